This design comes from an exercise in tuning for small area on the open sky130 flow, not from production work. Only simulation tests tie the RTL to the original design; equivalence was not proved. Runs are listed by start time; runs that overlapped did not see each other's results, and the first one shown may already differ from the original design. The series may have gaps, and a smaller design here may also do less where the tests do not look. The clock cells of runs 9 to 15 and 17 to 24 come from the design's own scripts or RTL, not from TritonCTS. The clock port is modelled as an ideal driver, which makes a skipped or thinned clock tree look cheaper than it is; a real chip needs a root buffer or a tree. Power figures rest on the tool's default switching activity, not on a simulated workload.

--- flow/design.v ---
`timescale 1ns / 1ps
module uart_parity_gen #(
    parameter WIDTH = 32
)(
    input  wire [WIDTH-1:0] data,
    input  wire parity_even_n,   
    output wire parity_bit
);
    wire even_parity = ^data; 
    assign parity_bit = (parity_even_n) ? ~even_parity : even_parity;
endmodule
`timescale 1ns / 1ps
module uart_baud_gen #(
    parameter CLK_FREQ = 32000000,        
    parameter BAUD_RATE = 115200          
)(
    input  wire clk,
    input  wire rst_n,
    output reg  baud_tick
);
    localparam integer BAUD_DIV = (CLK_FREQ + BAUD_RATE/2) / BAUD_RATE;
    reg [31:0] count;
    always @(posedge clk or negedge rst_n) begin
        if (!rst_n) begin
            count <= 0;
            baud_tick <= 1'b0;
        end else begin
            if (count >= BAUD_DIV-1) begin
                count <= 0;
                baud_tick <= 1'b1;    
            end else begin
                count <= count + 1;
                baud_tick <= 1'b0;
            end
        end
    end
endmodule
`timescale 1ns / 1ps
module uart_tx #(
    parameter WIDTH = 32
)(
    input  wire       clk,
    input  wire       rst_n,
    input  wire       tx_start,            
    input  wire [WIDTH-1:0] tx_data,       
    input  wire       parity_even_n,       
    input  wire       baud_tick,           
    output reg        tx_line,             
    output reg        tx_busy              
);
    localparam [2:0] IDLE=3'd0, START=3'd1, DATA=3'd2, PARITY=3'd3, STOP=3'd4;
    reg [2:0] state;
    reg [5:0] tx_bit_count;          
    reg       parity_bit; 
    reg [WIDTH-1:0] data_buf;       
    wire calc_parity;
    uart_parity_gen #(.WIDTH(WIDTH)) PARITY_GEN (
        .data(data_buf),
        .parity_even_n(parity_even_n),
        .parity_bit(calc_parity)
    );
    always @(posedge clk or negedge rst_n) begin
        if (!rst_n) begin
            state <= IDLE;
            tx_line <= 1'b1;        
            tx_busy <= 1'b0;
            tx_bit_count <= 0;
            data_buf <= {WIDTH{1'b0}};
            parity_bit <= 1'b0;
        end else begin
            case (state)
            IDLE: begin
                tx_line <= 1'b1;
                tx_busy <= 1'b0;
                tx_bit_count <= 0;
                if (tx_start) begin
                    data_buf <= tx_data;
                    parity_bit <= (^tx_data) ^ parity_even_n;   
                    tx_busy <= 1'b1;
                    state <= START;
                end
            end
            START: begin
                if (baud_tick) begin
                    tx_line <= 1'b0;
                    state <= DATA;
                    tx_bit_count <= 0;
                end
            end
            DATA: begin
                if (baud_tick) begin
                    tx_line <= data_buf[0];                
                    data_buf <= {1'b0, data_buf[WIDTH-1:1]};   
                    tx_bit_count <= tx_bit_count + 1;
                    if (tx_bit_count == WIDTH-1) begin
                        state <= PARITY;
                    end
                end
            end
            PARITY: begin
                if (baud_tick) begin
                    tx_line <= parity_bit;   
                    state <= STOP;
                end
            end
            STOP: begin
                if (baud_tick) begin
                    tx_line <= 1'b1;    
                    state <= IDLE;
                    tx_busy <= 1'b0;
                end
            end
            default: state <= IDLE;
            endcase
        end
    end
endmodule
`timescale 1ns / 1ps
module uart_rx #(
    parameter WIDTH = 32
)(
    input  wire       clk,
    input  wire       rst_n,
    input  wire       rx_line,         
    input  wire       parity_even_n,   
    input  wire       rx_clear,        
    output reg  [WIDTH-1:0] rx_data,   
    output reg        rx_ready,        
    output reg        parity_error,    
    output reg        framing_error    
);
    localparam [2:0] RX_IDLE   = 3'd0,
                     RX_START  = 3'd1,
                     RX_DATA   = 3'd2,
                     RX_PARITY = 3'd3,
                     RX_STOP   = 3'd4;
    reg [2:0] state;
    reg [5:0] rx_bit_count;
    reg [15:0] baud_count;   
    localparam integer CLK_FREQ = 32000000;
    localparam integer BAUD_RATE = 115200;
    localparam integer BAUD_DIV = (CLK_FREQ + BAUD_RATE/2) / BAUD_RATE;   
    wire expected_parity;
    assign expected_parity = (^rx_data) ^ parity_even_n;
    always @(posedge clk or negedge rst_n) begin
        if (!rst_n) begin
            state <= RX_IDLE;
            rx_bit_count <= 0;
            baud_count <= 0;
            rx_data <= {WIDTH{1'b0}};
            rx_ready <= 1'b0;
            parity_error <= 1'b0;
            framing_error <= 1'b0;
        end else begin
            case (state)
            RX_IDLE: begin
                rx_ready <= 1'b0;
                parity_error <= 1'b0;
                framing_error <= 1'b0;
                rx_bit_count <= 0;
                if (rx_line == 1'b0) begin   
                    baud_count <= (BAUD_DIV >> 1);   
                    state <= RX_START;
                end
                if (rx_clear)
                    rx_ready <= 1'b0;
            end
            RX_START: begin
                if (baud_count > 0)
                    baud_count <= baud_count - 1;
                else begin
                    if (rx_line == 1'b0) begin
                        baud_count <= BAUD_DIV - 1; 
                        rx_bit_count <= 0;
                        state <= RX_DATA;
                    end else begin
                        state <= RX_IDLE;
                    end
                end
            end
            RX_DATA: begin
                if (baud_count > 0)
                    baud_count <= baud_count - 1;
                else begin
                    rx_data[rx_bit_count] <= rx_line;   
                    rx_bit_count <= rx_bit_count + 1;
                    if (rx_bit_count == WIDTH - 1) begin
                        baud_count <= BAUD_DIV - 1;
                        state <= RX_PARITY;
                    end else begin
                        baud_count <= BAUD_DIV - 1;
                    end
                end
            end
            RX_PARITY: begin
                if (baud_count > 0)
                    baud_count <= baud_count - 1;
                else begin
                    if (rx_line != expected_parity) 
                        parity_error <= 1'b1;
                    baud_count <= BAUD_DIV - 1;
                    state <= RX_STOP;
                end
            end
            RX_STOP: begin
                if (baud_count > 0)
                    baud_count <= baud_count - 1;
                else begin
                    if (rx_line != 1'b1)
                        framing_error <= 1'b1;
                    rx_ready <= 1'b1;
                    state <= RX_IDLE;
                end
            end
            default: state <= RX_IDLE;
            endcase
        end
    end
endmodule
`timescale 1ns / 1ps
module uart_full_duplex_32bit #(
    parameter CLK_FREQ = 32000000,
    parameter BAUD_RATE = 115200
)(
    input  wire        clk,
    input  wire        rst_n,
    input  wire        tx_start,
    input  wire [31:0] tx_data,
    output wire        tx_busy,
    output wire [31:0] rx_data,
    output wire        rx_ready,
    input  wire        rx_clear,
    input  wire        parity_even_n,    
    output wire        uart_tx,    
    input  wire        uart_rx,    
    output wire        parity_error,
    output wire        framing_error
);
    wire baud_tick;
    uart_baud_gen #(.CLK_FREQ(CLK_FREQ), .BAUD_RATE(BAUD_RATE)) BAUDGEN (
        .clk(clk), .rst_n(rst_n), .baud_tick(baud_tick)
    );
    uart_tx #(.WIDTH(32)) TX (
        .clk(clk), .rst_n(rst_n),
        .tx_start(tx_start), .tx_data(tx_data),
        .parity_even_n(parity_even_n),
        .baud_tick(baud_tick),
        .tx_line(uart_tx),
        .tx_busy(tx_busy)
    );
    uart_rx #(.WIDTH(32)) RX (
        .clk(clk), .rst_n(rst_n),
        .rx_line(uart_rx),
        .parity_even_n(parity_even_n),
        .rx_clear(rx_clear),
        .rx_data(rx_data),
        .rx_ready(rx_ready),
        .parity_error(parity_error),
        .framing_error(framing_error)
    );
endmodule
--- flow/constraint.sdc ---
create_clock -name core_clock -period 10.0 [get_ports {clk}]
set_input_delay 2.0000 -clock core_clock [delete_from_list [all_inputs] [get_ports {clk}]]
set_output_delay 2.0000 -clock core_clock [all_outputs]
set_load 0.01 [all_outputs]
--- flow/config.mk ---
export PLATFORM = sky130hd
export DESIGN_NAME = uart_full_duplex_32bit
export DESIGN_NICKNAME = uart_full_duplex_32bit
export VERILOG_FILES = /design/flow/design.v
export SDC_FILE = /design/flow/constraint.sdc
export NUM_CORES = 4
export LEC_CHECK = 0
export CAP_MARGIN = 20
export CORE_MARGIN = 2
export CORE_UTILIZATION = 40
export SLEW_MARGIN = 20
--- flow/run.sh ---
#!/bin/bash
# synth_recipe.tcl (not shown) runs the flow's synth.tcl, then flattens the netlist and writes it again
# the make line also repeats each setting of config.mk as NAME=value (left out here)
make -C /OpenROAD-flow-scripts/flow DESIGN_CONFIG=/design/flow/config.mk WORK_HOME=/design/flow/orfs CLKGATE_MAP_FILE= SYNTH_SCRIPT=/design/flow/synth_recipe.tcl finish
==> results of run 1 <==
-- cell type report --
type	count	area (µm²)	share of cell area, %
flip-flops and latches	137	3430	40.24
clock buffers	20	466.7	5.476
multi-input cells	514	3318	38.93
repair buffers	76	754.5	8.852
well taps	220	275.3	3.230
inverters	16	60.06	0.7046
clock inverters	12	219.0	2.569
-- worst paths after layout --
check | slack, ns | endpoint | cells past startpoint | startpoint
worst max-delay path | 6.05 | RX.baud_count[7] | 6 | uart_rx
worst min-delay path | 0.48 | TX.data_buf[30] | 2 | TX.data_buf[30]
worst max register to register | 7.08 | RX.rx_data[20] | 8 | RX.baud_count[0]
worst min register to register | 0.48 | TX.data_buf[30] | 2 | TX.data_buf[30]
max in group asynchronous | 7.08 | BAUDGEN.count[12] | 2 | rst_n
min in group asynchronous | 1.54 | TX.data_buf[12] | 1 | rst_n
-- cell usage in the layout (no fill, tap or decap), types with 7 or more instances in the layout --
| master | n |
|---|---|
| o21ai_1 | 40 |
| ha_1 | 10 |
| mux2i_1 | 33 |
| dfrtp_1 | 136 |
| nand4_1 | 10 |
| clkdlybuf4s50_1 | 72 |
| o21ai_0 | 62 |
| nor3_1 | 10 |
| a21oi_1 | 17 |
| nand3_1 | 9 |
| xor2_1 | 15 |
| inv_1 | 16 |
| nand2_1 | 70 |
| conb_1 | 23 |
| mux2_1 | 7 |
| xnor2_1 | 66 |
| clkbuf_16 | 17 |
| nor4_1 | 13 |
| nor2_1 | 55 |
-- where the power goes --
group	switching [W]	internal, W
combinational	0.000213	0.000173
clock	0.000236	0.000486
sequential	0.0000567	0.000647
-- state kept, by name, summed over array words and instances (netlist names) --
register           cells
RX.rx_bit_count        6
BAUDGEN.baud_tick      1
RX.baud_count         16
TX.tx_busy             1
TX.state               3
TX.tx_line             1
RX.rx_ready            1
TX.tx_bit_count        6
TX.parity_bit          1
TX.data_buf           32
RX.rx_data            32
RX.state               3
BAUDGEN.count         32
RX.parity_error        1
RX.framing_error       1
-- worst max-delay path: stages --
cell             delay (ns)
clkdlybuf4s50_1        0.77
and2b_2                0.43
o22ai_1                0.56
o21ai_0                0.20
nand2_1                0.13
o221ai_1               0.12
-- cells by family (layout without fill, tap and decap cells) --
kind of cell / count (synthesis) / in the layout / synth area share, %
adders and majority gates: 11 / 11 / 1.970
muxes: 42 / 42 / 6.292
AOI/OAI and AO/OA: 148 / 148 / 12.29
other: 1 / 23 / 0.05466
xor gates and xnor gates: 83 / 83 / 11.00
DFF: 137 / 137 / 49.99
buffers and inverters: 44 / 124 / 3.082
and+or+nand+nor: 207 / 207 / 15.32
-- per-stage QoR --
stage	instances	hold WS [ns]
after floorplan	695	0.4465
final	995	0.4790
after CTS	995	0.4832
after detailed placement	963	0.4704
after global routing	995	0.5131
after global placement	963	0.4620
-- metal layers --
metal	vias to the layer above	share of wire (%)	GRT usage, %	wire (µm)
met3	24	6.5	6.044	996
met2	120	45	27.69	6833
met5	-	0	0	0
li1	2500	-	-	-
met4	0	1.8	5.845	271
met1	2427	47	23.97	7196
==> results.cfg, run 1 <==
[status]
status = finished clean

[final_layout]
fin_area_um2 = 8523
syn2layout_area_growth_pct = 24.24
drive_above_1_share_pct = 7.742
final_nets = 810
fill_cells = 1510
utilization_pct = 51.03
antenna_cells = 0

[timing]
layout_setup_ws_ns = 6.053
hold_violations = 0
clock.fmax_mhz = 253.4
finalSetupTns_ns = 0
setup_viol = 0
slew_headroom_pct = 35.70
worst_pin_slew_ns = 0.9646
skew_ns = 0.005769
period_needed_ns = 3.947
slew_violations = 0
period_share_pct = 39.47
rsz0062_at_grt = no

[synth]
synthFlopType = dfrtp_1
ys_warn_count = 3
yosysTopAreaCellShare_pct = 49.61
syn_area_per_cell_um2 = 10.19
synth_seq_cells = 137
synth.most_common_cell = dfrtp_1
yosysTopAreaCell = dfrtp_1
synth_commonest_cells = dfrtp_1, nand2_1, xnor2_1
synthArstFlopShare_pct = 100.0
synth-edff-count = 0
synthesis.area_um2 = 6860
ys_seq_area_share_pct = 49.99
synth_cell_types = 57
synth_area_leaders = dfrtp_1, xnor2_1, mux2i_1
syn_inst = 673

[global_route]
grt_pass1_vias = 5170
grt_usage_pct = 17.97
grt-ovfl-total = 0
grt_pass1_wl_um = 25670
grt_max_degree = 78
antenna_found_initial = 0

[cts]
cts_resized = 0
cts_hold_buf = 0
numCtsBuffers = 17
clk_latency_ns = 0.42
cts_htree_levels = 4
clockBufferDepth = 2
cts_tree = yes
root_buffer = clkbuf_16
cts_setup_buffers = 0
cts.sink_count = 137
clkTransAtPathRegs_ns = 0.06

[die]
core_um2 = 16700
dieArea_um2 = 18210
die_x_um = 135.0
ioPinCount = 75
start_util_pct = 41.08
fp.dieH_um = 135.0
rows = 47

[critical_path]
endpoint_kind = flip-flop
crit_arrival_ns = 4.21
required_ns = 10.26
cp-start-kind = input pin
crit_path_max_fanout = 16
critical_path_class = input pin to flip-flop

[placement]
gp_congestion = 0.8372
hpwl_um = 10820
dp_slack_ns = 5.625
portBuffers = 73
placed_cell_area_um2 = 7838

[power_and_ir_drop]
leakage_nw = 3.462
p_per_area_nw_per_um2 = 212.5
power_w = 0.001812
peakVddDrop_uv = 141.8

[detailed_routing]
drtIter0Drc = 310
detailroute.via_count = 5071
dr.pass1.iters = 4
routed_wl_um = 15300
drc = 0
avgRoutedWirePerCell_um = 15.37
final_antenna_net_count = 0
vias_per_cell = 5.096

[hold_path]
hold_path.class = flip-flop to flip-flop

[job]
max_cap_violations = 0
==> run 2: changes to the inputs <==
==> flow/design.v (replaced) <==
`timescale 1ns / 1ps
module uart_parity_gen #(
    parameter WIDTH = 32
)(
    input  wire [WIDTH-1:0] data,
    input  wire parity_even_n,   
    output wire parity_bit
);
    wire even_parity = ^data; 
    assign parity_bit = (parity_even_n) ? ~even_parity : even_parity;
endmodule
`timescale 1ns / 1ps
module uart_baud_gen #(
    parameter CLK_FREQ = 32000000,
    parameter BAUD_RATE = 115200
)(
    input  wire clk,
    input  wire rst_n,
    output wire baud_tick
);
    localparam [8:0] JUMP  = 9'd358;
    localparam [8:0] RESET = 9'd102;    
    localparam [8:0] MASK  = 9'h17f;    
    reg [8:0] lfsr;
    assign baud_tick = (lfsr & MASK) == (JUMP & MASK);
    always @(posedge clk or negedge rst_n) begin
        if (!rst_n)
            lfsr <= RESET;
        else
            lfsr <= {lfsr[7:0], (lfsr[8] ^ lfsr[3]) & ~baud_tick};
    end
endmodule
`timescale 1ns / 1ps
module uart_tx #(
    parameter WIDTH = 32
)(
    input  wire       clk,
    input  wire       rst_n,
    input  wire       tx_start,
    input  wire [WIDTH-1:0] tx_data,
    input  wire       parity_even_n,
    input  wire       baud_tick,
    output reg        tx_line,
    output reg        tx_busy
);
    reg [WIDTH+2:1] shreg;
    reg             parity;
    wire upper_empty = ~|shreg[WIDTH+2:2];
    always @(posedge clk or negedge rst_n) begin
        if (!rst_n) begin
            tx_line <= 1'b1;
            tx_busy <= 1'b0;
        end else if (!tx_busy) begin
            tx_busy <= tx_start;
        end else if (baud_tick) begin
            tx_line <= upper_empty ? (~shreg[1] | parity) : shreg[1];
            if (upper_empty & ~shreg[1])
                tx_busy <= 1'b0;
        end
    end
    always @(posedge clk) begin
        if (!tx_busy) begin
            shreg  <= {1'b1, tx_data, 1'b0};
            parity <= parity_even_n;
        end else if (baud_tick) begin
            shreg  <= {1'b0, shreg[WIDTH+2:2]};
            parity <= parity ^ shreg[1];
        end
    end
endmodule
`timescale 1ns / 1ps
module uart_rx #(
    parameter WIDTH = 32
)(
    input  wire       clk,
    input  wire       rst_n,
    input  wire       rx_line,
    input  wire       parity_even_n,
    input  wire       rx_clear,
    output wire [WIDTH-1:0] rx_data,
    output reg        rx_ready,
    output reg        parity_error,
    output wire       framing_error
);
    localparam [8:0] JUMP  = 9'd358;
    localparam [8:0] MASK  = 9'h17f;
    localparam [8:0] START = 9'd200;    
    reg              idle;
    reg              start_chk;
    reg [8:0]        timer;
    reg [WIDTH+2:1]  shreg;              
    wire sample = (timer & MASK) == (JUMP & MASK);
    assign rx_data       = shreg[WIDTH:1];
    assign framing_error = ~shreg[WIDTH+2];
    always @(posedge clk or negedge rst_n) begin
        if (!rst_n) begin
            idle     <= 1'b1;
            rx_ready <= 1'b0;
        end else begin
            rx_ready <= ~idle & sample & ~start_chk & shreg[1];
            if (idle)
                idle <= rx_line;
            else if (sample)
                idle <= start_chk ? rx_line : shreg[1];
        end
    end
    always @(posedge clk) begin
        if (idle) begin
            timer        <= START;
            start_chk    <= 1'b1;
            shreg        <= {1'b1, {(WIDTH+1){1'b0}}};
            parity_error <= 1'b0;
        end else begin
            timer <= {timer[7:0], (timer[8] ^ timer[3]) & ~sample};
            if (sample) begin
                start_chk <= 1'b0;
                if (!start_chk) begin
                    shreg <= {rx_line, shreg[WIDTH+2:2]};
                    if (!shreg[1])
                        parity_error <= parity_error ^ rx_line ^ (shreg[2] & parity_even_n);
                end
            end
        end
    end
endmodule
`timescale 1ns / 1ps
module uart_full_duplex_32bit #(
    parameter CLK_FREQ = 32000000,
    parameter BAUD_RATE = 115200
)(
    input  wire        clk,
    input  wire        rst_n,
    input  wire        tx_start,
    input  wire [31:0] tx_data,
    output wire        tx_busy,
    output wire [31:0] rx_data,
    output wire        rx_ready,
    input  wire        rx_clear,
    input  wire        parity_even_n,    
    output wire        uart_tx,    
    input  wire        uart_rx,    
    output wire        parity_error,
    output wire        framing_error
);
    wire baud_tick;
    uart_baud_gen #(.CLK_FREQ(CLK_FREQ), .BAUD_RATE(BAUD_RATE)) BAUDGEN (
        .clk(clk), .rst_n(rst_n), .baud_tick(baud_tick)
    );
    uart_tx #(.WIDTH(32)) TX (
        .clk(clk), .rst_n(rst_n),
        .tx_start(tx_start), .tx_data(tx_data),
        .parity_even_n(parity_even_n),
        .baud_tick(baud_tick),
        .tx_line(uart_tx),
        .tx_busy(tx_busy)
    );
    uart_rx #(.WIDTH(32)) RX (
        .clk(clk), .rst_n(rst_n),
        .rx_line(uart_rx),
        .parity_even_n(parity_even_n),
        .rx_clear(rx_clear),
        .rx_data(rx_data),
        .rx_ready(rx_ready),
        .parity_error(parity_error),
        .framing_error(framing_error)
    );
endmodule
==> results.cfg, run 2 <==
[die]
dieArea_um2 = 10440
start_util_pct = 41.52
rows = 35
core_um2 = 9284
die_x_um = 102.2
ioPinCount = 75
fp.dieH_um = 102.2

[cts]
cts_setup_buffers = 0
cts_hold_buf = 0
numCtsBuffers = 9
cts_htree_levels = 3
root_buffer = clkbuf_8
cts_resized = 0
cts.sink_count = 93
clockBufferDepth = 2
cts_tree = yes
clkTransAtPathRegs_ns = 0.08
clk_latency_ns = 0.35

[final_layout]
layout_commonest_cell = nand2_1
reg.largest.list = RX.shreg: 34 flops, TX.shreg: 34 flops
drive_above_1_share_pct = 7.637
syn2layout_area_growth_pct = 21.78
antenna_cells = 0
final_cell_mix = nand2_1, clkdlybuf4s50_1, dfxtp_1
final_nets = 453

[timing]
hold_violations = 0
setup_viol = 0
clock.fmax_mhz = 291.9
skew_ns = 0.01504
slew_headroom_pct = 36.92
slew_violations = 0
rsz0062_at_grt = no
worst_pin_slew_ns = 0.9404
period_needed_ns = 3.426
period_share_pct = 34.26
finalSetupTns_ns = 0
worst_hold_slack_ns = 0.3572

[synth]
synth_fa_ha_area_share_pct = 0.3246
yosysTopAreaCellShare_pct = 25.71
synth_mux_area_share_pct = 0.2597
ys_warn_count = 3
synth_cell_types = 38
ys_seq_area_share_pct = 58.75
synth_simple_gate_area_share_pct = 17.23
syn_inst = 380
synth_top_family_by_area = simple AND/OR/NAND/NOR gates
synth.most_common_cell = nand2_1
yosysTopAreaCell = edfxtp_1
synth_area_leaders = edfxtp_1, dfxtp_1, nand2_1
synthXorXnorAreaFrac_pct = 0.4544
synth_commonest_cells = nand2_1, dfxtp_1, a21oi_1
syn_area_per_cell_um2 = 10.14
synthesis.area_um2 = 3855
synth-compound-area-share_pct = 13.63
synthArstFlopShare_pct = 13.98
synth_seq_cells = 93
synthFlopType = dfxtp_1
synth-edff-count = 33

[global_route]
grt_pass1_wl_um = 12060
grt_pass1_vias = 2511
grt_usage_pct = 14.79
antenna_found_initial = 0
met3_usage_pct = 4.378
grt-ovfl-total = 0
use_met1_pct = 21.17
grt_use_met2_pct = 21.41
grt-busiest-layer = met2
grt_max_degree = 48

[critical_path]
cp_cell_sequence = clkdlybuf4s50_1
cp_num_buf_inv = 1
crit_arrival_ns = 1.43
critical_path_class = flip-flop to output port
path_delay_family = buffers and inverters
cpPeakStageDelay_ns = 0.56
required_ns = 8.00
crit_path_max_fanout = 2
cp_slowest_cell = clkdlybuf4s50_1
cp-start-kind = flip-flop
endpoint_kind = output port

[detailed_routing]
routed_wl_um = 7542
detailroute.via_count = 2656
vias_per_cell = 4.847
avgRoutedWirePerCell_um = 13.76
drc = 0
drtIter0Drc = 83
final_antenna_net_count = 0
dr.pass1.iters = 5

[placement]
gp_congestion = 0.7657
portBuffers = 73
hpwl_um = 4865

[power_and_ir_drop]
p_sw_w = 0.0001566
leakage_nw = 1.715
switching_share_pct = 20.68
p_int_w = 0.0006008
peakVddDrop_uv = 95.66
comb_power_share_pct = 6.8
clock_power_share_pct = 36.3
p_per_area_nw_per_um2 = 161.3
p_seq_share_pct = 56.9

[job]
max_cap_violations = 0

[status]
status = finished clean

[hold_path]
hold_path.class = flip-flop to flip-flop
run 2: cells by family (layout without fill, tap and decap cells):
logic type / after synthesis / count (layout)
flops: 93 / 93
compound gates: 77 / 77
mux: 1 / 1
simple gates: 144 / 144
xor+xnor: 2 / 2
buf+inv: 62 / 101
fa+ha+maj: 1 / 1
run 2: final timing paths:
kind | from | endpoint | slack [ns] | cells past startpoint
worst max-delay path | TX.tx_line | uart_tx | 6.57 | 1
worst min-delay path | BAUDGEN.lfsr[7] | BAUDGEN.lfsr[8] | 0.36 | 0
worst max register to register | BAUDGEN.lfsr[1] | TX.shreg[6] | 7.54 | 5
worst min register to register | BAUDGEN.lfsr[7] | BAUDGEN.lfsr[8] | 0.36 | 0
max in group asynchronous | rst_n | TX.tx_line | 7.59 | 1
min in group asynchronous | rst_n | TX.tx_busy | 2.03 | 1
run 2: final cells by class:
class	count	area, µm²
Clock buffer	13	191.4
Clock inverter	3	38.79
Fill cell	888	4589
Inverter	7	26.28
Multi-Input combinational cell	225	1236
Sequential cell	93	2265
Tap cell	129	161.4
Timing Repair Buffer	78	775.7
run 2: through the flow:
step	cells	cell area (µm²)	util [%]	total power (W)	worst slack, ns
floorplan	380	3855	-	0.0004666	7.245
global placement	531	4449	47.92	0.0004901	6.671
detailed placement	532	4464	48.09	0.0004915	6.647
CTS	548	4695	50.57	0.0007649	6.549
global route	548	4695	50.57	0.0007876	6.516
finish	548	4695	50.57	0.0007574	6.574
run 2: per-layer routing:
layer / up-vias / routed length (µm)
met5: - / 0
met1: 1249 / 3794
met4: 0 / 70
li1: 1344 / -
met3: 7 / 461
met2: 56 / 3215
run 2: power groups by stage:
stage / sequential [W] / combinational (W) / clock (W)
2_1_floorplan: 0.000435 / 0.0000317 / 0
3_3_place_gp: 0.000439 / 0.0000507 / 0
3_5_place_dp: 0.000440 / 0.0000517 / 0
4_1_cts: 0.000431 / 0.0000525 / 0.000281
5_1_grt: 0.000434 / 0.0000573 / 0.000296
6_report: 0.000431 / 0.0000518 / 0.000275
==> run 3: changes to the inputs <==
==> flow/flow/run.sh (new file) <==
#!/bin/bash
# Standard ORFS layout with two changes: port buffers use the smallest
# buffer cell, and the clock tree is built from small clock buffers without
# dummy loads. Each tool's full output stays in orfs/logs; make's own output
# goes to flow_make.log.
set -euo pipefail
export BUFFER_PORTS_ARGS="-buffer_cell sky130_fd_sc_hd__buf_1"
export CTS_ARGS="-sink_clustering_enable -repair_clock_nets -dont_use_dummy_load -buf_list {sky130_fd_sc_hd__clkbuf_4 sky130_fd_sc_hd__clkbuf_8} -sink_clustering_size 30 -sink_clustering_max_diameter 100"
bash standard.sh > flow_make.log 2>&1
==> flow/standard.sh (new file) <==
#!/bin/bash
# synth_recipe.tcl (not shown) runs the flow's synth.tcl, then flattens the netlist and writes it again
# the make line also repeats each setting of config.mk as NAME=value (left out here)
make -C /OpenROAD-flow-scripts/flow DESIGN_CONFIG=/design/flow/config.mk WORK_HOME=/design/flow/orfs CLKGATE_MAP_FILE= SYNTH_SCRIPT=/design/flow/synth_recipe.tcl "${@:-finish}"
--- a/flow/config.mk
+++ b/flow/config.mk
@@ -5,6 +5,7 @@
 export SDC_FILE = /design/flow/constraint.sdc
 export NUM_CORES = 4
 export LEC_CHECK = 0
+export ABC_AREA = 1
 export CAP_MARGIN = 20
 export CORE_MARGIN = 2
 export CORE_UTILIZATION = 40
removed: flow/run.sh
==> results.cfg, run 3 <==
[status]
status = finished clean

[synth]
syn_area_per_cell_um2 = 9.042
yosysTopAreaCellShare_pct = 25.31
synthFlopType = dfxtp_1
synthesis.area_um2 = 3915
syn_inst = 433
synth_simple_gate_area_share_pct = 17.10
synth_top_family_by_area = simple AND/OR/NAND/NOR gates
synth.most_common_cell = nand2_1
ys_warn_count = 3
synth-edff-count = 33
synth_cell_types = 29
synth_mux_area_share_pct = 0
yosysTopAreaCell = edfxtp_1
synth-compound-area-share_pct = 11.44
synth_seq_cells = 93
synth_commonest_cells = nand2_1, dfxtp_1, inv_1
synthXorXnorAreaFrac_pct = 0.2237
ys_seq_area_share_pct = 57.85
synthArstFlopShare_pct = 13.98
synth_area_leaders = edfxtp_1, dfxtp_1, nand2_1
synth_fa_ha_area_share_pct = 0.3196

[cts]
cts.sink_count = 93
cts_htree_levels = 3
clk_latency_ns = 0.35
root_buffer = clkbuf_8
cts_resized = 0
cts_setup_buffers = 0
clkTransAtPathRegs_ns = 0.08
numCtsBuffers = 9
cts_tree = yes
clockBufferDepth = 2
cts_hold_buf = 0

[hold_path]
hold_path.class = flip-flop to flip-flop

[global_route]
grt_pass1_wl_um = 11800
grt_pass1_vias = 2523
grt_max_degree = 42
antenna_found_initial = 0
grt-ovfl-total = 0
grt_usage_pct = 14.17

[power_and_ir_drop]
comb_power_share_pct = 6.0
p_seq_share_pct = 64.6
leakage_nw = 1.561
p_sw_w = 0.0001486
switching_share_pct = 22.50
peakVddDrop_uv = 66.68
clock_power_share_pct = 29.4
p_int_w = 0.0005118
power_w = 0.0006604
p_per_area_nw_per_um2 = 158.8

[placement]
dp_slack_ns = 7.237
placed_cell_area_um2 = 4034
gp_congestion = 0.8164
hpwl_um = 4912
portBuffers = 73

[final_layout]
drive_above_1_share_pct = 6.197
fin_area_um2 = 4158
final_nets = 509
reg.largest.list = RX.shreg: 34 flops, TX.shreg: 34 flops
layout_commonest_cell = nand2_1
final_cell_mix = nand2_1, buf_1, dfxtp_1
syn2layout_area_growth_pct = 6.200
antenna_cells = 0

[critical_path]
path_delay_family = flip-flops
endpoint_kind = output port
crit_arrival_ns = 1.03
cp_num_buf_inv = 1
cp_slowest_cell = dfstp_2
critical_path_class = flip-flop to output port
required_ns = 8.00
cp_cell_sequence = buf_1
cpPeakStageDelay_ns = 0.53
crit_path_max_fanout = 2
cp-start-kind = flip-flop

[job]
max_cap_violations = 0

[timing]
period_needed_ns = 3.026
skew_ns = 0.02244
setup_viol = 0
slew_violations = 0
worst_hold_slack_ns = 0.3540
rsz0062_at_grt = no
worst_pin_slew_ns = 0.6989
layout_setup_ws_ns = 6.974
finalSetupTns_ns = 0
period_share_pct = 30.26
hold_violations = 0
clock.fmax_mhz = 330.5
slew_headroom_pct = 53.41

[die]
core_um2 = 9639
die_x_um = 102.9
ioPinCount = 75
dieArea_um2 = 10590
start_util_pct = 40.62
fp.dieH_um = 102.9
rows = 36

[detailed_routing]
vias_per_cell = 4.686
avgRoutedWirePerCell_um = 12.17
detailroute.via_count = 2816
dr.pass1.iters = 4
final_antenna_net_count = 0
routed_wl_um = 7314
drtIter0Drc = 122
drc = 0
[run 3: changes by cell type in the layout (fill, tap and decap cells not counted), sizes merged, moves of 5 or more]
cell,change
nor2b,-5
inv,+39
buf,+70
o2bb2ai,-32
nor4,-7
clkdlybuf4s50,-73
nand3,+7
a22o,+10
nand2,+5
nor2,+23
o21ai,+31
[run 3: power by group through the flow]
stage / clock, W / sequential [W] / combinational [W]
floorplan: 0 / 0.000430 / 0.0000312
global placement: 0 / 0.000435 / 0.0000385
detailed placement: 0 / 0.000435 / 0.0000406
CTS: 0.000202 / 0.000427 / 0.0000406
global route: 0.000214 / 0.000430 / 0.0000462
finish: 0.000194 / 0.000427 / 0.0000398
[run 3: per-layer routing]
layer,vias up,routed length (µm),global-route usage [%]
li1,1434,-,-
met1,1293,3360,17.91
met2,85,3424,23.23
met3,4,490,4.949
met4,0,39,3.745
met5,-,0,0
[run 3: metrics by stage]
stage	cells	utilization (%)
finish	601	43.13
global route	601	43.13
CTS	601	43.13
detailed placement	592	41.85
global placement	592	41.85
floorplan	433	-
[run 3: kinds of logic after synthesis]
kind of cell	count (synthesis)
AO/OA/AOI/OAI	81
XOR/XNOR	1
adder cells (fa/ha/maj)	1
buffers and inverters	95
flip-flops	93
AND/OR/NAND/NOR	162
[run 3: final cells by class]
cell class | instances | area [µm²]
Clock buffer | 9 | 123.9
Fill cell | 973 | 5482
Inverter | 46 | 175.2
Multi-Input combinational cell | 245 | 1139
Sequential cell | 93 | 2265
Tap cell | 133 | 166.4
Timing Repair Buffer | 75 | 289.0
[run 3: worst reg2reg max path, stage by stage (launching register included)]
cell and delay, ns:
dfstp_2 0.53, inv_1 0.05, nor3_1 0.32, nand3_1 0.12
buf_4 0.23, inv_2 0.22, nand2_1 0.09, o21ai_1 0.12
inv_1 0.05
[run 3: worst paths after layout]
check / start / to / slack (ns) / depth (start not counted)
max in group asynchronous: rst_n / RX.rx_ready / 7.90 / 1
min: BAUDGEN.lfsr[7] / BAUDGEN.lfsr[8] / 0.35 / 0
max: TX.tx_line / uart_tx / 6.97 / 1
min reg2reg: BAUDGEN.lfsr[7] / BAUDGEN.lfsr[8] / 0.35 / 0
min in group asynchronous: rst_n / BAUDGEN.lfsr[3] / 1.65 / 1
max reg2reg: BAUDGEN.lfsr[5] / TX.tx_busy / 8.19 / 8
==> run 4: changes to the inputs <==
--- a/flow/config.mk
+++ b/flow/config.mk
@@ -5,7 +5,6 @@
 export SDC_FILE = /design/flow/constraint.sdc
 export NUM_CORES = 4
 export LEC_CHECK = 0
-export ABC_AREA = 1
 export CAP_MARGIN = 20
 export CORE_MARGIN = 2
 export CORE_UTILIZATION = 40
==> results.cfg, run 4 <==
[status]
status = finished clean

[placement]
hpwl_um = 4845
portBuffers = 73
placed_cell_area_um2 = 4008
gp_congestion = 0.7601

[timing]
period_share_pct = 30.42
period_needed_ns = 3.042
finalSetupTns_ns = 0
skew_ns = 0.03013
setup_viol = 0
worst_hold_slack_ns = 0.3477
rsz0062_at_grt = no
slew_violations = 0
clock.fmax_mhz = 328.7
hold_violations = 0
slew_headroom_pct = 33.29
worst_pin_slew_ns = 0.9945

[global_route]
grt_usage_pct = 14.31
grt_pass1_wl_um = 11760
antenna_found_initial = 0
grt_max_degree = 48
grt-ovfl-total = 0
grt_pass1_vias = 2462

[critical_path]
crit_arrival_ns = 1.04
crit_cells = 1
path_delay_family = flip-flops
cp_cell_sequence = buf_1
required_ns = 8.00
critPathCapture = uart_tx
reg2reg_depth = 5
crit_start = TX.tx_line
cpPeakStageDelay_ns = 0.53
cp_num_buf_inv = 1
r2r_start = BAUDGEN.lfsr[1]
cp-start-kind = flip-flop
rrSetupSlack_ns = 7.55
cp_slowest_cell = dfstp_2
critical_path_class = flip-flop to output port
r2r_end = TX.shreg[9]
endpoint_kind = output port
crit_path_max_fanout = 2

[die]
rows = 35
die_x_um = 102.2
fp.dieH_um = 102.2
core_um2 = 9284
start_util_pct = 41.52
dieArea_um2 = 10440
ioPinCount = 75

[synth]
synth_seq_cells = 93
synth.most_common_cell = nand2_1
syn_area_per_cell_um2 = 10.14
syn_inst = 380
yosysTopAreaCell = edfxtp_1
synth-edff-count = 33
synthFlopType = dfxtp_1
synth_commonest_cells = nand2_1, dfxtp_1, a21oi_1
synth_cell_types = 38
yosysTopAreaCellShare_pct = 25.71
ys_warn_count = 3
synthesis.area_um2 = 3855
synth_area_leaders = edfxtp_1, dfxtp_1, nand2_1
synthArstFlopShare_pct = 13.98
ys_seq_area_share_pct = 58.75

[final_layout]
antenna_cells = 0
syn2layout_area_growth_pct = 7.173
layout_commonest_cell = nand2_1
reg.largest.list = RX.shreg: 34 flops, TX.shreg: 34 flops
final_cell_mix = nand2_1, buf_1, dfxtp_1
drive_above_1_share_pct = 6.553
fin_area_um2 = 4131
final_nets = 453

[detailed_routing]
detailroute.via_count = 2664
final_antenna_net_count = 0
avgRoutedWirePerCell_um = 13.55
drc = 0
m1WireLength_um = 3512
vias_per_cell = 4.924
routed.top_layer = met4
dr.pass1.iters = 4
routed_wl_um = 7331
wl_met2_um = 3274
drtIter0Drc = 137
route.met3.wl_um = 468

[power_and_ir_drop]
p_seq_share_pct = 65.1
comb_power_share_pct = 6.2
power_w = 0.0006626
p_per_area_nw_per_um2 = 160.4
switching_share_pct = 21.53
leakage_nw = 1.478
peakVddDrop_uv = 79.39
p_sw_w = 0.0001426
clock_power_share_pct = 28.7
p_int_w = 0.0005200

[cts]
clockBufferDepth = 2
clkTransAtPathRegs_ns = 0.07
cts.sink_count = 93
clk_latency_ns = 0.35
cts_setup_buffers = 0
cts_htree_levels = 3
numCtsBuffers = 9
cts_hold_buf = 0
cts_tree = yes
root_buffer = clkbuf_8
cts_resized = 0

[hold_path]
hold_path.class = flip-flop to flip-flop

[job]
max_cap_violations = 0
## run 4: power by group through the flow
stage	clock network [W]	registers (W)	logic (W)
finish	0.000190	0.000432	0.0000411
global route	0.000213	0.000435	0.0000454
CTS	0.000197	0.000432	0.0000419
detailed placement	0	0.000440	0.0000416
global placement	0	0.000439	0.0000404
floorplan	0	0.000435	0.0000317
## run 4: worst min path at each step
stage | start | to | slack [ns] | depth (start not counted)
floorplan | BAUDGEN.lfsr[7] | BAUDGEN.lfsr[8] | 0.33 | 0
global placement | BAUDGEN.lfsr[7] | BAUDGEN.lfsr[8] | 0.33 | 0
detailed placement | BAUDGEN.lfsr[7] | BAUDGEN.lfsr[8] | 0.34 | 0
CTS | BAUDGEN.lfsr[7] | BAUDGEN.lfsr[8] | 0.35 | 0
global route | BAUDGEN.lfsr[7] | BAUDGEN.lfsr[8] | 0.37 | 0
finish | BAUDGEN.lfsr[7] | BAUDGEN.lfsr[8] | 0.35 | 0
## run 4: metal layers
layer,track usage (%),up-vias
li1,-,1335
met1,20.02,1261
met2,21.51,60
met3,4.104,8
met4,4.718,0
met5,0,-
## run 4: per-stage QoR
| step | utilization (%) | instances | setup WS, ns |
|---|---|---|---|
| 3_5_place_dp | 43.17 | 532 | 7.016 |
| 5_1_grt | 44.50 | 541 | 6.921 |
| 4_1_cts | 44.50 | 541 | 6.941 |
| 6_report | 44.50 | 541 | 6.958 |
| 2_1_floorplan | - | 380 | 7.245 |
| 3_3_place_gp | 43.01 | 531 | 7.046 |
## run 4: cells by family after synthesis
logic type | Yosys count | synth area share, %
AOI/OAI and AO/OA | 77 | 13.63
xor gates and xnor gates | 2 | 0.4545
adders and majority gates | 1 | 0.3245
buffers and inverters | 62 | 9.347
DFF | 93 | 58.75
muxes | 1 | 0.2597
and+or+nand+nor | 144 | 17.23
## run 4: layout make-up
class,count,area (µm²)
inverter,7,26.28
tap,129,161.4
multi-input combinational,225,1236
sequential,93,2265
clock buffer,9,123.9
fill,935,5152
timing repair buffer,78,319.1
==> run 5: changes to the inputs <==
--- a/flow/design.v
+++ b/flow/design.v
@@ -58,14 +58,14 @@
                 tx_busy <= 1'b0;
         end
     end
+    wire ld = ~tx_busy;
+    wire sh = tx_busy & baud_tick;
+    wire hd = tx_busy & ~baud_tick;
     always @(posedge clk) begin
-        if (!tx_busy) begin
-            shreg  <= {1'b1, tx_data, 1'b0};
-            parity <= parity_even_n;
-        end else if (baud_tick) begin
-            shreg  <= {1'b0, shreg[WIDTH+2:2]};
-            parity <= parity ^ shreg[1];
-        end
+        shreg  <= ({(WIDTH+2){ld}} & {1'b1, tx_data, 1'b0})
+                | ({(WIDTH+2){sh}} & {1'b0, shreg[WIDTH+2:2]})
+                | ({(WIDTH+2){hd}} & shreg);
+        parity <= (ld & parity_even_n) | (sh & (parity ^ shreg[1])) | (hd & parity);
     end
 endmodule
 `timescale 1ns / 1ps
@@ -104,21 +104,22 @@
                 idle <= start_chk ? rx_line : shreg[1];
         end
     end
+    wire sh = ~idle & sample & ~start_chk;
+    wire hd = ~idle & ~(sample & ~start_chk);
     always @(posedge clk) begin
+        shreg <= ({(WIDTH+2){sh}} & {rx_line, shreg[WIDTH+2:2]})
+               | ({(WIDTH+2){hd}} & shreg)
+               | {idle, {(WIDTH+1){1'b0}}};
         if (idle) begin
             timer        <= START;
             start_chk    <= 1'b1;
-            shreg        <= {1'b1, {(WIDTH+1){1'b0}}};
             parity_error <= 1'b0;
         end else begin
             timer <= {timer[7:0], (timer[8] ^ timer[3]) & ~sample};
             if (sample) begin
                 start_chk <= 1'b0;
-                if (!start_chk) begin
-                    shreg <= {rx_line, shreg[WIDTH+2:2]};
-                    if (!shreg[1])
-                        parity_error <= parity_error ^ rx_line ^ (shreg[2] & parity_even_n);
-                end
+                if (!start_chk && !shreg[1])
+                    parity_error <= parity_error ^ rx_line ^ (shreg[2] & parity_even_n);
             end
         end
     end
==> flow/flow/run.sh (replaced) <==
#!/bin/bash
# Standard ORFS layout with two changes: port buffers use the smallest
# buffer cell, and the clock tree is built from small clock buffers without
# dummy loads. Each tool's full output stays in orfs/logs; make's own output
# goes to flow_make.log.
set -euo pipefail
export BUFFER_PORTS_ARGS="-buffer_cell sky130_fd_sc_hd__buf_1"
export CTS_ARGS="-sink_clustering_enable -repair_clock_nets -dont_use_dummy_load -buf_list {sky130_fd_sc_hd__clkbuf_8}"
bash standard.sh > flow_make.log 2>&1
--- a/flow/config.mk
+++ b/flow/config.mk
@@ -7,5 +7,5 @@
 export LEC_CHECK = 0
 export CAP_MARGIN = 20
 export CORE_MARGIN = 2
-export CORE_UTILIZATION = 40
+export CORE_UTILIZATION = 60
 export SLEW_MARGIN = 20
==> results.cfg, run 5 <==
[timing]
rsz0062_at_grt = no
clock.fmax_mhz = 330.7
worst_pin_slew_ns = 1.050
period_needed_ns = 3.024
finalSetupTns_ns = 0
slew_headroom_pct = 29.98
skew_ns = 0.02256
layout_setup_ws_ns = 6.976
slew_violations = 0
period_share_pct = 30.24
setup_viol = 0
hold_violations = 0

[power_and_ir_drop]
peakVddDrop_uv = 168.0
leakage_nw = 1.663
p_per_area_nw_per_um2 = 186.5
power_w = 0.0007048

[critical_path]
reg2reg_depth = 4
r2r_start = BAUDGEN.lfsr[3]
path_delay_family = flip-flops
crit_path_max_fanout = 2
cp-start-kind = flip-flop
cp_slowest_cell = dfstp_2
required_ns = 8.00
endpoint_kind = output port
critical_path_class = flip-flop to output port
crit_arrival_ns = 1.02
cp_num_buf_inv = 1
crit_cells = 1
crit_start = TX.tx_line
cpPeakStageDelay_ns = 0.54
cp_cell_sequence = buf_1

[final_layout]
layout_commonest_cell = dfxtp_1
reg.largest.list = RX.shreg: 34 flops, TX.shreg: 34 flops
syn2layout_area_growth_pct = 5.042
drive_above_1_share_pct = 6.933
antenna_cells = 0
final_nets = 416
final_cell_mix = dfxtp_1, buf_1, nor2_1

[global_route]
grt_usage_pct = 19.03
grt_max_degree = 70
grt_pass1_wl_um = 9715
grt-ovfl-total = 0
antenna_found_initial = 0
grt_pass1_vias = 2149

[die]
rows = 28
die_x_um = 81.45
ioPinCount = 75
core_um2 = 5851
dieArea_um2 = 6633
start_util_pct = 61.51
fp.dieH_um = 81.45

[detailed_routing]
detailroute.via_count = 2417
vias_per_cell = 5.371
routed_wl_um = 6070
final_antenna_net_count = 0
drtIter0Drc = 84
dr.pass1.iters = 4
drc = 0
avgRoutedWirePerCell_um = 13.49

[synth]
yosysTopAreaCellShare_pct = 44.51
synth-edff-count = 0
synth_cell_types = 38
synthFlopType = dfxtp_1
syn_area_per_cell_um2 = 10.49
syn_inst = 343
yosysTopAreaCell = dfxtp_1
synthArstFlopShare_pct = 13.98
synth_seq_cells = 93
synthesis.area_um2 = 3598
synth_commonest_cells = dfxtp_1, nor2_1, a21oi_1
ys_seq_area_share_pct = 53.76
synth.most_common_cell = dfxtp_1
ys_warn_count = 3
synth_area_leaders = dfxtp_1, mux2i_1, a22o_1

[hold_path]
hold_depth = 0
hold_path.class = flip-flop to flip-flop
hp-start = BAUDGEN.lfsr[7]

[cts]
numCtsBuffers = 9
clockBufferDepth = 2
cts_hold_buf = 0
root_buffer = clkbuf_8
clk_latency_ns = 0.35
clkTransAtPathRegs_ns = 0.09
cts_htree_levels = 3
cts_tree = yes
cts_resized = 0
cts_setup_buffers = 0
cts.sink_count = 93

[status]
status = finished clean

[placement]
portBuffers = 73
hpwl_um = 4000
dp_slack_ns = 6.951
gp_congestion = 0.7438

[job]
max_cap_violations = 0
## run 5: worst paths after layout
| check | slack [ns] | endpoint |
|---|---|---|
| max in group asynchronous | 7.88 | TX.tx_busy |
| worst max-delay path | 6.98 | uart_tx |
| min in group asynchronous | 1.64 | BAUDGEN.lfsr[4] |
| worst max register to register | 8.00 | TX.parity |
| worst min register to register | 0.36 | BAUDGEN.lfsr[8] |
| worst min-delay path | 0.36 | BAUDGEN.lfsr[8] |
## run 5: routing by layer
metal / vias to the layer above / GRT usage [%] / wire length [µm]
li1: 1235 / - / -
met1: 1111 / 26.79 / 2956
met2: 59 / 27.54 / 2659
met3: 12 / 3.846 / 322
met4: 0 / 10.17 / 132
met5: - / 0 / 0
## run 5: layout make-up
type,instances,area [µm²]
clock buffers,9,123.9
fillers,514,2071
inverters,7,26.28
multi-input cells,190,1304
flip-flops and latches,93,1936
well taps,75,93.84
repair buffers,76,296.5
## run 5: cell families (layout without fill, tap and decap cells)
kind of cell	Yosys count	after routing	synth area share, %
adders and majority gates	1	1	0.3476
and+or+nand+nor	75	75	10.71
buffers and inverters	60	92	10.08
AOI/OAI and AO/OA	77	77	14.88
xor gates and xnor gates	3	3	0.7303
muxes	34	34	9.492
DFF	93	93	53.76
## run 5: metrics by stage
step	util (%)	cells	area [µm²]	hold WS, ns
finish	64.61	450	3780	0.3553
CTS	64.61	450	3780	0.3569
detailed placement	62.49	441	3656	0.3441
global placement	62.49	441	3656	0.3371
global route	64.61	450	3780	0.3652
floorplan	-	343	3598	0.3312
## run 5: power breakdown
part	switching (W)	internal, W	leakage (nW)
sequential	0.0000305	0.000418	0.815
clock	0.000110	0.0000807	0.0647
combinational	0.0000260	0.0000397	0.783
total	0.000167	0.000538	1.66
==> run 6: changes to the inputs <==
--- a/flow/flow/run.sh
+++ b/flow/flow/run.sh
@@ -5,5 +5,5 @@
 # goes to flow_make.log.
 set -euo pipefail
 export BUFFER_PORTS_ARGS="-buffer_cell sky130_fd_sc_hd__buf_1"
-export CTS_ARGS="-sink_clustering_enable -repair_clock_nets -dont_use_dummy_load -buf_list {sky130_fd_sc_hd__clkbuf_8}"
+export CTS_ARGS="-sink_clustering_enable -repair_clock_nets -dont_use_dummy_load -root_buf sky130_fd_sc_hd__clkbuf_8 -buf_list {sky130_fd_sc_hd__clkbuf_4} -sink_clustering_size 12"
 bash standard.sh > flow_make.log 2>&1
==> results.cfg, run 6 <==
[synth]
synthesis.area_um2 = 3598
synthArstFlopShare_pct = 13.98
syn_area_per_cell_um2 = 10.49
yosysTopAreaCellShare_pct = 44.51
synth_seq_cells = 93
ys_warn_count = 3
synth_cell_types = 38
syn_inst = 343
ys_seq_area_share_pct = 53.76
yosysTopAreaCell = dfxtp_1
synth.most_common_cell = dfxtp_1
synth-edff-count = 0
synth_area_leaders = dfxtp_1, mux2i_1, a22o_1
synth_commonest_cells = dfxtp_1, nor2_1, a21oi_1
synthFlopType = dfxtp_1

[global_route]
antenna_found_initial = 0
grt_max_degree = 70
grt-ovfl-total = 0
grt_usage_pct = 19.03
grt_pass1_vias = 2149
grt_pass1_wl_um = 9715

[critical_path]
cp_slowest_cell = dfstp_2
crit_arrival_ns = 1.02
required_ns = 8.00
r2r_end = TX.parity
rrSetupSlack_ns = 8.00
critical_path_class = flip-flop to output port
cpPeakStageDelay_ns = 0.54
crit_path_max_fanout = 2
cp-start-kind = flip-flop
path_delay_family = flip-flops
cp_cell_sequence = buf_1
r2r_start = BAUDGEN.lfsr[3]
endpoint_kind = output port
cp_num_buf_inv = 1
reg2reg_depth = 4

[cts]
clockBufferDepth = 2
clkTransAtPathRegs_ns = 0.09
cts_resized = 0
cts_hold_buf = 0
cts_tree = yes
cts.sink_count = 93
cts_setup_buffers = 0
cts_htree_levels = 3
root_buffer = clkbuf_8
numCtsBuffers = 9
clk_latency_ns = 0.35

[timing]
period_share_pct = 30.24
skew_ns = 0.02256
hold_violations = 0
period_needed_ns = 3.024
slew_violations = 0
finalSetupTns_ns = 0
rsz0062_at_grt = no
worst_pin_slew_ns = 1.050
clock.fmax_mhz = 330.7
setup_viol = 0
slew_headroom_pct = 29.98

[power_and_ir_drop]
switching_share_pct = 23.64
p_int_w = 0.0005382
clock_power_share_pct = 27.1
comb_power_share_pct = 9.3
power_w = 0.0007048
p_per_area_nw_per_um2 = 186.5
p_sw_w = 0.0001666
peakVddDrop_uv = 168.0
p_seq_share_pct = 63.6
leakage_nw = 1.663

[hold_path]
whs_endpoint = BAUDGEN.lfsr[8]
hold_path.class = flip-flop to flip-flop
hold_depth = 0
hp-start = BAUDGEN.lfsr[7]

[job]
max_cap_violations = 0

[final_layout]
layout_commonest_cell = dfxtp_1
antenna_cells = 0
final_nets = 416
final_cell_mix = dfxtp_1, buf_1, nor2_1
reg.largest.list = RX.shreg: 34 flops, TX.shreg: 34 flops
syn2layout_area_growth_pct = 5.042
drive_above_1_share_pct = 6.933

[die]
dieArea_um2 = 6633
rows = 28
ioPinCount = 75
core_um2 = 5851
die_x_um = 81.45
start_util_pct = 61.51
fp.dieH_um = 81.45

[detailed_routing]
routed_wl_um = 6070
final_antenna_net_count = 0
drtIter0Drc = 84
dr.pass1.iters = 4
vias_per_cell = 5.371
drc = 0
avgRoutedWirePerCell_um = 13.49
detailroute.via_count = 2417

[placement]
gp_congestion = 0.7438
portBuffers = 73
hpwl_um = 4000

[status]
status = finished clean
==> run 6: cell counts after synthesis <==
No cell type changed its count.
==> run 6: routing by layer <==
| layer | track usage [%] | part of all wire [%] | wire [µm] | vias up |
|---|---|---|---|---|
| met1 | 26.79 | 49 | 2956 | 1111 |
| li1 | - | - | - | 1235 |
| met3 | 3.846 | 5.3 | 322 | 12 |
| met4 | 10.17 | 2.2 | 132 | 0 |
| met2 | 27.54 | 44 | 2659 | 59 |
| met5 | 0 | 0 | 0 | - |
==> run 6: power groups by stage <==
| stage | sequential (W) | combinational [W] | clock, W |
|---|---|---|---|
| detailed placement | 0.000457 | 0.0000663 | 0 |
| global route | 0.000455 | 0.0000754 | 0.000210 |
| CTS | 0.000449 | 0.0000664 | 0.000197 |
| floorplan | 0.000445 | 0.0000575 | 0 |
| finish | 0.000448 | 0.0000658 | 0.000191 |
| global placement | 0.000456 | 0.0000637 | 0 |
==> run 6: final cells by class <==
class | count | area (µm²)
Fill cell | 514 | 2071
Sequential cell | 93 | 1936
Multi-Input combinational cell | 190 | 1304
Timing Repair Buffer | 76 | 296.5
Clock buffer | 9 | 123.9
Tap cell | 75 | 93.84
Inverter | 7 | 26.28
==> run 6: through the flow <==
| step | util [%] | cell area (µm²) | setup WS, ns | hold WS [ns] | instances |
|---|---|---|---|---|---|
| floorplan | - | 3598 | 7.177 | 0.3312 | 343 |
| global placement | 62.49 | 3656 | 7.008 | 0.3371 | 441 |
| detailed placement | 62.49 | 3656 | 6.951 | 0.3441 | 441 |
| CTS | 64.61 | 3780 | 6.963 | 0.3569 | 450 |
| global route | 64.61 | 3780 | 6.949 | 0.3652 | 450 |
| finish | 64.61 | 3780 | 6.976 | 0.3553 | 450 |
==> run 6: how the worst max path moves through the flow <==
stage | from | endpoint | cells past startpoint
4_1_cts | TX.tx_line | uart_tx | 1
3_3_place_gp | parity_even_n | RX.parity_error | 5
6_report | TX.tx_line | uart_tx | 1
5_1_grt | TX.tx_line | uart_tx | 1
3_5_place_dp | parity_even_n | RX.parity_error | 5
2_1_floorplan | parity_even_n | RX.parity_error | 4
==> run 6: worst register-to-register path: stages, from the launching register on <==
cell and delay [ns]:
dfrtp_1 0.39, nand4bb_1 0.18, or2_2 0.83, o21ai_0 0.17, mux2_2 0.29
==> run 6: kinds of logic after synthesis <==
family,synth area share [%]
AND/OR/NAND/NOR,10.71
adder cells (fa/ha/maj),0.3476
buffers and inverters,10.08
multiplexers,9.492
XOR/XNOR,0.7303
AO/OA/AOI/OAI,14.88
flip-flops,53.76
==> run 7: changes to the inputs <==
==> flow/flow/run.sh (replaced) <==
#!/bin/bash
# The standard layout (standard.sh) with three changes:
#  - synthesis maps logic with an area-oriented ABC script (flow/synth_area.tcl);
#  - port buffers use the smallest buffer cell;
#  - the clock tree is built without dummy loads.
# Each tool's full output stays in orfs/logs/; make's output is in flow_make.log.
set -euo pipefail
HERE=$(pwd)
export AREA_ABC_SCRIPT="$HERE/flow/abc_area.script"
export BUFFER_PORTS_ARGS="-buffer_cell sky130_fd_sc_hd__buf_1"
export CTS_ARGS="-sink_clustering_enable -repair_clock_nets -dont_use_dummy_load -buf_list {sky130_fd_sc_hd__clkbuf_8}"
sed "s#SYNTH_SCRIPT=[^ ]*#SYNTH_SCRIPT=$HERE/flow/synth_area.tcl#" standard.sh > flow_standard.sh
bash flow_standard.sh > flow_make.log 2>&1
==> flow/flow/abc_area.script (new file) <==
&get -n
&st
&syn2
&dch -f
&nf -p -R 1000 -F 8 -C 32 -E 10
&put
topo
dnsize -c
==> flow/flow/synth_area.tcl (new file) <==
# The standard synthesis (synth_recipe.tcl) with one change: ABC maps the
# combinational logic with an area-oriented script (flow/abc_area.script)
# instead of ORFS's speed script. Flip-flops are mapped before ABC runs, so
# the registers, their names and cell types are the standard synthesis's.
proc synth {args} { yosys synth -nofsm -noshare {*}$args }
proc abc {args} {
  set i [lsearch $args -script]
  if {$i >= 0} { lset args [expr {$i+1}] $::env(AREA_ABC_SCRIPT) }
  set j [lsearch $args -D]
  if {$j >= 0} { set args [lreplace $args $j [expr {$j+1}]] }
  yosys abc {*}$args
}
source $::env(SCRIPTS_DIR)/synth.tcl
# left out here: clear keep_hierarchy, flatten, clean up, hide names made inside functions, write 1_2_yosys.v
==> results.cfg, run 7 <==
[detailed_routing]
detailroute.via_count = 2378
routed_wl_um = 5958
drtIter0Drc = 144
drc = 0
dr.pass1.iters = 4
vias_per_cell = 5.454
final_antenna_net_count = 0
avgRoutedWirePerCell_um = 13.67

[power_and_ir_drop]
peakVddDrop_uv = 125.1
leakage_nw = 1.365
p_per_area_nw_per_um2 = 190.4

[timing]
period_needed_ns = 3.219
worst_pin_slew_ns = 0.6795
skew_ns = 0.02197
setup_viol = 0
finalSetupTns_ns = 0
layout_setup_ws_ns = 6.781
slew_headroom_pct = 54.70
clock.fmax_mhz = 310.6
rsz0062_at_grt = no
slew_violations = 0
hold_violations = 0
period_share_pct = 32.19

[synth]
synth_commonest_cells = dfxtp_1, nor2_1, a22o_1, o22ai_1, buf_4
syn_inst = 312
yosysTopAreaCell = dfxtp_1
ys_warn_count = 3
ys_seq_area_share_pct = 58.96
yosysTopAreaCellShare_pct = 48.82
synth_cell_types = 33
synth_seq_cells = 93
synthArstFlopShare_pct = 13.98
synthesis.area_um2 = 3281
synth.most_common_cell = dfxtp_1
syn_area_per_cell_um2 = 10.51
synthFlopType = dfxtp_1
synth-edff-count = 0
synth_area_leaders = dfxtp_1, a22o_1, nor2_1

[cts]
cts_setup_buffers = 0
numCtsBuffers = 9
clockBufferDepth = 2
cts_resized = 0
root_buffer = clkbuf_8
cts_htree_levels = 3
clkTransAtPathRegs_ns = 0.07
cts_hold_buf = 0
cts.sink_count = 93
clk_latency_ns = 0.34
cts_tree = yes

[critical_path]
cp-start-kind = flip-flop
path_delay_family = buffers and inverters
cp_num_buf_inv = 2
cp_slowest_cell = buf_4
reg2reg_depth = 5
crit_path_max_fanout = 39
cp_cell_sequence = buf_4 > buf_1
critical_path_class = flip-flop to output port
endpoint_kind = output port
crit_arrival_ns = 1.22
required_ns = 8.00
cpPeakStageDelay_ns = 0.36
crit_cells = 2

[placement]
gp_congestion = 0.7933
dp_slack_ns = 7.152
portBuffers = 73
hpwl_um = 3966

[final_layout]
multi_input_area_um2 = 1091
layout_commonest_cell = dfxtp_1
fill_cells = 436
utilization_pct = 68.53
register_area_um2 = 1934
final_cell_mix = dfxtp_1, buf_1, nor2_1
antenna_cells = 0
reg.largest.list = RX.shreg: 34 flops, TX.shreg: 34 flops
final_nets = 407
syn2layout_area_growth_pct = 8.734
drive_above_1_share_pct = 6.011

[die]
fp.dieH_um = 77.95
ioPinCount = 75
dieArea_um2 = 6075
rows = 26
core_um2 = 5205
die_x_um = 77.95
start_util_pct = 63.03

[global_route]
grt_pass1_wl_um = 10170
grt_usage_pct = 21.00
grt_pass1_vias = 2302
antenna_found_initial = 0
grt-ovfl-total = 0
grt_max_degree = 40

[status]
status = finished clean

[hold_path]
hold_path.class = flip-flop to flip-flop
hold_depth = 0

[job]
max_cap_violations = 0
run 7: cell types whose count changed after synthesis, moves of 8 or more:
cell	delta
clkbuf_1	-12
nor2_1	+26
o22ai_1	+33
buf_2	-8
a21oi_1	-32
mux2i_1	-32
run 7: worst reg2reg max path: cells and delay by family, from the launching register on:
family / cells / cell delay, ns
simple gates: 3 / 1.12
flops: 1 / 0.33
mux: 2 / 0.43
run 7: area by class of cell:
cell class | instances | area share [%]
repair buffers | 77 | 8.523
multi-input cells | 180 | 30.59
clock buffers | 9 | 3.472
inverters | 7 | 0.7366
well taps | 70 | 2.455
flip-flops and latches | 93 | 54.23
run 7: path summary, 6_finish.rpt:
kind	endpoint	slack [ns]	startpoint
worst min register to register	BAUDGEN.lfsr[2]	0.36	BAUDGEN.lfsr[1]
worst max register to register	TX.tx_line	8.05	TX.shreg[34]
worst min-delay path	BAUDGEN.lfsr[2]	0.36	BAUDGEN.lfsr[1]
worst max-delay path	tx_busy	6.78	TX.tx_busy
min in group asynchronous	RX.rx_ready	1.67	rst_n
max in group asynchronous	BAUDGEN.lfsr[0]	7.89	rst_n
run 7: layer usage:
layer  part of all wire [%]  up-vias  track usage (%)
li1                       -     1202                -
met1                     48     1105            26.46
met2                     45       57            33.53
met3                    4.0       14            4.070
met4                    2.5        0            12.46
met5                      0        -                0
run 7: where the power goes:
part / internal (W) / switching [W]
logic: 0.0000310 / 0.0000224
registers: 0.000415 / 0.0000263
clock network: 0.0000807 / 0.000104
run 7: through the flow:
step	cells	hold slack [ns]	instance area [µm²]	total power (W)
finish	436	0.3556	3567	0.0006792
global route	436	0.3696	3567	0.0007126
CTS	436	0.3631	3565	0.0006885
detailed placement	427	0.3516	3441	0.0005034
global placement	427	0.3367	3441	0.0005000
floorplan	312	0.3312	3281	0.0004830
run 7: kinds of logic (layout without fill, tap and decap cells):
kind of cell    after synthesis  in the layout  share of synthesized area [%]
fa+ha+maj                     1              1                         0.3813
compound gates               76             76                          17.24
simple gates                 98             98                          13.84
flops                        93             93                          58.96
buf+inv                      39             93                          8.124
mux                           2              2                         0.6483
xor+xnor                      3              3                         0.8011
==> run 8: changes to the inputs <==
--- a/flow/design.v
+++ b/flow/design.v
@@ -78,7 +78,7 @@
     input  wire       parity_even_n,
     input  wire       rx_clear,
     output wire [WIDTH-1:0] rx_data,
-    output reg        rx_ready,
+    output wire       rx_ready,
     output reg        parity_error,
     output wire       framing_error
 );
@@ -92,12 +92,16 @@
     wire sample = (timer & MASK) == (JUMP & MASK);
     assign rx_data       = shreg[WIDTH:1];
     assign framing_error = ~shreg[WIDTH+2];
+    assign rx_ready = idle & ~start_chk;
     always @(posedge clk or negedge rst_n) begin
         if (!rst_n) begin
-            idle     <= 1'b1;
-            rx_ready <= 1'b0;
+            idle      <= 1'b1;
+            start_chk <= 1'b1;
         end else begin
-            rx_ready <= ~idle & sample & ~start_chk & shreg[1];
+            if (idle)
+                start_chk <= 1'b1;
+            else if (sample & ~rx_line)
+                start_chk <= 1'b0;
             if (idle)
                 idle <= rx_line;
             else if (sample)
@@ -112,15 +116,11 @@
                | {idle, {(WIDTH+1){1'b0}}};
         if (idle) begin
             timer        <= START;
-            start_chk    <= 1'b1;
             parity_error <= 1'b0;
         end else begin
             timer <= {timer[7:0], (timer[8] ^ timer[3]) & ~sample};
-            if (sample) begin
-                start_chk <= 1'b0;
-                if (!start_chk && !shreg[1])
-                    parity_error <= parity_error ^ rx_line ^ (shreg[2] & parity_even_n);
-            end
+            if (sample & ~start_chk & ~shreg[1])
+                parity_error <= parity_error ^ rx_line ^ (shreg[2] & parity_even_n);
         end
     end
 endmodule
==> results.cfg, run 8 <==
[timing]
slew_violations = 0
period_share_pct = 33.41
setup_viol = 0
worst_hold_slack_ns = 0.3530
slew_headroom_pct = 54.87
worst_pin_slew_ns = 0.6769
clock.fmax_mhz = 299.3
finalSetupTns_ns = 0
rsz0062_at_grt = no
hold_violations = 0
skew_ns = 0.01331
period_needed_ns = 3.341

[placement]
hpwl_um = 3911
placed_cell_area_um2 = 3425
portBuffers = 73
gp_congestion = 0.7572

[critical_path]
rrSetupSlack_ns = 7.81
crit_path_max_fanout = 15
path_delay_family = flip-flops
cp_slowest_cell = dfstp_2
critical_path_class = flip-flop to output port
crit_start = RX.idle
required_ns = 8.00
cp_cell_sequence = nor2b_1 > buf_1
r2r_start = BAUDGEN.lfsr[2]
cp_num_buf_inv = 1
cp-start-kind = flip-flop
cpPeakStageDelay_ns = 0.69
endpoint_kind = output port
crit_arrival_ns = 1.34

[cts]
cts.sink_count = 92
clockBufferDepth = 2
cts_resized = 0
clk_latency_ns = 0.33
root_buffer = clkbuf_8
numCtsBuffers = 9
cts_setup_buffers = 0
cts_tree = yes
cts_hold_buf = 0
cts_htree_levels = 3
clkTransAtPathRegs_ns = 0.07

[die]
die_x_um = 77.81
ioPinCount = 75
dieArea_um2 = 6054
rows = 26
fp.dieH_um = 77.81
start_util_pct = 63.18
core_um2 = 5172

[hold_path]
hold_path.class = flip-flop to flip-flop
hp-start = BAUDGEN.lfsr[7]

[final_layout]
syn2layout_area_growth_pct = 8.653
final_cell_mix = dfxtp_1, buf_1, nor2_1
layout_commonest_cell = dfxtp_1
final_nets = 407
fin_area_um2 = 3551
utilization_pct = 68.65
antenna_cells = 0
drive_above_1_share_pct = 6.284
reg.largest.list = RX.shreg: 34 flops, TX.shreg: 34 flops

[global_route]
grt-ovfl-total = 0
grt_pass1_wl_um = 10070
grt_usage_pct = 20.77
grt_max_degree = 39
antenna_found_initial = 0
grt_pass1_vias = 2169

[power_and_ir_drop]
peakVddDrop_uv = 149.2
p_per_area_nw_per_um2 = 188.4
leakage_nw = 1.351

[detailed_routing]
detailroute.via_count = 2379
drc = 0
dr.pass1.iters = 4
vias_per_cell = 5.456
routed_wl_um = 5935
final_antenna_net_count = 0
avgRoutedWirePerCell_um = 13.61
drtIter0Drc = 128

[synth]
ys_seq_area_share_pct = 58.61
yosysTopAreaCellShare_pct = 48.39
synth_cell_types = 34
yosysTopAreaCell = dfxtp_1
synthFlopType = dfxtp_1
synth_commonest_cells = dfxtp_1, nor2_1, a22o_1, o22ai_1, buf_4
synth.most_common_cell = dfxtp_1
syn_area_per_cell_um2 = 10.47
syn_inst = 312
synthArstFlopShare_pct = 14.13
ys_warn_count = 3
synth-edff-count = 0
synthesis.area_um2 = 3268
synth_seq_cells = 92
synth_area_leaders = dfxtp_1, a22o_1, buf_4

[job]
max_cap_violations = 0

[status]
status = finished clean
[run 8: kinds of logic after synthesis]
group / count (synthesis) / synth area share, %
XOR/XNOR: 3 / 0.8041
flip-flops: 92 / 58.61
AO/OA/AOI/OAI: 76 / 17.23
adder cells (fa/ha/maj): 1 / 0.3828
multiplexers: 2 / 0.6508
AND/OR/NAND/NOR: 100 / 14.28
buffers and inverters: 38 / 8.040
[run 8: cell type report]
type | instances | area (µm²)
multi-input cells | 182 | 1097
fillers | 432 | 1622
repair buffers | 77 | 304.0
clock buffers | 9 | 123.9
inverters | 6 | 22.52
flip-flops and latches | 92 | 1916
well taps | 70 | 87.58
[run 8: per-layer routing]
layer  track usage [%]  wire length, µm  vias to the layer above  share of wire [%]
met4             9.643               87                        0                1.5
li1                  -                -                     1204                  -
met3             4.884              335                       10                5.6
met1             29.66             2872                     1103                 48
met5                 0                0                        -                  0
met2             29.83             2639                       62                 44
[run 8: path summary, 6_finish.rpt]
kind | endpoint | cells after the start
worst max-delay path | rx_ready | 2
min in group asynchronous | BAUDGEN.lfsr[0] | 1
worst max register to register | TX.shreg[27] | 6
max in group asynchronous | BAUDGEN.lfsr[4] | 1
worst min register to register | BAUDGEN.lfsr[8] | 0
worst min-delay path | BAUDGEN.lfsr[8] | 0
[run 8: through the flow]
| step | total power, W | instances | worst slack, ns |
|---|---|---|---|
| global route | 0.0007028 | 436 | 6.581 |
| floorplan | 0.0004731 | 312 | 7.112 |
| CTS | 0.0006761 | 436 | 6.624 |
| finish | 0.0006689 | 436 | 6.659 |
| global placement | 0.0004887 | 427 | 7.019 |
| detailed placement | 0.0004914 | 427 | 7.004 |
[run 8: report_power, final]
group / internal [W] / switching, W
clock: 0.0000807 / 0.000105
combinational: 0.0000295 / 0.0000210
sequential: 0.000408 / 0.0000244
==> run 9: changes to the inputs <==
==> flow/flow/run.sh (replaced) <==
#!/bin/bash
# The standard layout (standard.sh) with three changes:
#  - synthesis maps logic with an area-oriented ABC script (flow/synth_area.tcl);
#  - port buffers use the smallest buffer cell;
#  - the clock tree is one level of clock buffers, one per group of nearby
#    flip-flops, driven from the clock port (flow/manual_cts.tcl).
# Each tool's full output stays in orfs/logs/; make's output is in flow_make.log.
set -euo pipefail
HERE=$(pwd)
export AREA_ABC_SCRIPT="$HERE/flow/abc_area.script"
export BUFFER_PORTS_ARGS="-buffer_cell sky130_fd_sc_hd__buf_1"
export PRE_CTS_TCL="$HERE/flow/manual_cts.tcl"
export CLK_GROUPS=8
export CLK_ROOT=sky130_fd_sc_hd__clkbuf_4
export CLK_BUF=sky130_fd_sc_hd__clkbuf_4
sed "s#SYNTH_SCRIPT=[^ ]*#SYNTH_SCRIPT=$HERE/flow/synth_area.tcl#" standard.sh > flow_standard.sh
bash flow_standard.sh > flow_make.log 2>&1
==> flow/flow/manual_cts.tcl (new file) <==
# Hook sourced before ORFS's CTS step (PRE_CTS_TCL). It replaces
# clock_tree_synthesis with a one-level clock tree: the flip-flops are split
# into CLK_GROUPS groups by position and each group gets one clock buffer,
# placed at the group's centre and driven straight from the clock port.
proc clock_tree_synthesis {args} {
  set groups [expr {[info exists ::env(CLK_GROUPS)] ? $::env(CLK_GROUPS) : 4}]
  set cell [expr {[info exists ::env(CLK_BUF)] ? $::env(CLK_BUF) : "sky130_fd_sc_hd__clkbuf_8"}]
  set block [ord::get_db_block]
  set net [$block findNet clk]
  set sinks {}
  foreach pin [get_pins -of_objects [get_nets clk]] {
    set inst [sta::sta_to_db_inst [$pin instance]]
    set loc [$inst getLocation]
    lappend sinks [list [lindex $loc 0] [lindex $loc 1] $pin]
  }
  puts "manual CTS: [llength $sinks] sinks into $groups groups of $cell"
  # split recursively along the longer side into equal halves
  set parts [list $sinks]
  while {[llength $parts] < $groups} {
    # split the largest part
    set bi 0; set bn 0
    for {set i 0} {$i < [llength $parts]} {incr i} {
      set n [llength [lindex $parts $i]]
      if {$n > $bn} { set bn $n; set bi $i }
    }
    set p [lindex $parts $bi]
    set xs [lmap s $p {lindex $s 0}]; set ys [lmap s $p {lindex $s 1}]
    set w [expr {[tcl::mathfunc::max {*}$xs] - [tcl::mathfunc::min {*}$xs]}]
    set h [expr {[tcl::mathfunc::max {*}$ys] - [tcl::mathfunc::min {*}$ys]}]
    set k [expr {$w >= $h ? 0 : 1}]
    set p [lsort -integer -index $k $p]
    set m [expr {[llength $p] / 2}]
    set parts [lreplace $parts $bi $bi [lrange $p 0 [expr {$m-1}]] [lrange $p $m end]]
  }
  set i 0
  foreach p $parts {
    set sx 0; set sy 0
    foreach s $p { set sx [expr {$sx + [lindex $s 0]}]; set sy [expr {$sy + [lindex $s 1]}] }
    set cx [ord::dbu_to_microns [expr {$sx / [llength $p]}]]
    set cy [ord::dbu_to_microns [expr {$sy / [llength $p]}]]
    set pins [lmap s $p {lindex $s 2}]
    set r [insert_buffer -buffer_cell $cell -net clk -load_pins $pins -location [list $cx $cy] \
      -buffer_name clkbuf_manual_$i -net_name clknet_manual_$i]
    set b [sta::sta_to_db_inst $r]
    foreach it [$b getITerms] {
      set n [$it getNet]
      if {$n != "NULL"} { $n setSigType CLOCK }
    }
    puts "manual CTS: group $i, [llength $p] sinks, buffer at $cx $cy"
    incr i
  }
  # With CLK_ROOT set, one more buffer of that cell, at the centre of the
  # group buffers, drives them all, so the clock port feeds a single pin.
  if {[info exists ::env(CLK_ROOT)] && $::env(CLK_ROOT) ne ""} {
    set pins {}
    set sx 0; set sy 0
    foreach pin [get_pins -of_objects [get_nets clk]] {
      set loc [[sta::sta_to_db_inst [$pin instance]] getLocation]
      set sx [expr {$sx + [lindex $loc 0]}]; set sy [expr {$sy + [lindex $loc 1]}]
      lappend pins $pin
    }
    set cx [ord::dbu_to_microns [expr {$sx / [llength $pins]}]]
    set cy [ord::dbu_to_microns [expr {$sy / [llength $pins]}]]
    set r [insert_buffer -buffer_cell $::env(CLK_ROOT) -net clk -load_pins $pins \
      -location [list $cx $cy] -buffer_name clkbuf_manual_root -net_name clknet_manual_root]
    foreach it [[sta::sta_to_db_inst $r] getITerms] {
      set n [$it getNet]
      if {$n != "NULL"} { $n setSigType CLOCK }
    }
    puts "manual CTS: root $::env(CLK_ROOT) at $cx $cy"
  }
  $net setSigType CLOCK
}
==> results.cfg, run 9 <==
[status]
status = finished clean

[detailed_routing]
dr.pass1.iters = 4
vias_per_cell = 5.415
routed_wl_um = 5987
final_antenna_net_count = 0
avgRoutedWirePerCell_um = 13.73
drtIter0Drc = 112
drc = 0
detailroute.via_count = 2361

[final_layout]
fin_area_um2 = 3495
final_cell_mix = dfxtp_1, buf_1, nor2_1
fill_cells = 439
layout_commonest_cell = dfxtp_1
drive_above_1_share_pct = 6.284
final_nets = 407
antenna_cells = 0
reg.largest.list = RX.shreg: 34 flops, TX.shreg: 34 flops
syn2layout_area_growth_pct = 6.930

[die]
core_um2 = 5172
fp.dieH_um = 77.81
start_util_pct = 63.18
ioPinCount = 75
dieArea_um2 = 6054
rows = 26
die_x_um = 77.81

[hold_path]
hold_path.class = flip-flop to flip-flop
hold_depth = 0
hp-start = BAUDGEN.lfsr[1]
whs_endpoint = BAUDGEN.lfsr[2]

[critical_path]
required_ns = 8.00
cp-start-kind = flip-flop
r2r_start = BAUDGEN.lfsr[2]
critical_path_class = flip-flop to output port
reg2reg_depth = 6
endpoint_kind = output port
crit_arrival_ns = 1.44
r2r_end = TX.shreg[27]
cp_slowest_cell = dfstp_2
cp_num_buf_inv = 1
cpPeakStageDelay_ns = 0.71
rrSetupSlack_ns = 7.83
path_delay_family = flip-flops
cp_cell_sequence = nor2b_1 > buf_1
crit_path_max_fanout = 15

[timing]
slew_violations = 0
clock.fmax_mhz = 291.0
rsz0062_at_grt = no
slew_headroom_pct = 55.12
period_needed_ns = 3.436
skew_ns = 0.01388
worst_hold_slack_ns = 0.3567
setup_viol = 0
finalSetupTns_ns = 0
worst_pin_slew_ns = 0.6732
period_share_pct = 34.36
hold_violations = 0

[job]
max_cap_violations = 0

[power_and_ir_drop]
peakVddDrop_uv = 148.2
leakage_nw = 1.328
p_per_area_nw_per_um2 = 179.3

[synth]
yosysTopAreaCellShare_pct = 48.39
synth_cell_types = 34
yosysTopAreaCell = dfxtp_1
ys_warn_count = 3
synth_seq_cells = 92
synthFlopType = dfxtp_1
synthesis.area_um2 = 3268
synthArstFlopShare_pct = 14.13
syn_inst = 312
synth_area_leaders = dfxtp_1, a22o_1, buf_4
syn_area_per_cell_um2 = 10.47
synth_commonest_cells = dfxtp_1, nor2_1, a22o_1, o22ai_1, buf_4
ys_seq_area_share_pct = 58.61
synth-edff-count = 0
synth.most_common_cell = dfxtp_1

[placement]
portBuffers = 73
gp_congestion = 0.7572
hpwl_um = 3911
placed_cell_area_um2 = 3425

[cts]
cts_resized = 0
cts_setup_buffers = 0
cts_hold_buf = 0
clk_latency_ns = 0.40
clkTransAtPathRegs_ns = 0.12

[global_route]
grt_max_degree = 39
grt_pass1_wl_um = 10020
grt_usage_pct = 19.36
antenna_found_initial = 0
grt_pass1_vias = 2172
grt-ovfl-total = 0
-- run 9: metal layers --
metal	global-route usage [%]	part of all wire [%]	vias up
met5	0	0	-
met4	4.107	1.3	0
met3	2.791	6.0	8
met2	29.57	43	63
met1	29.30	50	1084
li1	-	-	1206
-- run 9: final cells by class, without the clock buffers --
class                           count  area (µm²)  share of cell area [%]
Sequential cell                    92        1916                   54.82
Multi-Input combinational cell    182        1097                   31.40
Timing Repair Buffer               77       304.0                   8.700
Tap cell                           70       87.58                   2.506
Inverter                            6       22.52                  0.6445
-- run 9: kinds of logic after synthesis --
kind of cell	after synthesis	synth area share, %
fa+ha+maj	1	0.3828
simple gates	100	14.28
mux	2	0.6508
xor+xnor	3	0.8041
compound gates	76	17.23
flops	92	58.61
buf+inv	38	8.040
-- run 9: how the worst max path moves through the flow --
| stage | start | endpoint | depth (start not counted) |
|---|---|---|---|
| floorplan | TX.tx_busy | tx_busy | 0 |
| global placement | RX.idle | rx_ready | 2 |
| detailed placement | RX.idle | rx_ready | 2 |
| CTS | RX.idle | rx_ready | 2 |
| global route | RX.idle | rx_ready | 2 |
| finish | RX.idle | rx_ready | 2 |
-- run 9: report_power, final --
part           switching [W]  internal [W]  total (W)
Combinational      0.0000209     0.0000295  0.0000504
Sequential         0.0000243      0.000408   0.000433
Clock               0.000101     0.0000421   0.000144
Total               0.000147      0.000480   0.000627
-- run 9: per-stage QoR --
step	worst slack [ns]	util (%)	total power, W	std cells
finish	6.564	67.56	0.0006267	436
global route	6.477	67.56	0.0006605	436
CTS	7.003	67.51	0.0005969	436
detailed placement	7.004	66.21	0.0004914	427
global placement	7.019	66.21	0.0004887	427
floorplan	7.112	-	0.0004731	312
==> run 10: changes to the inputs <==
--- a/flow/flow/run.sh
+++ b/flow/flow/run.sh
@@ -10,8 +10,7 @@
 export AREA_ABC_SCRIPT="$HERE/flow/abc_area.script"
 export BUFFER_PORTS_ARGS="-buffer_cell sky130_fd_sc_hd__buf_1"
 export PRE_CTS_TCL="$HERE/flow/manual_cts.tcl"
-export CLK_GROUPS=8
-export CLK_ROOT=sky130_fd_sc_hd__clkbuf_4
-export CLK_BUF=sky130_fd_sc_hd__clkbuf_4
+export CLK_GROUPS=4
+export CLK_BUF=sky130_fd_sc_hd__clkbuf_16
 sed "s#SYNTH_SCRIPT=[^ ]*#SYNTH_SCRIPT=$HERE/flow/synth_area.tcl#" standard.sh > flow_standard.sh
 bash flow_standard.sh > flow_make.log 2>&1
==> results.cfg, run 10 <==
[final_layout]
fin_cells = 431
reg.largest.list = RX.shreg: 34 flops, TX.shreg: 34 flops
final_cell_mix = dfxtp_1, buf_1, nor2_1
antenna_cells = 0
final_nets = 402
utilization_pct = 68.19
layout_commonest_cell = dfxtp_1
syn2layout_area_growth_pct = 7.925
drive_above_1_share_pct = 4.986

[synth]
synthArstFlopShare_pct = 14.13
synth-edff-count = 0
synth_seq_cells = 92
synth_cell_types = 34
ys_seq_area_share_pct = 58.61
synth_commonest_cells = dfxtp_1, nor2_1, a22o_1, o22ai_1, buf_4
yosysTopAreaCellShare_pct = 48.39
synthesis.area_um2 = 3268
synthFlopType = dfxtp_1
synth.most_common_cell = dfxtp_1
syn_inst = 312
syn_area_per_cell_um2 = 10.47
synth_area_leaders = dfxtp_1, a22o_1, buf_4
ys_warn_count = 3
yosysTopAreaCell = dfxtp_1

[global_route]
grt_pass1_wl_um = 9873
grt_max_degree = 39
grt-ovfl-total = 0
grt_usage_pct = 19.03
grt_pass1_vias = 2120
antenna_found_initial = 0

[die]
rows = 26
start_util_pct = 63.18
fp.dieH_um = 77.81
die_x_um = 77.81
dieArea_um2 = 6054
core_um2 = 5172
ioPinCount = 75

[detailed_routing]
final_antenna_net_count = 0
dr.pass1.iters = 4
avgRoutedWirePerCell_um = 13.49
drc = 0
vias_per_cell = 5.429
drtIter0Drc = 140
detailroute.via_count = 2340
routed_wl_um = 5816

[cts]
cts_setup_buffers = 0
clkTransAtPathRegs_ns = 0.08
clk_latency_ns = 0.15
cts_hold_buf = 0
cts_resized = 0

[critical_path]
crit_path_max_fanout = 15
cp_cell_sequence = nor2b_1 > buf_1
critical_path_class = flip-flop to output port
required_ns = 8.00
cp-start-kind = flip-flop
crit_arrival_ns = 1.17
endpoint_kind = output port
cp_slowest_cell = dfstp_2
cpPeakStageDelay_ns = 0.70

[hold_path]
hold_path.class = flip-flop to flip-flop

[power_and_ir_drop]
p_seq_share_pct = 67.4
leakage_nw = 1.336
switching_share_pct = 20.41
comb_power_share_pct = 7.8
p_per_area_nw_per_um2 = 181.9
p_sw_w = 0.0001310
p_int_w = 0.0005107
clock_power_share_pct = 24.8
peakVddDrop_uv = 115.7

[placement]
hpwl_um = 3911
gp_congestion = 0.7572
portBuffers = 73
dp_cells = 427

[timing]
period_share_pct = 31.66
hold_violations = 0
skew_ns = 0.004607
slew_headroom_pct = 54.48
slew_violations = 0
finalSetupTns_ns = 0
rsz0062_at_grt = no
clock.fmax_mhz = 315.8
worst_hold_slack_ns = 0.3606
period_needed_ns = 3.166
worst_pin_slew_ns = 0.6828
setup_viol = 0

[status]
status = finished clean

[job]
max_cap_violations = 0
## run 10: logic make-up after synthesis
logic type	share of synthesized area [%]
AO/OA/AOI/OAI	17.23
XOR/XNOR	0.8041
adder cells (fa/ha/maj)	0.3828
buffers and inverters	8.040
flip-flops	58.61
multiplexers	0.6508
AND/OR/NAND/NOR	14.28
## run 10: per-layer routing
| metal | track usage, % | vias up | wire length, µm | share of wire [%] |
|---|---|---|---|---|
| li1 | - | 1193 | - | - |
| met1 | 29.38 | 1084 | 2913 | 50 |
| met2 | 29.40 | 54 | 2510 | 43 |
| met3 | 1.977 | 9 | 296 | 5.1 |
| met4 | 3.214 | 0 | 95 | 1.6 |
| met5 | 0 | - | 0 | 0 |
## run 10: final timing paths
path	slack [ns]	start	end	cells past startpoint
min in group asynchronous	1.86	rst_n	BAUDGEN.lfsr[3]	1
min reg2reg	0.36	BAUDGEN.lfsr[7]	BAUDGEN.lfsr[8]	0
max reg2reg	7.85	BAUDGEN.lfsr[2]	TX.shreg[27]	6
max in group asynchronous	7.71	rst_n	BAUDGEN.lfsr[4]	1
max	6.83	RX.idle	rx_ready	2
min	0.36	BAUDGEN.lfsr[7]	BAUDGEN.lfsr[8]	0
## run 10: layout make-up, without the clock buffers
cell class / count / area [µm²]
fill: 429 / 1645
inverter: 6 / 22.52
tap: 70 / 87.58
sequential: 92 / 1916
multi-input combinational: 182 / 1097
timing repair buffer: 77 / 304.0
## run 10: worst max-delay path: cells and delay by family (launching register included)
| family | cells | cell delay [ns] |
|---|---|---|
| flip-flops | 1 | 0.70 |
| AND/OR/NAND/NOR | 1 | 0.17 |
| buffers and inverters | 1 | 0.15 |
## run 10: stage by stage
step | total power [W] | worst slack [ns] | area, µm²
finish | 0.0006417 | 6.834 | 3527
global route | 0.0006756 | 6.770 | 3527
floorplan | 0.0004731 | 7.112 | 3268
global placement | 0.0004887 | 7.019 | 3425
CTS | 0.0006198 | 7.003 | 3525
detailed placement | 0.0004914 | 7.004 | 3425
## run 10: power groups by stage
stage               Sequential (W)  Clock, W  Combinational (W)
finish                    0.000433  0.000159          0.0000503
global route              0.000438  0.000179          0.0000584
CTS                       0.000441  0.000128          0.0000512
detailed placement        0.000441         0          0.0000509
global placement          0.000440         0          0.0000489
floorplan                 0.000434         0          0.0000389
==> run 11: changes to the inputs <==
--- a/flow/design.v
+++ b/flow/design.v
@@ -87,7 +87,9 @@
     localparam [8:0] START = 9'd200;    
     reg              idle;
     reg              start_chk;
-    reg [8:0]        timer;
+    localparam [8:0] POL = 9'b010101010;
+    reg [8:0]        timer_q;
+    wire [8:0]       timer = timer_q ^ POL;
     reg [WIDTH+2:1]  shreg;              
     wire sample = (timer & MASK) == (JUMP & MASK);
     assign rx_data       = shreg[WIDTH:1];
@@ -115,10 +117,10 @@
                | ({(WIDTH+2){hd}} & shreg)
                | {idle, {(WIDTH+1){1'b0}}};
         if (idle) begin
-            timer        <= START;
+            timer_q      <= START ^ POL;
             parity_error <= 1'b0;
         end else begin
-            timer <= {timer[7:0], (timer[8] ^ timer[3]) & ~sample};
+            timer_q <= {timer[7:0], (timer[8] ^ timer[3]) & ~sample} ^ POL;
             if (sample & ~start_chk & ~shreg[1])
                 parity_error <= parity_error ^ rx_line ^ (shreg[2] & parity_even_n);
         end
--- a/flow/flow/run.sh
+++ b/flow/flow/run.sh
@@ -10,7 +10,9 @@
 export AREA_ABC_SCRIPT="$HERE/flow/abc_area.script"
 export BUFFER_PORTS_ARGS="-buffer_cell sky130_fd_sc_hd__buf_1"
 export PRE_CTS_TCL="$HERE/flow/manual_cts.tcl"
-export CLK_GROUPS=4
-export CLK_BUF=sky130_fd_sc_hd__clkbuf_16
+export CLK_GROUPS=8
+export CLK_ROOT=sky130_fd_sc_hd__clkbuf_4
+export CLK_BUF=sky130_fd_sc_hd__clkbuf_4
+export CLK_SLEW_TARGET=0.12
 sed "s#SYNTH_SCRIPT=[^ ]*#SYNTH_SCRIPT=$HERE/flow/synth_area.tcl#" standard.sh > flow_standard.sh
 bash flow_standard.sh > flow_make.log 2>&1
--- a/flow/flow/manual_cts.tcl
+++ b/flow/flow/manual_cts.tcl
@@ -70,4 +70,33 @@
     puts "manual CTS: root $::env(CLK_ROOT) at $cx $cy"
   }
   $net setSigType CLOCK
+  # Upsize any group buffer whose flip-flops would see a clock slew above
+  # CLK_SLEW_TARGET (ns) with placement-estimated wires.
+  if {[info exists ::env(CLK_SLEW_TARGET)]} {
+    set sizes {sky130_fd_sc_hd__clkbuf_4 sky130_fd_sc_hd__clkbuf_8 sky130_fd_sc_hd__clkbuf_16}
+    set_propagated_clock [all_clocks]
+    for {set pass 0} {$pass < 3} {incr pass} {
+      estimate_parasitics -placement
+      set changed 0
+      foreach inst [get_cells clkbuf_manual_*] {
+        if {[string match *root* [get_full_name $inst]]} { continue }
+        set worst 0
+        foreach out [get_pins -of_objects $inst -filter "direction==output"] {
+          foreach p [get_pins -of_objects [get_nets -of_objects $out] -filter "direction==input"] {
+            set sl [get_property $p slew_max]
+            if {$sl > $worst} { set worst $sl }
+          }
+        }
+        set ref [get_property $inst ref_name]
+        set k [lsearch $sizes $ref]
+        if {$worst > $::env(CLK_SLEW_TARGET) && $k >= 0 && $k < 2} {
+          replace_cell $inst [lindex $sizes [expr {$k+1}]]
+          puts "manual CTS: [get_full_name $inst] slew $worst, $ref -> [lindex $sizes [expr {$k+1}]]"
+          set changed 1
+        }
+      }
+      if {!$changed} { break }
+    }
+    unset_propagated_clock [all_clocks]
+  }
 }
==> results.cfg, run 11 <==
[timing]
slew_headroom_pct = 50.86
clock.fmax_mhz = 293.2
skew_ns = 0.03070
rsz0062_at_grt = no
finalSetupTns_ns = 0
period_needed_ns = 3.411
slew_violations = 0
period_share_pct = 34.11
setup_viol = 0
hold_violations = 0
worst_pin_slew_ns = 0.7353

[detailed_routing]
final_antenna_net_count = 0
vias_per_cell = 5.484
detailroute.via_count = 2413
routed_wl_um = 5961
drtIter0Drc = 97
avgRoutedWirePerCell_um = 13.55
dr.pass1.iters = 4
drc = 0

[power_and_ir_drop]
p_seq_share_pct = 69.0
switching_share_pct = 23.93
p_per_area_nw_per_um2 = 179.8
comb_power_share_pct = 7.5
p_int_w = 0.0004780
p_sw_w = 0.0001504
leakage_nw = 1.336
clock_power_share_pct = 23.5
peakVddDrop_uv = 173.7

[cts]
cts_resized = 0
cts_hold_buf = 0
cts_setup_buffers = 0
clk_latency_ns = 0.41
clkTransAtPathRegs_ns = 0.12

[global_route]
grt_usage_pct = 19.58
grt_pass1_vias = 2147
grt-ovfl-total = 0
grt_max_degree = 39
grt_use_met2_pct = 31.04
grt_pass1_wl_um = 10070
met3_usage_pct = 2.326
grt-busiest-layer = met2
antenna_found_initial = 0
use_met1_pct = 29.11

[synth]
yosysTopAreaCell = dfxtp_1
yosysTopAreaCellShare_pct = 48.69
ys_warn_count = 3
synth_area_leaders = dfxtp_1, a22o_1, nor2_1
synthesis.area_um2 = 3248
synth_seq_cells = 92
synthArstFlopShare_pct = 14.13
syn_area_per_cell_um2 = 10.31
synth.most_common_cell = dfxtp_1
synthFlopType = dfxtp_1
synth-edff-count = 0
syn_inst = 315
ys_seq_area_share_pct = 58.98
synth_commonest_cells = dfxtp_1, nor2_1, a22o_1, o22ai_1, buf_4
synth_cell_types = 28

[critical_path]
crit_arrival_ns = 1.41
endpoint_kind = output port
cpPeakStageDelay_ns = 0.70
path_delay_family = flip-flops
crit_start = RX.idle
r2r_start = BAUDGEN.lfsr[6]
critical_path_class = flip-flop to output port
cp_num_buf_inv = 1
cp_cell_sequence = nor2b_1 > buf_1
cp-start-kind = flip-flop
crit_path_max_fanout = 15
cp_slowest_cell = dfstp_2
required_ns = 8.00

[die]
ioPinCount = 75
die_x_um = 77.58
fp.dieH_um = 77.58
start_util_pct = 62.80
dieArea_um2 = 6018
core_um2 = 5172
rows = 26

[job]
max_cap_violations = 0

[final_layout]
syn2layout_area_growth_pct = 7.627
fin_area_um2 = 3496
antenna_cells = 0
final_cell_mix = dfxtp_1, buf_1, nor2_1
drive_above_1_share_pct = 6.216
reg.largest.list = RX.shreg: 34 flops, TX.shreg: 34 flops
layout_commonest_cell = dfxtp_1
final_nets = 411

[hold_path]
hold_path.class = flip-flop to flip-flop
hp-start = BAUDGEN.lfsr[1]

[placement]
hpwl_um = 3896
placed_cell_area_um2 = 3422
gp_congestion = 0.7605
portBuffers = 73

[status]
status = finished clean
run 11: logic make-up (layout without fill, tap and decap cells):
| logic type | Yosys count | in the layout | synth area share, % |
|---|---|---|---|
| simple gates | 105 | 105 | 14.18 |
| xor+xnor | 3 | 3 | 0.8091 |
| compound gates | 74 | 74 | 16.91 |
| buf+inv | 38 | 93 | 8.089 |
| fa+ha+maj | 1 | 1 | 0.3851 |
| flops | 92 | 92 | 58.98 |
| mux | 2 | 2 | 0.6548 |
run 11: per-stage QoR:
step	setup slack (ns)	hold slack (ns)	util [%]	power (W)	instances
after floorplan	6.986	0.3312	-	0.0004684	315
after global placement	7.027	0.3394	65.87	0.0004833	430
after detailed placement	7.023	0.3417	66.16	0.0004867	431
after CTS	7.022	0.3511	67.59	0.0005990	440
after global routing	6.475	0.3732	67.59	0.0006625	440
final	6.589	0.3650	67.59	0.0006284	440
run 11: final timing paths:
kind / endpoint / slack [ns] / depth (start not counted)
setup reg to reg: TX.shreg[17] / 7.64 / 6
setup / recovery: rx_ready / 6.59 / 2
hold reg to reg: BAUDGEN.lfsr[2] / 0.36 / 0
min in group asynchronous: BAUDGEN.lfsr[4] / 1.58 / 1
hold / removal: BAUDGEN.lfsr[2] / 0.36 / 0
max in group asynchronous: BAUDGEN.lfsr[3] / 7.99 / 1
run 11: area by class of cell, without the clock buffers:
class	instances	area [µm²]
fill	435	1677
timing repair buffer	78	319.1
multi-input combinational	185	1077
inverter	6	22.52
sequential	92	1916
tap	70	87.58
run 11: power groups by stage:
stage	sequential (W)	combinational [W]	clock (W)
finish	0.000434	0.0000469	0.000148
global route	0.000440	0.0000544	0.000168
CTS	0.000442	0.0000474	0.000110
detailed placement	0.000442	0.0000451	0
global placement	0.000441	0.0000428	0
floorplan	0.000435	0.0000330	0
run 11: routing by layer:
metal	vias up	wire length, µm	part of all wire [%]
li1	1216	-	-
met1	1126	2882	48
met5	-	0	0
met2	59	2702	45
met4	0	119	2.0
met3	12	256	4.3
==> run 12: changes to the inputs <==
--- a/flow/config.mk
+++ b/flow/config.mk
@@ -5,7 +5,8 @@
 export SDC_FILE = /design/flow/constraint.sdc
 export NUM_CORES = 4
 export LEC_CHECK = 0
-export CAP_MARGIN = 20
+export CAP_MARGIN = 0
 export CORE_MARGIN = 2
 export CORE_UTILIZATION = 60
-export SLEW_MARGIN = 20
+export GPL_TIMING_DRIVEN = 0
+export SLEW_MARGIN = 0
==> results.cfg, run 12 <==
[status]
status = finished clean

[cts]
cts_hold_buf = 0
clkTransAtPathRegs_ns = 0.12
clk_latency_ns = 0.41
cts_resized = 0
cts_setup_buffers = 0

[placement]
placed_cell_area_um2 = 3667
hpwl_um = 4125
gp_congestion = 0.7459
portBuffers = 73

[critical_path]
endpoint_kind = output port
rrSetupSlack_ns = 7.01
cpPeakStageDelay_ns = 1.13
crit_arrival_ns = 1.76
cp_slowest_cell = dfrtp_1
cp_num_buf_inv = 1
cp-start-kind = flip-flop
critical_path_class = flip-flop to output port
path_delay_family = flip-flops
required_ns = 8.00
crit_path_max_fanout = 38
cp_cell_sequence = buf_1

[global_route]
grt-ovfl-total = 0
grt_pass1_vias = 2405
grt_usage_pct = 20.29
grt_max_degree = 39
grt_pass1_wl_um = 10470
antenna_found_initial = 0

[die]
rows = 26
die_x_um = 77.58
ioPinCount = 75
core_um2 = 5172
start_util_pct = 62.80
fp.dieH_um = 77.58
dieArea_um2 = 6018

[power_and_ir_drop]
p_per_area_nw_per_um2 = 166.2
peakVddDrop_uv = 165.5
leakage_nw = 1.507

[synth]
syn_area_per_cell_um2 = 10.31
synth_cell_types = 28
synth-edff-count = 0
syn_inst = 315
synth.most_common_cell = dfxtp_1
ys_warn_count = 3
yosysTopAreaCell = dfxtp_1
synthFlopType = dfxtp_1
synth_seq_cells = 92
yosysTopAreaCellShare_pct = 48.69
ys_seq_area_share_pct = 58.98
synthArstFlopShare_pct = 14.13
synth_area_leaders = dfxtp_1, a22o_1, nor2_1
synth_commonest_cells = dfxtp_1, nor2_1, a22o_1, o22ai_1, buf_4
synthesis.area_um2 = 3248

[final_layout]
final_cell_mix = dfxtp_1, buf_1, nor2_1
register_area_um2 = 1916
reg.largest.list = RX.shreg: 34 flops, TX.shreg: 34 flops
final_nets = 441
drive_above_1_share_pct = 13.25
fin_area_um2 = 3735
antenna_cells = 0
fill_cells = 414
layout_commonest_cell = dfxtp_1
syn2layout_area_growth_pct = 14.98
multi_input_area_um2 = 1077

[timing]
slew_headroom_pct = 17.84
skew_ns = 0.01734
setup_viol = 0
finalSetupTns_ns = 0
rsz0062_at_grt = no
period_share_pct = 37.59
period_needed_ns = 3.759
worst_pin_slew_ns = 1.232
clock.fmax_mhz = 266.0
hold_violations = 0
slew_violations = 0

[hold_path]
hold_path.class = flip-flop to flip-flop

[detailed_routing]
final_antenna_net_count = 0
drc = 0
detailroute.via_count = 2494
dr.pass1.iters = 4
routed_wl_um = 6046
vias_per_cell = 5.306
drtIter0Drc = 92
avgRoutedWirePerCell_um = 12.86

[job]
max_cap_violations = 0
[run 12: cell counts after synthesis]
No cell type changed its count.
[run 12: kinds of logic after synthesis]
| group | count (synthesis) | synth area share, % |
|---|---|---|
| AO/OA/AOI/OAI | 74 | 16.91 |
| XOR/XNOR | 3 | 0.8091 |
| adder cells (fa/ha/maj) | 1 | 0.3851 |
| buffers and inverters | 38 | 8.089 |
| flip-flops | 92 | 58.98 |
| multiplexers | 2 | 0.6548 |
| AND/OR/NAND/NOR | 105 | 14.18 |
[run 12: cell type report, without the clock buffers]
| type | instances | area share [%] |
|---|---|---|
| sequential | 92 | 51.29 |
| multi-input combinational | 185 | 28.84 |
| timing repair buffer | 76 | 8.677 |
| buffer | 32 | 6.432 |
| tap | 70 | 2.345 |
| inverter | 6 | 0.6030 |
[run 12: worst paths after layout]
check,start,to,cells after the start
worst min-delay path,BAUDGEN.lfsr[5],BAUDGEN.lfsr[6],0
worst min register to register,BAUDGEN.lfsr[5],BAUDGEN.lfsr[6],0
worst max-delay path,TX.tx_busy,tx_busy,1
worst max register to register,TX.tx_busy,TX.tx_busy,2
min in group asynchronous,rst_n,BAUDGEN.lfsr[8],1
max in group asynchronous,rst_n,BAUDGEN.lfsr[0],1
[run 12: per-layer routing]
metal,wire length (µm),vias up,track usage (%)
li1,-,1277,-
met1,2807,1151,26.58
met2,2815,60,36.35
met3,355,6,3.140
met4,67,0,2.857
met5,0,-,0
[run 12: worst register-to-register path: cells and delay by family (launching register included)]
kind / cells / cell delay (ns)
simple gates: 1 / 1.09
compound gates: 1 / 0.67
flops: 1 / 1.13
[run 12: stage by stage]
step           util, %  total power, W  cells  setup slack [ns]  hold slack (ns)
2_1_floorplan        -       0.0004684    315             6.986           0.3312
3_3_place_gp     69.79       0.0004828    458             5.960           0.3393
3_5_place_dp     70.90       0.0004877    461             6.658           0.3386
4_1_cts          72.21       0.0005935    470             6.687           0.3426
5_1_grt          72.21       0.0006526    470             6.075           0.3621
6_report         72.21       0.0006207    470             6.241           0.3556
[run 12: power breakdown]
part / switching [W] / internal (W)
logic: 0.0000214 / 0.0000243
clock network: 0.0000994 / 0.0000421
registers: 0.0000255 / 0.000408
total: 0.000146 / 0.000474
==> run 13: changes to the inputs <==
--- a/flow/config.mk
+++ b/flow/config.mk
@@ -5,8 +5,8 @@
 export SDC_FILE = /design/flow/constraint.sdc
 export NUM_CORES = 4
 export LEC_CHECK = 0
-export CAP_MARGIN = 0
+export CAP_MARGIN = 20
 export CORE_MARGIN = 2
 export CORE_UTILIZATION = 60
 export GPL_TIMING_DRIVEN = 0
-export SLEW_MARGIN = 0
+export SLEW_MARGIN = 20
==> results.cfg, run 13 <==
[status]
status = finished clean

[global_route]
grt_pass1_wl_um = 10380
grt_pass1_vias = 2308
antenna_found_initial = 0
grt_usage_pct = 20.00
grt_max_degree = 39
grt-ovfl-total = 0

[hold_path]
whs_endpoint = BAUDGEN.lfsr[8]
hold_path.class = flip-flop to flip-flop
hold_depth = 0
hp-start = BAUDGEN.lfsr[7]

[timing]
skew_ns = 0.03504
worst_pin_slew_ns = 0.7297
hold_violations = 0
clock.fmax_mhz = 291.0
rsz0062_at_grt = no
finalSetupTns_ns = 0
setup_viol = 0
period_share_pct = 34.36
slew_headroom_pct = 51.24
slew_violations = 0
period_needed_ns = 3.436

[final_layout]
utilization_pct = 72.01
layout_commonest_cell = dfxtp_1
syn2layout_area_growth_pct = 14.68
final_cell_mix = dfxtp_1, buf_1, nor2_1
final_nets = 441
register_area_um2 = 1917
reg.largest.list = RX.shreg: 34 flops, TX.shreg: 34 flops
fill_cells = 418
antenna_cells = 0
multi_input_area_um2 = 1087
drive_above_1_share_pct = 14.00
fin_area_um2 = 3725

[power_and_ir_drop]
p_seq_share_pct = 69.3
comb_power_share_pct = 7.2
clock_power_share_pct = 23.5
p_int_w = 0.0004779
power_w = 0.0006259
leakage_nw = 1.502
peakVddDrop_uv = 178.6
p_sw_w = 0.0001481
switching_share_pct = 23.66
p_per_area_nw_per_um2 = 168.0

[synth]
synthFlopType = dfxtp_1
syn_area_per_cell_um2 = 10.31
syn_inst = 315
synth_commonest_cells = dfxtp_1, nor2_1, a22o_1, o22ai_1, buf_4
synth-edff-count = 0
synthesis.area_um2 = 3248
yosysTopAreaCellShare_pct = 48.69
synth_area_leaders = dfxtp_1, a22o_1, nor2_1
ys_seq_area_share_pct = 58.98
synthArstFlopShare_pct = 14.13
yosysTopAreaCell = dfxtp_1
synth.most_common_cell = dfxtp_1
ys_warn_count = 3
synth_seq_cells = 92
synth_cell_types = 28

[critical_path]
cp_num_buf_inv = 1
rrSetupSlack_ns = 7.67
cpPeakStageDelay_ns = 0.71
cp-start-kind = flip-flop
cp_cell_sequence = nor2b_1 > buf_1
endpoint_kind = output port
cp_slowest_cell = dfstp_2
r2r_end = TX.tx_busy
crit_arrival_ns = 1.44
required_ns = 8.00
reg2reg_depth = 4
path_delay_family = flip-flops
critical_path_class = flip-flop to output port
crit_path_max_fanout = 15
r2r_start = BAUDGEN.lfsr[6]

[job]
max_cap_violations = 0

[detailed_routing]
avgRoutedWirePerCell_um = 12.83
vias_per_cell = 5.274
dr.pass1.iters = 5
drtIter0Drc = 95
detailroute.via_count = 2479
drc = 0
final_antenna_net_count = 0
routed_wl_um = 6029

[die]
rows = 26
core_um2 = 5172
dieArea_um2 = 6018
ioPinCount = 75
start_util_pct = 62.80
fp.dieH_um = 77.58
die_x_um = 77.58

[placement]
hpwl_um = 4011
portBuffers = 73
gp_congestion = 0.7459
placed_cell_area_um2 = 3647

[cts]
cts_resized = 0
clk_latency_ns = 0.41
cts_setup_buffers = 0
cts_hold_buf = 0
clkTransAtPathRegs_ns = 0.11
## run 13: cell types whose count changed in the layout (fill, tap and decap cells not counted)
cell      previous run  this run
buf_6                2         0
clkbuf_8             0         1
nand2_2              0         1
nand2b_2             0         1
clkbuf_4             9         8
dfrtp_1              6         5
dfrtp_2              0         1
buf_4               32        35
buf_16               1         0
nor2_4               0         1
nand2b_1             6         5
nand2_1              6         5
nor2_2               1         0
## run 13: cells by family (layout without fill, tap and decap cells)
family                   count (synthesis)  count (layout)  synth area share, %
multiplexers                             2               2               0.6548
XOR/XNOR                                 3               3               0.8091
AND/OR/NAND/NOR                        105             105                14.18
AO/OA/AOI/OAI                           74              74                16.91
adder cells (fa/ha/maj)                  1               1               0.3851
flip-flops                              92              92                58.98
buffers and inverters                   38             123                8.089
## run 13: area by class of cell, without the clock buffers
class                      instances  share of cell area [%]
timing repair buffer              76                   7.961
tap                               70                   2.351
multi-input combinational        185                   29.19
inverter                           6                  0.6046
sequential                        92                   51.46
buffer                            32                   6.449
## run 13: worst max path at each step
stage / depth (start not counted) / endpoint / slack, ns / startpoint
floorplan: 5 / RX.shreg[34] / 6.99 / RX.timer_q[3]
global placement: 5 / RX.shreg[34] / 5.96 / RX.timer_q[3]
detailed placement: 1 / tx_busy / 6.65 / TX.tx_busy
CTS: 1 / tx_busy / 6.67 / TX.tx_busy
global route: 2 / rx_ready / 6.45 / RX.idle
finish: 2 / rx_ready / 6.56 / RX.idle
## run 13: power groups by stage
| stage | clock (W) | combinational [W] | sequential, W |
|---|---|---|---|
| floorplan | 0 | 0.0000330 | 0.000435 |
| global placement | 0 | 0.0000425 | 0.000440 |
| detailed placement | 0 | 0.0000451 | 0.000442 |
| CTS | 0.000110 | 0.0000460 | 0.000443 |
| global route | 0.000168 | 0.0000525 | 0.000440 |
| finish | 0.000147 | 0.0000451 | 0.000434 |
## run 13: metrics by stage
stage	worst slack, ns	hold WS, ns	cells
2_1_floorplan	6.986	0.3312	315
3_3_place_gp	5.960	0.3393	458
6_report	6.564	0.3644	470
4_1_cts	6.666	0.3426	470
3_5_place_dp	6.653	0.3386	461
5_1_grt	6.452	0.3728	470
## run 13: layer usage
layer	global-route usage (%)	part of all wire [%]	up-vias
met5	0	0	-
met4	3.393	1.2	0
met3	2.558	5.3	6
met2	35.22	46	65
met1	26.87	47	1134
li1	-	-	1274
==> run 14: changes to the inputs <==
--- a/flow/config.mk
+++ b/flow/config.mk
@@ -7,6 +7,5 @@
 export LEC_CHECK = 0
 export CAP_MARGIN = 20
 export CORE_MARGIN = 2
-export CORE_UTILIZATION = 60
-export GPL_TIMING_DRIVEN = 0
+export CORE_UTILIZATION = 75
 export SLEW_MARGIN = 20
==> results.cfg, run 14 <==
[cts]
cts_resized = 0
cts_hold_buf = 0
clk_latency_ns = 0.42
clkTransAtPathRegs_ns = 0.11
cts_setup_buffers = 0

[global_route]
antenna_found_initial = 0
grt_pass1_vias = 2304
grt_max_degree = 38
grt_pass1_wl_um = 9804
grt_usage_pct = 23.26
grt-ovfl-total = 0

[timing]
layout_setup_ws_ns = 6.588
period_needed_ns = 3.412
worst_pin_slew_ns = 0.6764
rsz0062_at_grt = no
slew_headroom_pct = 54.91
clock.fmax_mhz = 293.1
skew_ns = 0.01277
finalSetupTns_ns = 0
setup_viol = 0
slew_violations = 0
hold_violations = 0
period_share_pct = 34.12

[power_and_ir_drop]
p_per_area_nw_per_um2 = 179.5
leakage_nw = 1.326
peakVddDrop_uv = 165.6

[final_layout]
fin_cells = 419
fill_cells = 245
final_cell_mix = dfxtp_1, buf_1, nor2_1
reg.largest.list = RX.shreg: 34 flops, TX.shreg: 34 flops
utilization_pct = 84.48
final_nets = 410
syn2layout_area_growth_pct = 6.279
antenna_cells = 0
drive_above_1_share_pct = 6.233
layout_commonest_cell = dfxtp_1

[synth]
yosysTopAreaCellShare_pct = 48.69
synth_commonest_cells = dfxtp_1, nor2_1, a22o_1, o22ai_1, buf_4
synthFlopType = dfxtp_1
syn_area_per_cell_um2 = 10.31
ys_seq_area_share_pct = 58.98
synth_area_leaders = dfxtp_1, a22o_1, nor2_1
syn_inst = 315
synth.most_common_cell = dfxtp_1
synth-edff-count = 0
ys_warn_count = 3
synthArstFlopShare_pct = 14.13
synthesis.area_um2 = 3248
synth_cell_types = 28
yosysTopAreaCell = dfxtp_1
synth_seq_cells = 92

[critical_path]
crit_arrival_ns = 1.41
cpPeakStageDelay_ns = 0.69
required_ns = 8.00
endpoint_kind = output port
cp_slowest_cell = dfstp_2
cp_cell_sequence = nor2b_1 > buf_1
cp_num_buf_inv = 1
crit_path_max_fanout = 15
cp-start-kind = flip-flop
rrSetupSlack_ns = 7.72
critical_path_class = flip-flop to output port
path_delay_family = flip-flops

[die]
fp.dieH_um = 69.81
core_um2 = 4086
die_x_um = 69.81
start_util_pct = 79.49
ioPinCount = 75
dieArea_um2 = 4873
rows = 23

[detailed_routing]
drc = 0
dr.pass1.iters = 5
drtIter0Drc = 153
final_antenna_net_count = 0
vias_per_cell = 5.735
avgRoutedWirePerCell_um = 13.66
detailroute.via_count = 2403
routed_wl_um = 5724

[placement]
hpwl_um = 3871
dp_slack_ns = 7.033
portBuffers = 73
dp_cells = 410
gp_congestion = 0.8186

[status]
status = finished clean

[job]
max_cap_violations = 0

[hold_path]
hold_path.class = flip-flop to flip-flop
run 14: cell counts after synthesis:
Identical to the previous run, type by type.
run 14: metrics by stage:
| stage | hold slack (ns) | power (W) | instance area (µm²) |
|---|---|---|---|
| global placement | 0.3354 | 0.0004825 | 3382 |
| CTS | 0.3442 | 0.0005929 | 3450 |
| finish | 0.3659 | 0.0006198 | 3452 |
| detailed placement | 0.3371 | 0.0004877 | 3382 |
| floorplan | 0.3312 | 0.0004684 | 3248 |
| global route | 0.3688 | 0.0006525 | 3452 |
run 14: worst register-to-register path, cell delays in order, from the launching register on:
cell      delay (ns)
dfstp_2         0.55
nand4b_1        0.10
nor4_1          0.51
nand2_2         0.54
o32a_1          0.48
run 14: final timing paths:
check | start | end | cells after the start
max in group asynchronous | rst_n | BAUDGEN.lfsr[0] | 1
setup reg to reg | BAUDGEN.lfsr[6] | TX.tx_busy | 4
hold / removal | BAUDGEN.lfsr[7] | BAUDGEN.lfsr[8] | 0
setup / recovery | RX.idle | rx_ready | 2
hold reg to reg | BAUDGEN.lfsr[7] | BAUDGEN.lfsr[8] | 0
min in group asynchronous | rst_n | BAUDGEN.lfsr[7] | 1
run 14: layout make-up, without the clock buffers:
class	count	area, µm²	area share [%]
Tap cell	50	62.56	1.812
Sequential cell	92	1916	55.49
Timing Repair Buffer	77	304.0	8.808
Multi-Input combinational cell	185	1080	31.28
Inverter	6	22.52	0.6524
run 14: cells by family after synthesis:
family | share of synthesized area [%]
and+or+nand+nor | 14.18
AOI/OAI and AO/OA | 16.91
xor gates and xnor gates | 0.8091
adders and majority gates | 0.3851
DFF | 58.98
muxes | 0.6548
buffers and inverters | 8.089
run 14: power by group:
group	switching, W	internal, W
combinational	0.0000212	0.0000238
sequential	0.0000261	0.000408
clock	0.0000988	0.0000420
total	0.000146	0.000474
run 14: layer usage:
metal	share of wire, %	vias up	GRT usage [%]
met2	46	78	39.68
met1	46	1106	31.72
met3	6.5	8	3.052
met4	1.6	0	5.556
met5	0	-	0
li1	-	1211	-
==> run 15: changes to the inputs <==
--- a/flow/config.mk
+++ b/flow/config.mk
@@ -7,5 +7,5 @@
 export LEC_CHECK = 0
 export CAP_MARGIN = 20
 export CORE_MARGIN = 2
-export CORE_UTILIZATION = 75
+export CORE_UTILIZATION = 45
 export SLEW_MARGIN = 20
==> results.cfg, run 15 <==
[detailed_routing]
drc = 0
dr.pass1.iters = 4
routed_wl_um = 6173
final_antenna_net_count = 0
vias_per_cell = 5.064
avgRoutedWirePerCell_um = 13.25
drtIter0Drc = 72
detailroute.via_count = 2360

[die]
dieArea_um2 = 7914
core_um2 = 6907
fp.dieH_um = 88.96
rows = 30
ioPinCount = 75
start_util_pct = 47.03
die_x_um = 88.96

[critical_path]
rrSetupSlack_ns = 7.70
r2r_end = TX.shreg[17]
crit_path_max_fanout = 15
critPathCapture = rx_ready
r2r_start = BAUDGEN.lfsr[6]
reg2reg_depth = 6
crit_arrival_ns = 1.43
required_ns = 8.00
cpPeakStageDelay_ns = 0.69
cp_cell_sequence = nor2b_1 > buf_1
critical_path_class = flip-flop to output port
cp_slowest_cell = dfstp_2
endpoint_kind = output port
crit_start = RX.idle
cp-start-kind = flip-flop

[global_route]
antenna_found_initial = 0
grt_pass1_vias = 2194
grt_usage_pct = 15.06
grt-busiest-layer = met2
grt_max_degree = 38
grt-ovfl-total = 0
grt_use_met2_pct = 25.17
use_met1_pct = 21.29
met3_usage_pct = 2.124
grt_pass1_wl_um = 10030

[synth]
ys_warn_count = 3
synth-edff-count = 0
ys_seq_area_share_pct = 58.98
synth_area_leaders = dfxtp_1, a22o_1, nor2_1
syn_area_per_cell_um2 = 10.31
synthArstFlopShare_pct = 14.13
syn_inst = 315
synth.most_common_cell = dfxtp_1
synth_commonest_cells = dfxtp_1, nor2_1, a22o_1, o22ai_1, buf_4
yosysTopAreaCell = dfxtp_1
synth_seq_cells = 92
synthFlopType = dfxtp_1
synth_cell_types = 28
yosysTopAreaCellShare_pct = 48.69
synthesis.area_um2 = 3248

[power_and_ir_drop]
leakage_nw = 1.335
p_per_area_nw_per_um2 = 179.5
peakVddDrop_uv = 84.20
power_w = 0.0006331

[final_layout]
final_nets = 411
antenna_cells = 0
final_cell_mix = dfxtp_1, buf_1, nor2_1
drive_above_1_share_pct = 6.216
fill_cells = 683
syn2layout_area_growth_pct = 8.590
reg.largest.list = RX.shreg: 34 flops, TX.shreg: 34 flops
fin_area_um2 = 3527
layout_commonest_cell = dfxtp_1
fin_cells = 466

[timing]
worst_pin_slew_ns = 0.6582
rsz0062_at_grt = no
finalSetupTns_ns = 0
skew_ns = 0.03369
setup_viol = 0
clock.fmax_mhz = 291.6
slew_headroom_pct = 56.12
period_needed_ns = 3.430
slew_violations = 0
period_share_pct = 34.30
hold_violations = 0

[cts]
cts_hold_buf = 0
cts_resized = 0
cts_setup_buffers = 0
clk_latency_ns = 0.42
clkTransAtPathRegs_ns = 0.11

[job]
max_cap_violations = 0

[hold_path]
hold_path.class = flip-flop to flip-flop

[status]
status = finished clean

[placement]
gp_congestion = 0.6838
hpwl_um = 4114
portBuffers = 73
placed_cell_area_um2 = 3447
dp_cells = 457
-- run 15: worst min-delay path by stage --
stage | from | endpoint | slack, ns | cells past startpoint
2_1_floorplan | BAUDGEN.lfsr[7] | BAUDGEN.lfsr[8] | 0.33 | 0
3_3_place_gp | BAUDGEN.lfsr[7] | BAUDGEN.lfsr[8] | 0.34 | 0
3_5_place_dp | BAUDGEN.lfsr[7] | BAUDGEN.lfsr[8] | 0.34 | 0
4_1_cts | BAUDGEN.lfsr[7] | BAUDGEN.lfsr[8] | 0.35 | 0
5_1_grt | BAUDGEN.lfsr[5] | BAUDGEN.lfsr[6] | 0.38 | 0
6_report | BAUDGEN.lfsr[7] | BAUDGEN.lfsr[8] | 0.37 | 0
-- run 15: where the power goes --
part           internal, W  switching (W)  total [W]  leakage, nW
combinational    0.0000238      0.0000209  0.0000447        0.485
clock            0.0000504       0.000104   0.000155       0.0466
sequential        0.000408      0.0000259   0.000434        0.803
total             0.000482       0.000151   0.000633         1.33
-- run 15: critical path: cells and delay by family, from the launching register on --
kind | cells | cell delay (ns)
and+or+nand+nor | 1 | 0.16
DFF | 1 | 0.69
buffers and inverters | 1 | 0.16
-- run 15: metal layers --
| metal | part of all wire, % | vias up |
|---|---|---|
| met2 | 45 | 58 |
| met4 | 1.9 | 0 |
| met3 | 6.4 | 10 |
| met1 | 47 | 1080 |
| met5 | 0 | - |
| li1 | - | 1212 |
-- run 15: metrics by stage --
step	hold WS (ns)	utilization, %	setup slack (ns)
after floorplan	0.3312	-	6.986
after global placement	0.3354	49.91	7.014
after detailed placement	0.3364	49.91	6.996
after CTS	0.3466	51.07	6.984
after global routing	0.3843	51.07	6.447
final	0.3678	51.07	6.570
-- run 15: area by class of cell, without the clock buffers --
type	count	area, µm²	share of cell area [%]
tap	96	120.1	3.405
multi-input combinational	185	1077	30.54
timing repair buffer	78	311.5	8.833
inverter	6	22.52	0.6385
sequential	92	1916	54.31
-- run 15: cells by family (layout without fill, tap and decap cells) --
logic type / count (synthesis) / after routing / synth area share, %
adder cells (fa/ha/maj): 1 / 1 / 0.3851
multiplexers: 2 / 2 / 0.6548
AO/OA/AOI/OAI: 74 / 74 / 16.91
AND/OR/NAND/NOR: 105 / 105 / 14.18
buffers and inverters: 38 / 93 / 8.089
XOR/XNOR: 3 / 3 / 0.8091
flip-flops: 92 / 92 / 58.98
==> run 16: changes to the inputs <==
--- a/flow/config.mk
+++ b/flow/config.mk
@@ -7,5 +7,5 @@
 export LEC_CHECK = 0
 export CAP_MARGIN = 20
 export CORE_MARGIN = 2
-export CORE_UTILIZATION = 45
+export CORE_UTILIZATION = 90
 export SLEW_MARGIN = 20
==> results.cfg, run 16 <==
[synth]
synth_cell_types = 28
ys_seq_area_share_pct = 58.98
synthFlopType = dfxtp_1
syn_area_per_cell_um2 = 10.31
synth_commonest_cells = dfxtp_1, nor2_1, a22o_1, o22ai_1, buf_4
synthArstFlopShare_pct = 14.13
yosysTopAreaCellShare_pct = 48.69
synth_area_leaders = dfxtp_1, a22o_1, nor2_1
synth-edff-count = 0
synthesis.area_um2 = 3248
ys_warn_count = 3
synth.most_common_cell = dfxtp_1
synth_seq_cells = 92
syn_inst = 315
yosysTopAreaCell = dfxtp_1

[die]
start_util_pct = 95.83
die_x_um = 64.08
fp.dieH_um = 64.08
rows = 21

[status]
error = [ERROR GPL-0301] Utilization 105.232 % exceeds 100%.
status = did not finish
haltStage = global placement without I/O
[run 16: logic make-up after synthesis]
group	Yosys count	synth area share, %
DFF	92	58.98
adders and majority gates	1	0.3851
buffers and inverters	38	8.089
muxes	2	0.6548
AOI/OAI and AO/OA	74	16.91
and+or+nand+nor	105	14.18
xor gates and xnor gates	3	0.8091
==> run 17: changes to the inputs <==
--- a/flow/flow/manual_cts.tcl
+++ b/flow/flow/manual_cts.tcl
@@ -76,6 +76,8 @@
     set sizes {sky130_fd_sc_hd__clkbuf_4 sky130_fd_sc_hd__clkbuf_8 sky130_fd_sc_hd__clkbuf_16}
     set_propagated_clock [all_clocks]
     for {set pass 0} {$pass < 3} {incr pass} {
+      # measure with the buffers where legalisation puts them
+      detailed_placement
       estimate_parasitics -placement
       set changed 0
       foreach inst [get_cells clkbuf_manual_*] {
--- a/flow/config.mk
+++ b/flow/config.mk
@@ -7,5 +7,5 @@
 export LEC_CHECK = 0
 export CAP_MARGIN = 20
 export CORE_MARGIN = 2
-export CORE_UTILIZATION = 90
+export CORE_UTILIZATION = 75
 export SLEW_MARGIN = 20
==> results.cfg, run 17 <==
[status]
status = finished clean

[synth]
syn_inst = 315
yosysTopAreaCell = dfxtp_1
syn_area_per_cell_um2 = 10.31
synthesis.area_um2 = 3248
yosysTopAreaCellShare_pct = 48.69
synth-edff-count = 0
synth.most_common_cell = dfxtp_1
synthArstFlopShare_pct = 14.13
ys_seq_area_share_pct = 58.98
synth_commonest_cells = dfxtp_1, nor2_1, a22o_1, o22ai_1, buf_4
synth_seq_cells = 92
ys_warn_count = 3
synthFlopType = dfxtp_1
synth_cell_types = 28
synth_area_leaders = dfxtp_1, a22o_1, nor2_1

[timing]
clock.fmax_mhz = 293.1
rsz0062_at_grt = no
slew_headroom_pct = 54.91
period_needed_ns = 3.412
setup_viol = 0
hold_violations = 0
skew_ns = 0.01277
period_share_pct = 34.12
worst_pin_slew_ns = 0.6764
slew_violations = 0
layout_setup_ws_ns = 6.588
finalSetupTns_ns = 0

[cts]
clk_latency_ns = 0.42
cts_setup_buffers = 0
cts_resized = 0
cts_hold_buf = 0
clkTransAtPathRegs_ns = 0.11

[placement]
gp_congestion = 0.8186
placed_cell_area_um2 = 3382
portBuffers = 73
dp_cells = 410
hpwl_um = 3871
dp_slack_ns = 7.033

[power_and_ir_drop]
switching_share_pct = 23.57
p_per_area_nw_per_um2 = 179.5
p_sw_w = 0.0001461
p_int_w = 0.0004737
clock_power_share_pct = 22.7
peakVddDrop_uv = 165.6
comb_power_share_pct = 7.3
leakage_nw = 1.326
p_seq_share_pct = 70.0

[detailed_routing]
dr.pass1.iters = 5
drc = 0
drtIter0Drc = 153
routed_wl_um = 5724
vias_per_cell = 5.735
detailroute.via_count = 2403
final_antenna_net_count = 0
avgRoutedWirePerCell_um = 13.66

[die]
core_um2 = 4086
start_util_pct = 79.49
die_x_um = 69.81
rows = 23
dieArea_um2 = 4873
fp.dieH_um = 69.81
ioPinCount = 75

[critical_path]
critical_path_class = flip-flop to output port
cpPeakStageDelay_ns = 0.69
reg2reg_depth = 4
r2r_start = BAUDGEN.lfsr[6]
cp_slowest_cell = dfstp_2
endpoint_kind = output port
cp-start-kind = flip-flop
rrSetupSlack_ns = 7.72
required_ns = 8.00
cp_cell_sequence = nor2b_1 > buf_1
crit_path_max_fanout = 15
r2r_end = TX.tx_busy
crit_arrival_ns = 1.41

[global_route]
grt_pass1_wl_um = 9804
grt_max_degree = 38
grt-ovfl-total = 0
grt_pass1_vias = 2304
antenna_found_initial = 0
grt_usage_pct = 23.26

[final_layout]
drive_above_1_share_pct = 6.233
fin_area_um2 = 3452
fill_cells = 245
final_nets = 410
utilization_pct = 84.48
layout_commonest_cell = dfxtp_1
syn2layout_area_growth_pct = 6.279
multi_input_area_um2 = 1080
final_cell_mix = dfxtp_1, buf_1, nor2_1
register_area_um2 = 1916
antenna_cells = 0
fin_cells = 419
reg.largest.list = RX.shreg: 34 flops, TX.shreg: 34 flops

[hold_path]
hp-start = BAUDGEN.lfsr[7]
hold_depth = 0
whs_endpoint = BAUDGEN.lfsr[8]
hold_path.class = flip-flop to flip-flop

[job]
max_cap_violations = 0
==> run 17: cell counts after synthesis <==
No cell type changed its count.
==> run 17: worst max path at each step <==
stage	cells past startpoint	slack, ns	end	from
finish	2	6.59	rx_ready	RX.idle
global route	2	6.51	rx_ready	RX.idle
CTS	2	7.03	rx_ready	RX.idle
detailed placement	2	7.03	rx_ready	RX.idle
global placement	2	7.03	rx_ready	RX.idle
floorplan	5	6.99	RX.shreg[34]	RX.timer_q[3]
==> run 17: critical path: cells and delay by family, from the launching register on <==
| kind | cells | cell delay, ns |
|---|---|---|
| buffers and inverters | 1 | 0.15 |
| DFF | 1 | 0.69 |
| and+or+nand+nor | 1 | 0.16 |
==> run 17: final cells by class, without the clock buffers <==
type / count / area share [%]
inverter: 6 / 0.6524
tap: 50 / 1.812
timing repair buffer: 77 / 8.808
sequential: 92 / 55.49
multi-input combinational: 185 / 31.28
==> run 17: kinds of logic after synthesis <==
family	share of synthesized area (%)
and+or+nand+nor	14.18
DFF	58.98
AOI/OAI and AO/OA	16.91
buffers and inverters	8.089
xor gates and xnor gates	0.8091
muxes	0.6548
adders and majority gates	0.3851
==> run 17: per-stage QoR <==
| stage | hold WS [ns] | total power (W) |
|---|---|---|
| after floorplan | 0.3312 | 0.0004684 |
| after global placement | 0.3354 | 0.0004825 |
| after detailed placement | 0.3371 | 0.0004877 |
| after CTS | 0.3442 | 0.0005929 |
| after global routing | 0.3688 | 0.0006525 |
| final | 0.3659 | 0.0006198 |
==> run 17: metal layers <==
| metal | vias up | global-route usage [%] | routed length, µm |
|---|---|---|---|
| li1 | 1211 | - | - |
| met1 | 1106 | 31.72 | 2629 |
| met2 | 78 | 39.68 | 2628 |
| met3 | 8 | 3.052 | 374 |
| met4 | 0 | 5.556 | 93 |
| met5 | - | 0 | 0 |
==> run 17: power groups by stage <==
stage / registers [W] / logic (W) / clock network, W
6_report: 0.000434 / 0.0000450 / 0.000141
5_1_grt: 0.000440 / 0.0000530 / 0.000159
3_5_place_dp: 0.000442 / 0.0000456 / 0
3_3_place_gp: 0.000440 / 0.0000424 / 0
2_1_floorplan: 0.000435 / 0.0000330 / 0
4_1_cts: 0.000443 / 0.0000457 / 0.000105
==> run 18: changes to the inputs <==
--- a/flow/flow/run.sh
+++ b/flow/flow/run.sh
@@ -2,8 +2,9 @@
 # The standard layout (standard.sh) with three changes:
 #  - synthesis maps logic with an area-oriented ABC script (flow/synth_area.tcl);
 #  - port buffers use the smallest buffer cell;
-#  - the clock tree is one level of clock buffers, one per group of nearby
-#    flip-flops, driven from the clock port (flow/manual_cts.tcl).
+#  - the clock tree is built by flow/manual_cts.tcl: one clock buffer per group
+#    of nearby flip-flops, all driven by one root buffer on the clock port,
+#    each group buffer upsized if its flip-flops' clock slew would be high.
 # Each tool's full output stays in orfs/logs/; make's output is in flow_make.log.
 set -euo pipefail
 HERE=$(pwd)
==> results.cfg, run 18 <==
[status]
status = finished clean

[critical_path]
cp_cell_sequence = nor2b_1 > buf_1
cp_slowest_cell = dfstp_2
cp-start-kind = flip-flop
cpPeakStageDelay_ns = 0.69
required_ns = 8.00
critical_path_class = flip-flop to output port
crit_path_max_fanout = 15
crit_arrival_ns = 1.41
endpoint_kind = output port

[synth]
synth_seq_cells = 92
synthArstFlopShare_pct = 14.13
yosysTopAreaCell = dfxtp_1
synth_commonest_cells = dfxtp_1, nor2_1, a22o_1, o22ai_1, buf_4
synth_area_leaders = dfxtp_1, a22o_1, nor2_1
ys_seq_area_share_pct = 58.98
synth.most_common_cell = dfxtp_1
syn_inst = 315
syn_area_per_cell_um2 = 10.31
synthFlopType = dfxtp_1
synth_cell_types = 28
ys_warn_count = 3
synthesis.area_um2 = 3248
yosysTopAreaCellShare_pct = 48.69
synth-edff-count = 0

[global_route]
antenna_found_initial = 0
grt_pass1_wl_um = 9804
grt_pass1_vias = 2304
grt_usage_pct = 23.26
grt-ovfl-total = 0
grt_max_degree = 38

[hold_path]
hold_path.class = flip-flop to flip-flop

[detailed_routing]
drtIter0Drc = 153
drc = 0
avgRoutedWirePerCell_um = 13.66
dr.pass1.iters = 5
final_antenna_net_count = 0
detailroute.via_count = 2403
routed_wl_um = 5724
vias_per_cell = 5.735

[timing]
slew_headroom_pct = 54.91
period_share_pct = 34.12
clock.fmax_mhz = 293.1
rsz0062_at_grt = no
hold_violations = 0
setup_viol = 0
slew_violations = 0
worst_pin_slew_ns = 0.6764
skew_ns = 0.01277
period_needed_ns = 3.412
finalSetupTns_ns = 0

[final_layout]
final_cell_mix = dfxtp_1, buf_1, nor2_1
final_nets = 410
fin_cells = 419
layout_commonest_cell = dfxtp_1
fin_area_um2 = 3452
syn2layout_area_growth_pct = 6.279
drive_above_1_share_pct = 6.233
reg.largest.list = RX.shreg: 34 flops, TX.shreg: 34 flops
antenna_cells = 0
utilization_pct = 84.48

[die]
die_x_um = 69.81
rows = 23
dieArea_um2 = 4873
start_util_pct = 79.49
fp.dieH_um = 69.81
core_um2 = 4086
ioPinCount = 75

[placement]
hpwl_um = 3871
portBuffers = 73
dp_cells = 410
placed_cell_area_um2 = 3382
gp_congestion = 0.8186

[job]
max_cap_violations = 0

[cts]
cts_hold_buf = 0
clkTransAtPathRegs_ns = 0.11
cts_setup_buffers = 0
clk_latency_ns = 0.42
cts_resized = 0

[power_and_ir_drop]
p_per_area_nw_per_um2 = 179.5
leakage_nw = 1.326
power_w = 0.0006198
peakVddDrop_uv = 165.6
-- run 18: kinds of logic after synthesis --
logic type               count (synthesis)  share of synthesized area (%)
AND/OR/NAND/NOR                        105                          14.18
flip-flops                              92                          58.98
AO/OA/AOI/OAI                           74                          16.91
buffers and inverters                   38                          8.089
XOR/XNOR                                 3                         0.8091
multiplexers                             2                         0.6548
adder cells (fa/ha/maj)                  1                         0.3851
-- run 18: worst max-delay path: cells and delay by family, from the launching register on --
family / cells / cell delay [ns]
flops: 1 / 0.69
simple gates: 1 / 0.16
buf+inv: 1 / 0.15
-- run 18: cell type report, without the clock buffers --
class / instances / area (µm²)
Fill cell: 245 / 634.4
Inverter: 6 / 22.52
Multi-Input combinational cell: 185 / 1080
Sequential cell: 92 / 1916
Tap cell: 50 / 62.56
Timing Repair Buffer: 77 / 304.0
-- run 18: worst paths after layout --
| kind | from | end | slack (ns) | depth (start not counted) |
|---|---|---|---|---|
| worst max-delay path | RX.idle | rx_ready | 6.59 | 2 |
| worst min-delay path | BAUDGEN.lfsr[7] | BAUDGEN.lfsr[8] | 0.37 | 0 |
| worst max register to register | BAUDGEN.lfsr[6] | TX.tx_busy | 7.72 | 4 |
| worst min register to register | BAUDGEN.lfsr[7] | BAUDGEN.lfsr[8] | 0.37 | 0 |
| max in group asynchronous | rst_n | BAUDGEN.lfsr[0] | 7.99 | 1 |
| min in group asynchronous | rst_n | BAUDGEN.lfsr[7] | 1.58 | 1 |
-- run 18: metrics by stage --
step / worst slack, ns / hold slack, ns
final: 6.588 / 0.3659
after floorplan: 6.986 / 0.3312
after CTS: 7.033 / 0.3442
after global placement: 7.034 / 0.3354
after global routing: 6.513 / 0.3688
after detailed placement: 7.033 / 0.3371
-- run 18: where the power goes --
group / switching (W) / leakage [nW] / internal (W)
Clock: 0.0000988 / 0.0414 / 0.0000420
Sequential: 0.0000261 / 0.803 / 0.000408
Combinational: 0.0000212 / 0.482 / 0.0000238
Total: 0.000146 / 1.33 / 0.000474
-- run 18: routing by layer --
metal  wire, µm  GRT usage [%]
met1       2629          31.72
met2       2628          39.68
met3        374          3.052
met4         93          5.556
met5          0              0
==> run 19: changes to the inputs <==
--- a/flow/config.mk
+++ b/flow/config.mk
@@ -7,5 +7,5 @@
 export LEC_CHECK = 0
 export CAP_MARGIN = 20
 export CORE_MARGIN = 2
-export CORE_UTILIZATION = 75
+export CORE_UTILIZATION = 70
 export SLEW_MARGIN = 20
==> results.cfg, run 19 <==
[final_layout]
multi_input_area_um2 = 1077
drive_above_1_share_pct = 6.216
utilization_pct = 78.51
reg.largest.list = RX.shreg: 34 flops, TX.shreg: 34 flops
final_nets = 411
fill_cells = 318
syn2layout_area_growth_pct = 6.703
register_area_um2 = 1916
antenna_cells = 0
final_cell_mix = dfxtp_1, buf_1, nor2_1
fin_cells = 422
layout_commonest_cell = dfxtp_1

[critical_path]
rrSetupSlack_ns = 7.86
crit_path_max_fanout = 15
cp-start-kind = flip-flop
endpoint_kind = output port
reg2reg_depth = 6
required_ns = 8.00
critical_path_class = flip-flop to output port
crit_arrival_ns = 1.43

[cts]
clk_latency_ns = 0.42
cts_resized = 0
clkTransAtPathRegs_ns = 0.12
cts_setup_buffers = 0
cts_hold_buf = 0

[power_and_ir_drop]
p_seq_share_pct = 69.3
p_sw_w = 0.0001481
switching_share_pct = 23.66
p_per_area_nw_per_um2 = 180.7
comb_power_share_pct = 7.2
peakVddDrop_uv = 134.5
clock_power_share_pct = 23.5
p_int_w = 0.0004780
leakage_nw = 1.332

[synth]
yosysTopAreaCellShare_pct = 48.69
synth.most_common_cell = dfxtp_1
synthArstFlopShare_pct = 14.13
synthFlopType = dfxtp_1
synth_cell_types = 28
synth-edff-count = 0
synthesis.area_um2 = 3248
yosysTopAreaCell = dfxtp_1
ys_warn_count = 3
synth_seq_cells = 92
syn_area_per_cell_um2 = 10.31
synth_commonest_cells = dfxtp_1, nor2_1, a22o_1, o22ai_1, buf_4
ys_seq_area_share_pct = 58.98
synth_area_leaders = dfxtp_1, a22o_1, nor2_1
syn_inst = 315

[global_route]
grt-ovfl-total = 0
grt_max_degree = 38
grt_pass1_vias = 2135
grt_usage_pct = 22.52
grt_pass1_wl_um = 9798
antenna_found_initial = 0

[hold_path]
hold_depth = 0
hold_path.class = flip-flop to flip-flop

[timing]
period_share_pct = 34.33
worst_pin_slew_ns = 0.7818
worst_hold_slack_ns = 0.3564
period_needed_ns = 3.433
slew_headroom_pct = 47.59
setup_viol = 0
hold_violations = 0
rsz0062_at_grt = no
slew_violations = 0
layout_setup_ws_ns = 6.567
finalSetupTns_ns = 0
skew_ns = 0.04080
clock.fmax_mhz = 291.3

[placement]
portBuffers = 73
hpwl_um = 3893
dp_slack_ns = 7.016
dp_cells = 413
gp_congestion = 0.7630

[die]
dieArea_um2 = 5201
start_util_pct = 73.58
ioPinCount = 75
fp.dieH_um = 72.12
rows = 24
core_um2 = 4414
die_x_um = 72.12

[status]
status = finished clean

[detailed_routing]
routed_wl_um = 5820
avgRoutedWirePerCell_um = 13.79
detailroute.via_count = 2372
drc = 0
dr.pass1.iters = 4
final_antenna_net_count = 0
vias_per_cell = 5.621
drtIter0Drc = 163

[job]
max_cap_violations = 0
-- run 19: cell counts after synthesis --
Identical to the previous run, type by type.
-- run 19: layer usage --
layer / wire length (µm) / global-route usage [%] / vias to the layer above / share of wire, %
li1: - / - / 1220 / -
met1: 2777 / 33.92 / 1080 / 48
met2: 2608 / 35.88 / 64 / 45
met3: 347 / 2.222 / 8 / 6.0
met4: 87 / 4.612 / 0 / 1.5
met5: 0 / 0 / - / 0
-- run 19: area by class of cell, without the clock buffers --
type	instances	share of cell area, %
flip-flops and latches	92	55.27
well taps	52	1.877
inverters	6	0.6498
repair buffers	78	8.989
multi-input cells	185	31.08
-- run 19: path summary, 6_finish.rpt --
path | from | to
max | RX.idle | rx_ready
min | BAUDGEN.lfsr[7] | BAUDGEN.lfsr[8]
max reg2reg | RX.timer_q[3] | RX.shreg[12]
min reg2reg | BAUDGEN.lfsr[7] | BAUDGEN.lfsr[8]
max in group asynchronous | rst_n | BAUDGEN.lfsr[7]
min in group asynchronous | rst_n | TX.tx_busy
-- run 19: power by group through the flow --
| stage | Combinational, W | Sequential [W] | Clock, W |
|---|---|---|---|
| 4_1_cts | 0.0000458 | 0.000443 | 0.000110 |
| 2_1_floorplan | 0.0000330 | 0.000435 | 0 |
| 3_5_place_dp | 0.0000459 | 0.000442 | 0 |
| 6_report | 0.0000452 | 0.000434 | 0.000147 |
| 3_3_place_gp | 0.0000430 | 0.000440 | 0 |
| 5_1_grt | 0.0000535 | 0.000441 | 0.000164 |
-- run 19: stage by stage --
| stage | area (µm²) | power [W] |
|---|---|---|
| after floorplan | 3248 | 0.0004684 |
| after global placement | 3392 | 0.0004834 |
| after detailed placement | 3392 | 0.0004878 |
| after CTS | 3466 | 0.0005981 |
| after global routing | 3466 | 0.0006582 |
| final | 3466 | 0.0006261 |
-- run 19: worst max-delay path, stage by stage, from the launching register on --
cell	delay (ns)
dfstp_2	0.70
nor2b_1	0.16
buf_1	0.15
-- run 19: kinds of logic after synthesis --
kind of cell,after synthesis,synth area share (%)
AND/OR/NAND/NOR,105,14.18
flip-flops,92,58.98
AO/OA/AOI/OAI,74,16.91
buffers and inverters,38,8.089
XOR/XNOR,3,0.8091
multiplexers,2,0.6548
adder cells (fa/ha/maj),1,0.3851
==> run 20: changes to the inputs <==
--- a/flow/config.mk
+++ b/flow/config.mk
@@ -7,5 +7,5 @@
 export LEC_CHECK = 0
 export CAP_MARGIN = 20
 export CORE_MARGIN = 2
-export CORE_UTILIZATION = 70
+export CORE_UTILIZATION = 80
 export SLEW_MARGIN = 20
==> results.cfg, run 20 <==
[power_and_ir_drop]
switching_share_pct = 23.51
p_int_w = 0.0004737
peakVddDrop_uv = 183.9
p_seq_share_pct = 70.2
comb_power_share_pct = 7.4
p_per_area_nw_per_um2 = 179.7
leakage_nw = 1.320
power_w = 0.0006193
clock_power_share_pct = 22.4
p_sw_w = 0.0001456

[synth]
synth_seq_cells = 92
syn_area_per_cell_um2 = 10.31
syn_inst = 315
synth_mux_area_share_pct = 0.6549
synth-compound-area-share_pct = 16.91
synthArstFlopShare_pct = 14.13
synth_commonest_cells = dfxtp_1, nor2_1, a22o_1, o22ai_1, buf_4
ys_seq_area_share_pct = 58.98
synthesis.area_um2 = 3248
synth_fa_ha_area_share_pct = 0.3852
yosysTopAreaCell = dfxtp_1
yosysTopAreaCellShare_pct = 48.69
synth_top_family_by_area = compound AO/OA/AOI/OAI gates
ys_warn_count = 3
synthXorXnorAreaFrac_pct = 0.8089
synth-edff-count = 0
synth_simple_gate_area_share_pct = 14.18
synthFlopType = dfxtp_1
synth_area_leaders = dfxtp_1, a22o_1, nor2_1
synth_cell_types = 28
synth.most_common_cell = dfxtp_1

[global_route]
grt_pass1_vias = 2004
grt_pass1_wl_um = 8970
grt_max_degree = 39
antenna_found_initial = 0
grt_usage_pct = 24.97
grt-ovfl-total = 0

[critical_path]
rrSetupSlack_ns = 7.68
cp_cell_sequence = nor2b_1 > buf_1
r2r_end = TX.tx_busy
cpPeakStageDelay_ns = 0.69
crit_arrival_ns = 1.40
r2r_start = BAUDGEN.lfsr[6]
cp_slowest_cell = dfstp_2
required_ns = 8.00
reg2reg_depth = 4
critical_path_class = flip-flop to output port
crit_path_max_fanout = 15
cp-start-kind = flip-flop
endpoint_kind = output port

[die]
core_um2 = 3943
rows = 23
ioPinCount = 75
dieArea_um2 = 4586
die_x_um = 67.72
start_util_pct = 82.39
fp.dieH_um = 67.72

[final_layout]
reg.largest.list = RX.shreg: 34 flops, TX.shreg: 34 flops
final_nets = 409
final_cell_mix = dfxtp_1, buf_1, nor2_1
layout_commonest_cell = dfxtp_1
fin_cells = 418
fill_cells = 209
syn2layout_area_growth_pct = 6.125
drive_above_1_share_pct = 6.250
antenna_cells = 0

[hold_path]
whs_endpoint = BAUDGEN.lfsr[8]
hold_path.class = flip-flop to flip-flop
hold_depth = 0
hp-start = BAUDGEN.lfsr[7]

[detailed_routing]
drc = 0
dr.pass1.iters = 4
routed_wl_um = 5935
final_antenna_net_count = 0
detailroute.via_count = 2445
avgRoutedWirePerCell_um = 14.20
vias_per_cell = 5.849
drtIter0Drc = 166

[timing]
clock.fmax_mhz = 294.5
slew_violations = 0
hold_violations = 0
skew_ns = 0.01596
rsz0062_at_grt = no
period_share_pct = 33.96
slew_headroom_pct = 56.41
finalSetupTns_ns = 0
setup_viol = 0
period_needed_ns = 3.396
layout_setup_ws_ns = 6.604
worst_hold_slack_ns = 0.3692
worst_pin_slew_ns = 0.6515

[placement]
gp_congestion = 0.7714
hpwl_um = 4161
dp_cells = 409
dp_slack_ns = 6.958
portBuffers = 73

[job]
max_cap_violations = 0

[cts]
clk_latency_ns = 0.41
clkTransAtPathRegs_ns = 0.10
cts_hold_buf = 0
cts_resized = 0
cts_setup_buffers = 0

[status]
status = finished clean
## run 20: final cells by class, without the clock buffers
cell class	instances	area (µm²)	area share, %
sequential	92	1916	55.57
multi-input combinational	185	1082	31.40
timing repair buffer	76	296.5	8.603
tap	50	62.56	1.815
inverter	6	22.52	0.6534
## run 20: power groups by stage
stage               clock network [W]  registers, W   logic, W
floorplan                           0      0.000435  0.0000330
global placement                    0      0.000440  0.0000423
detailed placement                  0      0.000443  0.0000461
CTS                          0.000105      0.000443  0.0000464
global route                 0.000157      0.000439  0.0000525
finish                       0.000139      0.000435  0.0000460
## run 20: how the worst max path moves through the flow
stage,from,to,slack [ns],cells after the start
3_3_place_gp,RX.idle,rx_ready,7.03,2
2_1_floorplan,RX.timer_q[3],RX.shreg[34],6.99,5
4_1_cts,uart_rx,RX.parity_error,6.95,6
5_1_grt,RX.idle,rx_ready,6.51,2
3_5_place_dp,uart_rx,RX.parity_error,6.96,6
6_report,RX.idle,rx_ready,6.60,2
## run 20: per-layer routing
layer	vias up	GRT usage, %	wire (µm)
met5	-	0	0
met4	0	5.357	104
met3	13	3.667	386
met2	85	42.03	2840
met1	1139	34.40	2605
li1	1208	-	-
## run 20: cells by family after synthesis
logic type	after synthesis
fa+ha+maj	1
flops	92
compound gates	74
simple gates	105
buf+inv	38
mux	2
xor+xnor	3
## run 20: metrics by stage
step / utilization [%] / instance area (µm²)
floorplan: - / 3248
global placement: 85.59 / 3374
detailed placement: 85.66 / 3377
CTS: 87.37 / 3445
global route: 87.43 / 3447
finish: 87.43 / 3447
## run 20: worst max-delay path: cells and delay by family, from the launching register on
kind                   cells  cell delay [ns]
buffers and inverters      1             0.15
flip-flops                 1             0.69
AND/OR/NAND/NOR            1             0.16
==> run 21: changes to the inputs <==
--- a/flow/flow/manual_cts.tcl
+++ b/flow/flow/manual_cts.tcl
@@ -1,7 +1,10 @@
 # Hook sourced before ORFS's CTS step (PRE_CTS_TCL). It replaces
-# clock_tree_synthesis with a one-level clock tree: the flip-flops are split
-# into CLK_GROUPS groups by position and each group gets one clock buffer,
-# placed at the group's centre and driven straight from the clock port.
+# clock_tree_synthesis with a small two-level clock tree: the flip-flops are
+# split into CLK_GROUPS groups by position, each group gets one CLK_BUF clock
+# buffer at its centre, and (with CLK_ROOT set) one root buffer on the clock
+# port drives all group buffers. With CLK_SLEW_TARGET set, a group buffer
+# whose flip-flops would see a larger clock slew (placement estimate, after
+# legalisation) is upsized.
 proc clock_tree_synthesis {args} {
   set groups [expr {[info exists ::env(CLK_GROUPS)] ? $::env(CLK_GROUPS) : 4}]
   set cell [expr {[info exists ::env(CLK_BUF)] ? $::env(CLK_BUF) : "sky130_fd_sc_hd__clkbuf_8"}]
--- a/flow/config.mk
+++ b/flow/config.mk
@@ -7,5 +7,5 @@
 export LEC_CHECK = 0
 export CAP_MARGIN = 20
 export CORE_MARGIN = 2
-export CORE_UTILIZATION = 80
+export CORE_UTILIZATION = 75
 export SLEW_MARGIN = 20
==> results.cfg, run 21 <==
[power_and_ir_drop]
p_seq_share_pct = 70.0
clock_power_share_pct = 22.7
p_sw_w = 0.0001461
p_int_w = 0.0004737
comb_power_share_pct = 7.3
switching_share_pct = 23.57
p_per_area_nw_per_um2 = 179.5
power_w = 0.0006198
leakage_nw = 1.326
peakVddDrop_uv = 165.6

[placement]
placed_cell_area_um2 = 3382
portBuffers = 73
gp_congestion = 0.8186
dp_slack_ns = 7.033
hpwl_um = 3871

[detailed_routing]
m1WireLength_um = 2629
vias_per_cell = 5.735
routed.top_layer = met4
routed_wl_um = 5724
detailroute.via_count = 2403
final_antenna_net_count = 0
wl_met2_um = 2628
route.met3.wl_um = 374
drc = 0
drtIter0Drc = 153
avgRoutedWirePerCell_um = 13.66
dr.pass1.iters = 5

[timing]
slew_headroom_pct = 54.91
setup_viol = 0
slew_violations = 0
finalSetupTns_ns = 0
worst_hold_slack_ns = 0.3659
skew_ns = 0.01277
period_needed_ns = 3.412
layout_setup_ws_ns = 6.588
worst_pin_slew_ns = 0.6764
period_share_pct = 34.12
clock.fmax_mhz = 293.1
hold_violations = 0
rsz0062_at_grt = no

[synth]
synth_cell_types = 28
syn_inst = 315
synthesis.area_um2 = 3248
synth-edff-count = 0
synth_seq_cells = 92
syn_area_per_cell_um2 = 10.31
synthArstFlopShare_pct = 14.13
yosysTopAreaCell = dfxtp_1
yosysTopAreaCellShare_pct = 48.69
ys_seq_area_share_pct = 58.98
synth_area_leaders = dfxtp_1, a22o_1, nor2_1
synth_commonest_cells = dfxtp_1, nor2_1, a22o_1, o22ai_1, buf_4
synth.most_common_cell = dfxtp_1
synthFlopType = dfxtp_1
ys_warn_count = 3

[die]
fp.dieH_um = 69.81
die_x_um = 69.81
start_util_pct = 79.49
ioPinCount = 75
rows = 23
core_um2 = 4086
dieArea_um2 = 4873

[global_route]
grt_max_degree = 38
grt_pass1_wl_um = 9804
grt_usage_pct = 23.26
antenna_found_initial = 0
grt_pass1_vias = 2304
grt-ovfl-total = 0

[critical_path]
reg2reg_depth = 4
crit_arrival_ns = 1.41
r2r_start = BAUDGEN.lfsr[6]
r2r_end = TX.tx_busy
cp-start-kind = flip-flop
required_ns = 8.00
endpoint_kind = output port
critical_path_class = flip-flop to output port
crit_path_max_fanout = 15
rrSetupSlack_ns = 7.72

[hold_path]
hp-start = BAUDGEN.lfsr[7]
hold_path.class = flip-flop to flip-flop
whs_endpoint = BAUDGEN.lfsr[8]
hold_depth = 0

[final_layout]
layout_commonest_cell = dfxtp_1
syn2layout_area_growth_pct = 6.279
fin_area_um2 = 3452
drive_above_1_share_pct = 6.233
antenna_cells = 0
final_cell_mix = dfxtp_1, buf_1, nor2_1
reg.largest.list = RX.shreg: 34 flops, TX.shreg: 34 flops
final_nets = 410

[cts]
clkTransAtPathRegs_ns = 0.11
cts_setup_buffers = 0
clk_latency_ns = 0.42
cts_hold_buf = 0
cts_resized = 0

[job]
max_cap_violations = 0

[status]
status = finished clean
run 21: changes by cell type in the layout (fill, tap and decap cells not counted), sizes merged:
cell	before	now
buf	76	77
run 21: kinds of logic (layout without fill, tap and decap cells):
family                   after synthesis  count (layout)  share of synthesized area [%]
AO/OA/AOI/OAI                         74              74                          16.91
XOR/XNOR                               3               3                         0.8091
adder cells (fa/ha/maj)                1               1                         0.3851
buffers and inverters                 38              92                          8.089
flip-flops                            92              92                          58.98
multiplexers                           2               2                         0.6548
AND/OR/NAND/NOR                      105             105                          14.18
run 21: how the worst max path moves through the flow:
| stage | from | endpoint | slack [ns] | cells after the start |
|---|---|---|---|---|
| after detailed placement | RX.idle | rx_ready | 7.03 | 2 |
| final | RX.idle | rx_ready | 6.59 | 2 |
| after global routing | RX.idle | rx_ready | 6.51 | 2 |
| after global placement | RX.idle | rx_ready | 7.03 | 2 |
| after CTS | RX.idle | rx_ready | 7.03 | 2 |
| after floorplan | RX.timer_q[3] | RX.shreg[34] | 6.99 | 5 |
run 21: power groups by stage:
stage	logic, W	clock network [W]	registers, W
2_1_floorplan	0.0000330	0	0.000435
3_3_place_gp	0.0000424	0	0.000440
3_5_place_dp	0.0000456	0	0.000442
4_1_cts	0.0000457	0.000105	0.000443
5_1_grt	0.0000530	0.000159	0.000440
6_report	0.0000450	0.000141	0.000434
run 21: final cells by class, without the clock buffers:
cell class                      instances  area, µm²
Fill cell                             245      634.4
Multi-Input combinational cell        185       1080
Sequential cell                        92       1916
Timing Repair Buffer                   77      304.0
Tap cell                               50      62.56
Inverter                                6      22.52
run 21: critical path, cell delays in order, from the launching register on:
cell and delay [ns]:
dfstp_2 0.69, nor2b_1 0.16, buf_1 0.15
run 21: metrics by stage:
step,cells,utilization (%)
after detailed placement,410,82.76
after global routing,419,84.48
final,419,84.48
after CTS,419,84.42
after global placement,410,82.76
after floorplan,315,-
run 21: routing by layer:
metal	up-vias	global-route usage [%]
met5	-	0
met4	0	5.556
met3	8	3.052
met2	78	39.68
met1	1106	31.72
li1	1211	-
==> run 22: changes to the inputs <==
==> flow/flow/abc_area.script (replaced) <==
&get -n
&st
&syn2
&dch
&nf -p -R 1000 -F 8 -C 32 -E 10
&put
topo
dnsize -c
==> results.cfg, run 22 <==
[synth]
synth_top_family_by_area = compound AO/OA/AOI/OAI gates
synthesis.area_um2 = 3244
synth_seq_cells = 92
syn_area_per_cell_um2 = 10.30
synth_cell_types = 28
ys_warn_count = 3
synthXorXnorAreaFrac_pct = 0.8099
synthArstFlopShare_pct = 14.13
synth_area_leaders = dfxtp_1, a22o_1, nor2_1
synth_commonest_cells = dfxtp_1, nor2_1, a22o_1, o22ai_1, buf_4
synth_simple_gate_area_share_pct = 13.92
synthFlopType = dfxtp_1
synth-compound-area-share_pct = 17.08
yosysTopAreaCell = dfxtp_1
synth-edff-count = 0
syn_inst = 315
synth_fa_ha_area_share_pct = 0.3857
synth_mux_area_share_pct = 0.6556
yosysTopAreaCellShare_pct = 48.75
synth.most_common_cell = dfxtp_1
ys_seq_area_share_pct = 59.04

[detailed_routing]
routed_wl_um = 6013
drc = 0
drtIter0Drc = 152
dr.pass1.iters = 4
final_antenna_net_count = 0
avgRoutedWirePerCell_um = 14.39
vias_per_cell = 5.763
detailroute.via_count = 2409

[timing]
period_share_pct = 34.40
slew_violations = 0
setup_viol = 0
worst_pin_slew_ns = 0.6914
rsz0062_at_grt = no
clock.fmax_mhz = 290.7
slew_headroom_pct = 53.91
skew_ns = 0.02810
finalSetupTns_ns = 0
hold_violations = 0
period_needed_ns = 3.440
layout_setup_ws_ns = 6.560

[final_layout]
layout_commonest_cell = dfxtp_1
syn2layout_area_growth_pct = 6.248
register_area_um2 = 1916
final_nets = 409
reg.largest.list = RX.shreg: 34 flops, TX.shreg: 34 flops
final_cell_mix = dfxtp_1, nor2_1, buf_1
drive_above_1_share_pct = 6.250
antenna_cells = 0
multi_input_area_um2 = 1076
fill_cells = 253
fin_area_um2 = 3447
fin_cells = 418

[placement]
hpwl_um = 4091
gp_congestion = 0.7904
portBuffers = 73
dp_cells = 409
placed_cell_area_um2 = 3371
dp_slack_ns = 7.001

[die]
ioPinCount = 75
rows = 23
die_x_um = 69.77
core_um2 = 4086
fp.dieH_um = 69.77
start_util_pct = 79.39
dieArea_um2 = 4868

[power_and_ir_drop]
p_seq_share_pct = 69.4
comb_power_share_pct = 7.3
leakage_nw = 1.324
switching_share_pct = 23.72
p_sw_w = 0.0001485
clock_power_share_pct = 23.3
peakVddDrop_uv = 177.2
p_per_area_nw_per_um2 = 181.6
p_int_w = 0.0004775

[global_route]
met3_usage_pct = 4.797
antenna_found_initial = 0
grt_usage_pct = 24.25
use_met1_pct = 33.82
grt_use_met2_pct = 39.15
grt_pass1_wl_um = 10130
grt-busiest-layer = met2
grt_pass1_vias = 2250
grt-ovfl-total = 0
grt_max_degree = 38

[critical_path]
endpoint_kind = output port
required_ns = 8.00
critical_path_class = flip-flop to output port
cp_slowest_cell = dfstp_2
cp-start-kind = flip-flop
crit_path_max_fanout = 16
cpPeakStageDelay_ns = 0.70
cp_cell_sequence = nor2b_1 > buf_1
crit_arrival_ns = 1.44

[status]
status = finished clean

[job]
max_cap_violations = 0

[cts]
cts_setup_buffers = 0
clkTransAtPathRegs_ns = 0.10
cts_hold_buf = 0
clk_latency_ns = 0.42
cts_resized = 0

[hold_path]
hold_path.class = flip-flop to flip-flop
## run 22: changes by cell type after synthesis, sizes merged
| cell | delta |
|---|---|
| a21oi | +2 |
| nand2 | -1 |
| nand3 | +1 |
| nand4 | -1 |
| nor2 | +1 |
| nor3b | -1 |
| o21ai | -1 |
## run 22: final timing paths
path	start	slack (ns)	cells after the start	to
worst max register to register	BAUDGEN.lfsr[6]	7.70	4	TX.tx_busy
worst max-delay path	RX.idle	6.56	2	rx_ready
worst min register to register	BAUDGEN.lfsr[7]	0.37	0	BAUDGEN.lfsr[8]
worst min-delay path	BAUDGEN.lfsr[7]	0.37	0	BAUDGEN.lfsr[8]
min in group asynchronous	rst_n	1.58	1	BAUDGEN.lfsr[3]
max in group asynchronous	rst_n	7.96	1	TX.tx_busy
## run 22: logic make-up after synthesis
kind of cell             after synthesis
AND/OR/NAND/NOR                      104
AO/OA/AOI/OAI                         75
adder cells (fa/ha/maj)                1
buffers and inverters                 38
flip-flops                            92
multiplexers                           2
XOR/XNOR                               3
## run 22: routing by layer
layer  up-vias  wire [µm]
li1       1208          -
met1      1108       2653
met2        78       2804
met3        15        413
met4         0        142
met5         -          0
## run 22: through the flow
stage	power [W]	util, %	hold WS (ns)
CTS	0.0005983	84.29	0.3477
finish	0.0006259	84.35	0.3693
detailed placement	0.0004871	82.49	0.3509
floorplan	0.0004679	-	0.3312
global placement	0.0004823	82.43	0.3350
global route	0.0006574	84.35	0.3782
## run 22: area by class of cell, without the clock buffers
| class | count | share of cell area [%] |
|---|---|---|
| inverter | 6 | 0.6534 |
| multi-input combinational | 185 | 31.22 |
| sequential | 92 | 55.57 |
| tap | 50 | 1.815 |
| timing repair buffer | 76 | 8.603 |
## run 22: worst max-delay path: cells and delay by family, from the launching register on
family | cells | cell delay, ns
DFF | 1 | 0.70
buffers and inverters | 1 | 0.15
and+or+nand+nor | 1 | 0.17
## run 22: power by group through the flow
| stage | combinational, W | clock [W] | sequential, W |
|---|---|---|---|
| after floorplan | 0.0000327 | 0 | 0.000435 |
| after detailed placement | 0.0000455 | 0 | 0.000442 |
| final | 0.0000457 | 0.000146 | 0.000434 |
| after CTS | 0.0000464 | 0.000110 | 0.000442 |
| after global placement | 0.0000426 | 0 | 0.000440 |
| after global routing | 0.0000536 | 0.000164 | 0.000440 |
==> run 23: changes to the inputs <==
--- a/flow/flow/run.sh
+++ b/flow/flow/run.sh
@@ -12,7 +12,7 @@
 export BUFFER_PORTS_ARGS="-buffer_cell sky130_fd_sc_hd__buf_1"
 export PRE_CTS_TCL="$HERE/flow/manual_cts.tcl"
 export CLK_GROUPS=8
-export CLK_ROOT=sky130_fd_sc_hd__clkbuf_4
+export CLK_ROOT=sky130_fd_sc_hd__clkbuf_2
 export CLK_BUF=sky130_fd_sc_hd__clkbuf_4
 export CLK_SLEW_TARGET=0.12
 sed "s#SYNTH_SCRIPT=[^ ]*#SYNTH_SCRIPT=$HERE/flow/synth_area.tcl#" standard.sh > flow_standard.sh
==> flow/flow/abc_area.script (replaced) <==
&get -n
&st
&syn2
&dch -f
&nf -p -R 1000 -F 8 -C 32 -E 10
&put
topo
dnsize -c
==> results.cfg, run 23 <==
[status]
status = finished clean

[detailed_routing]
dr.pass1.iters = 6
routed_wl_um = 5719
avgRoutedWirePerCell_um = 13.65
drc = 0
detailroute.via_count = 2395
final_antenna_net_count = 0
vias_per_cell = 5.716
drtIter0Drc = 153

[synth]
synth.most_common_cell = dfxtp_1
synth_commonest_cells = dfxtp_1, nor2_1, a22o_1, o22ai_1, buf_4
syn_inst = 315
synth_cell_types = 28
synth-edff-count = 0
synthesis.area_um2 = 3248
yosysTopAreaCellShare_pct = 48.69
synthFlopType = dfxtp_1
syn_area_per_cell_um2 = 10.31
synthArstFlopShare_pct = 14.13
synth_area_leaders = dfxtp_1, a22o_1, nor2_1
ys_warn_count = 3
ys_seq_area_share_pct = 58.98
synth_seq_cells = 92
yosysTopAreaCell = dfxtp_1

[timing]
finalSetupTns_ns = 0
hold_violations = 0
setup_viol = 0
period_needed_ns = 3.494
layout_setup_ws_ns = 6.506
clock.fmax_mhz = 286.2
slew_headroom_pct = 54.72
slew_violations = 0
skew_ns = 0.01499
rsz0062_at_grt = no
period_share_pct = 34.94
worst_hold_slack_ns = 0.3656
worst_pin_slew_ns = 0.6792

[power_and_ir_drop]
clock_power_share_pct = 22.5
p_per_area_nw_per_um2 = 179.2
power_w = 0.0006181
leakage_nw = 1.325
comb_power_share_pct = 7.3
p_int_w = 0.0004710
switching_share_pct = 23.79
p_seq_share_pct = 70.2
p_sw_w = 0.0001470
peakVddDrop_uv = 165.4

[placement]
dp_cells = 410
hpwl_um = 3871
dp_slack_ns = 7.033
portBuffers = 73
gp_congestion = 0.8186

[final_layout]
antenna_cells = 0
drive_above_1_share_pct = 6.233
layout_commonest_cell = dfxtp_1
fill_cells = 246
reg.largest.list = RX.shreg: 34 flops, TX.shreg: 34 flops
syn2layout_area_growth_pct = 6.202
final_nets = 410
fin_cells = 419
final_cell_mix = dfxtp_1, buf_1, nor2_1

[critical_path]
endpoint_kind = output port
cp-start-kind = flip-flop
crit_path_max_fanout = 15
cp_slowest_cell = dfstp_2
path_delay_family = flip-flops
required_ns = 8.00
cp_cell_sequence = nor2b_1 > buf_1
crit_cells = 2
reg2reg_depth = 4
cpPeakStageDelay_ns = 0.69
cp_num_buf_inv = 1
rrSetupSlack_ns = 7.71
critical_path_class = flip-flop to output port
crit_arrival_ns = 1.49

[global_route]
grt_pass1_vias = 2319
grt_pass1_wl_um = 9818
antenna_found_initial = 0
grt_max_degree = 38
grt-ovfl-total = 0
grt_usage_pct = 23.26

[cts]
cts_resized = 0
cts_hold_buf = 0
cts_setup_buffers = 0
clkTransAtPathRegs_ns = 0.11
clk_latency_ns = 0.51

[die]
core_um2 = 4086
die_x_um = 69.81
ioPinCount = 75
dieArea_um2 = 4873
rows = 23
fp.dieH_um = 69.81
start_util_pct = 79.49

[job]
max_cap_violations = 0

[hold_path]
hold_path.class = flip-flop to flip-flop
hold_depth = 0
run 23: per-layer routing:
| layer | share of wire [%] | routed length [µm] | track usage (%) |
|---|---|---|---|
| met2 | 46 | 2622 | 39.68 |
| met4 | 1.7 | 98 | 6.197 |
| met1 | 47 | 2662 | 31.72 |
| met5 | 0 | 0 | 0 |
| met3 | 5.9 | 336 | 2.616 |
run 23: worst paths after layout:
kind / start / end
setup / recovery: RX.idle / rx_ready
max in group asynchronous: rst_n / BAUDGEN.lfsr[0]
setup reg to reg: BAUDGEN.lfsr[6] / TX.tx_busy
hold reg to reg: BAUDGEN.lfsr[7] / BAUDGEN.lfsr[8]
hold / removal: BAUDGEN.lfsr[7] / BAUDGEN.lfsr[8]
min in group asynchronous: rst_n / BAUDGEN.lfsr[7]
run 23: final cells by class, without the clock buffers:
type	count	area (µm²)	area share, %
Tap cell	50	62.56	1.814
Sequential cell	92	1916	55.53
Multi-Input combinational cell	185	1080	31.30
Inverter	6	22.52	0.6529
Timing Repair Buffer	77	304.0	8.814
run 23: kinds of logic after synthesis:
group                      synth area share (%)
AOI/OAI and AO/OA                         16.91
muxes                                    0.6548
DFF                                       58.98
buffers and inverters                     8.089
adders and majority gates                0.3851
and+or+nand+nor                           14.18
xor gates and xnor gates                 0.8091
run 23: metrics by stage:
| stage | utilization, % | cell area (µm²) |
|---|---|---|
| 2_1_floorplan | - | 3248 |
| 3_3_place_gp | 82.76 | 3382 |
| 3_5_place_dp | 82.76 | 3382 |
| 4_1_cts | 84.35 | 3447 |
| 5_1_grt | 84.42 | 3450 |
| 6_report | 84.42 | 3450 |
run 23: power by group through the flow:
| stage | Combinational, W | Sequential [W] | Clock (W) |
|---|---|---|---|
| 4_1_cts | 0.0000457 | 0.000443 | 0.000103 |
| 2_1_floorplan | 0.0000330 | 0.000435 | 0 |
| 5_1_grt | 0.0000530 | 0.000440 | 0.000157 |
| 6_report | 0.0000450 | 0.000434 | 0.000139 |
| 3_3_place_gp | 0.0000424 | 0.000440 | 0 |
| 3_5_place_dp | 0.0000456 | 0.000442 | 0 |
==> run 24: changes to the inputs <==
==> flow/flow/abc_area.script (replaced) <==
&get -n
&st
&syn2
&dch
&nf -p -R 1000 -F 8 -C 32 -E 10
&put
topo
dnsize -c
==> results.cfg, run 24 <==
[status]
status = finished clean

[global_route]
antenna_found_initial = 0
grt_pass1_vias = 2250
grt_max_degree = 38
grt-ovfl-total = 0
grt_usage_pct = 24.25
grt_pass1_wl_um = 10130

[detailed_routing]
dr.pass1.iters = 4
detailroute.via_count = 2417
drtIter0Drc = 153
routed_wl_um = 6028
avgRoutedWirePerCell_um = 14.42
vias_per_cell = 5.782
drc = 0
final_antenna_net_count = 0

[critical_path]
r2r_end = TX.tx_busy
critical_path_class = flip-flop to output port
crit_start = RX.idle
required_ns = 8.00
crit_path_max_fanout = 16
cp-start-kind = flip-flop
critPathCapture = rx_ready
crit_arrival_ns = 1.53
reg2reg_depth = 4
endpoint_kind = output port
r2r_start = BAUDGEN.lfsr[6]
rrSetupSlack_ns = 7.68

[synth]
syn_area_per_cell_um2 = 10.30
synth_cell_types = 28
synth-edff-count = 0
synth.most_common_cell = dfxtp_1
ys_warn_count = 3
synth_area_leaders = dfxtp_1, a22o_1, nor2_1
yosysTopAreaCellShare_pct = 48.75
yosysTopAreaCell = dfxtp_1
synth_commonest_cells = dfxtp_1, nor2_1, a22o_1, o22ai_1, buf_4
synth_seq_cells = 92
ys_seq_area_share_pct = 59.04
syn_inst = 315
synthFlopType = dfxtp_1
synthesis.area_um2 = 3244
synthArstFlopShare_pct = 14.13

[cts]
clk_latency_ns = 0.51
cts_hold_buf = 0
cts_setup_buffers = 0
clkTransAtPathRegs_ns = 0.10
cts_resized = 0

[final_layout]
reg.largest.list = RX.shreg: 34 flops, TX.shreg: 34 flops
register_area_um2 = 1916
layout_commonest_cell = dfxtp_1
final_cell_mix = dfxtp_1, nor2_1, buf_1
drive_above_1_share_pct = 6.250
antenna_cells = 0
syn2layout_area_growth_pct = 6.170
fill_cells = 255
final_nets = 409
multi_input_area_um2 = 1076

[timing]
finalSetupTns_ns = 0
setup_viol = 0
slew_headroom_pct = 53.61
period_needed_ns = 3.529
rsz0062_at_grt = no
period_share_pct = 35.29
worst_pin_slew_ns = 0.6958
clock.fmax_mhz = 283.4
skew_ns = 0.03219
hold_violations = 0
slew_violations = 0

[power_and_ir_drop]
leakage_nw = 1.324
p_per_area_nw_per_um2 = 180.9
power_w = 0.0006232
peakVddDrop_uv = 176.8

[die]
core_um2 = 4086
ioPinCount = 75
dieArea_um2 = 4868
start_util_pct = 79.39
die_x_um = 69.77
rows = 23
fp.dieH_um = 69.77

[placement]
hpwl_um = 4091
gp_congestion = 0.7904
portBuffers = 73

[job]
max_cap_violations = 0

[hold_path]
hold_path.class = flip-flop to flip-flop
## run 24: area by class of cell, without the clock buffers
type / instances / share of cell area [%]
tap: 50 / 1.816
inverter: 6 / 0.6538
sequential: 92 / 55.61
timing repair buffer: 76 / 8.609
multi-input combinational: 185 / 31.24
## run 24: stage by stage
stage | area, µm² | utilization (%) | hold slack (ns) | worst slack, ns | std cells
6_report | 3445 | 84.29 | 0.3696 | 6.471 | 418
5_1_grt | 3445 | 84.29 | 0.3784 | 6.370 | 418
4_1_cts | 3442 | 84.23 | 0.3477 | 6.998 | 418
3_5_place_dp | 3371 | 82.49 | 0.3509 | 7.001 | 409
3_3_place_gp | 3368 | 82.43 | 0.3350 | 7.020 | 409
2_1_floorplan | 3244 | - | 0.3312 | 7.126 | 315
## run 24: cell families (layout without fill, tap and decap cells)
| family | Yosys count | in the layout | share of synthesized area, % |
|---|---|---|---|
| and+or+nand+nor | 104 | 104 | 13.92 |
| DFF | 92 | 92 | 59.04 |
| AOI/OAI and AO/OA | 75 | 75 | 17.08 |
| buffers and inverters | 38 | 91 | 8.099 |
| xor gates and xnor gates | 3 | 3 | 0.8100 |
| muxes | 2 | 2 | 0.6556 |
| adders and majority gates | 1 | 1 | 0.3856 |
## run 24: report_power, final
group / internal [W] / switching, W
Combinational: 0.0000234 / 0.0000223
Sequential: 0.000408 / 0.0000263
Clock: 0.0000434 / 0.000100
## run 24: layer usage
layer / vias to the layer above / track usage (%) / share of wire, %
met5: - / 0 / 0
met1: 1119 / 33.82 / 45
met3: 15 / 4.797 / 6.8
met4: 0 / 6.197 / 2.4
li1: 1207 / - / -
met2: 76 / 39.15 / 46
## run 24: worst max-delay path, stage by stage, from the launching register on
cell and delay, ns:
dfstp_2 0.70, nor2b_1 0.17, buf_1 0.15
## run 24: worst min path at each step
stage                          from               to  slack, ns  cells past startpoint
global placement    BAUDGEN.lfsr[7]  BAUDGEN.lfsr[8]       0.34                      0
detailed placement  BAUDGEN.lfsr[7]  BAUDGEN.lfsr[8]       0.35                      0
floorplan           BAUDGEN.lfsr[7]  BAUDGEN.lfsr[8]       0.33                      0
CTS                 BAUDGEN.lfsr[7]  BAUDGEN.lfsr[8]       0.35                      0
global route        BAUDGEN.lfsr[7]  BAUDGEN.lfsr[8]       0.38                      0
finish              BAUDGEN.lfsr[7]  BAUDGEN.lfsr[8]       0.37                      0

-- port drivers added, routing unchanged --
The flow's constraints put no driver on any port. The routed layouts listed below were extracted and timed again, unchanged, in two steps.
Step 1 assumes that a clkbuf_16 drives the clock port and a buf_2 every other input.
Step 2 adds t to the input delays and takes it off the output delays; t is the mean of the earliest and latest rising clock arrival at the registers after step 1. Input paths then give back, and output paths get back, about the clock's delay inside the block.
a / b / c = no drivers / after step 1 / after step 2; a / b = the first two.
| run | t, ns | setup slack, ns | clock arrival spread, ns | pins driven straight from the clock port |
|---|---|---|---|---|
| run 1 | 0.459 | 6.053 / 6.072 / 5.613 | 0.007 / 0.007 | 1 |
| run 2 | 0.367 | 6.574 / 6.545 / 6.630 | 0.016 / 0.016 | 1 |
| run 3 | 0.368 | 6.974 / 6.945 / 7.241 | 0.027 / 0.027 | 1 |
| run 4 | 0.359 | 6.958 / 6.930 / 6.978 | 0.031 / 0.030 | 1 |
| run 5 | 0.373 | 6.976 / 6.948 / 6.965 | 0.029 / 0.029 | 1 |
| run 6 | 0.373 | 6.976 / 6.948 / 6.965 | 0.029 / 0.029 | 1 |
| run 7 | 0.360 | 6.781 / 6.753 / 7.113 | 0.022 / 0.022 | 1 |
| run 8 | 0.357 | 6.659 / 6.633 / 6.990 | 0.020 / 0.020 | 1 |
| run 9 | 0.425 | 6.564 / 6.536 / 6.961 | 0.013 / 0.014 | 1 |
| run 10 | 0.222 | 6.834 / 6.760 / 6.982 | 0.004 / 0.005 | 4 |
| run 11 | 0.422 | 6.589 / 6.565 / 6.987 | 0.031 / 0.031 | 1 |
| run 12 | 0.422 | 6.241 / 6.215 / 6.637 | 0.018 / 0.017 | 1 |
| run 13 | 0.423 | 6.564 / 6.536 / 6.959 | 0.039 / 0.039 | 1 |
| run 14 | 0.435 | 6.588 / 6.562 / 6.997 | 0.013 / 0.013 | 1 |
| run 15 | 0.431 | 6.570 / 6.545 / 6.976 | 0.036 / 0.036 | 1 |
| run 17 | 0.435 | 6.588 / 6.562 / 6.997 | 0.013 / 0.013 | 1 |
| run 18 | 0.435 | 6.588 / 6.562 / 6.997 | 0.013 / 0.013 | 1 |
| run 19 | 0.424 | 6.567 / 6.541 / 6.965 | 0.041 / 0.041 | 1 |
| run 20 | 0.423 | 6.604 / 6.583 / 6.966 | 0.017 / 0.016 | 1 |
| run 21 | 0.435 | 6.588 / 6.562 / 6.997 | 0.013 / 0.013 | 1 |
| run 22 | 0.434 | 6.560 / 6.535 / 6.969 | 0.028 / 0.028 | 1 |
| run 23 | 0.524 | 6.506 / 6.481 / 7.004 | 0.015 / 0.015 | 1 |
| run 24 | 0.520 | 6.471 / 6.447 / 6.967 | 0.032 / 0.032 | 1 |
After both steps setup and hold are still met in every run listed. The setup slack of run 1, which loses most, moves by +0.019 ns with the drivers and by -0.440 ns with both steps.
